What follows belongs to an exercise in optimizing a design on an open flow for small area, a short achievable clock period and few clock cycles; a production flow would make more cautious choices.
RTL that was checked went through simulation tests only; none was proved equivalent to the original.
Order is by start time. A run may have started before the one above it ended, and the first run may already hold edits.
Not every run is shown, and edits may drop behaviour that the tests do not exercise.
No functional check of the RTL was part of runs 2, 4 and 5.

`flow/config.mk`:
```
export PLATFORM = sky130hd
export DESIGN_NAME = cpu
export DESIGN_NICKNAME = cpu
export VERILOG_FILES = /design/flow/design.v
export SDC_FILE = /design/flow/constraint.sdc
export NUM_CORES = 4
export LEC_CHECK = 0
export CAP_MARGIN = 20
export CORE_MARGIN = 2
export CORE_UTILIZATION = 40
export SLEW_MARGIN = 20
```
`flow/run.sh`:
```
#!/bin/bash
# synth_recipe.tcl (not shown) runs the flow's synth.tcl, then flattens the netlist and writes it again
# the make line also repeats each setting of config.mk as NAME=value (left out here)
make -C /OpenROAD-flow-scripts/flow DESIGN_CONFIG=/design/flow/config.mk WORK_HOME=/design/flow/orfs CLKGATE_MAP_FILE= SYNTH_SCRIPT=/design/flow/synth_recipe.tcl finish
```
`flow/design.v`:
```
module cpu(clk, reset, imem_addr, imem_data, dmem_addr, dmem_we, dmem_wdata, dmem_rdata, done);
  input clk, reset;
  output [11:0] imem_addr;
  input [31:0] imem_data;
  output [15:0] dmem_addr;
  output dmem_we;
  output [31:0] dmem_wdata;
  input [31:0] dmem_rdata;
  output done;
  wire over;
  wire [31:0] ins;
  wire [4:0] EXDest, MADest, WBDest;
  wire [34:0] IFControl;
  wire [105:0] IDResult;
  wire [73:0] EXResult;
  wire [73:0] MAResult;
  wire [37:0] WBResult;
  IF fetch(.clk(clk), .reset(reset), .IFControl(IFControl), .ins(ins), .over(over),
                      .imem_addr(imem_addr), .imem_data(imem_data));
  ID decode(.clk(clk), .reset(reset), .ins(ins), .EXDest(EXDest), .MADest(MADest),
                      .WBDest(WBDest), .WBResult(WBResult),
                      .IFControl(IFControl), .IDResult(IDResult));
  EX alu(.clk(clk), .reset(reset), .IDResult(IDResult), .EXResult(EXResult),
                      .EXDest(EXDest));
  MA mem(.clk(clk), .reset(reset), .EXResult(EXResult), .MAResult(MAResult),
                      .MADest(MADest), .dmem_addr(dmem_addr), .dmem_we(dmem_we),
                      .dmem_wdata(dmem_wdata), .dmem_rdata(dmem_rdata));
  WB write_back(.clk(clk), .reset(reset), .MAResult(MAResult),
                      .WBResult(WBResult), .WBDest(WBDest));
  reg [1:0] drain;
  always @(posedge clk) begin
    if (reset)
      drain <= 2'd0;
    else if (over && IFControl[34] && drain != 2'd3)
      drain <= drain + 2'd1;
  end
  assign done = (drain == 2'd3);
endmodule
module IF(clk, reset, IFControl, ins, over, imem_addr, imem_data);
  input clk, reset;
  input [34:0] IFControl;
  output [31:0] ins;
  reg [31:0] ins;
  output over;
  output [11:0] imem_addr;
  input [31:0] imem_data;
  reg [31:0] PC;
  wire IFControlValid;
  wire IFControlBranch;
  wire IFControlStop;
  wire [31:0] IFControlBranchAddress;
  assign IFControlValid = IFControl[34]; 
  assign IFControlBranch = IFControl[33]; 
  assign IFControlStop = IFControl[32]; 
  assign IFControlBranchAddress = IFControl[31:0]; 
  wire [31:0] ins_out;
  assign imem_addr = PC[13:2];
  assign ins_out = imem_data;
  reg over_q;
  assign over = !reset && (over_q || (ins_out[31:28] == 4'b1111));
  always @(posedge clk) begin
    if (reset)
      over_q <= 1'b0;
    else
      over_q <= over;
  end
  reg ins_flag; 
  always @(posedge clk) begin
    if (reset)
      ins_flag <= 0;
    else
      ins_flag <= 1;
  end
  always @(posedge clk) begin
    if (reset) begin
      ins <= 0;
    end else if (IFControlStop) begin
      ins <= 0;
    end else if (!over && ins_flag && !(ins_out[31:28] == 4'b1111)) begin
      ins <= ins_out;
    end else begin
      ins <= 32'h00000000;
    end
  end
  always @(posedge clk) begin
    if (reset) begin
      PC <= 0;
    end else if (IFControlBranch) begin
      PC <= IFControlBranchAddress;
    end else if (IFControlValid) begin
      PC <= PC + 4;
    end else begin
      PC <= PC;
    end
  end
endmodule
module ID(clk, reset, ins, EXDest, MADest, WBDest, WBResult, IFControl, IDResult);
  input clk, reset;
  input [31:0] ins;
  input [4:0] EXDest, MADest, WBDest;
  input [37:0] WBResult;
  output [105:0] IDResult;
  reg [105:0] IDResult;
  output [34:0] IFControl;
  wire WBResultValid;
  wire [4:0] WBResultDest;
  wire [31:0] WBResultSrc;
  assign WBResultValid = WBResult[37];
  assign WBResultDest = WBResult[36:32];
  assign WBResultSrc = WBResult[31:0];
  wire [3:0] IDResultOpcode;
  reg [4:0] IDResultDest;
  wire [31:0] IDResultRec1;
  wire [31:0] IDResultRec2;
  reg [31:0] IDResultImm;
  reg IFControlValid;
  reg IFControlBranch;
  reg IFControlStop;
  reg [31:0] IFControlAddress;
  reg [31:0] innerIns;
  reg inner;
  always @(posedge clk) begin
    if (reset) begin
      inner <= 1'b0;
      innerIns <= 0;
    end else begin
      if (IFControlValid) begin
        inner <= 1'b0;
        innerIns <= 0;
      end else if (!inner) begin
        inner <= 1'b1;
        innerIns <= ins;
      end
    end
  end
  reg [31:0] curIns;
  always @(*) begin
    if (!inner)
      curIns = ins;
    else
      curIns = innerIns;
  end
  reg [4:0] regAddress1, regAddress2;
  always @(*) begin
    if (curIns[31:28]==4'b1011 || curIns[31:28]==4'b1100 ||
        curIns[31:28]==4'b1101 || curIns[31:28]==4'b1110 || curIns[31:28]==4'b1111) begin
      regAddress1 = curIns[27:23];
      regAddress2 = 0;
      IDResultDest = 0;
      IDResultImm = {9'b000000000, curIns[22:0]};
    end else if (curIns[31:28]==4'b1001) begin
      regAddress1 = curIns[27:23];
      regAddress2 = curIns[22:18];
      IDResultDest = 0;
      IDResultImm = {{15{curIns[17]}}, curIns[16:0]};
    end else if (curIns[31:28]==4'b0100 || curIns[31:28]==4'b0101 ||
        curIns[31:28]==4'b0110 || curIns[31:28]==4'b0111 || curIns[31:28]==4'b1000) begin
      regAddress1 = curIns[22:18];
      regAddress2 = 0;
      IDResultDest = curIns[27:23];
      IDResultImm = {{15{curIns[17]}}, curIns[16:0]};
    end else if (curIns[31:28]==4'b0001 || curIns[31:28]==4'b0010 ||
        curIns[31:28]==4'b0011) begin
      regAddress1 = curIns[22:18];
      regAddress2 = curIns[17:13];
      IDResultDest = curIns[27:23];
      IDResultImm = 0;
    end else if (curIns[31:28]==4'b1010) begin
      regAddress1 = 0;
      regAddress2 = 0;
      IDResultDest = 0;
      IDResultImm = {4'b0000, curIns[27:0]};
    end else begin
      regAddress1 = 0;
      regAddress2 = 0;
      IDResultDest = 0;
      IDResultImm = 0;
    end
  end
  Register registers(.clk(clk), .reset(reset), .rin1(regAddress1), .rout1(IDResultRec1),
  .rin2(regAddress2), .rout2(IDResultRec2), .we(WBResultValid),
  .waddr(WBResultDest), .win(WBResultSrc));
  assign IDResultOpcode = curIns[31:28];
  reg reset_over;
  always @(posedge clk) begin
    if (reset)
      reset_over <= 0;
    else
      reset_over <= 1;
  end
  always @(*) begin
    if (reset_over) begin
      IFControlValid = 1'b1;
    end else begin
      IFControlValid = 1'b0;
    end
    if (curIns[31:28] == 4'b1011 || curIns[31:28] == 4'b1100 ||
        curIns[31:28] == 4'b1101 || curIns[31:28] == 4'b1110 || curIns[31:28] == 4'b1111) begin
       if ((curIns[27:23] != 0) &&
          ((curIns[27:23] == EXDest) || (curIns[27:23] == MADest) || (curIns[27:23] == WBDest)))
         IFControlValid = 1'b0;
    end else if (curIns[31:28] == 4'b1001) begin
      if (((curIns[27:23] != 0) &&
          ((curIns[27:23] == EXDest) || (curIns[27:23]==MADest) || (curIns[27:23]==WBDest))) ||
          ((curIns[22:18] != 0) &&
          ((curIns[22:18] == EXDest) || (curIns[22:18]==MADest) || (curIns[22:18]==WBDest))) )
         IFControlValid = 1'b0;
    end else if (curIns[31:28] == 4'b0100 || curIns[31:28] == 4'b0101 ||
        curIns[31:28] == 4'b0110 || curIns[31:28] == 4'b0111 || curIns[31:28] == 4'b1000) begin
      if ((curIns[22:18] != 0) &&
        ((curIns[22:18] == EXDest) || (curIns[22:18] == MADest) || (curIns[22:18] == WBDest)))
         IFControlValid = 1'b0;
    end else if (curIns[31:28] == 4'b0001 || curIns[31:28] == 4'b0010 || curIns[31:28] == 4'b0011) begin
      if (((curIns[22:18] != 0) &&
          ((curIns[22:18] == EXDest) || (curIns[22:18] == MADest) || (curIns[22:18] == WBDest))) ||
          ((curIns[17:13] != 0) &&
          ((curIns[17:13] == EXDest) || (curIns[17:13] == MADest) || (curIns[17:13] == WBDest))))
         IFControlValid = 1'b0;
    end
  end
  always @(*) begin
    IFControlBranch = 1'b0;
    IFControlAddress = 32'h00000000;
    IFControlStop = 1'b0;
    if (curIns[31:28]==4'b1010) begin
      IFControlBranch = 1'b1;
      IFControlAddress = {4'b0000, curIns[27:0]};
      IFControlStop = 1'b1;
    end else if (curIns[31:28]==4'b1011 || curIns[31:28]==4'b1100 ||
        curIns[31:28]==4'b1101 || curIns[31:28]==4'b1110 || curIns[31:28]==4'b1111) begin
          if ((curIns[27:23] != EXDest) &&
              (curIns[27:23] != MADest) && (curIns[27:23] != WBDest)) begin
            case(curIns[31:28])
              4'b1011 : begin
                  if (IDResultRec1 == 0) begin
                    IFControlBranch = 1'b1;
                    IFControlAddress = {9'b000000000, curIns[22:0]};
                    IFControlStop = 1'b1;
                  end
                end
              4'b1100 : begin
                  if (IDResultRec1[31] == 0 && IDResultRec1[30:0] != 0) begin
                    IFControlBranch = 1'b1;
                    IFControlAddress = {9'b000000000, curIns[22:0]};
                    IFControlStop = 1'b1;
                  end
                end
              4'b1101 : begin
                  if (IDResultRec1[31] == 1) begin
                    IFControlBranch = 1'b1;
                    IFControlAddress = {9'b000000000, curIns[22:0]};
                    IFControlStop = 1'b1;
                  end
                end
              4'b1110 : begin
                  if (IDResultRec1[31] == 0) begin
                    IFControlBranch = 1'b1;
                    IFControlAddress = {9'b000000000, curIns[22:0]};
                    IFControlStop = 1'b1;
                  end
                end
              default : ;
            endcase
          end
    end
  end
  assign IFControl[34] = IFControlValid;
  assign IFControl[33] = IFControlBranch;
  assign IFControl[32] = IFControlStop;
  assign IFControl[31:0] = IFControlAddress;
  always @(posedge clk) begin
    if (reset) begin
      IDResult <= 0;
    end else if (!IFControlStop) begin
      IDResult[105] <= IFControlValid;
      IDResult[104:101] <= IDResultOpcode;
      IDResult[100:96] <= IDResultDest;
      IDResult[95:64] <= IDResultRec1;
      IDResult[63:32] <= IDResultRec2;
      IDResult[31:0] <= IDResultImm;
    end
  end
endmodule
module EX(clk, reset, IDResult, EXResult, EXDest);
  input clk, reset;
  input [105:0] IDResult;
  output [73:0] EXResult;
  reg [73:0] EXResult;
  output [4:0] EXDest;
  reg[4:0] EXDest;
  wire IDResultValid;
  wire [3:0] IDResultOpcode;
  wire [4:0] IDResultDest;
  wire [31:0] IDResultRec1;
  wire [31:0] IDResultRec2;
  wire [31:0] IDResultImm;
  assign IDResultValid = IDResult[105];
  assign IDResultOpcode = IDResult[104:101];
  assign IDResultDest = IDResult[100:96];
  assign IDResultRec1 = IDResult[95:64];
  assign IDResultRec2 = IDResult[63:32];
  assign IDResultImm = IDResult[31:0];
  reg EXResultValid;
  reg [3:0] EXResultOpcode;
  reg [4:0] EXResultDest;
  reg [31:0] EXResultAnswer;
  reg [31:0] EXResultValue;
  always @(*) begin
    if (IDResultValid)
      EXDest = IDResultDest;
    else
      EXDest = 0;
  end
  always @(*) begin
    EXResultValid = 0;
    EXResultOpcode = 0;
    EXResultDest = 0;
    EXResultAnswer = 32'h00000000;
    EXResultValue = 32'h00000000;
    if (IDResultValid) begin
      EXResultValid = 1'b1;
      EXResultOpcode = IDResultOpcode;
      EXResultDest = IDResultDest;
      case(IDResultOpcode)
        4'b0001:begin
          EXResultAnswer = IDResultRec1 + IDResultRec2;
        end
        4'b0010:begin
          EXResultAnswer = IDResultRec1 - IDResultRec2;
        end
        4'b0011:begin
          EXResultAnswer = IDResultRec1 * IDResultRec2;
        end
        4'b0100:begin
          EXResultAnswer = IDResultRec1 + IDResultImm;
        end
        4'b0101:begin
          EXResultAnswer = IDResultRec1 - IDResultImm;
        end
        4'b0110:begin
          EXResultAnswer = IDResultRec1 * IDResultImm;
        end
        4'b0111:begin
          EXResultAnswer = IDResultRec1 << IDResultImm[3:0];
        end
        4'b1000:begin
          EXResultAnswer = IDResultRec1 + IDResultImm;
        end
        4'b1001:begin
          EXResultAnswer = IDResultRec2 + IDResultImm;
          EXResultValue = IDResultRec1;
        end
        default : ;
      endcase
    end
  end
  always @(posedge clk) begin
    if (reset)
      EXResult <= 0;
    else begin
      EXResult[73] <= EXResultValid;
      EXResult[72:69] <= EXResultOpcode;
      EXResult[68:64] <= EXResultDest;
      EXResult[63:32] <= EXResultAnswer;
      EXResult[31:0] <= EXResultValue;
    end
  end
endmodule
module MA(clk, reset, EXResult, MAResult, MADest, dmem_addr, dmem_we, dmem_wdata, dmem_rdata);
  input clk, reset;
  input [73:0] EXResult;
  output [73:0] MAResult;
  output [4:0] MADest;
  output [15:0] dmem_addr;
  output dmem_we;
  output [31:0] dmem_wdata;
  input [31:0] dmem_rdata;
  reg [73:0] MAResult;
  reg [4:0] MADest;
  wire EXResultValid;
  wire [3:0] EXResultOpcode;
  wire [4:0] EXResultDest;
  wire [31:0] EXResultAnswer;
  wire [31:0] EXResultValue;
  assign EXResultValid = EXResult[73];
  assign EXResultOpcode = EXResult[72:69];
  assign EXResultDest = EXResult[68:64];
  assign EXResultAnswer = EXResult[63:32];
  assign EXResultValue = EXResult[31:0];
  wire MAResultValid;
  wire [3:0] MAResultOpcode;
  wire [4:0] MAResultDest;
  wire [31:0] MAResultAnswer;
  wire [31:0] MAResultMemoryAnswer;
  always @(*) begin
    if (EXResultValid)
      MADest = EXResultDest;
    else
      MADest = 0;
  end
  reg rd_we; 
  always @(*) begin
    rd_we = 0;
    if (EXResultOpcode == 4'b1001)
      rd_we = 1;
  end
  assign MAResultValid = EXResultValid;
  assign MAResultOpcode = EXResultOpcode;
  assign MAResultDest = EXResultDest;
  assign MAResultAnswer = EXResultAnswer;
  assign dmem_addr = EXResultAnswer[17:2];
  assign dmem_we = rd_we;
  assign dmem_wdata = EXResultValue;
  assign MAResultMemoryAnswer = dmem_rdata;
  always @(posedge clk) begin
    if (reset)
      MAResult <= 0;
    else begin
      MAResult[73] <= MAResultValid;
      MAResult[72:69] <= MAResultOpcode;
      MAResult[68:64] <= MAResultDest;
      MAResult[63:32] <= MAResultAnswer;
      MAResult[31:0] <= MAResultMemoryAnswer;
    end
  end
endmodule
module WB(clk, reset, MAResult, WBResult, WBDest);
  input clk, reset;
  input [73:0] MAResult;
  output [37:0] WBResult;
  reg[37:0] WBResult;
  output [4:0] WBDest;
  reg [4:0] WBDest;
  wire MAResultValid;
  wire [3:0] MAResultOpcode;
  wire [4:0] MAResultDest;
  wire [31:0] MAResultAnswer;
  wire [31:0] MAResultMemoryAnswer;
  assign MAResultValid = MAResult[73];
  assign MAResultOpcode = MAResult[72:69];
  assign MAResultDest = MAResult[68:64];
  assign MAResultAnswer = MAResult[63:32];
  assign MAResultMemoryAnswer = MAResult[31:0];
  reg WBResultValid;
  reg [4:0] WBResultDest;
  reg [31:0] WBResultSrc;
  always @(*) begin
    if (MAResultValid)
      WBDest = MAResultDest;
    else
      WBDest = 0;
  end
  always @(*) begin
    WBResultValid = 0;
    WBResultDest = 0;
    WBResultSrc = 0;
    if (MAResultValid) begin
      if ((MAResultOpcode[3]==1'b0) || (MAResultOpcode==4'b1000)) begin
        WBResultValid = 1'b1;
        WBResultDest = MAResultDest;
        if (MAResultOpcode == 4'b1000)
          WBResultSrc = MAResultMemoryAnswer;
        else
          WBResultSrc = MAResultAnswer;
      end
    end
  end
  always @(*) begin
    WBResult[37] = WBResultValid;
    WBResult[36:32] = WBResultDest;
    WBResult[31:0] = WBResultSrc;
  end
endmodule
module Register(clk, reset, rin1, rout1, rin2, rout2, we, waddr, win);
  input clk, reset, we;
  input [4:0] rin1, rin2, waddr;
  input [31:0] win;
  output [31:0] rout1, rout2;
  reg [31:0] R[31:1];
  assign rout1 = (rin1 == 5'd0) ? 32'b0 : R[rin1];
  assign rout2 = (rin2 == 5'd0) ? 32'b0 : R[rin2];
  integer i;
  always @(posedge clk) begin
    if (reset) begin
      for (i = 1; i <= 31; i = i + 1)
        R[i] <= 32'b0;
    end else if (we && waddr != 0) begin
      R[waddr] <= win;
    end
  end
endmodule
```
`flow/constraint.sdc`:
```
create_clock -name core_clock -period 10.0 [get_ports {clk}]
set_input_delay 2.0000 -clock core_clock [delete_from_list [all_inputs] [get_ports {clk}]]
set_output_delay 2.0000 -clock core_clock [all_outputs]
set_load 0.01 [all_outputs]
```
==> results.py, run 1 <==
metrics = {
    "global_routing": {
        "grt_max_degree": 137,
        "grt_first_pass_wirelength_um": 641500,
        "antenna_found_initial": 40,
        "overflow": 0,
        "grt_use_total": 0.3299,
        "grt_pass1_vias": 90120,
    },
    "synth": {
        "synth.most_common_cell": "nand2_1",
        "async_flop_share": 0,
        "yosys-top-cells-area": "edfxtp_1 29%, fa_1 16%, nand2_1 8.7%, dfxtp_1 6.3%, nor2_1 4.3%",
        "synth_flop_cell": "edfxtp_1",
        "yosysTopAreaCellShare": 0.2916,
        "avgSynthCellArea_um2": 8.910,
        "ys_seq_area_frac": 0.3547,
        "synth_cells": 11830,
        "synth_warnings": 7,
        "synth_area_leader_cell": "edfxtp_1",
        "syn_area_um2": 105400,
        "ys_seq_elements": 1356,
        "synth_edf_count": 1024,
        "synthTopCellsByCount": "2441 x nand2_1, 1199 x nor2_1, 1024 x edfxtp_1",
        "synth.distinct_cells": 105,
    },
    "sta": {
        "slew_viol_final": 0,
        "min_period_ps": 9229,
        "setup_viol": 0,
        "finalHoldViolations": 0,
        "finalClockSkew_ps": 97.80,
        "rsz0062_at_grt": "false",
        "relSlewSlack": 0.1742,
        "worst_slew_pin_slew_ps": 1230,
        "post-route-period-util": 0.9229,
        "setup_tns_ps": 0,
        "fmaxAchievable_mhz": 108.4,
    },
    "setup_path": {
        "reg2reg_from": "decode.inner",
        "cpPeakStageDelay_ps": 860,
        "r2r_cells": 20,
        "critPathCaptureType": "flip-flop",
        "path_buf_inv": 6,
        "arrival_ps": 9850,
        "cp-start-kind": "flip-flop",
        "crit_path_max_fanout": 27,
        "cpMostUsedCell": "buf_4",
        "crit_chain": "or4b_1, a211oi_4, a211oi_4, buf_8, buf_4, nor3_4, buf_4, nand3_1, o2111ai_1, o32ai_1, buf_4, nor3_1, nand3_1, nor4_2, a211oi_1, o21ai_4, buf_4, buf_4, a21oi_1, a211oi_1",
        "cp.required_ps": 10620,
        "crit_type": "flip-flop to flip-flop",
        "cp.depth": 20,
        "r2r_setup_slack_ps": 770,
        "slowest_stage": "nor3_4",
        "r2r-end": "decode.IDResult[74]",
        "crit_family": "simple AND/OR/NAND/NOR gates",
    },
    "clocking": {
        "cts_buffer_depth": 4,
        "cts-hold-fix-buffers": 0,
        "worstSkewPairLatency_ps": 870,
        "cts_inserted_buffers": 165,
        "cts_sinks": 1356,
        "h-tree-depth": 4,
        "ctsResizeCount": 0,
        "ctsRootBufferMaster": "clkbuf_16",
        "post-cts-setup-buffers": 0,
        "clkTransAtPathRegs_ps": 70,
        "cts_tree": "yes",
    },
    "die": {
        "die_x_um": 517.4,
        "row_count": 188,
        "start_util": 0.4020,
        "core_area_um2": 262300,
        "die_height_um": 517.4,
        "io_pins": 128,
        "dieArea_um2": 267700,
    },
    "hold_path": {
        "holdPathStages": 1,
        "hold_class": "flip-flop to flip-flop",
        "hold_path_end": "mem.MAResult[52]",
        "hp-start": "alu.EXResult[52]",
    },
    "routing": {
        "drt_iter0_drc": 13520,
        "routed_via_density": 6.125,
        "wire_per_inst_um": 29.71,
        "drc_errors": 0,
        "ant_nets": 0,
        "drtPass1Iterations": 7,
        "vias": 92640,
        "totalWireLength_um": 449300,
    },
    "placed_design": {
        "portBuffers": 127,
        "dp_hpwl_um": 298300,
        "globalplace.congestion": 1.014,
    },
    "status": {
        "status": "no timing/DRC/antenna violations",
    },
    "finish": {
        "seqCellArea_um2": 37430,
        "multiInputGateArea_um2": 60660,
        "areaGrowthSynthToFinish_pct": 9.585,
        "fillers": 25160,
        "drive_gt1_frac": 0.07238,
        "final_nets": 12660,
    },
    "flow_run": {
        "drv_cap": 0,
    },
}
-- cell type report --
class                   instances  area share
diodes                         17   0.0003682
clock buffers                 210     0.03979
clock inverters                85    0.007103
inverters                     947     0.03076
multi-input cells            8530      0.5250
flip-flops and latches       1356      0.3239
well taps                    3515     0.03806
repair buffers                464     0.03502
-- placed cells by master (no fill, tap or decap), types with 61 or more instances in the layout --
master and instances:
o21ai_0 160, nand3_1 592, and3_1 208, xor2_1 61
nor2b_1 97, a31oi_1 136, nor2_1 1195, a21oi_1 249
nor3_1 96, inv_1 945, a211oi_1 108, fa_1 818
dfxtp_1 307, edfxtp_1 1024, nand2_1 2364, buf_4 315
clkdlybuf4s50_1 126, clkbuf_16 173, xnor2_1 176, a311oi_1 202
ha_1 311, and2_1 584, mux2i_1 245
-- worst register-to-register path, stage by stage, from the launching register on --
cell	delay, ps
dfxtp_2	820
or4b_1	730
a211oi_4	840
a211oi_4	220
buf_8	260
buf_4	220
nor3_4	870
buf_4	370
nand3_1	120
o2111ai_1	370
o32ai_1	220
buf_4	250
nor3_1	440
nand3_1	310
nor4_2	670
a211oi_1	270
o21ai_4	230
buf_4	450
buf_4	390
a21oi_1	110
a211oi_1	850
-- through the flow --
step	instance area (um2)	utilization	hold WS [ps]	setup WS, ps	instances
2_1_floorplan	105600	-	413.8	1867	11870
6_report	115600	0.4406	408.2	770.8	15120
5_1_grt	115500	0.4404	430.5	825.2	15110
3_5_place_dp	110000	0.4195	442.1	1344	14810
3_3_place_gp	110000	0.4194	430.5	1321	14810
4_1_cts	115500	0.4402	423.7	1310	15110
-- state kept, by name (all words and copies together), names as in the netlist --
name	cells
decode.registers.R	1024
decode.IDResult	103
alu.EXResult	74
mem.MAResult	74
decode.innerIns	32
fetch.ins	32
fetch.PC	12
drain	2
decode.inner	1
decode.reset_over	1
fetch.over_q	1
-- cell families after synthesis --
kind of cell    count (synthesis)  synth area share
simple gates                 5408            0.2283
other cells                     1        0.00003556
fa+ha+maj                    1129            0.1922
mux                           314           0.03235
flops                        1356            0.3547
compound gates               1410           0.09604
buf+inv                      1979           0.07676
xor+xnor                      237           0.01969
-- how the worst max path moves through the flow --
stage / from / end / slack, ps
floorplan: decode.IDResult[2] / alu.EXResult[63] / 1870
global placement: decode.IDResult[70] / alu.EXResult[63] / 1320
detailed placement: decode.IDResult[70] / alu.EXResult[63] / 1340
CTS: decode.IDResult[70] / alu.EXResult[63] / 1310
global route: decode.inner / decode.IDResult[74] / 830
finish: decode.inner / decode.IDResult[74] / 770
-- metal layers --
layer	up-vias	GRT usage	share of wire
li1	38610	-	-
met1	45930	0.4311	0.37
met2	6675	0.4814	0.42
met3	1391	0.09675	0.13
met4	30	0.1984	0.071
met5	-	0	0.00045
Testbench counts, summed over its fixed seeds: cycles 81,643.
Power of run 1 is not shown: the default activity estimate is doubtful for this run.
==> inputs of run 2 (changes only) <==
==> flow/design.v (replaced) <==
module cpu(clk, reset, imem_addr, imem_data, dmem_addr, dmem_we, dmem_wdata, dmem_rdata, done);
  input clk, reset;
  output [11:0] imem_addr;
  input [31:0] imem_data;
  output [15:0] dmem_addr;
  output dmem_we;
  output [31:0] dmem_wdata;
  input [31:0] dmem_rdata;
  output done;
  localparam OP_NOP = 4'b0000, OP_ADD = 4'b0001, OP_SUB = 4'b0010, OP_MUL = 4'b0011,
             OP_ADDI = 4'b0100, OP_SUBI = 4'b0101, OP_MULI = 4'b0110, OP_SHLI = 4'b0111,
             OP_LW = 4'b1000, OP_SW = 4'b1001, OP_J = 4'b1010, OP_BZ = 4'b1011,
             OP_BGTZ = 4'b1100, OP_BLTZ = 4'b1101, OP_BGEZ = 4'b1110, OP_HALT = 4'b1111;
  integer m;
  reg [11:0] pc;
  reg [31:0] ir;
  reg ir_valid;
  reg ir_pred;           
  reg [11:0] ir_alt;     
  reg [4:0] ir_r2;       
  reg [31:1] s1, s2;     
  reg halted;
  wire [3:0] f_op = imem_data[31:28];
  wire f_jump = (f_op == OP_J);
  wire f_br = (f_op == OP_BZ) | (f_op == OP_BGTZ) | (f_op == OP_BLTZ) | (f_op == OP_BGEZ);
  wire f_back = f_br && (imem_data[13:2] <= pc);
  wire [11:0] pc_inc = pc + 12'd1;
  wire f_ra2 = (f_op == OP_SW) | f_br;
  wire [4:0] f_r2 = f_ra2 ? imem_data[27:23] : imem_data[17:13];
  wire [3:0] d_op = ir[31:28];
  wire [4:0] d_ra = ir[27:23], d_rb = ir[22:18];
  wire d_rtype = (d_op == OP_ADD) | (d_op == OP_SUB) | (d_op == OP_MUL);
  wire d_itype = (d_op == OP_ADDI) | (d_op == OP_SUBI) | (d_op == OP_MULI) | (d_op == OP_SHLI) | (d_op == OP_LW);
  wire d_sw = (d_op == OP_SW);
  wire d_br = (d_op == OP_BZ) | (d_op == OP_BGTZ) | (d_op == OP_BLTZ) | (d_op == OP_BGEZ);
  wire d_halt = (d_op == OP_HALT);
  wire d_use1 = d_rtype | d_itype | d_sw;
  wire d_use2 = d_rtype | d_sw | d_br;
  wire d_wr = (d_rtype | d_itype) & (d_ra != 5'd0);
  wire d_sub = (d_op == OP_SUB) | (d_op == OP_SUBI);
  wire d_mul = (d_op == OP_MUL) | (d_op == OP_MULI);
  reg e_valid;           
  reg [4:0] e_dest;
  reg e_mul, e_shl, e_lw, e_sw, e_cin;
  reg [31:0] e_a, e_b;   
  reg [31:0] e_ma;       
  reg [3:0] e_sh;        
  reg [15:0] e_bs1, e_bs2, e_bng;   
  reg [15:0] e_addr;     
  reg w_valid, w_mul;
  reg [4:0] w_dest;
  reg [31:0] w_x, w_y, w_z;   
  reg x_valid;
  reg [4:0] x_dest;
  reg [31:0] x_res;
  reg [31:0] R[31:1];
  reg [31:1] zf;
  wire [31:0] rf_wd = reset ? 32'b0 : x_res;
  wire rf_wz = reset | (x_res == 32'b0);
  always @(posedge clk) begin
    for (m = 1; m <= 31; m = m + 1)
      if (reset || (x_valid && x_dest == m)) begin
        R[m] <= rf_wd;
        zf[m] <= rf_wz;
      end
  end
  wire rf2_zero = |(s2 & zf) | (ir_r2 == 5'd0);
  wire [31:0] rf1, rf2;
  genvar i, j;
  generate
    for (i = 0; i < 32; i = i + 1) begin : rd
      wire [10:0] t1, t2;
      for (j = 0; j < 10; j = j + 1) begin : grp
        AO222 a1(.a(R[3*j+1][i]), .b(s1[3*j+1]), .c(R[3*j+2][i]), .d(s1[3*j+2]),
                 .e(R[3*j+3][i]), .f(s1[3*j+3]), .y(t1[j]));
        AO222 a2(.a(R[3*j+1][i]), .b(s2[3*j+1]), .c(R[3*j+2][i]), .d(s2[3*j+2]),
                 .e(R[3*j+3][i]), .f(s2[3*j+3]), .y(t2[j]));
      end
      assign t1[10] = ~(R[31][i] & s1[31]);
      assign t2[10] = ~(R[31][i] & s2[31]);
      NAND11 n1(.t(t1), .y(rf1[i]));
      NAND11 n2(.t(t2), .y(rf2[i]));
    end
  endgenerate
  wire [32:0] e_sum33 = {e_a, 1'b1} + {e_b, e_cin};
  wire [31:0] e_sum = e_sum33[32:1];
  wire e_sum_zero = (((e_a ^ e_b) ^ {e_a[30:0] | e_b[30:0], e_cin}) == 32'b0);
  wire [31:0] e_shv = e_a << e_sh;
  wire [31:0] e_px, e_py, e_pz;
  Mul mul(.a(e_ma), .bs1(e_bs1), .bs2(e_bs2), .bng(e_bng), .x(e_px), .y(e_py), .z(e_pz));
  wire [31:0] e_alu = e_shl ? e_shv : e_sum;
  wire [31:0] e_fwd = e_lw ? dmem_rdata : e_alu;
  wire [31:0] w_s, w_c;
  genvar q;
  generate
    for (q = 0; q < 32; q = q + 1) begin : csa
      FA f(.x(w_x[q]), .y(w_y[q]), .z(w_z[q]), .s(w_s[q]), .c(w_c[q]));
    end
  endgenerate
  wire [31:0] w_sum = w_s + {w_c[30:0], 1'b0};
  wire m1e = e_valid & (e_dest == d_rb);
  wire m1w = w_valid & (w_dest == d_rb);
  wire m1x = x_valid & (x_dest == d_rb);
  wire m2e = e_valid & (e_dest == ir_r2);
  wire m2w = w_valid & (w_dest == ir_r2);
  wire m2x = x_valid & (x_dest == ir_r2);
  wire [31:0] v1r = m1w ? w_x : m1x ? x_res : rf1;
  wire [31:0] v1 = m1e ? e_fwd : v1r;
  wire [31:0] v2 = m2e ? e_fwd : m2w ? w_x : m2x ? x_res : rf2;
  wire d_stall = ir_valid & (((e_mul & m1e) | (w_mul & ~m1e & m1w)) & d_use1 |
                             ((e_mul & m2e) | (w_mul & ~m2e & m2w)) & d_use2 |
                             (e_lw & m2e & d_br) | (m1e & (d_op == OP_LW | d_sw)));
  wire d_go = ir_valid & ~d_stall & ~halted;
  wire e_zero = e_shl ? (e_shv == 32'b0) : e_sum_zero;
  wire v2_zero = m2e ? e_zero : m2w ? (w_x == 32'b0) : m2x ? (x_res == 32'b0) : rf2_zero;
  wire v2_neg = m2e ? e_alu[31] : m2w ? w_x[31] : m2x ? x_res[31] : rf2[31];
  reg cond;
  always @(*) begin
    case (d_op)
      OP_BZ:   cond = v2_zero;
      OP_BGTZ: cond = ~v2_neg & ~v2_zero;
      OP_BLTZ: cond = v2_neg;
      default: cond = ~v2_neg;
    endcase
  end
  wire d_redirect = d_go & d_br & (cond != ir_pred);
  wire [4:0] s1_addr = d_stall ? d_rb : imem_data[22:18];
  wire [4:0] s2_addr = d_stall ? ir_r2 : f_r2;
  always @(posedge clk) begin
    if (reset) begin
      pc <= 12'd0;
      ir_valid <= 1'b0;
      ir_pred <= 1'b0;
      halted <= 1'b0;
    end else begin
      if (d_redirect) begin
        pc <= ir_alt;
        ir_valid <= 1'b0;
      end else if (!d_stall) begin
        pc <= (f_jump | f_back) ? imem_data[13:2] : pc_inc;
        ir_valid <= 1'b1;
        ir_pred <= f_back;
      end
      if (d_go & d_halt) halted <= 1'b1;
    end
    for (m = 1; m <= 31; m = m + 1) begin
      s1[m] <= (s1_addr == m);
      s2[m] <= (s2_addr == m);
    end
    if (!d_stall) begin
      ir <= imem_data;
      ir_r2 <= f_r2;
      ir_alt <= f_back ? pc_inc : imem_data[13:2];
    end
  end
  wire [31:0] d_sext = {{14{ir[17]}}, ir[17:0]};
  wire [31:0] d_b = d_itype ? d_sext : v2;
  wire [17:0] d_addr = v1r[17:0] + ir[17:0];
  wire [15:0] d_bs1, d_bs2, d_bng;
  BoothEnc benc(.b(d_b), .bs1(d_bs1), .bs2(d_bs2), .bng(d_bng));
  always @(posedge clk) begin
    if (reset) begin
      e_valid <= 1'b0;
      e_mul <= 1'b0;
      e_sw <= 1'b0;
    end else begin
      e_valid <= d_go & d_wr;
      e_mul <= d_go & d_mul;
      e_sw <= d_go & d_sw;
    end
    e_shl <= (d_op == OP_SHLI);
    e_lw <= (d_op == OP_LW);
    e_cin <= d_sub;
    e_dest <= d_ra;
    e_a <= v1;
    e_ma <= v1;
    e_sh <= d_b[3:0];
    e_b <= d_b ^ {32{d_sub}};
    e_bs1 <= d_bs1;
    e_bs2 <= d_bs2;
    e_bng <= d_bng;
    e_addr <= d_addr[17:2];
  end
  assign dmem_addr = e_addr;
  assign dmem_we = e_sw;
  assign dmem_wdata = e_b;
  always @(posedge clk) begin
    if (reset) begin
      w_valid <= 1'b0;
      w_mul <= 1'b0;
      x_valid <= 1'b0;
    end else begin
      w_valid <= e_valid;
      w_mul <= e_mul;
      x_valid <= w_valid;
    end
    w_dest <= e_dest;
    w_x <= e_mul ? e_px : e_fwd;
    w_y <= e_mul ? e_py : 32'b0;
    w_z <= e_mul ? e_pz : 32'b0;
    x_dest <= w_dest;
    x_res <= w_sum;
  end
  assign imem_addr = pc;
  assign done = halted;
endmodule
module Mul(a, bs1, bs2, bng, x, y, z);
  input [31:0] a;
  input [15:0] bs1, bs2, bng;
  output [31:0] x, y, z;
  wire s1_0;
  wire s2_0;
  wire ng_0;
  wire pp1;
  wire pp2;
  wire pp3;
  wire pp4;
  wire pp5;
  wire pp6;
  wire pp7;
  wire pp8;
  wire pp9;
  wire pp10;
  wire pp11;
  wire pp12;
  wire pp13;
  wire pp14;
  wire pp15;
  wire pp16;
  wire pp17;
  wire pp18;
  wire pp19;
  wire pp20;
  wire pp21;
  wire pp22;
  wire pp23;
  wire pp24;
  wire pp25;
  wire pp26;
  wire pp27;
  wire pp28;
  wire pp29;
  wire pp30;
  wire pp31;
  wire pp32;
  wire s1_1;
  wire s2_1;
  wire ng_1;
  wire pp33;
  wire pp34;
  wire pp35;
  wire pp36;
  wire pp37;
  wire pp38;
  wire pp39;
  wire pp40;
  wire pp41;
  wire pp42;
  wire pp43;
  wire pp44;
  wire pp45;
  wire pp46;
  wire pp47;
  wire pp48;
  wire pp49;
  wire pp50;
  wire pp51;
  wire pp52;
  wire pp53;
  wire pp54;
  wire pp55;
  wire pp56;
  wire pp57;
  wire pp58;
  wire pp59;
  wire pp60;
  wire pp61;
  wire pp62;
  wire s1_2;
  wire s2_2;
  wire ng_2;
  wire pp63;
  wire pp64;
  wire pp65;
  wire pp66;
  wire pp67;
  wire pp68;
  wire pp69;
  wire pp70;
  wire pp71;
  wire pp72;
  wire pp73;
  wire pp74;
  wire pp75;
  wire pp76;
  wire pp77;
  wire pp78;
  wire pp79;
  wire pp80;
  wire pp81;
  wire pp82;
  wire pp83;
  wire pp84;
  wire pp85;
  wire pp86;
  wire pp87;
  wire pp88;
  wire pp89;
  wire pp90;
  wire s1_3;
  wire s2_3;
  wire ng_3;
  wire pp91;
  wire pp92;
  wire pp93;
  wire pp94;
  wire pp95;
  wire pp96;
  wire pp97;
  wire pp98;
  wire pp99;
  wire pp100;
  wire pp101;
  wire pp102;
  wire pp103;
  wire pp104;
  wire pp105;
  wire pp106;
  wire pp107;
  wire pp108;
  wire pp109;
  wire pp110;
  wire pp111;
  wire pp112;
  wire pp113;
  wire pp114;
  wire pp115;
  wire pp116;
  wire s1_4;
  wire s2_4;
  wire ng_4;
  wire pp117;
  wire pp118;
  wire pp119;
  wire pp120;
  wire pp121;
  wire pp122;
  wire pp123;
  wire pp124;
  wire pp125;
  wire pp126;
  wire pp127;
  wire pp128;
  wire pp129;
  wire pp130;
  wire pp131;
  wire pp132;
  wire pp133;
  wire pp134;
  wire pp135;
  wire pp136;
  wire pp137;
  wire pp138;
  wire pp139;
  wire pp140;
  wire s1_5;
  wire s2_5;
  wire ng_5;
  wire pp141;
  wire pp142;
  wire pp143;
  wire pp144;
  wire pp145;
  wire pp146;
  wire pp147;
  wire pp148;
  wire pp149;
  wire pp150;
  wire pp151;
  wire pp152;
  wire pp153;
  wire pp154;
  wire pp155;
  wire pp156;
  wire pp157;
  wire pp158;
  wire pp159;
  wire pp160;
  wire pp161;
  wire pp162;
  wire s1_6;
  wire s2_6;
  wire ng_6;
  wire pp163;
  wire pp164;
  wire pp165;
  wire pp166;
  wire pp167;
  wire pp168;
  wire pp169;
  wire pp170;
  wire pp171;
  wire pp172;
  wire pp173;
  wire pp174;
  wire pp175;
  wire pp176;
  wire pp177;
  wire pp178;
  wire pp179;
  wire pp180;
  wire pp181;
  wire pp182;
  wire s1_7;
  wire s2_7;
  wire ng_7;
  wire pp183;
  wire pp184;
  wire pp185;
  wire pp186;
  wire pp187;
  wire pp188;
  wire pp189;
  wire pp190;
  wire pp191;
  wire pp192;
  wire pp193;
  wire pp194;
  wire pp195;
  wire pp196;
  wire pp197;
  wire pp198;
  wire pp199;
  wire pp200;
  wire s1_8;
  wire s2_8;
  wire ng_8;
  wire pp201;
  wire pp202;
  wire pp203;
  wire pp204;
  wire pp205;
  wire pp206;
  wire pp207;
  wire pp208;
  wire pp209;
  wire pp210;
  wire pp211;
  wire pp212;
  wire pp213;
  wire pp214;
  wire pp215;
  wire pp216;
  wire s1_9;
  wire s2_9;
  wire ng_9;
  wire pp217;
  wire pp218;
  wire pp219;
  wire pp220;
  wire pp221;
  wire pp222;
  wire pp223;
  wire pp224;
  wire pp225;
  wire pp226;
  wire pp227;
  wire pp228;
  wire pp229;
  wire pp230;
  wire s1_10;
  wire s2_10;
  wire ng_10;
  wire pp231;
  wire pp232;
  wire pp233;
  wire pp234;
  wire pp235;
  wire pp236;
  wire pp237;
  wire pp238;
  wire pp239;
  wire pp240;
  wire pp241;
  wire pp242;
  wire s1_11;
  wire s2_11;
  wire ng_11;
  wire pp243;
  wire pp244;
  wire pp245;
  wire pp246;
  wire pp247;
  wire pp248;
  wire pp249;
  wire pp250;
  wire pp251;
  wire pp252;
  wire s1_12;
  wire s2_12;
  wire ng_12;
  wire pp253;
  wire pp254;
  wire pp255;
  wire pp256;
  wire pp257;
  wire pp258;
  wire pp259;
  wire pp260;
  wire s1_13;
  wire s2_13;
  wire ng_13;
  wire pp261;
  wire pp262;
  wire pp263;
  wire pp264;
  wire pp265;
  wire pp266;
  wire s1_14;
  wire s2_14;
  wire ng_14;
  wire pp267;
  wire pp268;
  wire pp269;
  wire pp270;
  wire s1_15;
  wire s2_15;
  wire ng_15;
  wire pp271;
  wire pp272;
  wire s273;
  wire c274;
  wire s275;
  wire c276;
  wire s277;
  wire c278;
  wire s279;
  wire c280;
  wire s281;
  wire c282;
  wire s283;
  wire c284;
  wire s285;
  wire c286;
  wire s287;
  wire c288;
  wire s289;
  wire c290;
  wire s291;
  wire c292;
  wire s293;
  wire c294;
  wire s295;
  wire c296;
  wire s297;
  wire c298;
  wire s299;
  wire c300;
  wire s301;
  wire c302;
  wire s303;
  wire c304;
  wire s305;
  wire c306;
  wire s307;
  wire c308;
  wire s309;
  wire c310;
  wire s311;
  wire c312;
  wire s313;
  wire c314;
  wire s315;
  wire c316;
  wire s317;
  wire c318;
  wire s319;
  wire c320;
  wire s321;
  wire c322;
  wire s323;
  wire c324;
  wire s325;
  wire c326;
  wire s327;
  wire c328;
  wire s329;
  wire c330;
  wire s331;
  wire c332;
  wire s333;
  wire c334;
  wire s335;
  wire c336;
  wire s337;
  wire c338;
  wire s339;
  wire c340;
  wire s341;
  wire c342;
  wire s343;
  wire c344;
  wire s345;
  wire c346;
  wire s347;
  wire c348;
  wire s349;
  wire c350;
  wire s351;
  wire c352;
  wire s353;
  wire c354;
  wire s355;
  wire c356;
  wire s357;
  wire c358;
  wire s359;
  wire c360;
  wire s361;
  wire c362;
  wire s363;
  wire c364;
  wire s365;
  wire c366;
  wire s367;
  wire c368;
  wire s369;
  wire c370;
  wire s371;
  wire c372;
  wire s373;
  wire c374;
  wire s375;
  wire c376;
  wire s377;
  wire c378;
  wire s379;
  wire c380;
  wire s381;
  wire c382;
  wire s383;
  wire c384;
  wire s385;
  wire c386;
  wire s387;
  wire c388;
  wire s389;
  wire c390;
  wire s391;
  wire c392;
  wire s393;
  wire c394;
  wire s395;
  wire c396;
  wire s397;
  wire c398;
  wire s399;
  wire c400;
  wire s401;
  wire c402;
  wire s403;
  wire c404;
  wire s405;
  wire c406;
  wire s407;
  wire c408;
  wire s409;
  wire c410;
  wire s411;
  wire c412;
  wire s413;
  wire c414;
  wire s415;
  wire c416;
  wire s417;
  wire c418;
  wire s419;
  wire c420;
  wire s421;
  wire c422;
  wire s423;
  wire c424;
  wire s425;
  wire c426;
  wire s427;
  wire c428;
  wire s429;
  wire c430;
  wire s431;
  wire c432;
  wire s433;
  wire c434;
  wire s435;
  wire c436;
  wire s437;
  wire c438;
  wire s439;
  wire c440;
  wire s441;
  wire c442;
  wire s443;
  wire c444;
  wire s445;
  wire c446;
  wire s447;
  wire c448;
  wire s449;
  wire c450;
  wire s451;
  wire c452;
  wire s453;
  wire c454;
  wire s455;
  wire c456;
  wire s457;
  wire c458;
  wire s459;
  wire c460;
  wire s461;
  wire c462;
  wire s463;
  wire c464;
  wire s465;
  wire c466;
  wire s467;
  wire c468;
  wire s469;
  wire c470;
  wire s471;
  wire c472;
  wire s473;
  wire c474;
  wire s475;
  wire c476;
  wire s477;
  wire c478;
  wire s479;
  wire c480;
  wire s481;
  wire c482;
  wire s483;
  wire c484;
  wire s485;
  wire c486;
  wire s487;
  wire c488;
  wire s489;
  wire c490;
  wire s491;
  wire c492;
  wire s493;
  wire c494;
  wire s495;
  wire c496;
  wire s497;
  wire c498;
  wire s499;
  wire c500;
  wire s501;
  wire c502;
  wire s503;
  wire c504;
  wire s505;
  wire c506;
  wire s507;
  wire c508;
  wire s509;
  wire c510;
  wire s511;
  wire c512;
  wire s513;
  wire c514;
  wire s515;
  wire c516;
  wire s517;
  wire c518;
  wire s519;
  wire c520;
  wire s521;
  wire c522;
  wire s523;
  wire c524;
  wire s525;
  wire c526;
  wire s527;
  wire c528;
  wire s529;
  wire c530;
  wire s531;
  wire c532;
  wire s533;
  wire c534;
  wire s535;
  wire c536;
  wire s537;
  wire c538;
  wire s539;
  wire c540;
  wire s541;
  wire c542;
  wire s543;
  wire c544;
  wire s545;
  wire c546;
  wire s547;
  wire c548;
  wire s549;
  wire c550;
  wire s551;
  wire c552;
  wire s553;
  wire c554;
  wire s555;
  wire c556;
  wire s557;
  wire c558;
  wire s559;
  wire c560;
  wire s561;
  wire c562;
  wire s563;
  wire c564;
  wire s565;
  wire c566;
  wire s567;
  wire c568;
  wire s569;
  wire c570;
  wire s571;
  wire c572;
  wire s573;
  wire c574;
  wire s575;
  wire c576;
  wire s577;
  wire c578;
  wire s579;
  wire c580;
  wire s581;
  wire c582;
  wire s583;
  wire c584;
  wire s585;
  wire c586;
  wire s587;
  wire c588;
  wire s589;
  wire c590;
  wire s591;
  wire c592;
  wire s593;
  wire c594;
  wire s595;
  wire c596;
  wire s597;
  wire c598;
  wire s599;
  wire c600;
  wire s601;
  wire c602;
  wire s603;
  wire c604;
  wire s605;
  wire c606;
  wire s607;
  wire c608;
  wire s609;
  wire c610;
  wire s611;
  wire c612;
  wire s613;
  wire c614;
  wire s615;
  wire c616;
  wire s617;
  wire c618;
  wire s619;
  wire c620;
  wire s621;
  wire c622;
  wire s623;
  wire c624;
  wire s625;
  wire c626;
  wire s627;
  wire c628;
  wire s629;
  wire c630;
  wire s631;
  wire c632;
  wire s633;
  wire c634;
  wire s635;
  wire c636;
  wire s637;
  wire c638;
  wire s639;
  wire c640;
  wire s641;
  wire c642;
  wire s643;
  wire c644;
  wire s645;
  wire c646;
  wire s647;
  wire c648;
  wire s649;
  wire c650;
  wire s651;
  wire c652;
  wire s653;
  wire c654;
  wire s655;
  wire c656;
  wire s657;
  wire c658;
  wire s659;
  wire c660;
  wire s661;
  wire c662;
  wire s663;
  wire c664;
  wire s665;
  wire c666;
  wire s667;
  wire c668;
  wire s669;
  wire c670;
  wire s671;
  wire c672;
  wire s673;
  wire c674;
  wire s675;
  wire c676;
  wire s677;
  wire c678;
  wire s679;
  wire c680;
  wire s681;
  wire c682;
  wire s683;
  wire c684;
  wire s685;
  wire c686;
  wire s687;
  wire c688;
  wire s689;
  wire c690;
  wire s691;
  wire c692;
  assign s1_0 = bs1[0];
  assign s2_0 = bs2[0];
  assign ng_0 = bng[0];
  BoothPP upp1(.s1(s1_0), .s2(s2_0), .ng(ng_0), .a0(a[0]), .a1(1'b0), .p(pp1));
  BoothPP upp2(.s1(s1_0), .s2(s2_0), .ng(ng_0), .a0(a[1]), .a1(a[0]), .p(pp2));
  BoothPP upp3(.s1(s1_0), .s2(s2_0), .ng(ng_0), .a0(a[2]), .a1(a[1]), .p(pp3));
  BoothPP upp4(.s1(s1_0), .s2(s2_0), .ng(ng_0), .a0(a[3]), .a1(a[2]), .p(pp4));
  BoothPP upp5(.s1(s1_0), .s2(s2_0), .ng(ng_0), .a0(a[4]), .a1(a[3]), .p(pp5));
  BoothPP upp6(.s1(s1_0), .s2(s2_0), .ng(ng_0), .a0(a[5]), .a1(a[4]), .p(pp6));
  BoothPP upp7(.s1(s1_0), .s2(s2_0), .ng(ng_0), .a0(a[6]), .a1(a[5]), .p(pp7));
  BoothPP upp8(.s1(s1_0), .s2(s2_0), .ng(ng_0), .a0(a[7]), .a1(a[6]), .p(pp8));
  BoothPP upp9(.s1(s1_0), .s2(s2_0), .ng(ng_0), .a0(a[8]), .a1(a[7]), .p(pp9));
  BoothPP upp10(.s1(s1_0), .s2(s2_0), .ng(ng_0), .a0(a[9]), .a1(a[8]), .p(pp10));
  BoothPP upp11(.s1(s1_0), .s2(s2_0), .ng(ng_0), .a0(a[10]), .a1(a[9]), .p(pp11));
  BoothPP upp12(.s1(s1_0), .s2(s2_0), .ng(ng_0), .a0(a[11]), .a1(a[10]), .p(pp12));
  BoothPP upp13(.s1(s1_0), .s2(s2_0), .ng(ng_0), .a0(a[12]), .a1(a[11]), .p(pp13));
  BoothPP upp14(.s1(s1_0), .s2(s2_0), .ng(ng_0), .a0(a[13]), .a1(a[12]), .p(pp14));
  BoothPP upp15(.s1(s1_0), .s2(s2_0), .ng(ng_0), .a0(a[14]), .a1(a[13]), .p(pp15));
  BoothPP upp16(.s1(s1_0), .s2(s2_0), .ng(ng_0), .a0(a[15]), .a1(a[14]), .p(pp16));
  BoothPP upp17(.s1(s1_0), .s2(s2_0), .ng(ng_0), .a0(a[16]), .a1(a[15]), .p(pp17));
  BoothPP upp18(.s1(s1_0), .s2(s2_0), .ng(ng_0), .a0(a[17]), .a1(a[16]), .p(pp18));
  BoothPP upp19(.s1(s1_0), .s2(s2_0), .ng(ng_0), .a0(a[18]), .a1(a[17]), .p(pp19));
  BoothPP upp20(.s1(s1_0), .s2(s2_0), .ng(ng_0), .a0(a[19]), .a1(a[18]), .p(pp20));
  BoothPP upp21(.s1(s1_0), .s2(s2_0), .ng(ng_0), .a0(a[20]), .a1(a[19]), .p(pp21));
  BoothPP upp22(.s1(s1_0), .s2(s2_0), .ng(ng_0), .a0(a[21]), .a1(a[20]), .p(pp22));
  BoothPP upp23(.s1(s1_0), .s2(s2_0), .ng(ng_0), .a0(a[22]), .a1(a[21]), .p(pp23));
  BoothPP upp24(.s1(s1_0), .s2(s2_0), .ng(ng_0), .a0(a[23]), .a1(a[22]), .p(pp24));
  BoothPP upp25(.s1(s1_0), .s2(s2_0), .ng(ng_0), .a0(a[24]), .a1(a[23]), .p(pp25));
  BoothPP upp26(.s1(s1_0), .s2(s2_0), .ng(ng_0), .a0(a[25]), .a1(a[24]), .p(pp26));
  BoothPP upp27(.s1(s1_0), .s2(s2_0), .ng(ng_0), .a0(a[26]), .a1(a[25]), .p(pp27));
  BoothPP upp28(.s1(s1_0), .s2(s2_0), .ng(ng_0), .a0(a[27]), .a1(a[26]), .p(pp28));
  BoothPP upp29(.s1(s1_0), .s2(s2_0), .ng(ng_0), .a0(a[28]), .a1(a[27]), .p(pp29));
  BoothPP upp30(.s1(s1_0), .s2(s2_0), .ng(ng_0), .a0(a[29]), .a1(a[28]), .p(pp30));
  BoothPP upp31(.s1(s1_0), .s2(s2_0), .ng(ng_0), .a0(a[30]), .a1(a[29]), .p(pp31));
  BoothPP upp32(.s1(s1_0), .s2(s2_0), .ng(ng_0), .a0(a[31]), .a1(a[30]), .p(pp32));
  assign s1_1 = bs1[1];
  assign s2_1 = bs2[1];
  assign ng_1 = bng[1];
  BoothPP upp33(.s1(s1_1), .s2(s2_1), .ng(ng_1), .a0(a[0]), .a1(1'b0), .p(pp33));
  BoothPP upp34(.s1(s1_1), .s2(s2_1), .ng(ng_1), .a0(a[1]), .a1(a[0]), .p(pp34));
  BoothPP upp35(.s1(s1_1), .s2(s2_1), .ng(ng_1), .a0(a[2]), .a1(a[1]), .p(pp35));
  BoothPP upp36(.s1(s1_1), .s2(s2_1), .ng(ng_1), .a0(a[3]), .a1(a[2]), .p(pp36));
  BoothPP upp37(.s1(s1_1), .s2(s2_1), .ng(ng_1), .a0(a[4]), .a1(a[3]), .p(pp37));
  BoothPP upp38(.s1(s1_1), .s2(s2_1), .ng(ng_1), .a0(a[5]), .a1(a[4]), .p(pp38));
  BoothPP upp39(.s1(s1_1), .s2(s2_1), .ng(ng_1), .a0(a[6]), .a1(a[5]), .p(pp39));
  BoothPP upp40(.s1(s1_1), .s2(s2_1), .ng(ng_1), .a0(a[7]), .a1(a[6]), .p(pp40));
  BoothPP upp41(.s1(s1_1), .s2(s2_1), .ng(ng_1), .a0(a[8]), .a1(a[7]), .p(pp41));
  BoothPP upp42(.s1(s1_1), .s2(s2_1), .ng(ng_1), .a0(a[9]), .a1(a[8]), .p(pp42));
  BoothPP upp43(.s1(s1_1), .s2(s2_1), .ng(ng_1), .a0(a[10]), .a1(a[9]), .p(pp43));
  BoothPP upp44(.s1(s1_1), .s2(s2_1), .ng(ng_1), .a0(a[11]), .a1(a[10]), .p(pp44));
  BoothPP upp45(.s1(s1_1), .s2(s2_1), .ng(ng_1), .a0(a[12]), .a1(a[11]), .p(pp45));
  BoothPP upp46(.s1(s1_1), .s2(s2_1), .ng(ng_1), .a0(a[13]), .a1(a[12]), .p(pp46));
  BoothPP upp47(.s1(s1_1), .s2(s2_1), .ng(ng_1), .a0(a[14]), .a1(a[13]), .p(pp47));
  BoothPP upp48(.s1(s1_1), .s2(s2_1), .ng(ng_1), .a0(a[15]), .a1(a[14]), .p(pp48));
  BoothPP upp49(.s1(s1_1), .s2(s2_1), .ng(ng_1), .a0(a[16]), .a1(a[15]), .p(pp49));
  BoothPP upp50(.s1(s1_1), .s2(s2_1), .ng(ng_1), .a0(a[17]), .a1(a[16]), .p(pp50));
  BoothPP upp51(.s1(s1_1), .s2(s2_1), .ng(ng_1), .a0(a[18]), .a1(a[17]), .p(pp51));
  BoothPP upp52(.s1(s1_1), .s2(s2_1), .ng(ng_1), .a0(a[19]), .a1(a[18]), .p(pp52));
  BoothPP upp53(.s1(s1_1), .s2(s2_1), .ng(ng_1), .a0(a[20]), .a1(a[19]), .p(pp53));
  BoothPP upp54(.s1(s1_1), .s2(s2_1), .ng(ng_1), .a0(a[21]), .a1(a[20]), .p(pp54));
  BoothPP upp55(.s1(s1_1), .s2(s2_1), .ng(ng_1), .a0(a[22]), .a1(a[21]), .p(pp55));
  BoothPP upp56(.s1(s1_1), .s2(s2_1), .ng(ng_1), .a0(a[23]), .a1(a[22]), .p(pp56));
  BoothPP upp57(.s1(s1_1), .s2(s2_1), .ng(ng_1), .a0(a[24]), .a1(a[23]), .p(pp57));
  BoothPP upp58(.s1(s1_1), .s2(s2_1), .ng(ng_1), .a0(a[25]), .a1(a[24]), .p(pp58));
  BoothPP upp59(.s1(s1_1), .s2(s2_1), .ng(ng_1), .a0(a[26]), .a1(a[25]), .p(pp59));
  BoothPP upp60(.s1(s1_1), .s2(s2_1), .ng(ng_1), .a0(a[27]), .a1(a[26]), .p(pp60));
  BoothPP upp61(.s1(s1_1), .s2(s2_1), .ng(ng_1), .a0(a[28]), .a1(a[27]), .p(pp61));
  BoothPP upp62(.s1(s1_1), .s2(s2_1), .ng(ng_1), .a0(a[29]), .a1(a[28]), .p(pp62));
  assign s1_2 = bs1[2];
  assign s2_2 = bs2[2];
  assign ng_2 = bng[2];
  BoothPP upp63(.s1(s1_2), .s2(s2_2), .ng(ng_2), .a0(a[0]), .a1(1'b0), .p(pp63));
  BoothPP upp64(.s1(s1_2), .s2(s2_2), .ng(ng_2), .a0(a[1]), .a1(a[0]), .p(pp64));
  BoothPP upp65(.s1(s1_2), .s2(s2_2), .ng(ng_2), .a0(a[2]), .a1(a[1]), .p(pp65));
  BoothPP upp66(.s1(s1_2), .s2(s2_2), .ng(ng_2), .a0(a[3]), .a1(a[2]), .p(pp66));
  BoothPP upp67(.s1(s1_2), .s2(s2_2), .ng(ng_2), .a0(a[4]), .a1(a[3]), .p(pp67));
  BoothPP upp68(.s1(s1_2), .s2(s2_2), .ng(ng_2), .a0(a[5]), .a1(a[4]), .p(pp68));
  BoothPP upp69(.s1(s1_2), .s2(s2_2), .ng(ng_2), .a0(a[6]), .a1(a[5]), .p(pp69));
  BoothPP upp70(.s1(s1_2), .s2(s2_2), .ng(ng_2), .a0(a[7]), .a1(a[6]), .p(pp70));
  BoothPP upp71(.s1(s1_2), .s2(s2_2), .ng(ng_2), .a0(a[8]), .a1(a[7]), .p(pp71));
  BoothPP upp72(.s1(s1_2), .s2(s2_2), .ng(ng_2), .a0(a[9]), .a1(a[8]), .p(pp72));
  BoothPP upp73(.s1(s1_2), .s2(s2_2), .ng(ng_2), .a0(a[10]), .a1(a[9]), .p(pp73));
  BoothPP upp74(.s1(s1_2), .s2(s2_2), .ng(ng_2), .a0(a[11]), .a1(a[10]), .p(pp74));
  BoothPP upp75(.s1(s1_2), .s2(s2_2), .ng(ng_2), .a0(a[12]), .a1(a[11]), .p(pp75));
  BoothPP upp76(.s1(s1_2), .s2(s2_2), .ng(ng_2), .a0(a[13]), .a1(a[12]), .p(pp76));
  BoothPP upp77(.s1(s1_2), .s2(s2_2), .ng(ng_2), .a0(a[14]), .a1(a[13]), .p(pp77));
  BoothPP upp78(.s1(s1_2), .s2(s2_2), .ng(ng_2), .a0(a[15]), .a1(a[14]), .p(pp78));
  BoothPP upp79(.s1(s1_2), .s2(s2_2), .ng(ng_2), .a0(a[16]), .a1(a[15]), .p(pp79));
  BoothPP upp80(.s1(s1_2), .s2(s2_2), .ng(ng_2), .a0(a[17]), .a1(a[16]), .p(pp80));
  BoothPP upp81(.s1(s1_2), .s2(s2_2), .ng(ng_2), .a0(a[18]), .a1(a[17]), .p(pp81));
  BoothPP upp82(.s1(s1_2), .s2(s2_2), .ng(ng_2), .a0(a[19]), .a1(a[18]), .p(pp82));
  BoothPP upp83(.s1(s1_2), .s2(s2_2), .ng(ng_2), .a0(a[20]), .a1(a[19]), .p(pp83));
  BoothPP upp84(.s1(s1_2), .s2(s2_2), .ng(ng_2), .a0(a[21]), .a1(a[20]), .p(pp84));
  BoothPP upp85(.s1(s1_2), .s2(s2_2), .ng(ng_2), .a0(a[22]), .a1(a[21]), .p(pp85));
  BoothPP upp86(.s1(s1_2), .s2(s2_2), .ng(ng_2), .a0(a[23]), .a1(a[22]), .p(pp86));
  BoothPP upp87(.s1(s1_2), .s2(s2_2), .ng(ng_2), .a0(a[24]), .a1(a[23]), .p(pp87));
  BoothPP upp88(.s1(s1_2), .s2(s2_2), .ng(ng_2), .a0(a[25]), .a1(a[24]), .p(pp88));
  BoothPP upp89(.s1(s1_2), .s2(s2_2), .ng(ng_2), .a0(a[26]), .a1(a[25]), .p(pp89));
  BoothPP upp90(.s1(s1_2), .s2(s2_2), .ng(ng_2), .a0(a[27]), .a1(a[26]), .p(pp90));
  assign s1_3 = bs1[3];
  assign s2_3 = bs2[3];
  assign ng_3 = bng[3];
  BoothPP upp91(.s1(s1_3), .s2(s2_3), .ng(ng_3), .a0(a[0]), .a1(1'b0), .p(pp91));
  BoothPP upp92(.s1(s1_3), .s2(s2_3), .ng(ng_3), .a0(a[1]), .a1(a[0]), .p(pp92));
  BoothPP upp93(.s1(s1_3), .s2(s2_3), .ng(ng_3), .a0(a[2]), .a1(a[1]), .p(pp93));
  BoothPP upp94(.s1(s1_3), .s2(s2_3), .ng(ng_3), .a0(a[3]), .a1(a[2]), .p(pp94));
  BoothPP upp95(.s1(s1_3), .s2(s2_3), .ng(ng_3), .a0(a[4]), .a1(a[3]), .p(pp95));
  BoothPP upp96(.s1(s1_3), .s2(s2_3), .ng(ng_3), .a0(a[5]), .a1(a[4]), .p(pp96));
  BoothPP upp97(.s1(s1_3), .s2(s2_3), .ng(ng_3), .a0(a[6]), .a1(a[5]), .p(pp97));
  BoothPP upp98(.s1(s1_3), .s2(s2_3), .ng(ng_3), .a0(a[7]), .a1(a[6]), .p(pp98));
  BoothPP upp99(.s1(s1_3), .s2(s2_3), .ng(ng_3), .a0(a[8]), .a1(a[7]), .p(pp99));
  BoothPP upp100(.s1(s1_3), .s2(s2_3), .ng(ng_3), .a0(a[9]), .a1(a[8]), .p(pp100));
  BoothPP upp101(.s1(s1_3), .s2(s2_3), .ng(ng_3), .a0(a[10]), .a1(a[9]), .p(pp101));
  BoothPP upp102(.s1(s1_3), .s2(s2_3), .ng(ng_3), .a0(a[11]), .a1(a[10]), .p(pp102));
  BoothPP upp103(.s1(s1_3), .s2(s2_3), .ng(ng_3), .a0(a[12]), .a1(a[11]), .p(pp103));
  BoothPP upp104(.s1(s1_3), .s2(s2_3), .ng(ng_3), .a0(a[13]), .a1(a[12]), .p(pp104));
  BoothPP upp105(.s1(s1_3), .s2(s2_3), .ng(ng_3), .a0(a[14]), .a1(a[13]), .p(pp105));
  BoothPP upp106(.s1(s1_3), .s2(s2_3), .ng(ng_3), .a0(a[15]), .a1(a[14]), .p(pp106));
  BoothPP upp107(.s1(s1_3), .s2(s2_3), .ng(ng_3), .a0(a[16]), .a1(a[15]), .p(pp107));
  BoothPP upp108(.s1(s1_3), .s2(s2_3), .ng(ng_3), .a0(a[17]), .a1(a[16]), .p(pp108));
  BoothPP upp109(.s1(s1_3), .s2(s2_3), .ng(ng_3), .a0(a[18]), .a1(a[17]), .p(pp109));
  BoothPP upp110(.s1(s1_3), .s2(s2_3), .ng(ng_3), .a0(a[19]), .a1(a[18]), .p(pp110));
  BoothPP upp111(.s1(s1_3), .s2(s2_3), .ng(ng_3), .a0(a[20]), .a1(a[19]), .p(pp111));
  BoothPP upp112(.s1(s1_3), .s2(s2_3), .ng(ng_3), .a0(a[21]), .a1(a[20]), .p(pp112));
  BoothPP upp113(.s1(s1_3), .s2(s2_3), .ng(ng_3), .a0(a[22]), .a1(a[21]), .p(pp113));
  BoothPP upp114(.s1(s1_3), .s2(s2_3), .ng(ng_3), .a0(a[23]), .a1(a[22]), .p(pp114));
  BoothPP upp115(.s1(s1_3), .s2(s2_3), .ng(ng_3), .a0(a[24]), .a1(a[23]), .p(pp115));
  BoothPP upp116(.s1(s1_3), .s2(s2_3), .ng(ng_3), .a0(a[25]), .a1(a[24]), .p(pp116));
  assign s1_4 = bs1[4];
  assign s2_4 = bs2[4];
  assign ng_4 = bng[4];
  BoothPP upp117(.s1(s1_4), .s2(s2_4), .ng(ng_4), .a0(a[0]), .a1(1'b0), .p(pp117));
  BoothPP upp118(.s1(s1_4), .s2(s2_4), .ng(ng_4), .a0(a[1]), .a1(a[0]), .p(pp118));
  BoothPP upp119(.s1(s1_4), .s2(s2_4), .ng(ng_4), .a0(a[2]), .a1(a[1]), .p(pp119));
  BoothPP upp120(.s1(s1_4), .s2(s2_4), .ng(ng_4), .a0(a[3]), .a1(a[2]), .p(pp120));
  BoothPP upp121(.s1(s1_4), .s2(s2_4), .ng(ng_4), .a0(a[4]), .a1(a[3]), .p(pp121));
  BoothPP upp122(.s1(s1_4), .s2(s2_4), .ng(ng_4), .a0(a[5]), .a1(a[4]), .p(pp122));
  BoothPP upp123(.s1(s1_4), .s2(s2_4), .ng(ng_4), .a0(a[6]), .a1(a[5]), .p(pp123));
  BoothPP upp124(.s1(s1_4), .s2(s2_4), .ng(ng_4), .a0(a[7]), .a1(a[6]), .p(pp124));
  BoothPP upp125(.s1(s1_4), .s2(s2_4), .ng(ng_4), .a0(a[8]), .a1(a[7]), .p(pp125));
  BoothPP upp126(.s1(s1_4), .s2(s2_4), .ng(ng_4), .a0(a[9]), .a1(a[8]), .p(pp126));
  BoothPP upp127(.s1(s1_4), .s2(s2_4), .ng(ng_4), .a0(a[10]), .a1(a[9]), .p(pp127));
  BoothPP upp128(.s1(s1_4), .s2(s2_4), .ng(ng_4), .a0(a[11]), .a1(a[10]), .p(pp128));
  BoothPP upp129(.s1(s1_4), .s2(s2_4), .ng(ng_4), .a0(a[12]), .a1(a[11]), .p(pp129));
  BoothPP upp130(.s1(s1_4), .s2(s2_4), .ng(ng_4), .a0(a[13]), .a1(a[12]), .p(pp130));
  BoothPP upp131(.s1(s1_4), .s2(s2_4), .ng(ng_4), .a0(a[14]), .a1(a[13]), .p(pp131));
  BoothPP upp132(.s1(s1_4), .s2(s2_4), .ng(ng_4), .a0(a[15]), .a1(a[14]), .p(pp132));
  BoothPP upp133(.s1(s1_4), .s2(s2_4), .ng(ng_4), .a0(a[16]), .a1(a[15]), .p(pp133));
  BoothPP upp134(.s1(s1_4), .s2(s2_4), .ng(ng_4), .a0(a[17]), .a1(a[16]), .p(pp134));
  BoothPP upp135(.s1(s1_4), .s2(s2_4), .ng(ng_4), .a0(a[18]), .a1(a[17]), .p(pp135));
  BoothPP upp136(.s1(s1_4), .s2(s2_4), .ng(ng_4), .a0(a[19]), .a1(a[18]), .p(pp136));
  BoothPP upp137(.s1(s1_4), .s2(s2_4), .ng(ng_4), .a0(a[20]), .a1(a[19]), .p(pp137));
  BoothPP upp138(.s1(s1_4), .s2(s2_4), .ng(ng_4), .a0(a[21]), .a1(a[20]), .p(pp138));
  BoothPP upp139(.s1(s1_4), .s2(s2_4), .ng(ng_4), .a0(a[22]), .a1(a[21]), .p(pp139));
  BoothPP upp140(.s1(s1_4), .s2(s2_4), .ng(ng_4), .a0(a[23]), .a1(a[22]), .p(pp140));
  assign s1_5 = bs1[5];
  assign s2_5 = bs2[5];
  assign ng_5 = bng[5];
  BoothPP upp141(.s1(s1_5), .s2(s2_5), .ng(ng_5), .a0(a[0]), .a1(1'b0), .p(pp141));
  BoothPP upp142(.s1(s1_5), .s2(s2_5), .ng(ng_5), .a0(a[1]), .a1(a[0]), .p(pp142));
  BoothPP upp143(.s1(s1_5), .s2(s2_5), .ng(ng_5), .a0(a[2]), .a1(a[1]), .p(pp143));
  BoothPP upp144(.s1(s1_5), .s2(s2_5), .ng(ng_5), .a0(a[3]), .a1(a[2]), .p(pp144));
  BoothPP upp145(.s1(s1_5), .s2(s2_5), .ng(ng_5), .a0(a[4]), .a1(a[3]), .p(pp145));
  BoothPP upp146(.s1(s1_5), .s2(s2_5), .ng(ng_5), .a0(a[5]), .a1(a[4]), .p(pp146));
  BoothPP upp147(.s1(s1_5), .s2(s2_5), .ng(ng_5), .a0(a[6]), .a1(a[5]), .p(pp147));
  BoothPP upp148(.s1(s1_5), .s2(s2_5), .ng(ng_5), .a0(a[7]), .a1(a[6]), .p(pp148));
  BoothPP upp149(.s1(s1_5), .s2(s2_5), .ng(ng_5), .a0(a[8]), .a1(a[7]), .p(pp149));
  BoothPP upp150(.s1(s1_5), .s2(s2_5), .ng(ng_5), .a0(a[9]), .a1(a[8]), .p(pp150));
  BoothPP upp151(.s1(s1_5), .s2(s2_5), .ng(ng_5), .a0(a[10]), .a1(a[9]), .p(pp151));
  BoothPP upp152(.s1(s1_5), .s2(s2_5), .ng(ng_5), .a0(a[11]), .a1(a[10]), .p(pp152));
  BoothPP upp153(.s1(s1_5), .s2(s2_5), .ng(ng_5), .a0(a[12]), .a1(a[11]), .p(pp153));
  BoothPP upp154(.s1(s1_5), .s2(s2_5), .ng(ng_5), .a0(a[13]), .a1(a[12]), .p(pp154));
  BoothPP upp155(.s1(s1_5), .s2(s2_5), .ng(ng_5), .a0(a[14]), .a1(a[13]), .p(pp155));
  BoothPP upp156(.s1(s1_5), .s2(s2_5), .ng(ng_5), .a0(a[15]), .a1(a[14]), .p(pp156));
  BoothPP upp157(.s1(s1_5), .s2(s2_5), .ng(ng_5), .a0(a[16]), .a1(a[15]), .p(pp157));
  BoothPP upp158(.s1(s1_5), .s2(s2_5), .ng(ng_5), .a0(a[17]), .a1(a[16]), .p(pp158));
  BoothPP upp159(.s1(s1_5), .s2(s2_5), .ng(ng_5), .a0(a[18]), .a1(a[17]), .p(pp159));
  BoothPP upp160(.s1(s1_5), .s2(s2_5), .ng(ng_5), .a0(a[19]), .a1(a[18]), .p(pp160));
  BoothPP upp161(.s1(s1_5), .s2(s2_5), .ng(ng_5), .a0(a[20]), .a1(a[19]), .p(pp161));
  BoothPP upp162(.s1(s1_5), .s2(s2_5), .ng(ng_5), .a0(a[21]), .a1(a[20]), .p(pp162));
  assign s1_6 = bs1[6];
  assign s2_6 = bs2[6];
  assign ng_6 = bng[6];
  BoothPP upp163(.s1(s1_6), .s2(s2_6), .ng(ng_6), .a0(a[0]), .a1(1'b0), .p(pp163));
  BoothPP upp164(.s1(s1_6), .s2(s2_6), .ng(ng_6), .a0(a[1]), .a1(a[0]), .p(pp164));
  BoothPP upp165(.s1(s1_6), .s2(s2_6), .ng(ng_6), .a0(a[2]), .a1(a[1]), .p(pp165));
  BoothPP upp166(.s1(s1_6), .s2(s2_6), .ng(ng_6), .a0(a[3]), .a1(a[2]), .p(pp166));
  BoothPP upp167(.s1(s1_6), .s2(s2_6), .ng(ng_6), .a0(a[4]), .a1(a[3]), .p(pp167));
  BoothPP upp168(.s1(s1_6), .s2(s2_6), .ng(ng_6), .a0(a[5]), .a1(a[4]), .p(pp168));
  BoothPP upp169(.s1(s1_6), .s2(s2_6), .ng(ng_6), .a0(a[6]), .a1(a[5]), .p(pp169));
  BoothPP upp170(.s1(s1_6), .s2(s2_6), .ng(ng_6), .a0(a[7]), .a1(a[6]), .p(pp170));
  BoothPP upp171(.s1(s1_6), .s2(s2_6), .ng(ng_6), .a0(a[8]), .a1(a[7]), .p(pp171));
  BoothPP upp172(.s1(s1_6), .s2(s2_6), .ng(ng_6), .a0(a[9]), .a1(a[8]), .p(pp172));
  BoothPP upp173(.s1(s1_6), .s2(s2_6), .ng(ng_6), .a0(a[10]), .a1(a[9]), .p(pp173));
  BoothPP upp174(.s1(s1_6), .s2(s2_6), .ng(ng_6), .a0(a[11]), .a1(a[10]), .p(pp174));
  BoothPP upp175(.s1(s1_6), .s2(s2_6), .ng(ng_6), .a0(a[12]), .a1(a[11]), .p(pp175));
  BoothPP upp176(.s1(s1_6), .s2(s2_6), .ng(ng_6), .a0(a[13]), .a1(a[12]), .p(pp176));
  BoothPP upp177(.s1(s1_6), .s2(s2_6), .ng(ng_6), .a0(a[14]), .a1(a[13]), .p(pp177));
  BoothPP upp178(.s1(s1_6), .s2(s2_6), .ng(ng_6), .a0(a[15]), .a1(a[14]), .p(pp178));
  BoothPP upp179(.s1(s1_6), .s2(s2_6), .ng(ng_6), .a0(a[16]), .a1(a[15]), .p(pp179));
  BoothPP upp180(.s1(s1_6), .s2(s2_6), .ng(ng_6), .a0(a[17]), .a1(a[16]), .p(pp180));
  BoothPP upp181(.s1(s1_6), .s2(s2_6), .ng(ng_6), .a0(a[18]), .a1(a[17]), .p(pp181));
  BoothPP upp182(.s1(s1_6), .s2(s2_6), .ng(ng_6), .a0(a[19]), .a1(a[18]), .p(pp182));
  assign s1_7 = bs1[7];
  assign s2_7 = bs2[7];
  assign ng_7 = bng[7];
  BoothPP upp183(.s1(s1_7), .s2(s2_7), .ng(ng_7), .a0(a[0]), .a1(1'b0), .p(pp183));
  BoothPP upp184(.s1(s1_7), .s2(s2_7), .ng(ng_7), .a0(a[1]), .a1(a[0]), .p(pp184));
  BoothPP upp185(.s1(s1_7), .s2(s2_7), .ng(ng_7), .a0(a[2]), .a1(a[1]), .p(pp185));
  BoothPP upp186(.s1(s1_7), .s2(s2_7), .ng(ng_7), .a0(a[3]), .a1(a[2]), .p(pp186));
  BoothPP upp187(.s1(s1_7), .s2(s2_7), .ng(ng_7), .a0(a[4]), .a1(a[3]), .p(pp187));
  BoothPP upp188(.s1(s1_7), .s2(s2_7), .ng(ng_7), .a0(a[5]), .a1(a[4]), .p(pp188));
  BoothPP upp189(.s1(s1_7), .s2(s2_7), .ng(ng_7), .a0(a[6]), .a1(a[5]), .p(pp189));
  BoothPP upp190(.s1(s1_7), .s2(s2_7), .ng(ng_7), .a0(a[7]), .a1(a[6]), .p(pp190));
  BoothPP upp191(.s1(s1_7), .s2(s2_7), .ng(ng_7), .a0(a[8]), .a1(a[7]), .p(pp191));
  BoothPP upp192(.s1(s1_7), .s2(s2_7), .ng(ng_7), .a0(a[9]), .a1(a[8]), .p(pp192));
  BoothPP upp193(.s1(s1_7), .s2(s2_7), .ng(ng_7), .a0(a[10]), .a1(a[9]), .p(pp193));
  BoothPP upp194(.s1(s1_7), .s2(s2_7), .ng(ng_7), .a0(a[11]), .a1(a[10]), .p(pp194));
  BoothPP upp195(.s1(s1_7), .s2(s2_7), .ng(ng_7), .a0(a[12]), .a1(a[11]), .p(pp195));
  BoothPP upp196(.s1(s1_7), .s2(s2_7), .ng(ng_7), .a0(a[13]), .a1(a[12]), .p(pp196));
  BoothPP upp197(.s1(s1_7), .s2(s2_7), .ng(ng_7), .a0(a[14]), .a1(a[13]), .p(pp197));
  BoothPP upp198(.s1(s1_7), .s2(s2_7), .ng(ng_7), .a0(a[15]), .a1(a[14]), .p(pp198));
  BoothPP upp199(.s1(s1_7), .s2(s2_7), .ng(ng_7), .a0(a[16]), .a1(a[15]), .p(pp199));
  BoothPP upp200(.s1(s1_7), .s2(s2_7), .ng(ng_7), .a0(a[17]), .a1(a[16]), .p(pp200));
  assign s1_8 = bs1[8];
  assign s2_8 = bs2[8];
  assign ng_8 = bng[8];
  BoothPP upp201(.s1(s1_8), .s2(s2_8), .ng(ng_8), .a0(a[0]), .a1(1'b0), .p(pp201));
  BoothPP upp202(.s1(s1_8), .s2(s2_8), .ng(ng_8), .a0(a[1]), .a1(a[0]), .p(pp202));
  BoothPP upp203(.s1(s1_8), .s2(s2_8), .ng(ng_8), .a0(a[2]), .a1(a[1]), .p(pp203));
  BoothPP upp204(.s1(s1_8), .s2(s2_8), .ng(ng_8), .a0(a[3]), .a1(a[2]), .p(pp204));
  BoothPP upp205(.s1(s1_8), .s2(s2_8), .ng(ng_8), .a0(a[4]), .a1(a[3]), .p(pp205));
  BoothPP upp206(.s1(s1_8), .s2(s2_8), .ng(ng_8), .a0(a[5]), .a1(a[4]), .p(pp206));
  BoothPP upp207(.s1(s1_8), .s2(s2_8), .ng(ng_8), .a0(a[6]), .a1(a[5]), .p(pp207));
  BoothPP upp208(.s1(s1_8), .s2(s2_8), .ng(ng_8), .a0(a[7]), .a1(a[6]), .p(pp208));
  BoothPP upp209(.s1(s1_8), .s2(s2_8), .ng(ng_8), .a0(a[8]), .a1(a[7]), .p(pp209));
  BoothPP upp210(.s1(s1_8), .s2(s2_8), .ng(ng_8), .a0(a[9]), .a1(a[8]), .p(pp210));
  BoothPP upp211(.s1(s1_8), .s2(s2_8), .ng(ng_8), .a0(a[10]), .a1(a[9]), .p(pp211));
  BoothPP upp212(.s1(s1_8), .s2(s2_8), .ng(ng_8), .a0(a[11]), .a1(a[10]), .p(pp212));
  BoothPP upp213(.s1(s1_8), .s2(s2_8), .ng(ng_8), .a0(a[12]), .a1(a[11]), .p(pp213));
  BoothPP upp214(.s1(s1_8), .s2(s2_8), .ng(ng_8), .a0(a[13]), .a1(a[12]), .p(pp214));
  BoothPP upp215(.s1(s1_8), .s2(s2_8), .ng(ng_8), .a0(a[14]), .a1(a[13]), .p(pp215));
  BoothPP upp216(.s1(s1_8), .s2(s2_8), .ng(ng_8), .a0(a[15]), .a1(a[14]), .p(pp216));
  assign s1_9 = bs1[9];
  assign s2_9 = bs2[9];
  assign ng_9 = bng[9];
  BoothPP upp217(.s1(s1_9), .s2(s2_9), .ng(ng_9), .a0(a[0]), .a1(1'b0), .p(pp217));
  BoothPP upp218(.s1(s1_9), .s2(s2_9), .ng(ng_9), .a0(a[1]), .a1(a[0]), .p(pp218));
  BoothPP upp219(.s1(s1_9), .s2(s2_9), .ng(ng_9), .a0(a[2]), .a1(a[1]), .p(pp219));
  BoothPP upp220(.s1(s1_9), .s2(s2_9), .ng(ng_9), .a0(a[3]), .a1(a[2]), .p(pp220));
  BoothPP upp221(.s1(s1_9), .s2(s2_9), .ng(ng_9), .a0(a[4]), .a1(a[3]), .p(pp221));
  BoothPP upp222(.s1(s1_9), .s2(s2_9), .ng(ng_9), .a0(a[5]), .a1(a[4]), .p(pp222));
  BoothPP upp223(.s1(s1_9), .s2(s2_9), .ng(ng_9), .a0(a[6]), .a1(a[5]), .p(pp223));
  BoothPP upp224(.s1(s1_9), .s2(s2_9), .ng(ng_9), .a0(a[7]), .a1(a[6]), .p(pp224));
  BoothPP upp225(.s1(s1_9), .s2(s2_9), .ng(ng_9), .a0(a[8]), .a1(a[7]), .p(pp225));
  BoothPP upp226(.s1(s1_9), .s2(s2_9), .ng(ng_9), .a0(a[9]), .a1(a[8]), .p(pp226));
  BoothPP upp227(.s1(s1_9), .s2(s2_9), .ng(ng_9), .a0(a[10]), .a1(a[9]), .p(pp227));
  BoothPP upp228(.s1(s1_9), .s2(s2_9), .ng(ng_9), .a0(a[11]), .a1(a[10]), .p(pp228));
  BoothPP upp229(.s1(s1_9), .s2(s2_9), .ng(ng_9), .a0(a[12]), .a1(a[11]), .p(pp229));
  BoothPP upp230(.s1(s1_9), .s2(s2_9), .ng(ng_9), .a0(a[13]), .a1(a[12]), .p(pp230));
  assign s1_10 = bs1[10];
  assign s2_10 = bs2[10];
  assign ng_10 = bng[10];
  BoothPP upp231(.s1(s1_10), .s2(s2_10), .ng(ng_10), .a0(a[0]), .a1(1'b0), .p(pp231));
  BoothPP upp232(.s1(s1_10), .s2(s2_10), .ng(ng_10), .a0(a[1]), .a1(a[0]), .p(pp232));
  BoothPP upp233(.s1(s1_10), .s2(s2_10), .ng(ng_10), .a0(a[2]), .a1(a[1]), .p(pp233));
  BoothPP upp234(.s1(s1_10), .s2(s2_10), .ng(ng_10), .a0(a[3]), .a1(a[2]), .p(pp234));
  BoothPP upp235(.s1(s1_10), .s2(s2_10), .ng(ng_10), .a0(a[4]), .a1(a[3]), .p(pp235));
  BoothPP upp236(.s1(s1_10), .s2(s2_10), .ng(ng_10), .a0(a[5]), .a1(a[4]), .p(pp236));
  BoothPP upp237(.s1(s1_10), .s2(s2_10), .ng(ng_10), .a0(a[6]), .a1(a[5]), .p(pp237));
  BoothPP upp238(.s1(s1_10), .s2(s2_10), .ng(ng_10), .a0(a[7]), .a1(a[6]), .p(pp238));
  BoothPP upp239(.s1(s1_10), .s2(s2_10), .ng(ng_10), .a0(a[8]), .a1(a[7]), .p(pp239));
  BoothPP upp240(.s1(s1_10), .s2(s2_10), .ng(ng_10), .a0(a[9]), .a1(a[8]), .p(pp240));
  BoothPP upp241(.s1(s1_10), .s2(s2_10), .ng(ng_10), .a0(a[10]), .a1(a[9]), .p(pp241));
  BoothPP upp242(.s1(s1_10), .s2(s2_10), .ng(ng_10), .a0(a[11]), .a1(a[10]), .p(pp242));
  assign s1_11 = bs1[11];
  assign s2_11 = bs2[11];
  assign ng_11 = bng[11];
  BoothPP upp243(.s1(s1_11), .s2(s2_11), .ng(ng_11), .a0(a[0]), .a1(1'b0), .p(pp243));
  BoothPP upp244(.s1(s1_11), .s2(s2_11), .ng(ng_11), .a0(a[1]), .a1(a[0]), .p(pp244));
  BoothPP upp245(.s1(s1_11), .s2(s2_11), .ng(ng_11), .a0(a[2]), .a1(a[1]), .p(pp245));
  BoothPP upp246(.s1(s1_11), .s2(s2_11), .ng(ng_11), .a0(a[3]), .a1(a[2]), .p(pp246));
  BoothPP upp247(.s1(s1_11), .s2(s2_11), .ng(ng_11), .a0(a[4]), .a1(a[3]), .p(pp247));
  BoothPP upp248(.s1(s1_11), .s2(s2_11), .ng(ng_11), .a0(a[5]), .a1(a[4]), .p(pp248));
  BoothPP upp249(.s1(s1_11), .s2(s2_11), .ng(ng_11), .a0(a[6]), .a1(a[5]), .p(pp249));
  BoothPP upp250(.s1(s1_11), .s2(s2_11), .ng(ng_11), .a0(a[7]), .a1(a[6]), .p(pp250));
  BoothPP upp251(.s1(s1_11), .s2(s2_11), .ng(ng_11), .a0(a[8]), .a1(a[7]), .p(pp251));
  BoothPP upp252(.s1(s1_11), .s2(s2_11), .ng(ng_11), .a0(a[9]), .a1(a[8]), .p(pp252));
  assign s1_12 = bs1[12];
  assign s2_12 = bs2[12];
  assign ng_12 = bng[12];
  BoothPP upp253(.s1(s1_12), .s2(s2_12), .ng(ng_12), .a0(a[0]), .a1(1'b0), .p(pp253));
  BoothPP upp254(.s1(s1_12), .s2(s2_12), .ng(ng_12), .a0(a[1]), .a1(a[0]), .p(pp254));
  BoothPP upp255(.s1(s1_12), .s2(s2_12), .ng(ng_12), .a0(a[2]), .a1(a[1]), .p(pp255));
  BoothPP upp256(.s1(s1_12), .s2(s2_12), .ng(ng_12), .a0(a[3]), .a1(a[2]), .p(pp256));
  BoothPP upp257(.s1(s1_12), .s2(s2_12), .ng(ng_12), .a0(a[4]), .a1(a[3]), .p(pp257));
  BoothPP upp258(.s1(s1_12), .s2(s2_12), .ng(ng_12), .a0(a[5]), .a1(a[4]), .p(pp258));
  BoothPP upp259(.s1(s1_12), .s2(s2_12), .ng(ng_12), .a0(a[6]), .a1(a[5]), .p(pp259));
  BoothPP upp260(.s1(s1_12), .s2(s2_12), .ng(ng_12), .a0(a[7]), .a1(a[6]), .p(pp260));
  assign s1_13 = bs1[13];
  assign s2_13 = bs2[13];
  assign ng_13 = bng[13];
  BoothPP upp261(.s1(s1_13), .s2(s2_13), .ng(ng_13), .a0(a[0]), .a1(1'b0), .p(pp261));
  BoothPP upp262(.s1(s1_13), .s2(s2_13), .ng(ng_13), .a0(a[1]), .a1(a[0]), .p(pp262));
  BoothPP upp263(.s1(s1_13), .s2(s2_13), .ng(ng_13), .a0(a[2]), .a1(a[1]), .p(pp263));
  BoothPP upp264(.s1(s1_13), .s2(s2_13), .ng(ng_13), .a0(a[3]), .a1(a[2]), .p(pp264));
  BoothPP upp265(.s1(s1_13), .s2(s2_13), .ng(ng_13), .a0(a[4]), .a1(a[3]), .p(pp265));
  BoothPP upp266(.s1(s1_13), .s2(s2_13), .ng(ng_13), .a0(a[5]), .a1(a[4]), .p(pp266));
  assign s1_14 = bs1[14];
  assign s2_14 = bs2[14];
  assign ng_14 = bng[14];
  BoothPP upp267(.s1(s1_14), .s2(s2_14), .ng(ng_14), .a0(a[0]), .a1(1'b0), .p(pp267));
  BoothPP upp268(.s1(s1_14), .s2(s2_14), .ng(ng_14), .a0(a[1]), .a1(a[0]), .p(pp268));
  BoothPP upp269(.s1(s1_14), .s2(s2_14), .ng(ng_14), .a0(a[2]), .a1(a[1]), .p(pp269));
  BoothPP upp270(.s1(s1_14), .s2(s2_14), .ng(ng_14), .a0(a[3]), .a1(a[2]), .p(pp270));
  assign s1_15 = bs1[15];
  assign s2_15 = bs2[15];
  assign ng_15 = bng[15];
  BoothPP upp271(.s1(s1_15), .s2(s2_15), .ng(ng_15), .a0(a[0]), .a1(1'b0), .p(pp271));
  BoothPP upp272(.s1(s1_15), .s2(s2_15), .ng(ng_15), .a0(a[1]), .a1(a[0]), .p(pp272));
  HA us273(.x(pp25), .y(pp55), .s(s273), .c(c274));
  HA us275(.x(pp26), .y(pp56), .s(s275), .c(c276));
  FA us277(.x(pp27), .y(pp57), .z(pp85), .s(s277), .c(c278));
  HA us279(.x(pp111), .y(pp135), .s(s279), .c(c280));
  FA us281(.x(pp28), .y(pp58), .z(pp86), .s(s281), .c(c282));
  HA us283(.x(pp112), .y(pp136), .s(s283), .c(c284));
  FA us285(.x(pp29), .y(pp59), .z(pp87), .s(s285), .c(c286));
  FA us287(.x(pp113), .y(pp137), .z(pp159), .s(s287), .c(c288));
  HA us289(.x(pp179), .y(pp197), .s(s289), .c(c290));
  FA us291(.x(pp30), .y(pp60), .z(pp88), .s(s291), .c(c292));
  FA us293(.x(pp114), .y(pp138), .z(pp160), .s(s293), .c(c294));
  HA us295(.x(pp180), .y(pp198), .s(s295), .c(c296));
  FA us297(.x(pp31), .y(pp61), .z(pp89), .s(s297), .c(c298));
  FA us299(.x(pp115), .y(pp139), .z(pp161), .s(s299), .c(c300));
  FA us301(.x(pp181), .y(pp199), .z(pp215), .s(s301), .c(c302));
  HA us303(.x(pp229), .y(pp241), .s(s303), .c(c304));
  FA us305(.x(pp32), .y(pp62), .z(pp90), .s(s305), .c(c306));
  FA us307(.x(pp116), .y(pp140), .z(pp162), .s(s307), .c(c308));
  FA us309(.x(pp182), .y(pp200), .z(pp216), .s(s309), .c(c310));
  HA us311(.x(pp230), .y(pp242), .s(s311), .c(c312));
  HA us313(.x(pp17), .y(pp47), .s(s313), .c(c314));
  HA us315(.x(pp18), .y(pp48), .s(s315), .c(c316));
  FA us317(.x(pp19), .y(pp49), .z(pp77), .s(s317), .c(c318));
  HA us319(.x(pp103), .y(pp127), .s(s319), .c(c320));
  FA us321(.x(pp20), .y(pp50), .z(pp78), .s(s321), .c(c322));
  HA us323(.x(pp104), .y(pp128), .s(s323), .c(c324));
  FA us325(.x(pp21), .y(pp51), .z(pp79), .s(s325), .c(c326));
  FA us327(.x(pp105), .y(pp129), .z(pp151), .s(s327), .c(c328));
  HA us329(.x(pp171), .y(pp189), .s(s329), .c(c330));
  FA us331(.x(pp22), .y(pp52), .z(pp80), .s(s331), .c(c332));
  FA us333(.x(pp106), .y(pp130), .z(pp152), .s(s333), .c(c334));
  HA us335(.x(pp172), .y(pp190), .s(s335), .c(c336));
  FA us337(.x(pp23), .y(pp53), .z(pp81), .s(s337), .c(c338));
  FA us339(.x(pp107), .y(pp131), .z(pp153), .s(s339), .c(c340));
  FA us341(.x(pp173), .y(pp191), .z(pp207), .s(s341), .c(c342));
  HA us343(.x(pp221), .y(pp233), .s(s343), .c(c344));
  FA us345(.x(pp24), .y(pp54), .z(pp82), .s(s345), .c(c346));
  FA us347(.x(pp108), .y(pp132), .z(pp154), .s(s347), .c(c348));
  FA us349(.x(pp174), .y(pp192), .z(pp208), .s(s349), .c(c350));
  HA us351(.x(pp222), .y(pp234), .s(s351), .c(c352));
  FA us353(.x(s273), .y(pp83), .z(pp109), .s(s353), .c(c354));
  FA us355(.x(pp133), .y(pp155), .z(pp175), .s(s355), .c(c356));
  FA us357(.x(pp193), .y(pp209), .z(pp223), .s(s357), .c(c358));
  FA us359(.x(pp235), .y(pp245), .z(pp253), .s(s359), .c(c360));
  FA us361(.x(c274), .y(s275), .z(pp84), .s(s361), .c(c362));
  FA us363(.x(pp110), .y(pp134), .z(pp156), .s(s363), .c(c364));
  FA us365(.x(pp176), .y(pp194), .z(pp210), .s(s365), .c(c366));
  FA us367(.x(pp224), .y(pp236), .z(pp246), .s(s367), .c(c368));
  FA us369(.x(c276), .y(s277), .z(s279), .s(s369), .c(c370));
  FA us371(.x(pp157), .y(pp177), .z(pp195), .s(s371), .c(c372));
  FA us373(.x(pp211), .y(pp225), .z(pp237), .s(s373), .c(c374));
  FA us375(.x(pp247), .y(pp255), .z(pp261), .s(s375), .c(c376));
  FA us377(.x(c278), .y(c280), .z(s281), .s(s377), .c(c378));
  FA us379(.x(s283), .y(pp158), .z(pp178), .s(s379), .c(c380));
  FA us381(.x(pp196), .y(pp212), .z(pp226), .s(s381), .c(c382));
  FA us383(.x(pp238), .y(pp248), .z(pp256), .s(s383), .c(c384));
  FA us385(.x(c282), .y(c284), .z(s285), .s(s385), .c(c386));
  FA us387(.x(s287), .y(s289), .z(pp213), .s(s387), .c(c388));
  FA us389(.x(pp227), .y(pp239), .z(pp249), .s(s389), .c(c390));
  FA us391(.x(pp257), .y(pp263), .z(pp267), .s(s391), .c(c392));
  FA us393(.x(c286), .y(c288), .z(c290), .s(s393), .c(c394));
  FA us395(.x(s291), .y(s293), .z(s295), .s(s395), .c(c396));
  FA us397(.x(pp214), .y(pp228), .z(pp240), .s(s397), .c(c398));
  FA us399(.x(pp250), .y(pp258), .z(pp264), .s(s399), .c(c400));
  FA us401(.x(c292), .y(c294), .z(c296), .s(s401), .c(c402));
  FA us403(.x(s297), .y(s299), .z(s301), .s(s403), .c(c404));
  FA us405(.x(s303), .y(pp251), .z(pp259), .s(s405), .c(c406));
  FA us407(.x(pp265), .y(pp269), .z(pp271), .s(s407), .c(c408));
  FA us409(.x(c298), .y(c300), .z(c302), .s(s409), .c(c410));
  FA us411(.x(c304), .y(s305), .z(s307), .s(s411), .c(c412));
  FA us413(.x(s309), .y(s311), .z(pp252), .s(s413), .c(c414));
  FA us415(.x(pp260), .y(pp266), .z(pp270), .s(s415), .c(c416));
  HA us417(.x(pp11), .y(pp41), .s(s417), .c(c418));
  HA us419(.x(pp12), .y(pp42), .s(s419), .c(c420));
  FA us421(.x(pp13), .y(pp43), .z(pp71), .s(s421), .c(c422));
  HA us423(.x(pp97), .y(pp121), .s(s423), .c(c424));
  FA us425(.x(pp14), .y(pp44), .z(pp72), .s(s425), .c(c426));
  HA us427(.x(pp98), .y(pp122), .s(s427), .c(c428));
  FA us429(.x(pp15), .y(pp45), .z(pp73), .s(s429), .c(c430));
  FA us431(.x(pp99), .y(pp123), .z(pp145), .s(s431), .c(c432));
  HA us433(.x(pp165), .y(pp183), .s(s433), .c(c434));
  FA us435(.x(pp16), .y(pp46), .z(pp74), .s(s435), .c(c436));
  FA us437(.x(pp100), .y(pp124), .z(pp146), .s(s437), .c(c438));
  HA us439(.x(pp166), .y(pp184), .s(s439), .c(c440));
  FA us441(.x(s313), .y(pp75), .z(pp101), .s(s441), .c(c442));
  FA us443(.x(pp125), .y(pp147), .z(pp167), .s(s443), .c(c444));
  FA us445(.x(pp185), .y(pp201), .z(ng_8), .s(s445), .c(c446));
  FA us447(.x(c314), .y(s315), .z(pp76), .s(s447), .c(c448));
  FA us449(.x(pp102), .y(pp126), .z(pp148), .s(s449), .c(c450));
  FA us451(.x(pp168), .y(pp186), .z(pp202), .s(s451), .c(c452));
  FA us453(.x(c316), .y(s317), .z(s319), .s(s453), .c(c454));
  FA us455(.x(pp149), .y(pp169), .z(pp187), .s(s455), .c(c456));
  FA us457(.x(pp203), .y(pp217), .z(ng_9), .s(s457), .c(c458));
  FA us459(.x(c318), .y(c320), .z(s321), .s(s459), .c(c460));
  FA us461(.x(s323), .y(pp150), .z(pp170), .s(s461), .c(c462));
  FA us463(.x(pp188), .y(pp204), .z(pp218), .s(s463), .c(c464));
  FA us465(.x(c322), .y(c324), .z(s325), .s(s465), .c(c466));
  FA us467(.x(s327), .y(s329), .z(pp205), .s(s467), .c(c468));
  FA us469(.x(pp219), .y(pp231), .z(ng_10), .s(s469), .c(c470));
  FA us471(.x(c326), .y(c328), .z(c330), .s(s471), .c(c472));
  FA us473(.x(s331), .y(s333), .z(s335), .s(s473), .c(c474));
  FA us475(.x(pp206), .y(pp220), .z(pp232), .s(s475), .c(c476));
  FA us477(.x(c332), .y(c334), .z(c336), .s(s477), .c(c478));
  FA us479(.x(s337), .y(s339), .z(s341), .s(s479), .c(c480));
  FA us481(.x(s343), .y(pp243), .z(ng_11), .s(s481), .c(c482));
  FA us483(.x(c338), .y(c340), .z(c342), .s(s483), .c(c484));
  FA us485(.x(c344), .y(s345), .z(s347), .s(s485), .c(c486));
  FA us487(.x(s349), .y(s351), .z(pp244), .s(s487), .c(c488));
  FA us489(.x(c346), .y(c348), .z(c350), .s(s489), .c(c490));
  FA us491(.x(c352), .y(s353), .z(s355), .s(s491), .c(c492));
  FA us493(.x(s357), .y(s359), .z(ng_12), .s(s493), .c(c494));
  FA us495(.x(c354), .y(c356), .z(c358), .s(s495), .c(c496));
  FA us497(.x(c360), .y(s361), .z(s363), .s(s497), .c(c498));
  FA us499(.x(s365), .y(s367), .z(pp254), .s(s499), .c(c500));
  FA us501(.x(c362), .y(c364), .z(c366), .s(s501), .c(c502));
  FA us503(.x(c368), .y(s369), .z(s371), .s(s503), .c(c504));
  FA us505(.x(s373), .y(s375), .z(ng_13), .s(s505), .c(c506));
  FA us507(.x(c370), .y(c372), .z(c374), .s(s507), .c(c508));
  FA us509(.x(c376), .y(s377), .z(s379), .s(s509), .c(c510));
  FA us511(.x(s381), .y(s383), .z(pp262), .s(s511), .c(c512));
  FA us513(.x(c378), .y(c380), .z(c382), .s(s513), .c(c514));
  FA us515(.x(c384), .y(s385), .z(s387), .s(s515), .c(c516));
  FA us517(.x(s389), .y(s391), .z(ng_14), .s(s517), .c(c518));
  FA us519(.x(c386), .y(c388), .z(c390), .s(s519), .c(c520));
  FA us521(.x(c392), .y(s393), .z(s395), .s(s521), .c(c522));
  FA us523(.x(s397), .y(s399), .z(pp268), .s(s523), .c(c524));
  FA us525(.x(c394), .y(c396), .z(c398), .s(s525), .c(c526));
  FA us527(.x(c400), .y(s401), .z(s403), .s(s527), .c(c528));
  FA us529(.x(s405), .y(s407), .z(ng_15), .s(s529), .c(c530));
  FA us531(.x(c402), .y(c404), .z(c406), .s(s531), .c(c532));
  FA us533(.x(c408), .y(s409), .z(s411), .s(s533), .c(c534));
  FA us535(.x(s413), .y(s415), .z(pp272), .s(s535), .c(c536));
  HA us537(.x(pp7), .y(pp37), .s(s537), .c(c538));
  HA us539(.x(pp8), .y(pp38), .s(s539), .c(c540));
  FA us541(.x(pp9), .y(pp39), .z(pp67), .s(s541), .c(c542));
  HA us543(.x(pp93), .y(pp117), .s(s543), .c(c544));
  FA us545(.x(pp10), .y(pp40), .z(pp68), .s(s545), .c(c546));
  HA us547(.x(pp94), .y(pp118), .s(s547), .c(c548));
  FA us549(.x(s417), .y(pp69), .z(pp95), .s(s549), .c(c550));
  FA us551(.x(pp119), .y(pp141), .z(ng_5), .s(s551), .c(c552));
  FA us553(.x(c418), .y(s419), .z(pp70), .s(s553), .c(c554));
  FA us555(.x(pp96), .y(pp120), .z(pp142), .s(s555), .c(c556));
  FA us557(.x(c420), .y(s421), .z(s423), .s(s557), .c(c558));
  FA us559(.x(pp143), .y(pp163), .z(ng_6), .s(s559), .c(c560));
  FA us561(.x(c422), .y(c424), .z(s425), .s(s561), .c(c562));
  FA us563(.x(s427), .y(pp144), .z(pp164), .s(s563), .c(c564));
  FA us565(.x(c426), .y(c428), .z(s429), .s(s565), .c(c566));
  FA us567(.x(s431), .y(s433), .z(ng_7), .s(s567), .c(c568));
  FA us569(.x(c430), .y(c432), .z(c434), .s(s569), .c(c570));
  FA us571(.x(s435), .y(s437), .z(s439), .s(s571), .c(c572));
  FA us573(.x(c436), .y(c438), .z(c440), .s(s573), .c(c574));
  FA us575(.x(s441), .y(s443), .z(s445), .s(s575), .c(c576));
  FA us577(.x(c442), .y(c444), .z(c446), .s(s577), .c(c578));
  FA us579(.x(s447), .y(s449), .z(s451), .s(s579), .c(c580));
  FA us581(.x(c448), .y(c450), .z(c452), .s(s581), .c(c582));
  FA us583(.x(s453), .y(s455), .z(s457), .s(s583), .c(c584));
  FA us585(.x(c454), .y(c456), .z(c458), .s(s585), .c(c586));
  FA us587(.x(s459), .y(s461), .z(s463), .s(s587), .c(c588));
  FA us589(.x(c460), .y(c462), .z(c464), .s(s589), .c(c590));
  FA us591(.x(s465), .y(s467), .z(s469), .s(s591), .c(c592));
  FA us593(.x(c466), .y(c468), .z(c470), .s(s593), .c(c594));
  FA us595(.x(s471), .y(s473), .z(s475), .s(s595), .c(c596));
  FA us597(.x(c472), .y(c474), .z(c476), .s(s597), .c(c598));
  FA us599(.x(s477), .y(s479), .z(s481), .s(s599), .c(c600));
  FA us601(.x(c478), .y(c480), .z(c482), .s(s601), .c(c602));
  FA us603(.x(s483), .y(s485), .z(s487), .s(s603), .c(c604));
  FA us605(.x(c484), .y(c486), .z(c488), .s(s605), .c(c606));
  FA us607(.x(s489), .y(s491), .z(s493), .s(s607), .c(c608));
  FA us609(.x(c490), .y(c492), .z(c494), .s(s609), .c(c610));
  FA us611(.x(s495), .y(s497), .z(s499), .s(s611), .c(c612));
  FA us613(.x(c496), .y(c498), .z(c500), .s(s613), .c(c614));
  FA us615(.x(s501), .y(s503), .z(s505), .s(s615), .c(c616));
  FA us617(.x(c502), .y(c504), .z(c506), .s(s617), .c(c618));
  FA us619(.x(s507), .y(s509), .z(s511), .s(s619), .c(c620));
  FA us621(.x(c508), .y(c510), .z(c512), .s(s621), .c(c622));
  FA us623(.x(s513), .y(s515), .z(s517), .s(s623), .c(c624));
  FA us625(.x(c514), .y(c516), .z(c518), .s(s625), .c(c626));
  FA us627(.x(s519), .y(s521), .z(s523), .s(s627), .c(c628));
  FA us629(.x(c520), .y(c522), .z(c524), .s(s629), .c(c630));
  FA us631(.x(s525), .y(s527), .z(s529), .s(s631), .c(c632));
  FA us633(.x(c526), .y(c528), .z(c530), .s(s633), .c(c634));
  FA us635(.x(s531), .y(s533), .z(s535), .s(s635), .c(c636));
  HA us637(.x(pp5), .y(pp35), .s(s637), .c(c638));
  HA us639(.x(pp6), .y(pp36), .s(s639), .c(c640));
  FA us641(.x(s537), .y(pp65), .z(pp91), .s(s641), .c(c642));
  FA us643(.x(c538), .y(s539), .z(pp66), .s(s643), .c(c644));
  FA us645(.x(c540), .y(s541), .z(s543), .s(s645), .c(c646));
  FA us647(.x(c542), .y(c544), .z(s545), .s(s647), .c(c648));
  FA us649(.x(c546), .y(c548), .z(s549), .s(s649), .c(c650));
  FA us651(.x(c550), .y(c552), .z(s553), .s(s651), .c(c652));
  FA us653(.x(c554), .y(c556), .z(s557), .s(s653), .c(c654));
  FA us655(.x(c558), .y(c560), .z(s561), .s(s655), .c(c656));
  FA us657(.x(c562), .y(c564), .z(s565), .s(s657), .c(c658));
  FA us659(.x(c566), .y(c568), .z(s569), .s(s659), .c(c660));
  FA us661(.x(c570), .y(c572), .z(s573), .s(s661), .c(c662));
  FA us663(.x(c574), .y(c576), .z(s577), .s(s663), .c(c664));
  FA us665(.x(c578), .y(c580), .z(s581), .s(s665), .c(c666));
  FA us667(.x(c582), .y(c584), .z(s585), .s(s667), .c(c668));
  FA us669(.x(c586), .y(c588), .z(s589), .s(s669), .c(c670));
  FA us671(.x(c590), .y(c592), .z(s593), .s(s671), .c(c672));
  FA us673(.x(c594), .y(c596), .z(s597), .s(s673), .c(c674));
  FA us675(.x(c598), .y(c600), .z(s601), .s(s675), .c(c676));
  FA us677(.x(c602), .y(c604), .z(s605), .s(s677), .c(c678));
  FA us679(.x(c606), .y(c608), .z(s609), .s(s679), .c(c680));
  FA us681(.x(c610), .y(c612), .z(s613), .s(s681), .c(c682));
  FA us683(.x(c614), .y(c616), .z(s617), .s(s683), .c(c684));
  FA us685(.x(c618), .y(c620), .z(s621), .s(s685), .c(c686));
  FA us687(.x(c622), .y(c624), .z(s625), .s(s687), .c(c688));
  FA us689(.x(c626), .y(c628), .z(s629), .s(s689), .c(c690));
  FA us691(.x(c630), .y(c632), .z(s633), .s(s691), .c(c692));
  assign x = {c690, c688, c686, c684, c682, c680, c678, c676, c674, c672, c670, c668, c666, c664, c662, c660, c658, c656, c654, c652, c650, c648, c646, c644, c642, c640, c638, s637, pp4, pp3, pp2, pp1};
  assign y = {s691, s689, s687, s685, s683, s681, s679, s677, s675, s673, s671, s669, s667, s665, s663, s661, s659, s657, s655, s653, s651, s649, s647, s645, s643, s641, s639, pp63, pp34, pp33, 1'b0, ng_0};
  assign z = {s635, s631, s627, s623, s619, s615, s611, s607, s603, s599, s595, s591, s587, s583, s579, s575, s571, s567, s563, s559, s555, s551, s547, ng_4, pp92, ng_3, pp64, ng_2, 1'b0, ng_1, 1'b0, 1'b0};
endmodule
module BoothEnc(b, bs1, bs2, bng);
  input [31:0] b;
  output [15:0] bs1, bs2, bng;
  wire [32:0] bb = {b, 1'b0};
  genvar j;
  generate
    for (j = 0; j < 16; j = j + 1) begin : d
      assign bs1[j] = bb[2*j+1] ^ bb[2*j];
      assign bs2[j] = (bb[2*j+2] & ~bb[2*j+1] & ~bb[2*j]) | (~bb[2*j+2] & bb[2*j+1] & bb[2*j]);
      assign bng[j] = bb[2*j+2];
    end
  endgenerate
endmodule
module FA(x, y, z, s, c);
  input x, y, z;
  output s, c;
  assign s = x ^ y ^ z;
  assign c = (x & y) | (x & z) | (y & z);
endmodule
module HA(x, y, s, c);
  input x, y;
  output s, c;
  assign s = x ^ y;
  assign c = x & y;
endmodule
module BoothPP(s1, s2, ng, a0, a1, p);
  input s1, s2, ng, a0, a1;
  output p;
  wire t;
  AO22 u0(.a(s1), .b(a0), .c(s2), .d(a1), .y(t));
  XOR2 u1(.a(t), .b(ng), .y(p));
endmodule
module AO22(a, b, c, d, y);
  input a, b, c, d;
  output y;
  assign y = (a & b) | (c & d);
endmodule
module XOR2(a, b, y);
  input a, b;
  output y;
  assign y = a ^ b;
endmodule
module AO222(a, b, c, d, e, f, y);
  input a, b, c, d, e, f;
  output y;
  assign y = ~((a & b) | (c & d) | (e & f));
endmodule
module NAND11(t, y);
  input [10:0] t;
  output y;
  assign y = ~&t;
endmodule
==> flow/flow/run.sh (new file) <==
#!/bin/bash
# Standard layout, with timing repair aiming below the clock period by
# SETUP_SLACK_MARGIN ns. The SDC (clock period, I/O delays) is unchanged.
set -euo pipefail
bash standard.sh SETUP_SLACK_MARGIN=6 finish > standard.log 2>&1
==> flow/standard.sh (new file) <==
#!/bin/bash
# synth_recipe.tcl (not shown) runs the flow's synth.tcl, then flattens the netlist and writes it again
# the make line also repeats each setting of config.mk as NAME=value (left out here)
make -C /OpenROAD-flow-scripts/flow DESIGN_CONFIG=/design/flow/config.mk WORK_HOME=/design/flow/orfs CLKGATE_MAP_FILE= SYNTH_SCRIPT=/design/flow/synth_recipe.tcl "${@:-finish}"
--- a/flow/config.mk
+++ b/flow/config.mk
@@ -7,5 +7,8 @@
 export LEC_CHECK = 0
 export CAP_MARGIN = 20
 export CORE_MARGIN = 2
-export CORE_UTILIZATION = 40
+export CORE_UTILIZATION = 65
+export CTS_BUF_LIST = sky130_fd_sc_hd__clkbuf_8
 export SLEW_MARGIN = 20
+export SYNTH_HIERARCHICAL = 1
+export SYNTH_MINIMUM_KEEP_SIZE = 0
removed: flow/run.sh
==> run 2 against run 1 <==
Largest cell class is now registers. Die area decreased by 58%. Setup slack improved by 4700 ps. Via count decreased by 38%. Utilization increased by 31 points. Critical path depth decreased by 2. Synthesized area decreased by 32%. Global-route usage increased by 12 points. Clock skew decreased by 27 ps.
==> results.py, run 2 <==
metrics = {
    "status": {
        "status": "no timing/DRC/antenna violations",
    },
    "clocking": {
        "cts_sinks": 1433,
        "worstSkewPairLatency_ps": 940,
        "h-tree-depth": 4,
        "cts_tree": "yes",
        "cts_buffer_depth": 3,
        "clkTransAtPathRegs_ps": 60,
        "ctsRootBufferMaster": "clkbuf_8",
        "cts_inserted_buffers": 221,
        "cts-hold-fix-buffers": 0,
    },
    "die": {
        "core_area_um2": 110400,
        "dieArea_um2": 113600,
        "io_pins": 128,
        "row_count": 122,
        "die_height_um": 337,
        "die_x_um": 337,
        "start_util": 0.6531,
    },
    "synth": {
        "synth_cells": 5444,
        "ys_seq_elements": 1433,
        "avgSynthCellArea_um2": 13.24,
        "synth.most_common_cell": "edfxtp_1",
        "synth_flop_cell": "edfxtp_1",
        "synth_fa_ha_area_frac": 0.08586,
        "async_flop_share": 0,
        "synthMuxAreaShare": 0.03140,
        "ys_seq_area_frac": 0.5462,
        "synth_area_leader_cell": "edfxtp_1",
        "synth_edf_count": 1067,
        "syn_area_um2": 72080,
        "synth_top_family_by_area": "compound AO/OA/AOI/OAI gates",
        "synthSimpleGateAreaFrac": 0.08004,
        "yosysTopAreaCellShare": 0.4445,
        "synth.distinct_cells": 85,
        "synth_warnings": 9,
        "synthTopCellsByCount": "1067 x edfxtp_1, 641 x a222oi_1, 369 x xor2_1",
        "synth-xor-area-share": 0.05590,
        "synth_compound_area_frac": 0.1735,
        "yosys-top-cells-area": "edfxtp_1 44%, dfxtp_1 10%, a222oi_1 8.9%, fa_1 6.0%, xor2_1 4.5%",
    },
    "routing": {
        "drt_iter0_drc": 12530,
        "ant_nets": 0,
        "vias": 57420,
        "drtPass1Iterations": 15,
        "drc_errors": 0,
        "routed_via_density": 7.602,
        "wire_per_inst_um": 35.23,
        "totalWireLength_um": 266100,
    },
    "setup_path": {
        "r2r_cells": 18,
        "crit_path_max_fanout": 8,
        "cp-start-kind": "flip-flop",
        "cp.depth": 18,
        "crit_type": "flip-flop to flip-flop",
        "cp.required_ps": 10770,
        "slowest_stage": "or3_4",
        "path_buf_inv": 3,
        "crit_family": "compound AO/OA/AOI/OAI gates",
        "cpMostUsedCell": "a21o_1",
        "critPathCaptureType": "flip-flop",
        "crit_chain": "buf_12, a222oi_1, nand4_1, or3_4, mux2i_1, a21oi_2, ha_1, a21o_1, a21o_1, a221oi_4, nor2_2, o31a_1, buf_4, buf_6, a21oi_4, nor2b_1, nor3_2, a211oi_1",
        "cpPeakStageDelay_ps": 550,
        "arrival_ps": 5280,
    },
    "finish": {
        "drive_gt1_frac": 0.1568,
        "multiInputGateArea_um2": 32090,
        "largest_reg_flops": 992,
        "postLayoutCellArea_um2": 82860,
        "fillers": 7217,
        "areaGrowthSynthToFinish_pct": 14.95,
        "regMostFlops": "R",
        "post-route-util": 0.7508,
        "final_common_cell": "edfxtp_1",
        "final_nets": 6294,
        "seqCellArea_um2": 39470,
        "layout_common_cells": "1067 x edfxtp_1, 641 x a222oi_1, 366 x xor2_1",
    },
    "global_routing": {
        "grt_use_total": 0.4526,
        "grt_first_pass_wirelength_um": 370400,
        "grt_pass1_vias": 55710,
        "overflow": 0,
        "grt_max_degree": 96,
        "antenna_found_initial": 12,
    },
    "sta": {
        "setup_tns_ps": 0,
        "worst_slew_pin_slew_ps": 1093,
        "post-route-period-util": 0.4504,
        "slew_viol_final": 0,
        "setup_viol": 0,
        "rsz0062_at_grt": "true",
        "min_period_ps": 4504,
        "relSlewSlack": 0.2715,
        "fin_worst_hold_slack_ps": 365.3,
        "finalClockSkew_ps": 70.35,
        "fmaxAchievable_mhz": 222.0,
        "finalHoldViolations": 0,
    },
    "placed_design": {
        "place_area_um2": 75710,
        "globalplace.congestion": 0.9951,
        "portBuffers": 127,
        "dp_hpwl_um": 161300,
    },
    "flow_run": {
        "drv_cap": 0,
    },
    "hold_path": {
        "holdPathStages": 0,
        "hold_class": "flip-flop to flip-flop",
    },
}
run 2: kinds of logic (layout without fill, tap and decap cells):
group                    after synthesis  after routing
other                                  1             27
XOR/XNOR                             460            460
flip-flops                          1433           1433
AO/OA/AOI/OAI                       1476           1477
multiplexers                         181            181
AND/OR/NAND/NOR                     1136           1137
buffers and inverters                392            985
adder cells (fa/ha/maj)              365            365
run 2: Yosys stat by module (local to each module, per instance), a selection:
module	flip-flops and latches	copies in the design	area, um2
BoothEnc	0	1	544.3
AO22	0	272	8.758
Mul	0	1	724.4
cpu	1433	1	53480
FA	0	214	20.02
NAND11	0	64	23.77
AO222	0	640	10.01
HA	0	28	12.51
XOR2	0	272	8.758
run 2: path summary, 6_finish.rpt:
path	start	end	slack [ps]
setup / recovery	s1[4]	e_addr[12]	5500
hold / removal	ir[25]	e_dest[2]	370
setup reg to reg	s1[4]	e_addr[12]	5500
hold reg to reg	ir[25]	e_dest[2]	370
run 2: cell type report:
type	instances	area share
Timing Repair inverter	1	0.00006040
Inverter	126	0.005995
Multi-Input combinational cell	3640	0.3872
Timing Repair Buffer	440	0.05492
Tap cell	1488	0.02247
Clock buffer	239	0.03970
Antenna cell	7	0.0002114
Clock inverter	179	0.01306
Sequential cell	1433	0.4763
run 2: per-stage QoR:
stage / cells / worst slack (ps)
after floorplan: 5463 / 5821
after global placement: 7009 / 4730
after detailed placement: 7010 / 4697
after CTS: 7474 / 5837
after global routing: 7548 / 5397
final: 7553 / 5496
run 2: what timing repair did:
action                                  4_1_cts  5_1_grt
endpoints found under the setup margin      224      136
pin swaps                                    49       54
gates cloned                                  8       14
resized for setup                           165      177
setup buffers                                38       55
run 2: worst reg2reg max path, cell delays in order, from the launching register on:
cell      delay (ps)
dfxtp_4          350
buf_12           130
a222oi_1         410
nand4_1          440
or3_4            550
mux2i_1          180
a21oi_2           90
ha_1             330
a21o_1           170
a21o_1           200
a221oi_4         360
nor2_2            80
o31a_1           330
buf_4            150
buf_6            120
a21oi_4          140
nor2b_1           80
nor3_2           180
a211oi_1          70
run 2: layer usage:
layer,track usage,routed length [um],vias up
met2,0.6538,112100,5526
li1,-,-,23110
met3,0.1534,44280,1186
met5,0.001702,25,-
met4,0.3021,20740,4
met1,0.5812,88890,27600
Power of run 2 is not shown: the default activity estimate is doubtful for this run.
==> inputs of run 3 (changes only) <==
--- a/flow/design.v
+++ b/flow/design.v
@@ -43,8 +43,6 @@
   reg [4:0] e_dest;
   reg e_mul, e_shl, e_lw, e_sw, e_cin;
   reg [31:0] e_a, e_b;   
-  reg [31:0] e_ma;       
-  reg [3:0] e_sh;        
   reg [15:0] e_bs1, e_bs2, e_bng;   
   reg [15:0] e_addr;     
   reg w_valid, w_mul;
@@ -54,17 +52,12 @@
   reg [4:0] x_dest;
   reg [31:0] x_res;
   reg [31:0] R[31:1];
-  reg [31:1] zf;
   wire [31:0] rf_wd = reset ? 32'b0 : x_res;
-  wire rf_wz = reset | (x_res == 32'b0);
   always @(posedge clk) begin
     for (m = 1; m <= 31; m = m + 1)
-      if (reset || (x_valid && x_dest == m)) begin
+      if (reset || (x_valid && x_dest == m))
         R[m] <= rf_wd;
-        zf[m] <= rf_wz;
-      end
   end
-  wire rf2_zero = |(s2 & zf) | (ir_r2 == 5'd0);
   wire [31:0] rf1, rf2;
   genvar i, j;
   generate
@@ -85,9 +78,9 @@
   wire [32:0] e_sum33 = {e_a, 1'b1} + {e_b, e_cin};
   wire [31:0] e_sum = e_sum33[32:1];
   wire e_sum_zero = (((e_a ^ e_b) ^ {e_a[30:0] | e_b[30:0], e_cin}) == 32'b0);
-  wire [31:0] e_shv = e_a << e_sh;
+  wire [31:0] e_shv = e_a << e_b[3:0];
   wire [31:0] e_px, e_py, e_pz;
-  Mul mul(.a(e_ma), .bs1(e_bs1), .bs2(e_bs2), .bng(e_bng), .x(e_px), .y(e_py), .z(e_pz));
+  Mul mul(.a(e_a), .bs1(e_bs1), .bs2(e_bs2), .bng(e_bng), .x(e_px), .y(e_py), .z(e_pz));
   wire [31:0] e_alu = e_shl ? e_shv : e_sum;
   wire [31:0] e_fwd = e_lw ? dmem_rdata : e_alu;
   wire [31:0] w_s, w_c;
@@ -104,15 +97,14 @@
   wire m2e = e_valid & (e_dest == ir_r2);
   wire m2w = w_valid & (w_dest == ir_r2);
   wire m2x = x_valid & (x_dest == ir_r2);
-  wire [31:0] v1r = m1w ? w_x : m1x ? x_res : rf1;
-  wire [31:0] v1 = m1e ? e_fwd : v1r;
+  wire [31:0] v1 = m1e ? e_fwd : m1w ? w_x : m1x ? x_res : rf1;
   wire [31:0] v2 = m2e ? e_fwd : m2w ? w_x : m2x ? x_res : rf2;
   wire d_stall = ir_valid & (((e_mul & m1e) | (w_mul & ~m1e & m1w)) & d_use1 |
                              ((e_mul & m2e) | (w_mul & ~m2e & m2w)) & d_use2 |
-                             (e_lw & m2e & d_br) | (m1e & (d_op == OP_LW | d_sw)));
+                             (e_lw & m2e & d_br));
   wire d_go = ir_valid & ~d_stall & ~halted;
   wire e_zero = e_shl ? (e_shv == 32'b0) : e_sum_zero;
-  wire v2_zero = m2e ? e_zero : m2w ? (w_x == 32'b0) : m2x ? (x_res == 32'b0) : rf2_zero;
+  wire v2_zero = m2e ? e_zero : m2w ? (w_x == 32'b0) : m2x ? (x_res == 32'b0) : (rf2 == 32'b0);
   wire v2_neg = m2e ? e_alu[31] : m2w ? w_x[31] : m2x ? x_res[31] : rf2[31];
   reg cond;
   always @(*) begin
@@ -155,7 +147,7 @@
   end
   wire [31:0] d_sext = {{14{ir[17]}}, ir[17:0]};
   wire [31:0] d_b = d_itype ? d_sext : v2;
-  wire [17:0] d_addr = v1r[17:0] + ir[17:0];
+  wire [17:0] d_addr = v1[17:0] + ir[17:0];
   wire [15:0] d_bs1, d_bs2, d_bng;
   BoothEnc benc(.b(d_b), .bs1(d_bs1), .bs2(d_bs2), .bng(d_bng));
   always @(posedge clk) begin
@@ -173,8 +165,6 @@
     e_cin <= d_sub;
     e_dest <= d_ra;
     e_a <= v1;
-    e_ma <= v1;
-    e_sh <= d_b[3:0];
     e_b <= d_b ^ {32{d_sub}};
     e_bs1 <= d_bs1;
     e_bs2 <= d_bs2;
==> flow/run.sh (new file) <==
#!/bin/bash
# synth_recipe.tcl (not shown) runs the flow's synth.tcl, then flattens the netlist and writes it again
# the make line also repeats each setting of config.mk as NAME=value (left out here)
make -C /OpenROAD-flow-scripts/flow DESIGN_CONFIG=/design/flow/config.mk WORK_HOME=/design/flow/orfs CLKGATE_MAP_FILE= SYNTH_SCRIPT=/design/flow/synth_recipe.tcl finish
--- a/flow/config.mk
+++ b/flow/config.mk
@@ -9,6 +9,7 @@
 export CORE_MARGIN = 2
 export CORE_UTILIZATION = 65
 export CTS_BUF_LIST = sky130_fd_sc_hd__clkbuf_8
+export SETUP_SLACK_MARGIN = 5
 export SLEW_MARGIN = 20
 export SYNTH_HIERARCHICAL = 1
 export SYNTH_MINIMUM_KEEP_SIZE = 0
removed: flow/flow/run.sh
removed: flow/standard.sh
==> run 3 against run 2 <==
Still clean. Synthesized area decreased by 1.8%. Utilization decreased by 2.6 points. Cell area decreased by 5.2%. First-iteration DRC count decreased by 4.3%. Final cell count decreased by 3.7%. Global-route usage decreased by 1.4 points. Setup slack got worse by 480 ps. Non-clock buffer count decreased by 124. Largest cell class unchanged.
==> results.py, run 3 <==
metrics = {
    "finish": {
        "drive_gt1_frac": 0.1092,
        "final_common_cell": "edfxtp_1",
        "fillers": 7488,
        "largest_reg_flops": 992,
        "areaGrowthSynthToFinish_pct": 10.92,
        "final_nets": 6101,
        "regMostFlops": "R",
        "layout_common_cells": "1036 x edfxtp_1, 644 x a222oi_1, 388 x xor2_1",
    },
    "sta": {
        "fmaxAchievable_mhz": 200.6,
        "setup_viol": 0,
        "slew_viol_final": 0,
        "worst_slew_pin_slew_ps": 1175,
        "min_period_ps": 4984,
        "relSlewSlack": 0.2133,
        "post-route-period-util": 0.4984,
        "rsz0062_at_grt": "true",
        "setup_tns_ps": 0,
        "finalClockSkew_ps": 84.22,
        "finalHoldViolations": 0,
    },
    "setup_path": {
        "crit_path_max_fanout": 32,
        "r2r-end": "pc[1]",
        "r2r_cells": 15,
        "startpoint": "s2[4]",
        "crit_type": "flip-flop to flip-flop",
        "endpoint": "pc[1]",
        "arrival_ps": 5760,
        "cp-start-kind": "flip-flop",
        "cp.required_ps": 10770,
        "critPathCaptureType": "flip-flop",
        "r2r_setup_slack_ps": 5020,
        "reg2reg_from": "s2[4]",
    },
    "synth": {
        "synth.most_common_cell": "edfxtp_1",
        "async_flop_share": 0,
        "yosys-top-cells-area": "edfxtp_1 44%, dfxtp_1 10%, a222oi_1 9.1%, fa_1 6.1%, xor2_1 4.8%",
        "synth_compound_area_frac": 0.1766,
        "synthMuxAreaShare": 0.02951,
        "synth_area_leader_cell": "edfxtp_1",
        "synth_fa_ha_area_frac": 0.08758,
        "synth_warnings": 9,
        "synth-xor-area-share": 0.05653,
        "synthSimpleGateAreaFrac": 0.08142,
        "avgSynthCellArea_um2": 13.17,
        "ys_seq_elements": 1398,
        "yosysTopAreaCellShare": 0.4394,
        "ys_seq_area_frac": 0.5418,
        "synth_flop_cell": "edfxtp_1",
        "synth_top_family_by_area": "compound AO/OA/AOI/OAI gates",
        "synth.distinct_cells": 85,
        "synth_edf_count": 1036,
        "synth_cells": 5377,
        "syn_area_um2": 70800,
        "synthTopCellsByCount": "1036 x edfxtp_1, 644 x a222oi_1, 388 x xor2_1",
    },
    "routing": {
        "drtPass1Iterations": 13,
        "vias": 55470,
        "drt_iter0_drc": 11990,
        "wire_per_inst_um": 34.40,
        "ant_nets": 0,
        "drc_errors": 0,
        "totalWireLength_um": 250100,
        "routed_via_density": 7.628,
    },
    "die": {
        "row_count": 121,
        "die_height_um": 334.0,
        "io_pins": 128,
        "start_util": 0.6531,
        "die_x_um": 334.0,
        "core_area_um2": 108400,
        "dieArea_um2": 111600,
    },
    "status": {
        "status": "no timing/DRC/antenna violations",
    },
    "clocking": {
        "cts_tree": "yes",
        "cts_inserted_buffers": 215,
        "h-tree-depth": 4,
        "cts_buffer_depth": 3,
        "cts_sinks": 1398,
        "worstSkewPairLatency_ps": 960,
        "ctsRootBufferMaster": "clkbuf_8",
        "clkTransAtPathRegs_ps": 60,
    },
    "flow_run": {
        "drv_cap": 0,
    },
    "placed_design": {
        "dp_hpwl_um": 155900,
        "globalplace.congestion": 0.9687,
        "portBuffers": 127,
    },
    "global_routing": {
        "grt_max_degree": 71,
        "grt_first_pass_wirelength_um": 358200,
        "grt_use_total": 0.4386,
        "antenna_found_initial": 2,
        "overflow": 0,
        "grt_pass1_vias": 54480,
    },
    "hold_path": {
        "hold_class": "flip-flop to flip-flop",
        "hp-start": "ir[26]",
    },
}
==> run 3: cell count changes after synthesis, moves of 13 or more <==
cell | before | now
inv_1 | 125 | 112
xnor2_1 | 91 | 69
nand2_1 | 283 | 268
xor2_1 | 369 | 388
mux2_2 | 55 | 40
o211ai_1 | 28 | 50
edfxtp_1 | 1067 | 1036
o21ai_0 | 120 | 137
nand4_1 | 149 | 168
==> run 3: how the worst min path moves through the flow <==
stage,to,slack (ps),cells after the start
after floorplan,e_dest[4],340,0
after global placement,e_dest[3],350,0
after detailed placement,e_dest[3],350,0
after CTS,e_dest[3],370,0
after global routing,e_dest[4],380,0
final,e_dest[3],370,0
==> run 3: area by class of cell <==
cell class / instances / area [um2] / share of cell area
flip-flops and latches: 1398 / 38370 / 0.4886
multi-input cells: 3623 / 31110 / 0.3961
diodes: 4 / 10.01 / 0.0001275
repair buffers: 316 / 2708 / 0.03448
well taps: 1414 / 1769 / 0.02253
clock inverters: 174 / 994.7 / 0.01267
inverters: 115 / 440.4 / 0.005608
clock buffers: 228 / 3138 / 0.03996
==> run 3: per-stage QoR <==
stage | hold slack [ps] | utilization | cells | instance area [um2] | setup WS, ps
after floorplan | 338.8 | - | 5396 | 70870 | 5341
after global placement | 346.8 | 0.6843 | 6860 | 74170 | 4258
after detailed placement | 353.6 | 0.6843 | 6860 | 74170 | 4192
after CTS | 370.8 | 0.7225 | 7262 | 78320 | 4964
after global routing | 381.1 | 0.7244 | 7269 | 78530 | 4966
final | 369.2 | 0.7245 | 7272 | 78540 | 5016
==> run 3: critical path, cell delays in order, from the launching register on <==
cell,delay [ps]
dfxtp_1,290
buf_4,280
a222oi_1,510
nand4_1,350
or3_1,530
nor4_1,450
nand4_1,430
nor2_1,210
mux2_2,180
a211o_1,270
a31oi_1,120
o21ai_1,110
a211oi_2,160
or3_4,530
and3_4,220
o2bb2ai_1,110
==> run 3: logic make-up (layout without fill, tap and decap cells) <==
kind of cell    Yosys count  count (layout)
other cells               1              24
compound gates         1487            1487
fa+ha+maj               366             366
buf+inv                 376             833
simple gates           1122            1123
flops                  1398            1398
xor+xnor                457             457
mux                     170             170
==> run 3: repair_timing <==
action,4_1_cts,5_1_grt
setup buffers,0,5
hold buffers,0,0
setup endpoints to repair,57,37
gates cloned,0,1
pin swaps,0,7
resized for setup,7,23
==> run 3: modules after synthesis (local to each module, per instance), a selection <==
module    times used  area, um2  flip-flops and latches
BoothEnc           1      544.3                       0
cpu                1      52210                    1398
NAND11            64      23.77                       0
Mul                1      724.4                       0
XOR2             272      8.758                       0
AO222            640      10.01                       0
AO22             272      8.758                       0
HA                28      12.51                       0
FA               214      20.02                       0
==> run 3: layer usage <==
layer,vias to the layer above,GRT usage,routed length (um)
li1,22640,-,-
met2,5223,0.6246,106200
met3,932,0.1405,41010
met4,4,0.2507,16110
met1,26680,0.5946,86600
met5,-,0,196
Testbench counts for the RTL of run 3, summed over its fixed seeds: cycles 51,708.
Power of run 3 is not shown: the default activity estimate is doubtful for this run.
==> inputs of run 4 (changes only) <==
==> flow/design.v: back to that of run 2 <==
==> flow/flow/run.sh (new file) <==
#!/bin/bash
# Standard layout, with timing repair aiming below the clock period by
# SETUP_SLACK_MARGIN ns. The SDC (clock period, I/O delays) is unchanged.
set -euo pipefail
bash standard.sh SETUP_SLACK_MARGIN=6 finish > standard.log 2>&1
==> flow/standard.sh (new file) <==
#!/bin/bash
# synth_recipe.tcl (not shown) runs the flow's synth.tcl, then flattens the netlist and writes it again
# the make line also repeats each setting of config.mk as NAME=value (left out here)
make -C /OpenROAD-flow-scripts/flow DESIGN_CONFIG=/design/flow/config.mk WORK_HOME=/design/flow/orfs CLKGATE_MAP_FILE= SYNTH_SCRIPT=/design/flow/synth_recipe.tcl "${@:-finish}"
--- a/flow/config.mk
+++ b/flow/config.mk
@@ -8,8 +8,9 @@
 export CAP_MARGIN = 20
 export CORE_MARGIN = 2
 export CORE_UTILIZATION = 65
-export CTS_BUF_LIST = sky130_fd_sc_hd__clkbuf_8
-export SETUP_SLACK_MARGIN = 5
+export CTS_BUF_LIST = sky130_fd_sc_hd__clkbuf_16
+export CTS_CLUSTER_DIAMETER = 80
+export CTS_CLUSTER_SIZE = 24
 export SLEW_MARGIN = 20
 export SYNTH_HIERARCHICAL = 1
 export SYNTH_MINIMUM_KEEP_SIZE = 0
removed: flow/run.sh
==> run 4 against run 3 <==
Hold slack improved by 1.6 ps. Clock skew fell by 45 ps. Cell area increased by 2.7%. Die area rose by 1.8%. Global-route usage up 1.0 points. Highest routed layer unchanged. Largest cell class unchanged. Setup slack gained 440 ps. Critical endpoint is now e_addr[12]. Critical path depth grew 3. Still clean on timing, DRC and antenna. Utilization is 0.67 points higher. Register-to-register slack better by 440 ps. Synthesized area increased by 1.8%. Non-clock buffer count up 122.
==> results.py, run 4 <==
metrics = {
    "routing": {
        "totalWireLength_um": 263200,
        "wire_per_inst_um": 36.30,
        "ant_nets": 0,
        "vias": 56510,
        "routed_via_density": 7.795,
        "drt_iter0_drc": 12630,
        "drc_errors": 0,
        "drtPass1Iterations": 14,
    },
    "sta": {
        "worst_slew_pin_slew_ps": 1156,
        "setup_viol": 0,
        "slew_viol_final": 0,
        "post-route-period-util": 0.4546,
        "min_period_ps": 4546,
        "setup_tns_ps": 0,
        "fin_worst_hold_slack_ps": 370.8,
        "finalClockSkew_ps": 39.27,
        "relSlewSlack": 0.2258,
        "finalHoldViolations": 0,
        "fmaxAchievable_mhz": 220.0,
        "rsz0062_at_grt": "true",
    },
    "die": {
        "die_x_um": 337,
        "core_area_um2": 110400,
        "die_height_um": 337,
        "io_pins": 128,
        "start_util": 0.6531,
        "dieArea_um2": 113600,
        "row_count": 122,
    },
    "clocking": {
        "ctsRootBufferMaster": "clkbuf_16",
        "cts_sinks": 1433,
        "h-tree-depth": 3,
        "cts_buffer_depth": 3,
        "clkTransAtPathRegs_ps": 100,
        "worstSkewPairLatency_ps": 710,
        "cts_tree": "yes",
        "cts_inserted_buffers": 75,
    },
    "global_routing": {
        "grt_first_pass_wirelength_um": 367400,
        "antenna_found_initial": 12,
        "grt_use_total": 0.4490,
        "overflow": 0,
        "grt_max_degree": 96,
        "grt_pass1_vias": 54480,
    },
    "synth": {
        "ys_seq_area_frac": 0.5462,
        "synth.most_common_cell": "edfxtp_1",
        "yosysTopAreaCellShare": 0.4445,
        "async_flop_share": 0,
        "avgSynthCellArea_um2": 13.24,
        "synth_warnings": 9,
        "synth.distinct_cells": 85,
        "yosys-top-cells-area": "edfxtp_1 44%, dfxtp_1 10%, a222oi_1 8.9%, fa_1 6.0%, xor2_1 4.5%",
        "synth_edf_count": 1067,
        "synthTopCellsByCount": "1067 x edfxtp_1, 641 x a222oi_1, 369 x xor2_1",
        "syn_area_um2": 72080,
        "synth_cells": 5444,
        "synth_area_leader_cell": "edfxtp_1",
        "ys_seq_elements": 1433,
        "synth_flop_cell": "edfxtp_1",
    },
    "finish": {
        "largest_reg_flops": 992,
        "regMostFlops": "R",
        "fillers": 7378,
        "layout_common_cells": "1067 x edfxtp_1, 641 x a222oi_1, 368 x xor2_1",
        "post-route-util": 0.7312,
        "areaGrowthSynthToFinish_pct": 11.95,
        "final_common_cell": "edfxtp_1",
        "final_nets": 6146,
        "drive_gt1_frac": 0.1299,
    },
    "setup_path": {
        "arrival_ps": 5120,
        "cp-start-kind": "flip-flop",
        "startpoint": "s1[22]",
        "path_buf_inv": 3,
        "crit_path_max_fanout": 6,
        "reg2reg_from": "s1[22]",
        "slowest_stage": "or3_4",
        "r2r-end": "e_addr[12]",
        "crit_family": "compound AO/OA/AOI/OAI gates",
        "r2r_cells": 18,
        "cp.depth": 18,
        "critPathCaptureType": "flip-flop",
        "cp.required_ps": 10580,
        "endpoint": "e_addr[12]",
        "crit_chain": "buf_12, a222oi_1, nand4_1, or3_4, mux2i_1, a21oi_2, ha_1, a21o_1, a21o_1, a221oi_4, nor2_2, o31a_1, buf_4, buf_6, a21oi_4, nor2b_2, nor3_2, a211oi_1",
        "r2r_setup_slack_ps": 5450,
        "crit_type": "flip-flop to flip-flop",
        "cpPeakStageDelay_ps": 540,
        "cpMostUsedCell": "a21o_1",
    },
    "placed_design": {
        "globalplace.congestion": 0.9951,
        "dp_hpwl_um": 161300,
        "portBuffers": 127,
    },
    "flow_run": {
        "drv_cap": 0,
    },
    "hold_path": {
        "hp-start": "ir[26]",
        "hold_class": "flip-flop to flip-flop",
    },
    "status": {
        "status": "no timing/DRC/antenna violations",
    },
}
==> run 4: worst min-delay path by stage <==
stage	endpoint	slack, ps	cells after the start
floorplan	e_dest[2]	350	0
global placement	e_dest[3]	350	0
detailed placement	e_dest[3]	360	0
CTS	e_dest[3]	370	0
global route	e_dest[4]	390	0
finish	e_dest[3]	370	0
==> run 4: cells by family after synthesis <==
kind of cell    count (synthesis)  share of synthesized area
mux                           181                    0.03140
flops                        1433                     0.5462
simple gates                 1136                    0.08004
other cells                     1                 0.00005203
compound gates               1476                     0.1735
xor+xnor                      460                    0.05589
fa+ha+maj                     365                    0.08586
buf+inv                       392                    0.02711
==> run 4: stage by stage <==
step	setup WS, ps	instance area [um2]	instances
global route	5438	80670	7240
global placement	4730	75700	7009
CTS	5865	79320	7178
finish	5454	80690	7249
floorplan	5821	72280	5463
detailed placement	4697	75710	7010
==> run 4: final cells by class <==
class	instances	area, um2	area share
Inverter	126	499.2	0.006187
Timing Repair inverter	1	5.005	0.00006202
Timing Repair Buffer	438	4469	0.05539
Sequential cell	1433	39460	0.4890
Clock inverter	37	342.8	0.004249
Multi-Input combinational cell	3640	32110	0.3979
Clock buffer	77	1927	0.02388
Tap cell	1488	1862	0.02307
Antenna cell	9	22.52	0.0002791
==> run 4: what timing repair did <==
action	4_1_cts	5_1_grt
buffers inserted	44	52
setup endpoints to repair	220	150
resized for setup	168	172
hold buffers	0	0
gates cloned	10	9
pin swaps	51	72
==> run 4: per-module statistics from Yosys, one instance, submodules excluded, a selection <==
module    times used  cell area (um2)
HA                28            12.51
BoothEnc           1            544.3
NAND11            64            23.77
XOR2             272            8.758
AO22             272            8.758
AO222            640            10.01
Mul                1            724.4
cpu                1            53480
==> run 4: layer usage <==
metal | GRT usage | vias to the layer above | wire [um]
li1 | - | 22670 | -
met1 | 0.5848 | 27210 | 88230
met2 | 0.6570 | 5461 | 112100
met3 | 0.1459 | 1160 | 42720
met4 | 0.2724 | 10 | 20030
met5 | 0 | - | 69
Power of run 4 is not shown: the default activity estimate is doubtful for this run.
==> inputs of run 5 (changes only) <==
--- a/flow/design.v
+++ b/flow/design.v
@@ -155,7 +155,8 @@
   end
   wire [31:0] d_sext = {{14{ir[17]}}, ir[17:0]};
   wire [31:0] d_b = d_itype ? d_sext : v2;
-  wire [17:0] d_addr = v1r[17:0] + ir[17:0];
+  wire [17:0] d_addr;
+  KSAdd #(.N(18)) aadd(.a(v1r[17:0]), .b(ir[17:0]), .s(d_addr));
   wire [15:0] d_bs1, d_bs2, d_bng;
   BoothEnc benc(.b(d_b), .bs1(d_bs1), .bs2(d_bs2), .bng(d_bng));
   always @(posedge clk) begin
@@ -1534,3 +1535,42 @@
   output y;
   assign y = ~&t;
 endmodule
+module KSAdd(a, b, s);
+  parameter N = 18;
+  localparam L = $clog2(N);
+  input [N-1:0] a, b;
+  output [N-1:0] s;
+  wire [N*(L+1)-1:0] g, p;
+  genvar i, k;
+  generate
+    for (i = 0; i < N; i = i + 1) begin : pg
+      AND2 ga(.a(a[i]), .b(b[i]), .y(g[i]));
+      XOR2 px(.a(a[i]), .b(b[i]), .y(p[i]));
+    end
+    for (k = 0; k < L; k = k + 1) begin : lvl
+      for (i = 0; i < N; i = i + 1) begin : c
+        if (i >= (1 << k)) begin : m
+          AO21 go(.a(p[k*N+i]), .b(g[k*N+i-(1<<k)]), .c(g[k*N+i]), .y(g[(k+1)*N+i]));
+          AND2 pa(.a(p[k*N+i]), .b(p[k*N+i-(1<<k)]), .y(p[(k+1)*N+i]));
+        end else begin : t
+          assign g[(k+1)*N+i] = g[k*N+i];
+          assign p[(k+1)*N+i] = p[k*N+i];
+        end
+      end
+    end
+    assign s[0] = p[0];
+    for (i = 1; i < N; i = i + 1) begin : sm
+      XOR2 sx(.a(p[i]), .b(g[L*N+i-1]), .y(s[i]));
+    end
+  endgenerate
+endmodule
+module AND2(a, b, y);
+  input a, b;
+  output y;
+  assign y = a & b;
+endmodule
+module AO21(a, b, c, y);
+  input a, b, c;
+  output y;
+  assign y = (a & b) | c;
+endmodule
==> flow/flow/run.sh (replaced) <==
#!/bin/bash
# The standard layout, with two changes after the standard synthesis:
#  - timing repair aims MARGIN ns below the clock period (the SDC is unchanged);
#  - the clkdlybuf4s* delay cells are not used, so the port buffers that
#    buffer_ports inserts are plain buffers instead of delay cells.
set -euo pipefail
MARGIN=${MARGIN:-6.2}
DONT_USE="sky130_fd_sc_hd__probe_p_8 sky130_fd_sc_hd__probec_p_8 sky130_fd_sc_hd__lpflow_bleeder_1 sky130_fd_sc_hd__lpflow_clkbufkapwr_1 sky130_fd_sc_hd__lpflow_clkbufkapwr_16 sky130_fd_sc_hd__lpflow_clkbufkapwr_2 sky130_fd_sc_hd__lpflow_clkbufkapwr_4 sky130_fd_sc_hd__lpflow_clkbufkapwr_8 sky130_fd_sc_hd__lpflow_clkinvkapwr_1 sky130_fd_sc_hd__lpflow_clkinvkapwr_16 sky130_fd_sc_hd__lpflow_clkinvkapwr_2 sky130_fd_sc_hd__lpflow_clkinvkapwr_4 sky130_fd_sc_hd__lpflow_clkinvkapwr_8 sky130_fd_sc_hd__lpflow_decapkapwr_12 sky130_fd_sc_hd__lpflow_decapkapwr_3 sky130_fd_sc_hd__lpflow_decapkapwr_4 sky130_fd_sc_hd__lpflow_decapkapwr_6 sky130_fd_sc_hd__lpflow_decapkapwr_8 sky130_fd_sc_hd__lpflow_inputiso0n_1 sky130_fd_sc_hd__lpflow_inputiso0p_1 sky130_fd_sc_hd__lpflow_inputiso1n_1 sky130_fd_sc_hd__lpflow_inputiso1p_1 sky130_fd_sc_hd__lpflow_inputisolatch_1 sky130_fd_sc_hd__lpflow_isobufsrc_1 sky130_fd_sc_hd__lpflow_isobufsrc_16 sky130_fd_sc_hd__lpflow_isobufsrc_2 sky130_fd_sc_hd__lpflow_isobufsrc_4 sky130_fd_sc_hd__lpflow_isobufsrc_8 sky130_fd_sc_hd__lpflow_isobufsrckapwr_16 sky130_fd_sc_hd__lpflow_lsbuf_lh_hl_isowell_tap_1 sky130_fd_sc_hd__lpflow_lsbuf_lh_hl_isowell_tap_2 sky130_fd_sc_hd__lpflow_lsbuf_lh_hl_isowell_tap_4 sky130_fd_sc_hd__lpflow_lsbuf_lh_isowell_4 sky130_fd_sc_hd__lpflow_lsbuf_lh_isowell_tap_1 sky130_fd_sc_hd__lpflow_lsbuf_lh_isowell_tap_2 sky130_fd_sc_hd__lpflow_lsbuf_lh_isowell_tap_4"
DONT_USE="$DONT_USE sky130_fd_sc_hd__clkdlybuf4s15_1 sky130_fd_sc_hd__clkdlybuf4s15_2 sky130_fd_sc_hd__clkdlybuf4s18_1 sky130_fd_sc_hd__clkdlybuf4s18_2 sky130_fd_sc_hd__clkdlybuf4s25_1 sky130_fd_sc_hd__clkdlybuf4s25_2 sky130_fd_sc_hd__clkdlybuf4s50_1 sky130_fd_sc_hd__clkdlybuf4s50_2"
# standard synthesis, unchanged
bash standard.sh synth > synth.log 2>&1
# floorplan to final layout
bash standard.sh "SETUP_SLACK_MARGIN=$MARGIN" "DONT_USE_CELLS=$DONT_USE" finish > layout.log 2>&1
--- a/flow/config.mk
+++ b/flow/config.mk
@@ -8,9 +8,7 @@
 export CAP_MARGIN = 20
 export CORE_MARGIN = 2
 export CORE_UTILIZATION = 65
-export CTS_BUF_LIST = sky130_fd_sc_hd__clkbuf_16
-export CTS_CLUSTER_DIAMETER = 80
-export CTS_CLUSTER_SIZE = 24
+export CTS_BUF_LIST = sky130_fd_sc_hd__clkbuf_8
 export SLEW_MARGIN = 20
 export SYNTH_HIERARCHICAL = 1
 export SYNTH_MINIMUM_KEEP_SIZE = 0
==> run 5 against run 4 <==
Still clean on timing, DRC and antenna. Register-to-register slack improved by 490 ps. Hold slack got worse by 1.9 ps. Flip-flop and latch count did not move. Critical path depth fell by 5. Final cell count rose by 6.5%. Critical endpoint is now pc[5].
==> results.py, run 5 <==
metrics = {
    "status": {
        "status": "no timing/DRC/antenna violations",
    },
    "finish": {
        "drive_gt1_frac": 0.1630,
        "seqCellArea_um2": 39590,
        "final_nets": 6443,
        "regMostFlops": "R",
        "multiInputGateArea_um2": 32750,
        "layout_common_cells": "1067 x edfxtp_1, 645 x a222oi_1, 390 x xor2_1",
        "post-route-util": 0.7420,
        "final_common_cell": "edfxtp_1",
        "largest_reg_flops": 992,
        "areaGrowthSynthToFinish_pct": 13.26,
        "fillers": 7436,
    },
    "setup_path": {
        "cpPeakStageDelay_ps": 720,
        "arrival_ps": 4890,
        "slowest_stage": "a222oi_1",
        "cp.depth": 13,
        "r2r_cells": 13,
        "cp-start-kind": "flip-flop",
        "crit_path_max_fanout": 33,
        "crit_family": "compound AO/OA/AOI/OAI gates",
        "critPathCaptureType": "flip-flop",
        "path_buf_inv": 2,
        "crit_chain": "buf_12, a222oi_1, nand4_1, or3_4, mux2i_4, nand2_1, o211ai_1, nand4_1, o21a_4, nor3_4, nor4bb_4, buf_6, a221o_1",
        "cp.required_ps": 10840,
        "crit_type": "flip-flop to flip-flop",
        "cpMostUsedCell": "nand4_1",
    },
    "synth": {
        "synth_warnings": 9,
        "avgSynthCellArea_um2": 13.12,
        "syn_area_um2": 72510,
        "synth_cells": 5528,
    },
    "sta": {
        "relSlewSlack": 0.1799,
        "setup_viol": 0,
        "fmaxAchievable_mhz": 246.9,
        "finalHoldViolations": 0,
        "setup_tns_ps": 0,
        "worst_slew_pin_slew_ps": 1226,
        "post-route-period-util": 0.4051,
        "min_period_ps": 4051,
        "finalClockSkew_ps": 68.77,
        "rsz0062_at_grt": "true",
        "slew_viol_final": 0,
    },
    "die": {
        "dieArea_um2": 114200,
        "die_x_um": 338.0,
        "start_util": 0.6552,
        "io_pins": 128,
        "die_height_um": 338.0,
        "core_area_um2": 110700,
        "row_count": 122,
    },
    "routing": {
        "drtPass1Iterations": 15,
        "ant_nets": 0,
        "totalWireLength_um": 267600,
        "drc_errors": 0,
        "routed_via_density": 7.620,
        "vias": 58810,
        "drt_iter0_drc": 12420,
        "wire_per_inst_um": 34.67,
    },
    "global_routing": {
        "grt_pass1_vias": 54690,
        "grt_max_degree": 60,
        "overflow": 0,
        "antenna_found_initial": 11,
        "grt_first_pass_wirelength_um": 374200,
        "grt_use_total": 0.4536,
    },
    "placed_design": {
        "dp_hpwl_um": 181500,
        "portBuffers": 127,
        "globalplace.congestion": 1.002,
    },
    "hold_path": {
        "hold_class": "flip-flop to flip-flop",
        "holdPathStages": 0,
    },
    "clocking": {
        "cts_tree": "yes",
        "cts_sinks": 1433,
        "cts_inserted_buffers": 221,
        "worstSkewPairLatency_ps": 980,
        "clkTransAtPathRegs_ps": 60,
        "cts_buffer_depth": 3,
        "ctsRootBufferMaster": "clkbuf_8",
        "h-tree-depth": 4,
    },
    "flow_run": {
        "drv_cap": 0,
    },
}
==> run 5: per-layer routing <==
metal | global-route usage | wire length [um]
met1 | 0.6371 | 93660
met4 | 0.2465 | 17410
met5 | 0 | 257
met2 | 0.6368 | 111900
met3 | 0.1324 | 44390
==> run 5: area by class of cell <==
class                   instances  area share
clock inverters               169     0.01164
diodes                          7   0.0002133
inverters                     128    0.005942
well taps                    1488     0.02267
flip-flops and latches       1433      0.4821
multi-input cells            3726      0.3988
repair buffers                518     0.03711
clock buffers                 248     0.04156
==> run 5: worst paths after layout <==
path	from	to	slack, ps
min reg2reg	ir[27]	e_dest[4]	370
max	s2[16]	pc[5]	5950
min	ir[27]	e_dest[4]	370
max reg2reg	s2[16]	pc[5]	5950
==> run 5: timing repair <==
| item | in CTS | in global routing |
|---|---|---|
| gates cloned | 3 | 7 |
| endpoints found under the setup margin | 480 | 316 |
| pin swaps | 46 | 68 |
| gates resized for setup | 254 | 183 |
| setup buffers | 72 | 140 |
| hold buffers | 0 | 0 |
==> run 5: per-stage QoR <==
step	worst slack, ps	instances	hold slack (ps)	area (um2)
2_1_floorplan	5611	5547	338.8	72690
4_1_cts	5917	7559	367.5	80430
3_5_place_dp	4563	7067	363.5	74850
3_3_place_gp	4685	7057	351.2	74660
6_report	5949	7717	368.9	82120
5_1_grt	5958	7712	375.5	82110
==> run 5: worst reg2reg max path, delay by kind of cell, from the launching register on <==
family	cells	cell delay, ps
DFF	1	320
muxes	1	190
and+or+nand+nor	6	1460
AOI/OAI and AO/OA	4	1610
buffers and inverters	2	360
Power of run 5 is not shown: the default activity estimate is doubtful for this run.
==> inputs of run 6 (changes only) <==
--- a/flow/design.v
+++ b/flow/design.v
@@ -89,6 +89,9 @@
   wire [31:0] e_px, e_py, e_pz;
   Mul mul(.a(e_ma), .bs1(e_bs1), .bs2(e_bs2), .bng(e_bng), .x(e_px), .y(e_py), .z(e_pz));
   wire [31:0] e_alu = e_shl ? e_shv : e_sum;
+  wire e_c31;
+  CarryTree #(.N(31)) csign(.a(e_a[30:0]), .b(e_b[30:0]), .cin(e_cin), .co(e_c31));
+  wire e_sign = e_shl ? e_shv[31] : (e_a[31] ^ e_b[31] ^ e_c31);
   wire [31:0] e_fwd = e_lw ? dmem_rdata : e_alu;
   wire [31:0] w_s, w_c;
   genvar q;
@@ -113,7 +116,7 @@
   wire d_go = ir_valid & ~d_stall & ~halted;
   wire e_zero = e_shl ? (e_shv == 32'b0) : e_sum_zero;
   wire v2_zero = m2e ? e_zero : m2w ? (w_x == 32'b0) : m2x ? (x_res == 32'b0) : rf2_zero;
-  wire v2_neg = m2e ? e_alu[31] : m2w ? w_x[31] : m2x ? x_res[31] : rf2[31];
+  wire v2_neg = m2e ? e_sign : m2w ? w_x[31] : m2x ? x_res[31] : rf2[31];
   reg cond;
   always @(*) begin
     case (d_op)
@@ -1537,7 +1540,7 @@
 endmodule
 module KSAdd(a, b, s);
   parameter N = 18;
-  localparam L = $clog2(N);
+  parameter L = 5;    
   input [N-1:0] a, b;
   output [N-1:0] s;
   wire [N*(L+1)-1:0] g, p;
@@ -1574,3 +1577,35 @@
   output y;
   assign y = (a & b) | c;
 endmodule
+module CarryTree(a, b, cin, co);
+  parameter N = 31;   
+  parameter L = 5;    
+  input [N-1:0] a, b;
+  input cin;
+  output co;
+  wire [2*(N+1)-1:0] g, t;
+  assign g[0] = cin;
+  assign t[0] = 1'b0;
+  genvar i, k;
+  generate
+    for (i = 0; i < N; i = i + 1) begin : l0
+      AND2 ga(.a(a[i]), .b(b[i]), .y(g[i+1]));
+      OR2 to(.a(a[i]), .b(b[i]), .y(t[i+1]));
+    end
+    for (k = 0; k < L; k = k + 1) begin : lvl
+      for (i = 0; i < ((N + 1) >> (k + 1)); i = i + 1) begin : n
+        localparam LO = (2 * (N + 1) - (2 * (N + 1) >> k)) + 2 * i;
+        localparam HI = LO + 1;
+        localparam O = (2 * (N + 1) - (2 * (N + 1) >> (k + 1))) + i;
+        AO21 go(.a(t[HI]), .b(g[LO]), .c(g[HI]), .y(g[O]));
+        AND2 ta(.a(t[HI]), .b(t[LO]), .y(t[O]));
+      end
+    end
+  endgenerate
+  assign co = g[2*(N+1)-2];
+endmodule
+module OR2(a, b, y);
+  input a, b;
+  output y;
+  assign y = a | b;
+endmodule
--- a/flow/config.mk
+++ b/flow/config.mk
@@ -8,7 +8,9 @@
 export CAP_MARGIN = 20
 export CORE_MARGIN = 2
 export CORE_UTILIZATION = 65
-export CTS_BUF_LIST = sky130_fd_sc_hd__clkbuf_8
+export CTS_BUF_LIST = sky130_fd_sc_hd__clkbuf_16
+export CTS_CLUSTER_DIAMETER = 80
+export CTS_CLUSTER_SIZE = 24
 export SLEW_MARGIN = 20
 export SYNTH_HIERARCHICAL = 1
 export SYNTH_MINIMUM_KEEP_SIZE = 0
==> run 6 against run 5 <==
Hold slack better by 3.7 ps. Setup slack better by 160 ps. Cell area is 1.6% lower. Final cell count is 2.4% lower. Flip-flop and latch count stayed put. Largest cell class unchanged. Synthesized area is 1.1% higher. Routed wire length is 2.5% lower. Sequential share of layout area is 0.74 points higher. Synthesized cell count is 1.7% higher. Count of clock-buffer cells in the layout is 169 lower. Critical path depth stayed put. Register-to-register slack better by 160 ps.
==> results.py, run 6 <==
metrics = {
    "status": {
        "status": "no timing/DRC/antenna violations",
    },
    "synth": {
        "avgSynthCellArea_um2": 13.04,
        "synth_warnings": 9,
        "synth_cells": 5622,
        "syn_area_um2": 73320,
    },
    "die": {
        "die_height_um": 339.9,
        "start_util": 0.6535,
        "dieArea_um2": 115500,
        "io_pins": 128,
        "core_area_um2": 112200,
        "die_x_um": 339.9,
        "row_count": 123,
    },
    "flow_run": {
        "drv_cap": 0,
    },
    "setup_path": {
        "cp-start-kind": "flip-flop",
        "crit_family": "multiplexers",
        "cp.required_ps": 10630,
        "crit_chain": "buf_6, mux4_2, mux2_2, o2bb2ai_2, a2111oi_4, nand4_1, nor4_4, mux2i_4, buf_6, mux2i_4, buf_6, o21ai_1, a31oi_1",
        "crit_path_max_fanout": 11,
        "slowest_stage": "nor4_4",
        "cpPeakStageDelay_ps": 550,
        "cpMostUsedCell": "buf_6",
        "path_buf_inv": 3,
        "critPathCaptureType": "flip-flop",
        "arrival_ps": 4520,
        "crit_type": "flip-flop to flip-flop",
    },
    "clocking": {
        "ctsRootBufferMaster": "clkbuf_16",
        "cts_sinks": 1433,
        "h-tree-depth": 3,
        "cts_buffer_depth": 3,
        "cts-hold-fix-buffers": 0,
        "cts_inserted_buffers": 76,
        "worstSkewPairLatency_ps": 710,
        "cts_tree": "yes",
        "clkTransAtPathRegs_ps": 100,
    },
    "finish": {
        "layout_common_cells": "1067 x edfxtp_1, 642 x a222oi_1, 387 x xor2_1",
        "final_nets": 6395,
        "fillers": 7661,
        "regMostFlops": "R",
        "areaGrowthSynthToFinish_pct": 10.26,
        "largest_reg_flops": 992,
        "final_common_cell": "edfxtp_1",
        "drive_gt1_frac": 0.1279,
    },
    "routing": {
        "wire_per_inst_um": 34.64,
        "routed_via_density": 7.703,
        "drc_errors": 0,
        "drt_iter0_drc": 12480,
        "drtPass1Iterations": 17,
        "vias": 58000,
        "totalWireLength_um": 260800,
        "ant_nets": 0,
    },
    "sta": {
        "post-route-period-util": 0.3896,
        "relSlewSlack": 0.1237,
        "slew_viol_final": 0,
        "rsz0062_at_grt": "true",
        "finalClockSkew_ps": 44.49,
        "setup_viol": 0,
        "setup_tns_ps": 0,
        "finalHoldViolations": 0,
        "worst_slew_pin_slew_ps": 1310,
        "min_period_ps": 3896,
        "fmaxAchievable_mhz": 256.7,
    },
    "global_routing": {
        "grt_max_degree": 58,
        "grt_use_total": 0.4354,
        "overflow": 0,
        "grt_first_pass_wirelength_um": 370200,
        "antenna_found_initial": 8,
        "grt_pass1_vias": 55130,
    },
    "hold_path": {
        "hold_class": "flip-flop to flip-flop",
    },
    "placed_design": {
        "globalplace.congestion": 1.014,
        "dp_hpwl_um": 176400,
        "portBuffers": 127,
    },
}
run 6: worst paths after layout:
check                           cells after the start  slack [ps]   endpoint  startpoint
worst min register to register                      0         370  e_dest[3]      ir[26]
worst max register to register                     13        6100      pc[8]     e_ma[1]
worst min-delay path                                0         370  e_dest[3]      ir[26]
worst max-delay path                               13        6100      pc[8]     e_ma[1]
run 6: repair_timing:
| item | 4_1_cts | 5_1_grt |
|---|---|---|
| endpoints found under the setup margin | 909 | 564 |
| cloned | 4 | 4 |
| resized for setup | 239 | 237 |
| setup buffers | 53 | 131 |
| pin swaps | 14 | 51 |
run 6: worst register-to-register path: stages (launching register included):
cell and delay, ps:
dfxtp_4 390, buf_6 190, mux4_2 550, mux2_2 330
o2bb2ai_2 190, a2111oi_4 200, nand4_1 240, nor4_4 550
mux2i_4 390, buf_6 140, mux2i_4 260, buf_6 150
o21ai_1 70, a31oi_1 160
run 6: layer usage:
metal,global-route usage,share of wire,vias up
li1,-,-,23570
met2,0.6284,0.42,5152
met1,0.6000,0.35,28310
met3,0.1233,0.15,957
met5,0,0.00029,-
met4,0.2367,0.067,10
run 6: final cells by class:
cell class / instances / area [um2] / area share
Multi-Input combinational cell: 3844 / 33600 / 0.4157
Sequential cell: 1433 / 39570 / 0.4895
Antenna cell: 8 / 20.02 / 0.0002476
Tap cell: 1500 / 1877 / 0.02322
Inverter: 112 / 430.4 / 0.005324
Timing Repair inverter: 1 / 5.005 / 0.00006191
Clock inverter: 40 / 360.3 / 0.004457
Timing Repair Buffer: 512 / 2995 / 0.03705
Clock buffer: 79 / 1977 / 0.02445
run 6: through the flow:
stage | instance area (um2) | hold WS (ps) | setup slack, ps | utilization | std cells
after floorplan | 73620 | 338.8 | 5799 | - | 5641
after detailed placement | 75790 | 352.2 | 4422 | 0.6755 | 7207
after global placement | 75730 | 348.2 | 4473 | 0.6750 | 7203
after global routing | 80820 | 388.1 | 5929 | 0.7204 | 7522
final | 80840 | 372.6 | 6104 | 0.7206 | 7529
after CTS | 79100 | 373.1 | 5829 | 0.7051 | 7383
Testbench counts for the RTL of run 6, summed over its fixed seeds: cycles 51,781.
Power of run 6 is not shown: the default activity estimate is doubtful for this run.
==> inputs of run 7 (changes only) <==
--- a/flow/flow/run.sh
+++ b/flow/flow/run.sh
@@ -4,7 +4,7 @@
 #  - the clkdlybuf4s* delay cells are not used, so the port buffers that
 #    buffer_ports inserts are plain buffers instead of delay cells.
 set -euo pipefail
-MARGIN=${MARGIN:-6.2}
+MARGIN=${MARGIN:-6.5}
 DONT_USE="sky130_fd_sc_hd__probe_p_8 sky130_fd_sc_hd__probec_p_8 sky130_fd_sc_hd__lpflow_bleeder_1 sky130_fd_sc_hd__lpflow_clkbufkapwr_1 sky130_fd_sc_hd__lpflow_clkbufkapwr_16 sky130_fd_sc_hd__lpflow_clkbufkapwr_2 sky130_fd_sc_hd__lpflow_clkbufkapwr_4 sky130_fd_sc_hd__lpflow_clkbufkapwr_8 sky130_fd_sc_hd__lpflow_clkinvkapwr_1 sky130_fd_sc_hd__lpflow_clkinvkapwr_16 sky130_fd_sc_hd__lpflow_clkinvkapwr_2 sky130_fd_sc_hd__lpflow_clkinvkapwr_4 sky130_fd_sc_hd__lpflow_clkinvkapwr_8 sky130_fd_sc_hd__lpflow_decapkapwr_12 sky130_fd_sc_hd__lpflow_decapkapwr_3 sky130_fd_sc_hd__lpflow_decapkapwr_4 sky130_fd_sc_hd__lpflow_decapkapwr_6 sky130_fd_sc_hd__lpflow_decapkapwr_8 sky130_fd_sc_hd__lpflow_inputiso0n_1 sky130_fd_sc_hd__lpflow_inputiso0p_1 sky130_fd_sc_hd__lpflow_inputiso1n_1 sky130_fd_sc_hd__lpflow_inputiso1p_1 sky130_fd_sc_hd__lpflow_inputisolatch_1 sky130_fd_sc_hd__lpflow_isobufsrc_1 sky130_fd_sc_hd__lpflow_isobufsrc_16 sky130_fd_sc_hd__lpflow_isobufsrc_2 sky130_fd_sc_hd__lpflow_isobufsrc_4 sky130_fd_sc_hd__lpflow_isobufsrc_8 sky130_fd_sc_hd__lpflow_isobufsrckapwr_16 sky130_fd_sc_hd__lpflow_lsbuf_lh_hl_isowell_tap_1 sky130_fd_sc_hd__lpflow_lsbuf_lh_hl_isowell_tap_2 sky130_fd_sc_hd__lpflow_lsbuf_lh_hl_isowell_tap_4 sky130_fd_sc_hd__lpflow_lsbuf_lh_isowell_4 sky130_fd_sc_hd__lpflow_lsbuf_lh_isowell_tap_1 sky130_fd_sc_hd__lpflow_lsbuf_lh_isowell_tap_2 sky130_fd_sc_hd__lpflow_lsbuf_lh_isowell_tap_4"
 DONT_USE="$DONT_USE sky130_fd_sc_hd__clkdlybuf4s15_1 sky130_fd_sc_hd__clkdlybuf4s15_2 sky130_fd_sc_hd__clkdlybuf4s18_1 sky130_fd_sc_hd__clkdlybuf4s18_2 sky130_fd_sc_hd__clkdlybuf4s25_1 sky130_fd_sc_hd__clkdlybuf4s25_2 sky130_fd_sc_hd__clkdlybuf4s50_1 sky130_fd_sc_hd__clkdlybuf4s50_2"
 # standard synthesis, unchanged
==> run 7 against run 6 <==
Still clean. Count of clock-buffer cells in the layout shrank 2. First-iteration DRC count fell by 2.0%. Setup slack lost 120 ps. Critical path type unchanged. Critical endpoint is now pc[1].
==> results.py, run 7 <==
metrics = {
    "status": {
        "status": "no timing/DRC/antenna violations",
    },
    "sta": {
        "finalClockSkew_ps": 53.43,
        "slew_viol_final": 0,
        "fmaxAchievable_mhz": 249.1,
        "finalHoldViolations": 0,
        "relSlewSlack": 0.2223,
        "post-route-period-util": 0.4014,
        "min_period_ps": 4014,
        "setup_viol": 0,
        "rsz0062_at_grt": "true",
        "setup_tns_ps": 0,
        "worst_slew_pin_slew_ps": 1161,
    },
    "synth": {
        "syn_area_um2": 73320,
        "avgSynthCellArea_um2": 13.04,
        "synth_warnings": 9,
        "synth_cells": 5622,
    },
    "finish": {
        "drive_gt1_frac": 0.1523,
        "fillers": 7506,
        "areaGrowthSynthToFinish_pct": 11.81,
        "largest_reg_flops": 992,
        "regMostFlops": "R",
        "final_common_cell": "edfxtp_1",
        "post-route-util": 0.7307,
        "multiInputGateArea_um2": 34400,
        "final_nets": 6381,
        "seqCellArea_um2": 39650,
        "layout_common_cells": "1067 x edfxtp_1, 642 x a222oi_1, 372 x xor2_1",
    },
    "setup_path": {
        "cp.required_ps": 10600,
        "cp-start-kind": "flip-flop",
        "cpPeakStageDelay_ps": 580,
        "critPathCaptureType": "flip-flop",
        "slowest_stage": "nor4_4",
        "startpoint": "e_sh[0]",
        "crit_chain": "buf_12, mux4_2, mux2_4, nand2b_4, a2111oi_4, nand4_1, nor4_4, mux2i_4, mux2i_4, buf_6, nor4_4, o2bb2ai_1",
        "crit_type": "flip-flop to flip-flop",
        "path_buf_inv": 2,
        "crit_family": "multiplexers",
        "arrival_ps": 4610,
        "crit_path_max_fanout": 5,
        "reg2reg_from": "e_sh[0]",
    },
    "clocking": {
        "worstSkewPairLatency_ps": 730,
        "cts_inserted_buffers": 77,
        "cts_tree": "yes",
        "h-tree-depth": 3,
        "clkTransAtPathRegs_ps": 100,
        "ctsRootBufferMaster": "clkbuf_16",
        "cts-hold-fix-buffers": 0,
        "cts_sinks": 1433,
        "cts_buffer_depth": 3,
    },
    "hold_path": {
        "hp-start": "ir[25]",
        "hold_class": "flip-flop to flip-flop",
    },
    "routing": {
        "ant_nets": 0,
        "wire_per_inst_um": 35.85,
        "vias": 58440,
        "routed_via_density": 7.783,
        "totalWireLength_um": 269200,
        "drtPass1Iterations": 17,
        "drc_errors": 0,
        "drt_iter0_drc": 12230,
    },
    "global_routing": {
        "grt_first_pass_wirelength_um": 378300,
        "grt_max_degree": 62,
        "antenna_found_initial": 7,
        "overflow": 0,
        "grt_use_total": 0.4484,
        "grt_pass1_vias": 56230,
    },
    "die": {
        "die_height_um": 339.9,
        "start_util": 0.6535,
        "die_x_um": 339.9,
        "core_area_um2": 112200,
        "io_pins": 128,
        "row_count": 123,
        "dieArea_um2": 115500,
    },
    "flow_run": {
        "drv_cap": 0,
    },
    "placed_design": {
        "globalplace.congestion": 1.003,
        "portBuffers": 127,
        "dp_hpwl_um": 171700,
    },
}
[run 7: layout make-up]
cell class | instances | share of cell area
antenna | 1 | 0.00003052
clock buffer | 77 | 0.02350
clock inverter | 43 | 0.005449
inverter | 112 | 0.005220
multi-input combinational | 3846 | 0.4196
sequential | 1433 | 0.4837
tap | 1500 | 0.02289
timing repair buffer | 494 | 0.03948
timing repair inverter | 2 | 0.0001221
[run 7: per-stage QoR]
stage / cell area (um2) / cells / hold WS [ps] / setup WS [ps]
floorplan: 74010 / 5641 / 338.8 / 5799
global placement: 75870 / 7156 / 348.5 / 4370
detailed placement: 75900 / 7157 / 348.3 / 4342
CTS: 80640 / 7422 / 369.9 / 6201
global route: 81980 / 7507 / 379.8 / 6004
finish: 81980 / 7508 / 368.6 / 5986
[run 7: worst reg2reg max path: cells and delay by family (launching register included)]
family	cells	cell delay, ps
muxes	4	1640
and+or+nand+nor	4	1030
AOI/OAI and AO/OA	2	490
DFF	1	450
buffers and inverters	2	320
[run 7: per-layer routing]
layer / vias to the layer above / part of all wire / wire length [um] / global-route usage
met2: 5579 / 0.42 / 112800 / 0.6388
met4: 10 / 0.066 / 17740 / 0.2423
met5: - / 0.0013 / 348 / 0
met3: 986 / 0.17 / 45780 / 0.1520
li1: 23510 / - / - / -
met1: 28350 / 0.34 / 92500 / 0.6088
[run 7: path summary, 6_finish.rpt]
kind | end | slack (ps) | depth (start not counted)
worst max-delay path | pc[1] | 5990 | 12
worst min-delay path | e_dest[2] | 370 | 0
worst max register to register | pc[1] | 5990 | 12
worst min register to register | e_dest[2] | 370 | 0
[run 7: repair_timing]
action / in CTS / in global routing
buffers inserted: 138 / 78
gates resized for setup: 390 / 239
pin swaps: 81 / 106
setup endpoints to repair: 1431 / 765
cloned: 7 / 7
Power of run 7 is not shown: the default activity estimate is doubtful for this run.
==> inputs of run 8 (changes only) <==
--- a/flow/flow/run.sh
+++ b/flow/flow/run.sh
@@ -4,7 +4,7 @@
 #  - the clkdlybuf4s* delay cells are not used, so the port buffers that
 #    buffer_ports inserts are plain buffers instead of delay cells.
 set -euo pipefail
-MARGIN=${MARGIN:-6.5}
+MARGIN=${MARGIN:-6.2}
 DONT_USE="sky130_fd_sc_hd__probe_p_8 sky130_fd_sc_hd__probec_p_8 sky130_fd_sc_hd__lpflow_bleeder_1 sky130_fd_sc_hd__lpflow_clkbufkapwr_1 sky130_fd_sc_hd__lpflow_clkbufkapwr_16 sky130_fd_sc_hd__lpflow_clkbufkapwr_2 sky130_fd_sc_hd__lpflow_clkbufkapwr_4 sky130_fd_sc_hd__lpflow_clkbufkapwr_8 sky130_fd_sc_hd__lpflow_clkinvkapwr_1 sky130_fd_sc_hd__lpflow_clkinvkapwr_16 sky130_fd_sc_hd__lpflow_clkinvkapwr_2 sky130_fd_sc_hd__lpflow_clkinvkapwr_4 sky130_fd_sc_hd__lpflow_clkinvkapwr_8 sky130_fd_sc_hd__lpflow_decapkapwr_12 sky130_fd_sc_hd__lpflow_decapkapwr_3 sky130_fd_sc_hd__lpflow_decapkapwr_4 sky130_fd_sc_hd__lpflow_decapkapwr_6 sky130_fd_sc_hd__lpflow_decapkapwr_8 sky130_fd_sc_hd__lpflow_inputiso0n_1 sky130_fd_sc_hd__lpflow_inputiso0p_1 sky130_fd_sc_hd__lpflow_inputiso1n_1 sky130_fd_sc_hd__lpflow_inputiso1p_1 sky130_fd_sc_hd__lpflow_inputisolatch_1 sky130_fd_sc_hd__lpflow_isobufsrc_1 sky130_fd_sc_hd__lpflow_isobufsrc_16 sky130_fd_sc_hd__lpflow_isobufsrc_2 sky130_fd_sc_hd__lpflow_isobufsrc_4 sky130_fd_sc_hd__lpflow_isobufsrc_8 sky130_fd_sc_hd__lpflow_isobufsrckapwr_16 sky130_fd_sc_hd__lpflow_lsbuf_lh_hl_isowell_tap_1 sky130_fd_sc_hd__lpflow_lsbuf_lh_hl_isowell_tap_2 sky130_fd_sc_hd__lpflow_lsbuf_lh_hl_isowell_tap_4 sky130_fd_sc_hd__lpflow_lsbuf_lh_isowell_4 sky130_fd_sc_hd__lpflow_lsbuf_lh_isowell_tap_1 sky130_fd_sc_hd__lpflow_lsbuf_lh_isowell_tap_2 sky130_fd_sc_hd__lpflow_lsbuf_lh_isowell_tap_4"
 DONT_USE="$DONT_USE sky130_fd_sc_hd__clkdlybuf4s15_1 sky130_fd_sc_hd__clkdlybuf4s15_2 sky130_fd_sc_hd__clkdlybuf4s18_1 sky130_fd_sc_hd__clkdlybuf4s18_2 sky130_fd_sc_hd__clkdlybuf4s25_1 sky130_fd_sc_hd__clkdlybuf4s25_2 sky130_fd_sc_hd__clkdlybuf4s50_1 sky130_fd_sc_hd__clkdlybuf4s50_2"
 # standard synthesis, unchanged
--- a/flow/config.mk
+++ b/flow/config.mk
@@ -9,8 +9,8 @@
 export CORE_MARGIN = 2
 export CORE_UTILIZATION = 65
 export CTS_BUF_LIST = sky130_fd_sc_hd__clkbuf_16
-export CTS_CLUSTER_DIAMETER = 80
-export CTS_CLUSTER_SIZE = 24
+export CTS_CLUSTER_DIAMETER = 100
+export CTS_CLUSTER_SIZE = 32
 export SLEW_MARGIN = 20
 export SYNTH_HIERARCHICAL = 1
 export SYNTH_MINIMUM_KEEP_SIZE = 0
==> run 8 against run 7 <==
Via count fell by 0.94%. Utilization fell by 1.3 points. Critical path depth grew 1. Cell area is 1.8% lower. Critical path type unchanged. Routed wire length fell by 3.3%. Count of clock-buffer cells in the layout down 21. Still clean.
==> results.py, run 8 <==
metrics = {
    "sta": {
        "fmaxAchievable_mhz": 258.7,
        "post-route-period-util": 0.3865,
        "slew_viol_final": 0,
        "finalHoldViolations": 0,
        "min_period_ps": 3865,
        "rsz0062_at_grt": "true",
        "worst_slew_pin_slew_ps": 1310,
        "finalClockSkew_ps": 58.43,
        "setup_viol": 0,
        "setup_tns_ps": 0,
        "relSlewSlack": 0.1235,
        "worst_slack_ps": 6135,
    },
    "placed_design": {
        "portBuffers": 127,
        "dp_hpwl_um": 176400,
        "globalplace.congestion": 1.014,
        "placedCellCount": 7207,
        "place_ws_ps": 4422,
    },
    "routing": {
        "wl_met2_um": 111800,
        "routed_via_density": 7.714,
        "vias": 57880,
        "wire_per_inst_um": 34.68,
        "routed.top_layer": "met5",
        "wl_met1_um": 92270,
        "dr_wl_met3_um": 40040,
        "ant_nets": 0,
        "totalWireLength_um": 260300,
        "drtPass1Iterations": 14,
        "drt_iter0_drc": 11880,
        "drc_errors": 0,
    },
    "synth": {
        "synth_cells": 5622,
        "avgSynthCellArea_um2": 13.04,
        "syn_area_um2": 73320,
        "synth_warnings": 9,
    },
    "die": {
        "core_area_um2": 112200,
        "row_count": 123,
        "die_x_um": 339.9,
        "io_pins": 128,
        "start_util": 0.6535,
        "die_height_um": 339.9,
        "dieArea_um2": 115500,
    },
    "status": {
        "status": "no timing/DRC/antenna violations",
    },
    "clocking": {
        "cts_tree": "yes",
        "worstSkewPairLatency_ps": 750,
        "h-tree-depth": 2,
        "cts_inserted_buffers": 55,
        "clkTransAtPathRegs_ps": 120,
        "ctsRootBufferMaster": "clkbuf_16",
        "cts_sinks": 1433,
        "cts-hold-fix-buffers": 0,
        "cts_buffer_depth": 3,
    },
    "setup_path": {
        "crit_path_max_fanout": 7,
        "arrival_ps": 4530,
        "critPathCaptureType": "flip-flop",
        "cp.required_ps": 10670,
        "crit_type": "flip-flop to flip-flop",
        "cp-start-kind": "flip-flop",
    },
    "finish": {
        "drive_gt1_frac": 0.1294,
        "largest_reg_flops": 992,
        "final_nets": 6366,
        "fillers": 7734,
        "final_common_cell": "edfxtp_1",
        "layout_common_cells": "1067 x edfxtp_1, 642 x a222oi_1, 380 x xor2_1",
        "areaGrowthSynthToFinish_pct": 9.816,
        "fin_cells": 7504,
        "regMostFlops": "R",
    },
    "hold_path": {
        "hold_class": "flip-flop to flip-flop",
    },
    "global_routing": {
        "grt_pass1_vias": 54910,
        "overflow": 0,
        "antenna_found_initial": 4,
        "grt_first_pass_wirelength_um": 368800,
        "grt_max_degree": 58,
        "grt_use_total": 0.4334,
    },
    "flow_run": {
        "drv_cap": 0,
    },
}
## run 8: per-stage QoR
stage	hold slack (ps)	utilization	cell area [um2]
after floorplan	338.8	-	73620
after global routing	400.6	0.7175	80500
after CTS	380.2	0.7020	78760
after detailed placement	352.2	0.6755	75790
final	380.3	0.7177	80520
after global placement	348.2	0.6750	75730
## run 8: what timing repair did
action,in CTS,in global routing
pin swaps,21,77
cloned,5,3
setup endpoints to repair,843,342
buffers inserted,67,110
resized for setup,271,274
## run 8: critical path, stage by stage, from the launching register on
cell and delay (ps):
dfxtp_4 440, buf_12 140, mux4_2 510, mux2_4 290, nand2b_4 160, a2111oi_4 280, nand4_1 230, nor4_4 560
mux2i_4 390, buf_6 140, mux2i_4 260, buf_6 160, o21ai_1 70, a31oi_1 150
## run 8: path summary, 6_finish.rpt
kind	from	to	slack, ps	depth (start not counted)
worst max-delay path	e_sh[0]	pc[5]	6140	13
worst min-delay path	ir[23]	e_dest[0]	380	0
worst max register to register	e_sh[0]	pc[5]	6140	13
worst min register to register	ir[23]	e_dest[0]	380	0
## run 8: cell type report
class,count,area [um2],share of cell area
antenna,6,15.01,0.0001865
clock inverter,48,371.6,0.004615
multi-input combinational,3845,33810,0.4200
tap,1500,1877,0.02331
sequential,1433,39600,0.4918
inverter,112,427.9,0.005315
timing repair inverter,1,5.005,0.00006216
timing repair buffer,503,3004,0.03731
clock buffer,56,1401,0.01740
## run 8: routing by layer
metal  GRT usage  vias up
li1            -    23490
met1      0.5995    28430
met2      0.6284     5130
met3      0.1200      838
met4      0.2280        4
met5           0        -
Power of run 8 is not shown: the default activity estimate is doubtful for this run.
==> inputs of run 9 (changes only) <==
--- a/flow/design.v
+++ b/flow/design.v
@@ -101,12 +101,7 @@
     end
   endgenerate
   wire [31:0] w_sum = w_s + {w_c[30:0], 1'b0};
-  wire m1e = e_valid & (e_dest == d_rb);
-  wire m1w = w_valid & (w_dest == d_rb);
-  wire m1x = x_valid & (x_dest == d_rb);
-  wire m2e = e_valid & (e_dest == ir_r2);
-  wire m2w = w_valid & (w_dest == ir_r2);
-  wire m2x = x_valid & (x_dest == ir_r2);
+  reg m1e, m1w, m1x, m2e, m2w, m2x;
   wire [31:0] v1r = m1w ? w_x : m1x ? x_res : rf1;
   wire [31:0] v1 = m1e ? e_fwd : v1r;
   wire [31:0] v2 = m2e ? e_fwd : m2w ? w_x : m2x ? x_res : rf2;
@@ -129,6 +124,20 @@
   wire d_redirect = d_go & d_br & (cond != ir_pred);
   wire [4:0] s1_addr = d_stall ? d_rb : imem_data[22:18];
   wire [4:0] s2_addr = d_stall ? ir_r2 : f_r2;
+  wire d_ewr = d_go & d_wr;   
+  always @(posedge clk) begin
+    if (reset) begin
+      m1e <= 1'b0; m1w <= 1'b0; m1x <= 1'b0;
+      m2e <= 1'b0; m2w <= 1'b0; m2x <= 1'b0;
+    end else begin
+      m1e <= d_ewr & (d_ra == s1_addr);
+      m1w <= e_valid & (e_dest == s1_addr);
+      m1x <= w_valid & (w_dest == s1_addr);
+      m2e <= d_ewr & (d_ra == s2_addr);
+      m2w <= e_valid & (e_dest == s2_addr);
+      m2x <= w_valid & (w_dest == s2_addr);
+    end
+  end
   always @(posedge clk) begin
     if (reset) begin
       pc <= 12'd0;
--- a/flow/config.mk
+++ b/flow/config.mk
@@ -9,8 +9,8 @@
 export CORE_MARGIN = 2
 export CORE_UTILIZATION = 65
 export CTS_BUF_LIST = sky130_fd_sc_hd__clkbuf_16
-export CTS_CLUSTER_DIAMETER = 100
-export CTS_CLUSTER_SIZE = 32
+export CTS_CLUSTER_DIAMETER = 80
+export CTS_CLUSTER_SIZE = 24
 export SLEW_MARGIN = 20
 export SYNTH_HIERARCHICAL = 1
 export SYNTH_MINIMUM_KEEP_SIZE = 0
==> run 9 against run 8 <==
Sequential share of layout area increased by 0.24 points. Via count decreased by 1.3%. Maximum frequency decreased by 4.0%. Synthesized area decreased by 0.46%. Count of clock-buffer cells in the layout increased by 18. Non-clock buffer count decreased by 2. First-iteration DRC count decreased by 0.90%. Cell area about the same. Final cell count decreased by 0.47%. Global-route usage about the same. Synthesized cell count decreased by 0.75%. Critical path type unchanged.
==> results.py, run 9 <==
metrics = {
    "die": {
        "die_height_um": 339.1,
        "row_count": 122,
        "dieArea_um2": 115000,
        "die_x_um": 339.1,
        "start_util": 0.6577,
        "io_pins": 128,
        "core_area_um2": 111000,
    },
    "finish": {
        "largest_reg_flops": 992,
        "multiInputGateArea_um2": 33270,
        "final_nets": 6342,
        "seqCellArea_um2": 39770,
        "layout_common_cells": "1067 x edfxtp_1, 640 x a222oi_1, 375 x xor2_1",
        "fillers": 7520,
        "final_common_cell": "edfxtp_1",
        "regMostFlops": "R",
        "postLayoutCellArea_um2": 80470,
        "areaGrowthSynthToFinish_pct": 10.26,
        "drive_gt1_frac": 0.1332,
    },
    "global_routing": {
        "grt_pass1_vias": 54520,
        "grt_use_total": 0.4337,
        "overflow": 0,
        "grt_max_degree": 70,
        "antenna_found_initial": 7,
        "grt_first_pass_wirelength_um": 366600,
    },
    "routing": {
        "vias": 57150,
        "wire_per_inst_um": 34.49,
        "drc_errors": 0,
        "drt_iter0_drc": 11770,
        "drtPass1Iterations": 15,
        "totalWireLength_um": 257600,
        "routed_via_density": 7.652,
        "ant_nets": 0,
    },
    "placed_design": {
        "dp_hpwl_um": 173400,
        "portBuffers": 127,
        "place_area_um2": 75410,
        "place_ws_ps": 4311,
        "globalplace.congestion": 0.9529,
    },
    "setup_path": {
        "r2r-end": "pc[0]",
        "crit_chain": "inv_1, ha_1, xor2_4, nand4_1, nor4_1, a41o_1, o21ai_1, a311o_1, a21o_1, xor2_2, nand2_2, buf_6, a311oi_1",
        "slowest_stage": "dfxtp_4",
        "cp.required_ps": 10600,
        "r2r_cells": 13,
        "cpPeakStageDelay_ps": 510,
        "crit_path_max_fanout": 15,
        "critPathCaptureType": "flip-flop",
        "path_buf_inv": 2,
        "r2r_setup_slack_ps": 5970,
        "crit_family": "compound AO/OA/AOI/OAI gates",
        "cp-start-kind": "flip-flop",
        "reg2reg_from": "e_ma[25]",
        "arrival_ps": 4630,
        "crit_type": "flip-flop to flip-flop",
    },
    "sta": {
        "rsz0062_at_grt": "true",
        "worst_slack_ps": 5972,
        "post-route-period-util": 0.4028,
        "setup_tns_ps": 0,
        "worst_slew_pin_slew_ps": 1255,
        "slew_viol_final": 0,
        "finalClockSkew_ps": 53.24,
        "fin_worst_hold_slack_ps": 401.7,
        "min_period_ps": 4028,
        "setup_viol": 0,
        "finalHoldViolations": 0,
        "relSlewSlack": 0.1601,
        "fmaxAchievable_mhz": 248.3,
    },
    "clocking": {
        "cts_sinks": 1439,
        "cts_inserted_buffers": 73,
        "cts_buffer_depth": 3,
        "cts-hold-fix-buffers": 0,
        "cts_tree": "yes",
        "h-tree-depth": 3,
        "worstSkewPairLatency_ps": 720,
        "ctsRootBufferMaster": "clkbuf_16",
        "clkTransAtPathRegs_ps": 90,
    },
    "hold_path": {
        "hold_class": "flip-flop to flip-flop",
        "holdPathStages": 0,
        "hp-start": "w_dest[2]",
        "hold_path_end": "x_dest[2]",
    },
    "synth": {
        "synth_cells": 5580,
        "avgSynthCellArea_um2": 13.08,
        "synth_warnings": 9,
        "syn_area_um2": 72980,
    },
    "status": {
        "status": "no timing/DRC/antenna violations",
    },
    "flow_run": {
        "drv_cap": 0,
    },
}
==> run 9: final cells by class <==
class,count,area share
Sequential cell,1439,0.4942
Clock inverter,52,0.004711
Antenna cell,3,0.00009329
Multi-Input combinational cell,3800,0.4134
Timing Repair Buffer,501,0.03599
Clock buffer,74,0.02301
Tap cell,1488,0.02314
Inverter,112,0.005395
==> run 9: layer usage <==
layer  global-route usage  vias up  share of wire
li1                     -    23230              -
met1               0.5978    27900           0.35
met2               0.6090     5165           0.42
met3               0.1422      849           0.16
met4               0.2317       12          0.061
met5              0.02250        -        0.00080
==> run 9: timing repair <==
| action | 4_1_cts | 5_1_grt |
|---|---|---|
| gates resized for setup | 310 | 267 |
| setup endpoints to repair | 805 | 289 |
| setup buffers | 75 | 99 |
| gates cloned | 0 | 2 |
| pin swaps | 25 | 100 |
| hold endpoints to repair | 0 | 0 |
==> run 9: worst reg2reg max path, stage by stage (launching register included) <==
cell      delay (ps)
dfxtp_4          510
inv_1             90
ha_1             440
xor2_4           310
nand4_1          340
nor4_1           340
a41o_1           380
o21ai_1          190
a311o_1          350
a21o_1           200
xor2_2           200
nand2_2          130
buf_6            200
a311oi_1         270
==> run 9: worst max-delay path by stage <==
stage / start / to / slack [ps] / cells past startpoint
after CTS: w_x[25] / pc[0] / 5920 / 14
after floorplan: reset / R[21][0] / 5710 / 4
after detailed placement: e_sh[0] / pc[0] / 4310 / 13
after global placement: e_sh[0] / pc[8] / 4400 / 13
after global routing: w_x[25] / pc[0] / 5930 / 13
final: e_ma[25] / pc[0] / 5970 / 13
==> run 9: per-stage QoR <==
step	util	cells
finish	0.7251	7469
global route	0.7251	7466
CTS	0.7110	7362
detailed placement	0.6795	7161
global placement	0.6789	7157
floorplan	-	5599
Testbench counts for the RTL of run 9, summed over its fixed seeds: cycles 51,781.
Power of run 9 is not shown: the default activity estimate is doubtful for this run.
==> inputs of run 10 (changes only) <==
--- a/flow/flow/run.sh
+++ b/flow/flow/run.sh
@@ -4,7 +4,7 @@
 #  - the clkdlybuf4s* delay cells are not used, so the port buffers that
 #    buffer_ports inserts are plain buffers instead of delay cells.
 set -euo pipefail
-MARGIN=${MARGIN:-6.2}
+MARGIN=${MARGIN:-6.0}
 DONT_USE="sky130_fd_sc_hd__probe_p_8 sky130_fd_sc_hd__probec_p_8 sky130_fd_sc_hd__lpflow_bleeder_1 sky130_fd_sc_hd__lpflow_clkbufkapwr_1 sky130_fd_sc_hd__lpflow_clkbufkapwr_16 sky130_fd_sc_hd__lpflow_clkbufkapwr_2 sky130_fd_sc_hd__lpflow_clkbufkapwr_4 sky130_fd_sc_hd__lpflow_clkbufkapwr_8 sky130_fd_sc_hd__lpflow_clkinvkapwr_1 sky130_fd_sc_hd__lpflow_clkinvkapwr_16 sky130_fd_sc_hd__lpflow_clkinvkapwr_2 sky130_fd_sc_hd__lpflow_clkinvkapwr_4 sky130_fd_sc_hd__lpflow_clkinvkapwr_8 sky130_fd_sc_hd__lpflow_decapkapwr_12 sky130_fd_sc_hd__lpflow_decapkapwr_3 sky130_fd_sc_hd__lpflow_decapkapwr_4 sky130_fd_sc_hd__lpflow_decapkapwr_6 sky130_fd_sc_hd__lpflow_decapkapwr_8 sky130_fd_sc_hd__lpflow_inputiso0n_1 sky130_fd_sc_hd__lpflow_inputiso0p_1 sky130_fd_sc_hd__lpflow_inputiso1n_1 sky130_fd_sc_hd__lpflow_inputiso1p_1 sky130_fd_sc_hd__lpflow_inputisolatch_1 sky130_fd_sc_hd__lpflow_isobufsrc_1 sky130_fd_sc_hd__lpflow_isobufsrc_16 sky130_fd_sc_hd__lpflow_isobufsrc_2 sky130_fd_sc_hd__lpflow_isobufsrc_4 sky130_fd_sc_hd__lpflow_isobufsrc_8 sky130_fd_sc_hd__lpflow_isobufsrckapwr_16 sky130_fd_sc_hd__lpflow_lsbuf_lh_hl_isowell_tap_1 sky130_fd_sc_hd__lpflow_lsbuf_lh_hl_isowell_tap_2 sky130_fd_sc_hd__lpflow_lsbuf_lh_hl_isowell_tap_4 sky130_fd_sc_hd__lpflow_lsbuf_lh_isowell_4 sky130_fd_sc_hd__lpflow_lsbuf_lh_isowell_tap_1 sky130_fd_sc_hd__lpflow_lsbuf_lh_isowell_tap_2 sky130_fd_sc_hd__lpflow_lsbuf_lh_isowell_tap_4"
 DONT_USE="$DONT_USE sky130_fd_sc_hd__clkdlybuf4s15_1 sky130_fd_sc_hd__clkdlybuf4s15_2 sky130_fd_sc_hd__clkdlybuf4s18_1 sky130_fd_sc_hd__clkdlybuf4s18_2 sky130_fd_sc_hd__clkdlybuf4s25_1 sky130_fd_sc_hd__clkdlybuf4s25_2 sky130_fd_sc_hd__clkdlybuf4s50_1 sky130_fd_sc_hd__clkdlybuf4s50_2"
 # standard synthesis, unchanged
==> run 10 against run 9 <==
Flip-flop and latch count is the same. Clock skew increased by 6.7 ps. Hold slack got worse by 5.3 ps. Still clean on timing, DRC and antenna. First-iteration DRC count fell by 2.7%. Sequential share of layout area rose by 0.43 points. Critical path depth up 1. Final cell count down 0.58%. Largest cell class unchanged. Die area did not move. Non-clock buffer count down 49. Synthesized cell count is the same. Routed wire length is 1.6% lower.
==> results.py, run 10 <==
metrics = {
    "finish": {
        "final_nets": 6294,
        "areaGrowthSynthToFinish_pct": 9.042,
        "drive_gt1_frac": 0.1105,
        "layout_common_cells": "1067 x edfxtp_1, 640 x a222oi_1, 387 x xor2_1",
        "regMostFlops": "R",
        "seqCellArea_um2": 39680,
        "largest_reg_flops": 992,
        "fillers": 7843,
        "final_common_cell": "edfxtp_1",
        "multiInputGateArea_um2": 32780,
    },
    "setup_path": {
        "r2r_setup_slack_ps": 5850,
        "critPathCaptureType": "flip-flop",
        "crit_path_max_fanout": 32,
        "cp-start-kind": "flip-flop",
        "crit_type": "flip-flop to flip-flop",
        "cp.required_ps": 10580,
        "startpoint": "s2[1]",
        "reg2reg_from": "s2[1]",
        "arrival_ps": 4720,
    },
    "global_routing": {
        "grt_pass1_vias": 54050,
        "antenna_found_initial": 13,
        "grt_first_pass_wirelength_um": 363300,
        "grt_max_degree": 65,
        "overflow": 0,
        "grt_use_total": 0.4291,
    },
    "routing": {
        "drt_iter0_drc": 11450,
        "wire_per_inst_um": 34.13,
        "drtPass1Iterations": 17,
        "routed_via_density": 7.617,
        "drc_errors": 0,
        "ant_nets": 0,
        "vias": 56560,
        "totalWireLength_um": 253400,
    },
    "clocking": {
        "h-tree-depth": 3,
        "cts_buffer_depth": 3,
        "cts-hold-fix-buffers": 0,
        "worstSkewPairLatency_ps": 720,
        "ctsRootBufferMaster": "clkbuf_16",
        "clkTransAtPathRegs_ps": 100,
        "cts_inserted_buffers": 73,
        "cts_tree": "yes",
        "cts_sinks": 1439,
    },
    "sta": {
        "rsz0062_at_grt": "true",
        "finalHoldViolations": 0,
        "finalClockSkew_ps": 59.95,
        "setup_tns_ps": 0,
        "fmaxAchievable_mhz": 241.1,
        "setup_viol": 0,
        "relSlewSlack": 0.1983,
        "min_period_ps": 4147,
        "slew_viol_final": 0,
        "post-route-period-util": 0.4147,
        "worst_slew_pin_slew_ps": 1203,
    },
    "die": {
        "row_count": 122,
        "die_height_um": 339.1,
        "die_x_um": 339.1,
        "dieArea_um2": 115000,
        "start_util": 0.6577,
        "io_pins": 128,
        "core_area_um2": 111000,
    },
    "hold_path": {
        "hold_class": "flip-flop to flip-flop",
        "hp-start": "e_dest[1]",
    },
    "synth": {
        "synth_cells": 5580,
        "syn_area_um2": 72980,
        "avgSynthCellArea_um2": 13.08,
        "synth_warnings": 9,
    },
    "placed_design": {
        "globalplace.congestion": 1.003,
        "portBuffers": 127,
        "dp_hpwl_um": 175600,
    },
    "flow_run": {
        "drv_cap": 0,
    },
    "status": {
        "status": "no timing/DRC/antenna violations",
    },
}
run 10: critical path: stages (launching register included):
cell	delay [ps]
dfxtp_1	650
buf_4	620
a22oi_1	200
nand4_1	260
a2111oi_4	80
buf_1	150
o31ai_1	470
o21ai_1	230
a311o_1	350
a21o_1	190
xor2_2	190
nand2_2	120
bufbuf_16	340
o2111ai_1	80
a21oi_1	90
run 10: cell type report:
cell class                      count  share of cell area
Sequential cell                  1439              0.4985
Inverter                          112            0.005345
Clock buffer                       75             0.02358
Timing Repair Buffer              452             0.03245
Multi-Input combinational cell   3801              0.4119
Antenna cell                        8           0.0002516
Clock inverter                     51            0.004575
Tap cell                         1488             0.02339
run 10: path summary, 6_finish.rpt:
path | endpoint | depth (start not counted)
max | pc[11] | 14
min | w_dest[1] | 0
max reg2reg | pc[11] | 14
min reg2reg | w_dest[1] | 0
run 10: layer usage:
metal / GRT usage / vias to the layer above / part of all wire
met5: 0 / - / 0.00022
met4: 0.2432 / 8 / 0.066
met3: 0.1275 / 802 / 0.15
met2: 0.6124 / 4868 / 0.42
met1: 0.5880 / 27740 / 0.36
li1: - / 23140 / -
run 10: stage by stage:
stage | instance area, um2 | hold slack, ps | cells | util | setup slack (ps)
5_1_grt | 79560 | 398.5 | 7418 | 0.7169 | 5862
3_5_place_dp | 75450 | 382.9 | 7176 | 0.6799 | 4422
2_1_floorplan | 73160 | 374.1 | 5599 | - | 5705
3_3_place_gp | 75340 | 385.2 | 7171 | 0.6789 | 4387
4_1_cts | 78460 | 395.8 | 7339 | 0.7070 | 5986
6_report | 79580 | 396.4 | 7426 | 0.7171 | 5853
run 10: repair_timing:
item | CTS | global route
cloned | 1 | 1
pin swaps | 15 | 40
hold endpoints to repair | 0 | 0
buffers inserted | 36 | 71
setup endpoints to repair | 288 | 178
resized for setup | 209 | 181
Power of run 10 is not shown: the default activity estimate is doubtful for this run.
==> inputs of run 11 (changes only) <==
--- a/flow/flow/run.sh
+++ b/flow/flow/run.sh
@@ -4,7 +4,7 @@
 #  - the clkdlybuf4s* delay cells are not used, so the port buffers that
 #    buffer_ports inserts are plain buffers instead of delay cells.
 set -euo pipefail
-MARGIN=${MARGIN:-6.0}
+MARGIN=${MARGIN:-6.2}
 DONT_USE="sky130_fd_sc_hd__probe_p_8 sky130_fd_sc_hd__probec_p_8 sky130_fd_sc_hd__lpflow_bleeder_1 sky130_fd_sc_hd__lpflow_clkbufkapwr_1 sky130_fd_sc_hd__lpflow_clkbufkapwr_16 sky130_fd_sc_hd__lpflow_clkbufkapwr_2 sky130_fd_sc_hd__lpflow_clkbufkapwr_4 sky130_fd_sc_hd__lpflow_clkbufkapwr_8 sky130_fd_sc_hd__lpflow_clkinvkapwr_1 sky130_fd_sc_hd__lpflow_clkinvkapwr_16 sky130_fd_sc_hd__lpflow_clkinvkapwr_2 sky130_fd_sc_hd__lpflow_clkinvkapwr_4 sky130_fd_sc_hd__lpflow_clkinvkapwr_8 sky130_fd_sc_hd__lpflow_decapkapwr_12 sky130_fd_sc_hd__lpflow_decapkapwr_3 sky130_fd_sc_hd__lpflow_decapkapwr_4 sky130_fd_sc_hd__lpflow_decapkapwr_6 sky130_fd_sc_hd__lpflow_decapkapwr_8 sky130_fd_sc_hd__lpflow_inputiso0n_1 sky130_fd_sc_hd__lpflow_inputiso0p_1 sky130_fd_sc_hd__lpflow_inputiso1n_1 sky130_fd_sc_hd__lpflow_inputiso1p_1 sky130_fd_sc_hd__lpflow_inputisolatch_1 sky130_fd_sc_hd__lpflow_isobufsrc_1 sky130_fd_sc_hd__lpflow_isobufsrc_16 sky130_fd_sc_hd__lpflow_isobufsrc_2 sky130_fd_sc_hd__lpflow_isobufsrc_4 sky130_fd_sc_hd__lpflow_isobufsrc_8 sky130_fd_sc_hd__lpflow_isobufsrckapwr_16 sky130_fd_sc_hd__lpflow_lsbuf_lh_hl_isowell_tap_1 sky130_fd_sc_hd__lpflow_lsbuf_lh_hl_isowell_tap_2 sky130_fd_sc_hd__lpflow_lsbuf_lh_hl_isowell_tap_4 sky130_fd_sc_hd__lpflow_lsbuf_lh_isowell_4 sky130_fd_sc_hd__lpflow_lsbuf_lh_isowell_tap_1 sky130_fd_sc_hd__lpflow_lsbuf_lh_isowell_tap_2 sky130_fd_sc_hd__lpflow_lsbuf_lh_isowell_tap_4"
 DONT_USE="$DONT_USE sky130_fd_sc_hd__clkdlybuf4s15_1 sky130_fd_sc_hd__clkdlybuf4s15_2 sky130_fd_sc_hd__clkdlybuf4s18_1 sky130_fd_sc_hd__clkdlybuf4s18_2 sky130_fd_sc_hd__clkdlybuf4s25_1 sky130_fd_sc_hd__clkdlybuf4s25_2 sky130_fd_sc_hd__clkdlybuf4s50_1 sky130_fd_sc_hd__clkdlybuf4s50_2"
 # standard synthesis, unchanged
--- a/flow/config.mk
+++ b/flow/config.mk
@@ -10,7 +10,7 @@
 export CORE_UTILIZATION = 65
 export CTS_BUF_LIST = sky130_fd_sc_hd__clkbuf_16
 export CTS_CLUSTER_DIAMETER = 80
-export CTS_CLUSTER_SIZE = 24
+export CTS_CLUSTER_SIZE = 28
 export SLEW_MARGIN = 20
 export SYNTH_HIERARCHICAL = 1
 export SYNTH_MINIMUM_KEEP_SIZE = 0
==> run 11 against run 10 <==
Sequential share of layout area is 0.37 points lower. Still clean on timing, DRC and antenna. Die area did not move. Highest routed layer unchanged. Largest cell class unchanged. Synthesized cell count unchanged. Final cell count increased by 0.58%. Utilization up 0.70 points.
==> results.py, run 11 <==
metrics = {
    "status": {
        "status": "no timing/DRC/antenna violations",
    },
    "clocking": {
        "ctsRootBufferMaster": "clkbuf_16",
        "cts-hold-fix-buffers": 0,
        "cts_tree": "yes",
        "clkTransAtPathRegs_ps": 110,
        "cts_buffer_depth": 3,
        "cts_sinks": 1439,
        "cts_inserted_buffers": 67,
        "worstSkewPairLatency_ps": 700,
        "h-tree-depth": 3,
    },
    "setup_path": {
        "critPathCaptureType": "flip-flop",
        "cpPeakStageDelay_ps": 480,
        "cp-start-kind": "flip-flop",
        "crit_chain": "buf_4, a222oi_1, nand4_1, or3_1, mux2i_1, o21ai_1, nand2_1, o21ai_2, a311o_1, a21o_1, xor2_2, nand2_2, buf_6, a311oi_1",
        "reg2reg_from": "s2[17]",
        "crit_path_max_fanout": 33,
        "arrival_ps": 4570,
        "startpoint": "s2[17]",
        "cp.required_ps": 10580,
        "slowest_stage": "or3_1",
        "crit_family": "compound AO/OA/AOI/OAI gates",
        "path_buf_inv": 2,
        "crit_type": "flip-flop to flip-flop",
    },
    "global_routing": {
        "antenna_found_initial": 6,
        "grt_max_degree": 70,
        "grt_first_pass_wirelength_um": 366600,
        "grt_use_total": 0.4333,
        "grt_pass1_vias": 54200,
        "overflow": 0,
    },
    "sta": {
        "rsz0062_at_grt": "true",
        "slew_viol_final": 0,
        "setup_tns_ps": 0,
        "worst_slew_pin_slew_ps": 1197,
        "finalClockSkew_ps": 60.37,
        "post-route-period-util": 0.3989,
        "min_period_ps": 3989,
        "fmaxAchievable_mhz": 250.7,
        "setup_viol": 0,
        "finalHoldViolations": 0,
        "relSlewSlack": 0.1989,
    },
    "routing": {
        "vias": 57090,
        "routed_via_density": 7.644,
        "wire_per_inst_um": 34.46,
        "drc_errors": 0,
        "ant_nets": 0,
        "totalWireLength_um": 257400,
        "drtPass1Iterations": 21,
        "drt_iter0_drc": 12140,
    },
    "finish": {
        "regMostFlops": "R",
        "largest_reg_flops": 992,
        "final_common_cell": "edfxtp_1",
        "postLayoutCellArea_um2": 80360,
        "drive_gt1_frac": 0.1329,
        "areaGrowthSynthToFinish_pct": 10.11,
        "layout_common_cells": "1067 x edfxtp_1, 640 x a222oi_1, 375 x xor2_1",
        "final_nets": 6343,
    },
    "die": {
        "die_x_um": 339.1,
        "io_pins": 128,
        "row_count": 122,
        "start_util": 0.6577,
        "die_height_um": 339.1,
        "dieArea_um2": 115000,
        "core_area_um2": 111000,
    },
    "hold_path": {
        "hp-start": "e_dest[0]",
        "hold_class": "flip-flop to flip-flop",
    },
    "placed_design": {
        "portBuffers": 127,
        "place_area_um2": 75410,
        "dp_hpwl_um": 173400,
        "globalplace.congestion": 0.9529,
    },
    "synth": {
        "synth_cells": 5580,
        "synth_warnings": 9,
        "syn_area_um2": 72980,
        "avgSynthCellArea_um2": 13.08,
    },
    "flow_run": {
        "drv_cap": 0,
    },
}
==> run 11: layout make-up <==
cell class,instances,area (um2)
inverter,112,434.2
tap,1488,1862
fill,7518,30610
clock inverter,46,395.4
timing repair buffer,508,2938
antenna,8,20.02
multi-input combinational,3800,33240
sequential,1439,39770
clock buffer,68,1702
==> run 11: final timing paths <==
path	to	slack (ps)	cells after the start
worst max-delay path	pc[0]	6010	14
worst min-delay path	w_dest[0]	410	0
worst max register to register	pc[0]	6010	14
worst min register to register	w_dest[0]	410	0
==> run 11: stage by stage <==
| stage | setup WS (ps) | hold slack, ps | instances | utilization |
|---|---|---|---|---|
| after CTS | 5909 | 401.1 | 7354 | 0.7099 |
| after global routing | 5913 | 409.3 | 7463 | 0.7240 |
| after floorplan | 5705 | 374.1 | 5599 | - |
| final | 6011 | 405.9 | 7469 | 0.7242 |
| after detailed placement | 4311 | 386.5 | 7161 | 0.6795 |
| after global placement | 4400 | 385.8 | 7157 | 0.6789 |
==> run 11: metal layers <==
layer / share of wire / vias to the layer above / global-route usage
met4: 0.061 / 4 / 0.2261
met5: 0.00081 / - / 0.0004167
li1: - / 23250 / -
met3: 0.16 / 844 / 0.1423
met1: 0.35 / 27850 / 0.5983
met2: 0.42 / 5144 / 0.6121
==> run 11: repair_timing <==
action / 4_1_cts / 5_1_grt
setup endpoints to repair: 814 / 287
pin swaps: 35 / 112
gates resized for setup: 313 / 264
gates cloned: 0 / 1
buffers inserted: 79 / 103
Power of run 11 is not shown: the default activity estimate is doubtful for this run.
==> inputs of run 12 (changes only) <==
--- a/flow/design.v
+++ b/flow/design.v
@@ -101,7 +101,12 @@
     end
   endgenerate
   wire [31:0] w_sum = w_s + {w_c[30:0], 1'b0};
-  reg m1e, m1w, m1x, m2e, m2w, m2x;
+  wire m1e = e_valid & (e_dest == d_rb);
+  wire m1w = w_valid & (w_dest == d_rb);
+  wire m1x = x_valid & (x_dest == d_rb);
+  wire m2e = e_valid & (e_dest == ir_r2);
+  wire m2w = w_valid & (w_dest == ir_r2);
+  wire m2x = x_valid & (x_dest == ir_r2);
   wire [31:0] v1r = m1w ? w_x : m1x ? x_res : rf1;
   wire [31:0] v1 = m1e ? e_fwd : v1r;
   wire [31:0] v2 = m2e ? e_fwd : m2w ? w_x : m2x ? x_res : rf2;
@@ -124,20 +129,6 @@
   wire d_redirect = d_go & d_br & (cond != ir_pred);
   wire [4:0] s1_addr = d_stall ? d_rb : imem_data[22:18];
   wire [4:0] s2_addr = d_stall ? ir_r2 : f_r2;
-  wire d_ewr = d_go & d_wr;   
-  always @(posedge clk) begin
-    if (reset) begin
-      m1e <= 1'b0; m1w <= 1'b0; m1x <= 1'b0;
-      m2e <= 1'b0; m2w <= 1'b0; m2x <= 1'b0;
-    end else begin
-      m1e <= d_ewr & (d_ra == s1_addr);
-      m1w <= e_valid & (e_dest == s1_addr);
-      m1x <= w_valid & (w_dest == s1_addr);
-      m2e <= d_ewr & (d_ra == s2_addr);
-      m2w <= e_valid & (e_dest == s2_addr);
-      m2x <= w_valid & (w_dest == s2_addr);
-    end
-  end
   always @(posedge clk) begin
     if (reset) begin
       pc <= 12'd0;
==> run 12 against run 11 <==
Still clean. Via count rose by 1.2%. Final cell count is 0.47% higher. Routed wire length increased by 0.92%. Hold slack worse by 30 ps. Count of clock-buffer cells in the layout increased by 2. Sequential share of layout area decreased by 0.49 points. Critical path depth decreased by 4. Flip-flop and latch count down 6. Critical path type unchanged.
==> results.py, run 12 <==
metrics = {
    "status": {
        "status": "no timing/DRC/antenna violations",
    },
    "routing": {
        "wire_per_inst_um": 34.62,
        "routed_via_density": 7.703,
        "drtPass1Iterations": 15,
        "drt_iter0_drc": 12280,
        "drc_errors": 0,
        "totalWireLength_um": 259800,
        "ant_nets": 0,
        "vias": 57800,
    },
    "setup_path": {
        "crit_path_max_fanout": 25,
        "r2r_setup_slack_ps": 6110,
        "reg2reg_from": "s2[22]",
        "cp-start-kind": "flip-flop",
        "cp.required_ps": 10540,
        "arrival_ps": 4430,
        "critPathCaptureType": "flip-flop",
        "r2r_cells": 10,
        "r2r-end": "e_bs2[12]",
        "crit_type": "flip-flop to flip-flop",
    },
    "die": {
        "row_count": 123,
        "core_area_um2": 112200,
        "io_pins": 128,
        "die_x_um": 339.9,
        "start_util": 0.6535,
        "dieArea_um2": 115500,
        "die_height_um": 339.9,
    },
    "global_routing": {
        "overflow": 0,
        "grt_use_total": 0.4351,
        "grt_pass1_vias": 55020,
        "antenna_found_initial": 10,
        "grt_max_degree": 58,
        "grt_first_pass_wirelength_um": 369900,
    },
    "hold_path": {
        "holdPathStages": 0,
        "hp-start": "ir[23]",
        "hold_class": "flip-flop to flip-flop",
        "hold_path_end": "e_dest[0]",
    },
    "sta": {
        "post-route-period-util": 0.3885,
        "slew_viol_final": 0,
        "setup_viol": 0,
        "setup_tns_ps": 0,
        "min_period_ps": 3885,
        "rsz0062_at_grt": "true",
        "finalHoldViolations": 0,
        "relSlewSlack": 0.2128,
        "finalClockSkew_ps": 68.30,
        "worst_slew_pin_slew_ps": 1181,
        "fmaxAchievable_mhz": 257.4,
    },
    "synth": {
        "syn_area_um2": 73320,
        "synth_warnings": 9,
        "synth_cells": 5622,
        "avgSynthCellArea_um2": 13.04,
    },
    "finish": {
        "final_nets": 6359,
        "final_common_cell": "edfxtp_1",
        "layout_common_cells": "1067 x edfxtp_1, 642 x a222oi_1, 383 x xor2_1",
        "areaGrowthSynthToFinish_pct": 10.20,
        "regMostFlops": "R",
        "drive_gt1_frac": 0.1308,
        "largest_reg_flops": 992,
        "fillers": 7716,
    },
    "clocking": {
        "clkTransAtPathRegs_ps": 100,
        "ctsRootBufferMaster": "clkbuf_16",
        "worstSkewPairLatency_ps": 720,
        "cts_inserted_buffers": 68,
        "cts_sinks": 1433,
        "cts_buffer_depth": 3,
        "h-tree-depth": 3,
        "cts_tree": "yes",
        "cts-hold-fix-buffers": 0,
    },
    "placed_design": {
        "globalplace.congestion": 1.014,
        "portBuffers": 127,
        "dp_hpwl_um": 176400,
    },
    "flow_run": {
        "drv_cap": 0,
    },
}
-- run 12: through the flow --
step / util / setup slack (ps) / cell area, um2 / cells / hold WS [ps]
6_report: 0.7202 / 6115 / 80800 / 7504 / 375.6
2_1_floorplan: - / 5799 / 73620 / 5641 / 338.8
5_1_grt: 0.7198 / 6067 / 80760 / 7487 / 389.3
3_3_place_gp: 0.6750 / 4473 / 75730 / 7203 / 348.2
4_1_cts: 0.7063 / 5842 / 79240 / 7393 / 376.0
3_5_place_dp: 0.6755 / 4422 / 75790 / 7207 / 352.2
-- run 12: layer usage --
metal	vias to the layer above	share of wire	routed length (um)	track usage
li1	23490	-	-	-
met1	28420	0.35	92110	0.5968
met5	-	0.00095	248	0
met3	883	0.15	39550	0.1255
met2	4997	0.43	111700	0.6312
met4	10	0.062	16110	0.2317
-- run 12: worst max-delay path by stage --
stage	from	to	depth (start not counted)
2_1_floorplan	reset	R[23][0]	4
3_3_place_gp	e_sh[0]	pc[1]	11
3_5_place_dp	e_sh[0]	pc[0]	11
4_1_cts	reset	R[6][27]	4
5_1_grt	e_sh[0]	pc[11]	13
6_report	s2[22]	e_bs2[12]	10
-- run 12: critical path: stages (launching register included) --
cell and delay [ps]:
dfxtp_1 670, buf_2 710, a222oi_1 240, nand4_1 270
or3_1 270, mux2i_1 130, a211oi_1 670, a21oi_1 130
a21oi_2 370, nand3b_1 160, o21ai_1 70
-- run 12: final cells by class --
| class | instances | area [um2] | area share |
|---|---|---|---|
| Timing Repair inverter | 1 | 5.005 | 0.00006194 |
| Sequential cell | 1433 | 39590 | 0.4900 |
| Clock inverter | 43 | 444.2 | 0.005497 |
| Tap cell | 1500 | 1877 | 0.02323 |
| Multi-Input combinational cell | 3844 | 33780 | 0.4180 |
| Clock buffer | 70 | 1752 | 0.02168 |
| Antenna cell | 17 | 42.54 | 0.0005265 |
| Timing Repair Buffer | 484 | 2880 | 0.03565 |
| Inverter | 112 | 427.9 | 0.005296 |
-- run 12: repair_timing --
item	4_1_cts	5_1_grt
setup endpoints to repair	905	631
cloned	5	3
pin swaps	25	71
buffers inserted	68	89
resized for setup	284	258
Testbench counts for the RTL of run 12, summed over its fixed seeds: cycles 51,781.
Power of run 12 is not shown: the default activity estimate is doubtful for this run.
==> inputs of run 13 (changes only) <==
--- a/flow/config.mk
+++ b/flow/config.mk
@@ -5,12 +5,12 @@
 export SDC_FILE = /design/flow/constraint.sdc
 export NUM_CORES = 4
 export LEC_CHECK = 0
-export CAP_MARGIN = 20
+export CAP_MARGIN = 10
 export CORE_MARGIN = 2
 export CORE_UTILIZATION = 65
 export CTS_BUF_LIST = sky130_fd_sc_hd__clkbuf_16
 export CTS_CLUSTER_DIAMETER = 80
 export CTS_CLUSTER_SIZE = 28
-export SLEW_MARGIN = 20
+export SLEW_MARGIN = 10
 export SYNTH_HIERARCHICAL = 1
 export SYNTH_MINIMUM_KEEP_SIZE = 0
==> run 13 against run 12 <==
Still clean on timing, DRC and antenna. Synthesized area is the same. First-iteration DRC count fell by 4.3%. Setup slack worse by 61 ps. Critical endpoint is now e_bs2[15]. Highest routed layer unchanged.
==> results.py, run 13 <==
metrics = {
    "setup_path": {
        "cp-start-kind": "flip-flop",
        "cp.required_ps": 10570,
        "critPathCaptureType": "flip-flop",
        "cpPeakStageDelay_ps": 830,
        "slowest_stage": "a31oi_1",
        "path_buf_inv": 1,
        "crit_chain": "buf_4, a222oi_1, nand4_1, or3_1, a21bo_2, a31oi_1, o31ai_1, a31oi_2, nand3b_1, o21ai_1",
        "crit_type": "flip-flop to flip-flop",
        "crit_path_max_fanout": 23,
        "arrival_ps": 4520,
        "crit_family": "compound AO/OA/AOI/OAI gates",
    },
    "sta": {
        "min_period_ps": 3946,
        "setup_viol": 0,
        "finalHoldViolations": 0,
        "post-route-period-util": 0.3946,
        "rsz0062_at_grt": "true",
        "setup_tns_ps": 0,
        "fmaxAchievable_mhz": 253.4,
        "slew_viol_final": 0,
        "finalClockSkew_ps": 56.44,
        "worst_slew_pin_slew_ps": 1385,
        "relSlewSlack": 0.06686,
    },
    "routing": {
        "wire_per_inst_um": 34.77,
        "vias": 57870,
        "drtPass1Iterations": 17,
        "dr_wl_met3_um": 40280,
        "drt_iter0_drc": 11750,
        "routed.top_layer": "met5",
        "ant_nets": 0,
        "totalWireLength_um": 260100,
        "drc_errors": 0,
        "routed_via_density": 7.736,
        "wl_met1_um": 91600,
        "wl_met2_um": 110400,
    },
    "flow_run": {
        "drv_cap": 0,
    },
    "die": {
        "dieArea_um2": 115500,
        "io_pins": 128,
        "die_x_um": 339.9,
        "row_count": 123,
        "core_area_um2": 112200,
        "die_height_um": 339.9,
        "start_util": 0.6535,
    },
    "placed_design": {
        "dp_hpwl_um": 175900,
        "portBuffers": 127,
        "globalplace.congestion": 1.014,
    },
    "synth": {
        "synth_warnings": 9,
        "avgSynthCellArea_um2": 13.04,
        "syn_area_um2": 73320,
        "synth_cells": 5622,
    },
    "hold_path": {
        "hold_class": "flip-flop to flip-flop",
    },
    "global_routing": {
        "grt_max_degree": 58,
        "antenna_found_initial": 10,
        "grt_pass1_vias": 55130,
        "grt_first_pass_wirelength_um": 370400,
        "grt_use_total": 0.4360,
        "overflow": 0,
    },
    "clocking": {
        "cts_tree": "yes",
        "h-tree-depth": 3,
        "worstSkewPairLatency_ps": 720,
        "cts_buffer_depth": 3,
        "cts_sinks": 1433,
        "cts_inserted_buffers": 70,
        "clkTransAtPathRegs_ps": 110,
        "cts-hold-fix-buffers": 0,
        "ctsRootBufferMaster": "clkbuf_16",
    },
    "finish": {
        "final_nets": 6350,
        "areaGrowthSynthToFinish_pct": 9.991,
        "final_common_cell": "edfxtp_1",
        "drive_gt1_frac": 0.1279,
        "largest_reg_flops": 992,
        "regMostFlops": "R",
        "layout_common_cells": "1067 x edfxtp_1, 642 x a222oi_1, 388 x xor2_1",
    },
    "status": {
        "status": "no timing/DRC/antenna violations",
    },
}
[run 13: worst paths after layout]
path / from / slack [ps] / cells past startpoint / end
min: ir[26] / 380 / 0 / e_dest[3]
max reg2reg: s2[7] / 6050 / 10 / e_bs2[15]
max: s2[7] / 6050 / 10 / e_bs2[15]
min reg2reg: ir[26] / 380 / 0 / e_dest[3]
[run 13: final cells by class]
type / count / area (um2)
sequential: 1433 / 39590
multi-input combinational: 3844 / 33640
fill: 7685 / 31550
timing repair buffer: 473 / 2814
tap: 1500 / 1877
clock buffer: 71 / 1777
clock inverter: 41 / 501.7
inverter: 112 / 426.7
antenna: 6 / 15.01
timing repair inverter: 1 / 5.005
[run 13: repair_timing]
action / in CTS / in global routing
hold endpoints to repair: 0 / 0
setup endpoints to repair: 950 / 383
buffers inserted: 64 / 88
pin swaps: 19 / 61
resized for setup: 272 / 245
cloned: 4 / 1
[run 13: metrics by stage]
| stage | instances | setup slack (ps) | util | cell area, um2 | hold slack, ps |
|---|---|---|---|---|---|
| 2_1_floorplan | 5641 | 5799 | - | 73620 | 338.8 |
| 3_3_place_gp | 7203 | 4473 | 0.6750 | 75730 | 348.2 |
| 6_report | 7481 | 6054 | 0.7188 | 80650 | 378.7 |
| 3_5_place_dp | 7204 | 4399 | 0.6751 | 75750 | 352.2 |
| 4_1_cts | 7384 | 6069 | 0.7062 | 79230 | 376.5 |
| 5_1_grt | 7475 | 6008 | 0.7187 | 80630 | 396.0 |
[run 13: metal layers]
metal / up-vias / track usage
li1: 23470 / -
met1: 28320 / 0.5983
met2: 5120 / 0.6270
met3: 948 / 0.1241
met4: 12 / 0.2467
met5: - / 0
Power of run 13 is not shown: the default activity estimate is doubtful for this run.

[what the ideal ports hide]
The results above use ideal ports. As a check the final layouts listed here were re-extracted and re-timed, cells and wires unchanged. Step 1: set_driving_cell puts a clkbuf_16 on clk and a buf_2 on each other input, an assumption about the parent block. Step 2 adds t to the input delays and takes it off the output delays; t is the mean of the earliest and latest rising clock arrival at the registers after step 1. Input paths then give back, and output paths get back, about the clock's delay inside the block. a / b / c = ideal / step 1 / step 2; a / b = the first two.
| run | t, ns | setup slack, ns | worst setup path after step 2 | worst register clock-pin slew, ns |
|---|---|---|---|---|
| run 1 | 0.904 | 0.771 / 0.771 / 0.771 | register to register | 0.07 / 0.07 |
| run 2 | 0.980 | 5.496 / 5.496 / 5.219 | input to register | 0.07 / 0.07 |
| run 3 | 0.990 | 5.016 / 5.016 / 4.684 | input to register | 0.08 / 0.08 |
| run 4 | 0.770 | 5.454 / 5.454 / 5.351 | input to register | 0.10 / 0.10 |
| run 5 | 1.022 | 5.949 / 5.949 / 5.134 | input to register | 0.08 / 0.08 |
| run 6 | 0.766 | 6.104 / 6.104 / 5.502 | input to register | 0.10 / 0.10 |
| run 7 | 0.786 | 5.986 / 5.986 / 5.312 | input to register | 0.10 / 0.10 |
| run 8 | 0.797 | 6.135 / 6.135 / 5.477 | input to register | 0.12 / 0.12 |
| run 9 | 0.773 | 5.972 / 5.972 / 5.377 | input to register | 0.10 / 0.10 |
| run 10 | 0.770 | 5.853 / 5.853 / 5.300 | input to register | 0.10 / 0.10 |
| run 11 | 0.755 | 6.011 / 6.011 / 5.390 | input to register | 0.11 / 0.11 |
| run 12 | 0.766 | 6.115 / 6.115 / 5.530 | input to register | 0.11 / 0.11 |
| run 13 | 0.770 | 6.054 / 6.054 / 5.518 | input to register | 0.11 / 0.11 |
After both steps setup and hold are still met in every run listed. For run 5, which loses most, drivers alone change the setup slack by 0.000 ns; drivers and shift together by -0.815 ns.
